Source: an optimization exercise on an open RTL-to-GDS flow (aim: small area). Production flows keep margins and buffers that such runs may drop.
The RTL was checked by simulation tests, not by an equivalence proof against the original design.
Order is by start time. A run may have started before the one above it ended, and the first run may already hold edits.
Some runs may be left out. An edit can pass the tests and still lose a function that they never use.

<file path="design/flow/config.mk">
export PLATFORM = sky130hd
export DESIGN_NAME = MIPS_TopModule
export DESIGN_NICKNAME = MIPS_TopModule
export VERILOG_FILES = /design/flow/design.v
export SDC_FILE = /design/flow/constraint.sdc
export NUM_CORES = 4
export LEC_CHECK = 0
export CAP_MARGIN = 20
export CORE_MARGIN = 2
export CORE_UTILIZATION = 30
export SLEW_MARGIN = 20
</file>
<file path="design/flow/run.sh">
#!/bin/bash
# synth_recipe.tcl (not shown) runs the flow's synth.tcl, then flattens the netlist and writes it again
# the make line also repeats each setting of config.mk as NAME=value (left out here)
make -C /OpenROAD-flow-scripts/flow DESIGN_CONFIG=/design/flow/config.mk WORK_HOME=/design/flow/orfs CLKGATE_MAP_FILE= SYNTH_SCRIPT=/design/flow/synth_recipe.tcl finish
</file>
<file path="design/flow/design.v">
module MIPS_ProgramCounter #(parameter width = 32)
(
input wire 			         CLK, 
input wire 					 RST,
input wire [width-1:0] 	 PC_old,
output reg [width-1:0] 	 PC_new
);
always @ (posedge CLK or negedge RST)
	begin
	  if(!RST)
      begin
        PC_new <= 0;
      end
    else
      begin
        PC_new <= PC_old;
      end
  end
endmodule
module MIPS_RegisterFile #(parameter width = 32 , depth = 32 , Address = 5)
(
	input wire [Address-1:0] 	A1,
	input wire [Address-1:0] 	A2,
	input wire [Address-1:0] 	A3,
	input wire 				CLK,
	input wire 				RST,
	input wire 			 	WE3,	
	input wire [width-1:0]	WD3,
	output reg [width-1:0]	RD1,
	output reg [width-1:0]	RD2
);
reg [width-1:0] RegFile [depth-1:0];
integer i;
always @ (posedge CLK or negedge RST)	 
	begin 
		if (!RST)
			begin
				for (i = 0 ; i < depth ; i = i + 1)
				begin
					RegFile[i] <= 32'b0;
				end
			end
		else if (WE3)
			begin
				RegFile[A3] <= WD3;
			end
	end
always @ (*)
	begin
		RD1 = RegFile[A1];
	end
always @ (*)
	begin
		RD2 = RegFile[A2];
	end
endmodule
module MIPS_ALU #(parameter width = 32)
(
input wire 	[width-1:0] 	SrcA,		 
input wire 	[width-1:0] 	SrcB,		 
input wire 	[2:0]  	       	ALUControl,
output reg 	[width-1:0]  ALUResult,
output wire 					           ZeroFlag   
);
always @ (*)
	begin
		case (ALUControl)
			3'b000: 
				begin
					ALUResult = SrcA && SrcB;	 
				end
			3'b001:
				begin
					ALUResult = SrcA || SrcB;	 
				end
			3'b010:
				begin
					ALUResult = SrcA + SrcB;
				end
			3'b100:
				begin
					ALUResult = SrcA - SrcB;
				end
			3'b101:
				begin
					ALUResult = SrcA * SrcB;
				end
			3'b110:
				begin
					if (SrcA < SrcB)
						ALUResult = 32'b1;
					else
						ALUResult = 32'b0;
				end
			default:
				begin
					ALUResult = 32'b0;			 
				end
		endcase
	end
assign ZeroFlag = (ALUResult == 32'b0);
endmodule 
module MIPS_SignExtend 
  (
  input wire [15:0] Inst,
  output reg [31:0] Signlmm
  );
  always @(*)
    begin 
      if (Inst[15] == 0)
        Signlmm = {16'b0 , Inst};
      else
        Signlmm = {~(16'b0) , Inst};
    end
  endmodule
module MIPS_MainDecoder 
(
input wire [5:0] 	Opcode,
output reg			Mem2Reg,
output wire			MemWrite,
output wire			Branch,
output reg			ALUSrc,
output wire			RegDst,
output reg			RegWrite,
output wire			Jump,
output reg	[1:0]	ALUOp
);
assign Jump 	= (Opcode == 6'b000010);
assign MemWrite = (Opcode == 6'b101011);
assign RegDst 	= (Opcode == 6'b000000);
assign Branch 	= (Opcode == 6'b000100);
always @(*)
  begin
	casex(Opcode)
		6'b10x011: 	begin	Mem2Reg = 1'b1;		end
		default:	begin	Mem2Reg = 1'b0;		end
	endcase
  end
always @(*)
  begin
	case(Opcode)
		6'b000000: 	begin	ALUOp = 2'b10;		end
		6'b000100: 	begin	ALUOp = 2'b01;		end
		default:	begin	ALUOp = 2'b00;		end
	endcase
  end 
always @(*)
  begin
	casex(Opcode)
		6'b100011: 	begin	RegWrite = 1'b1;	end
		6'b00x000: 	begin	RegWrite = 1'b1;	end
		default:	begin	RegWrite = 1'b0;	end
	endcase
  end
always @(*)
  begin
	casex(Opcode)
		6'b10x011: 	begin	ALUSrc = 1'b1;		end
		6'b001000: 	begin	ALUSrc = 1'b1;		end
		default:	begin	ALUSrc = 1'b0;		end
	endcase
  end
endmodule
module MIPS_ALUDecoder 
(
input wire	[1:0]	ALUOp,
input wire  [5:0] 	Funct,
output reg	[2:0]	ALUControl
);
always @(*)
  begin
	case(ALUOp)
		2'b00:	begin	ALUControl = 3'b010;	end
		2'b01:	begin	ALUControl = 3'b100;	end
		2'b10:	
		  begin	
			case(Funct)
				6'b100000: begin 	ALUControl = 3'b010;	end
				6'b100010: begin 	ALUControl = 3'b100;	end
				6'b101010: begin 	ALUControl = 3'b110;	end
				6'b011100: begin 	ALUControl = 3'b101;	end
				6'b100100: begin 	ALUControl = 3'b000;	end
				6'b100101: begin 	ALUControl = 3'b001;	end
				default:   begin	ALUControl = 3'b010;	end
			endcase
		  end
		 default: begin	ALUControl = 3'b010;	end
	endcase
  end
  endmodule
module MIPS_shift_left_twice #(parameter width = 32)
(
	input wire [width-3:0] IN ,
	output wire [width-1:0] OUT
);
assign OUT = IN << 2 ;
endmodule
module MIPS_Adder #(parameter width = 32)
(
input wire 	[width-1:0] A,		
input wire 	[width-1:0] B,		
output wire 	[width-1:0] C
 );
assign C = A + B;
endmodule
module MIPS_MUX #(parameter width =32)
(
input wire [width-1:0] 	IN1,
input wire [width-1:0] 	IN2,
input wire 			   	sel,
output reg [width-1:0] OUT
);
always @(*)
	begin
		if (sel)
			OUT = IN2;
		else
			OUT = IN1;
	end
endmodule
module MIPS_TopModule 
#( parameter 	Width32 = 32, Depth32 = 32, Address5 = 5,
				Depth100 = 100, Width28 = 28  )
(
input  wire			CLK_Top,			 
input  wire			RST_Top,			 
output wire [31:0]	imem_addr_Top,
input  wire [31:0]	imem_rdata_Top,
output wire [31:0]	dmem_addr_Top,
output wire [31:0]	dmem_wdata_Top,
output wire			dmem_we_Top,
input  wire [31:0]	dmem_rdata_Top
);
wire 				Jump_Top;			 
wire 				Mem2Reg_Top;		 
wire 				Memwrite_Top;		 
wire 				Branch_Top;			 
wire [2:0]			ALUControl_Top;		 
wire 				ALUSrc_Top;			 
wire 				RegDst_Top;			 
wire 				RegWrite_Top;		 
wire [1:0]			ALUOp_Top;			 
wire [Width32-1:0]	Instr_Top;			 
wire [Width32-1:0]	PC_old_Top;			 
wire [Width32-1:0]	PC_new_Top;			 
wire [Address5-1:0]	WrireAddress_Top;	 
wire [Width32-1:0]	ALUResult_Top;		 
wire [Width32-1:0]	SrcA_Top;			 
wire [Width32-1:0]	SrcB_Top;			 
wire 				Zeroflag_Top;		 
wire [Width32-1:0]	WriteData_Top;		 
wire [Width32-1:0]	ReadData_Top;		 
wire [Width32-1:0]	Result_Top;			 
wire [Width32-1:0]	Signlmm_Top;		 
wire [Width32-1:0]	ShiftedSignlmm_Top;	 
wire [Width32-1:0]	PCPlus4_Top;		 
wire [Width32-1:0]	PCBranch_Top;		 
wire [Width28-1:0]	PCJump_Top;			 
wire [Width32-1:0]	NOJump_Top;			 
 MIPS_ProgramCounter #(.width(Width32)) ProgramCounter_inst 
  (
    .CLK(CLK_Top),
    .RST(RST_Top),
    .PC_old(PC_old_Top),
    .PC_new(PC_new_Top)
  );
 MIPS_RegisterFile #(.width(Width32),.depth(Depth32),.Address(Address5)) RegisterFile_inst 
  (
    .A1(Instr_Top[25:21]),
    .A2(Instr_Top[20:16]),
    .A3(WrireAddress_Top),				
    .CLK(CLK_Top),
    .RST(RST_Top),				
    .WE3(RegWrite_Top),				
    .WD3(Result_Top),				
    .RD1(SrcA_Top),				
    .RD2(WriteData_Top)				
  );
 assign imem_addr_Top  = PC_new_Top;
 assign Instr_Top      = imem_rdata_Top;
 assign dmem_addr_Top  = ALUResult_Top;
 assign dmem_wdata_Top = WriteData_Top;
 assign dmem_we_Top    = Memwrite_Top;
 assign ReadData_Top   = dmem_rdata_Top;
 MIPS_ALU #(.width(Width32)) inst
  (
    .SrcA(SrcA_Top),
    .SrcB(SrcB_Top),
    .ALUControl(ALUControl_Top),
    .ALUResult(ALUResult_Top),
    .ZeroFlag(Zeroflag_Top)
  );
 MIPS_SignExtend  SignExtend_inst
  (
	.Inst(Instr_Top[15:0]),
	.Signlmm(Signlmm_Top)
	);
 MIPS_MainDecoder MainDecoder_inst
 (
	.Opcode(Instr_Top[31:26]), 
	.Mem2Reg(Mem2Reg_Top),
	.MemWrite(Memwrite_Top),
	.Branch(Branch_Top),
	.ALUSrc(ALUSrc_Top),
	.RegDst(RegDst_Top),
	.RegWrite(RegWrite_Top),
	.Jump(Jump_Top),
	.ALUOp(ALUOp_Top)		
);
 MIPS_ALUDecoder ALUDecoder_inst
 (
	.ALUOp(ALUOp_Top), 
	.Funct(Instr_Top[5:0]), 
	.ALUControl(ALUControl_Top)
 );
 MIPS_shift_left_twice #(.width(Width32)) shift_left_twice_inst1
 (
	.IN(Signlmm_Top), 
	.OUT(ShiftedSignlmm_Top)
 );
 MIPS_Adder #(.width(Width32)) Adder_inst1
 (
	.A(ShiftedSignlmm_Top), 
	.B(PCPlus4_Top), 
	.C(PCBranch_Top)
 );
 MIPS_Adder #(.width(Width32)) Adder_inst2
 (
	.A(PC_new_Top), 
	.B(32'd4), 
	.C(PCPlus4_Top)
 );
 MIPS_shift_left_twice #(.width(Width28)) shift_left_twice_inst2
 (
	.IN(Instr_Top[25:0]), 
	.OUT(PCJump_Top)
 );
 MIPS_MUX #(.width(Width32)) MUX_inst1
 (
	.IN1(NOJump_Top), 
	.IN2({PCPlus4_Top[31:28],PCJump_Top[27:0]}),
	.sel(Jump_Top),
	.OUT(PC_old_Top)
 );
 MIPS_MUX #(.width(Width32)) MUX_inst2
 (
	.IN1(PCPlus4_Top), 
	.IN2(PCBranch_Top),
	.sel(Branch_Top && Zeroflag_Top),
	.OUT(NOJump_Top)
 );
 MIPS_MUX #(.width(Width32)) MUX_inst3
 (
	.IN1(WriteData_Top),  
	.IN2(Signlmm_Top),
	.sel(ALUSrc_Top),
	.OUT(SrcB_Top)
 );
 MIPS_MUX #(.width(Width32)) MUX_inst4
 (
	.IN1(Instr_Top[20:16]), 
	.IN2(Instr_Top[15:11]),
	.sel(RegDst_Top),
	.OUT(WrireAddress_Top)
 );
 MIPS_MUX #(.width(Width32)) MUX_inst5
 (
	.IN1(ALUResult_Top), 
	.IN2(ReadData_Top),
	.sel(Mem2Reg_Top),
	.OUT(Result_Top)
 );
endmodule
</file>
<file path="design/flow/constraint.sdc">
create_clock -name core_clock -period 20.0 [get_ports {CLK_Top}]
set_input_delay 4.0000 -clock core_clock [delete_from_list [all_inputs] [get_ports {CLK_Top}]]
set_output_delay 4.0000 -clock core_clock [all_outputs]
set_load 0.01 [all_outputs]
</file>
==> results.txt, run 1 <==
The worst slew margin relative to its limit is 0.0698. The maximum number of buffers from clock root to sink came out at 3. The congestion estimate from routability-driven global placement came to between 1 and 1.5. The floorplan row count is 185. Along the worst path, the maximum fanout reaches 18. The number of cells on the worst hold path came out at 2. For the worst setup path, the data required time is 16000 ps. The number of global-route vias before repair came to 74900.

The number of cells on the worst reg-to-reg path is 39. The netlist area before placement is 76500 sq um. From synthesis to final layout, the design area changed by 16.1%.

The all-layer global routing usage is 0.362. At the pin with the least slew margin, the transition time is 1360 ps. TritonCTS built the clock tree. In this run the critical register-to-register path is launched from RegisterFile_inst.RegFile[5][7]. Pin placement for this block handled 163 I/O pins. The leftover overflow at the end of global routing is 0. For the worst-skew pair, the clock arrives at the later sink with an insertion delay of 890 ps. The data arrival time at the worst-slack endpoint came out at 15750 ps. The final layout contains routed wiring with a total length of 479 mm. The highest cell delay on the worst timing path is 850 ps. The number of hold-repair buffers added at the cts stage came out at 0. The cell with the largest stage delay on the worst path is sky130_fd_sc_hd__nor2_1. The most used cell along the critical path is sky130_fd_sc_hd__fa_1. The number of hold-slack violations in the final timing report came out at 0. The sum of net half-perimeters after detailed placement is 343 mm. The kind of launch point of the worst setup path is an input port. The most used flip-flop cell after synthesis is sky130_fd_sc_hd__dfrtp_1. The fraction of final layout cells with drive strength greater than 1 came out at 0.135. Timing would allow up to 0.0506 GHz. The global-route wire length before repair came out at approximately 650 mm.

The setup check on the worst reg-to-reg path leaves a slack of 7810 ps. The floorplan step set the die width to just over 500 um. The cell count after synthesis came out at about 8800.

For this configuration, the core starts out at a cell density of 0.301. The synthesized design contains approximately 1100 register bits. The length of the first detailed-routing pass in iterations is 10. The worst clock skew is 143 ps.

The cell family contributing the most delay on the critical path is adder cells. The portion of the clock cycle consumed by the worst path in the final layout is 0.988. The number of enable flip-flop cells after synthesis is 0. The finished cells cover 88800 sq um. In this run the most critical hold path is launched from RegisterFile_inst.RegFile[6][18].

The number of DRC markers after the initial detailed-route iteration came out at 13300. The placed instances occupy a cell area of between 80000 and 90000 sq um. The reported max-cap violation count is 0.

The core region is 254000 sq um. The deepest level of the CTS H-tree came out at 3. The wire length per cell is 38.6 um. The critical path contains buffers and inverters numbering 8 combined. In this run the worst setup path begins at imem_rdata_Top[18]. The library cells used most frequently in the layout, excluding fill and tap cells, are 1154 x sky130_fd_sc_hd__nand2_1, 1054 x sky130_fd_sc_hd__dfrtp_1, 908 x sky130_fd_sc_hd__o21ai_0, 714 x sky130_fd_sc_hd__nand3_1, 579 x sky130_fd_sc_hd__inv_1.

The flow ran to the end and the layout has no timing, DRC or antenna violations. The sequential fraction of the synthesis area came out at 0.345. Setup violations remaining at the end of the flow were counted as 0. The capture instance of the worst register-to-register path is ProgramCounter_inst.PC_new[7]. The count of warnings emitted by yosys came out at 12. The clock buffer count from CTS came out at 120. The register clock-pin slew on the reported worst setup and hold paths is 70 ps. The maximum number of pins on one net before global-route repair is 160.

The final antenna-violating net count came out at 0. The unique cell type count in the Yosys netlist came out at 92. The via count came out at 78900. The class of the most critical setup path is input port to output port. The number of clock sinks came out at 1054. The post-layout minimum cycle time came out at 19750 ps. The worst hold path belongs to the class flip-flop to flip-flop.

For hold timing, the worst endpoint is RegisterFile_inst.RegFile[6][18]. The number of antenna violations at the first check in global routing is 72. The max-slew violation total from the final report came to 0. The die area came out at ~260000 sq um.

CTS placed an instance of sky130_fd_sc_hd__clkbuf_16 at the clock tree root. The routed via count divided by cell count came out at roughly 6.4. The number of filler instances in the final layout is 26200. A synthesized cell averages just under 9 sq um.

The most common cell after layout, fill and taps aside is sky130_fd_sc_hd__nand2_1. The number of buffers inserted by port buffering came out at 160. The die extent in y is 509 um. The number of design rule violations left after detail routing is 0. The worst setup path is captured at an output port. The layout net count came out at 9594. The async set-reset flop share out of synthesis is 1.00.

Setup repair after global routing left no endpoint under its margin.
==> synth_stat cells (99+ instances only) <==
cell / number / share of area
sky130_fd_sc_hd__nor2_1: 407 / 0.020
sky130_fd_sc_hd__nand4_1: 245 / 0.020
sky130_fd_sc_hd__inv_1: 579 / 0.028
sky130_fd_sc_hd__a2111oi_0: 103 / 0.012
sky130_fd_sc_hd__mux2_2: 248 / 0.036
sky130_fd_sc_hd__nand2_1: 1155 / 0.057
sky130_fd_sc_hd__nand3_1: 715 / 0.047
sky130_fd_sc_hd__fa_1: 411 / 0.11
sky130_fd_sc_hd__a21oi_1: 137 / 0.0090
sky130_fd_sc_hd__ha_1: 218 / 0.036
sky130_fd_sc_hd__and2_1: 126 / 0.010
sky130_fd_sc_hd__a22oi_1: 261 / 0.026
sky130_fd_sc_hd__and3_1: 381 / 0.031
sky130_fd_sc_hd__clkbuf_1: 604 / 0.030
sky130_fd_sc_hd__o21ai_0: 912 / 0.060
sky130_fd_sc_hd__buf_2: 99 / 0.0065
sky130_fd_sc_hd__dfrtp_1: 1054 / 0.34
==> flip-flops by register name, summed over array words and instances, names as in the netlist <==
name / count
RegisterFile_inst.RegFile: 1024
ProgramCounter_inst.PC_new: 30
==> layout make-up <==
type / count / area [sq um] / share of cell area
Antenna cell: 43 / 108 / 0.00121
Clock buffer: 162 / 3420 / 0.0385
Clock inverter: 64 / 1010 / 0.0113
Inverter: 592 / 2220 / 0.0250
Multi-Input combinational cell: 6441 / 45600 / 0.513
Sequential cell: 1054 / 26400 / 0.297
Tap cell: 3366 / 4210 / 0.0474
Timing Repair Buffer: 690 / 5870 / 0.0661
==> worst max path at each step <==
stage,cells past startpoint,end
6_report,35,dmem_addr_Top[31]
5_1_grt,37,dmem_addr_Top[28]
4_1_cts,41,dmem_addr_Top[31]
3_5_place_dp,40,dmem_addr_Top[31]
3_3_place_gp,41,dmem_addr_Top[31]
2_1_floorplan,45,dmem_addr_Top[31]
==> cell families (layout without fill, tap and decap cells) <==
kind of cell,count (synthesis),in the layout,synth area share
other,1,45,0.0000490
multiplexers,289,289,0.0419
AO/OA/AOI/OAI,1890,1890,0.157
buffers and inverters,1352,1508,0.0693
AND/OR/NAND/NOR,3494,3494,0.226
XOR/XNOR,137,137,0.0171
flip-flops,1054,1054,0.345
adder cells (fa/ha/maj),629,629,0.143
==> worst reg2reg max path, delay by kind of cell, from the launching register on <==
kind / cells / cell delay [ps]
adders and majority gates: 9 / 4020
and+or+nand+nor: 9 / 2880
AOI/OAI and AO/OA: 10 / 2610
buffers and inverters: 9 / 1280
DFF: 1 / 620
muxes: 1 / 510
xor gates and xnor gates: 1 / 180
==> metrics by stage <==
stage	setup TNS [ps]	hold slack, ps	worst slack (ps)	util	instances
after detailed placement	-729	481	-363	0.332	12100
after floorplan	0	455	2330	-	8847
after CTS	0	496	88.2	0.349	12400
after global placement	-2060	474	-763	0.332	12100
final	0	500	249	0.350	12400
after global routing	0	526	34.6	0.349	12400
==> metal layers <==
layer,GRT usage,part of all wire,routed length [um]
met1,0.476,0.39,189000
met2,0.501,0.40,191000
met3,0.133,0.13,63900
met4,0.218,0.074,35400
met5,0,0.00061,294
==> timing repair <==
item                                    in CTS  in global routing
endpoints found under the setup margin       3                  3
gates resized for setup                      2                  3
cloned                                       0                  0
buffers inserted                             0                  0
Power of run 1 is not shown: the default activity estimate is doubtful for this run.
==> inputs of run 2 (changes only) <==
==> design/flow/design.v (replaced) <==
module MIPS_RegisterFile
(
	input  wire [31:0]   Sel,
	input  wire [1023:0] Q,
	output wire [31:0]   RD
);
wire [32*11-1:0] y;
genvar g;
generate for (g = 0; g < 10; g = g + 1) begin : ao3
	MIPS_AO222 u (
		.s0(Sel[3*g]), .s1(Sel[3*g+1]), .s2(Sel[3*g+2]),
		.d0(Q[32*(3*g)   +: 32]),
		.d1(Q[32*(3*g+1) +: 32]),
		.d2(Q[32*(3*g+2) +: 32]),
		.yn(y[32*g +: 32]));
end endgenerate
MIPS_AO22 ao2 (
	.s0(Sel[30]), .s1(Sel[31]),
	.d0(Q[32*30 +: 32]), .d1(Q[32*31 +: 32]),
	.yn(y[32*10 +: 32]));
genvar b;
generate for (b = 0; b < 32; b = b + 1) begin : comb
	assign RD[b] = ~(y[b] & y[32+b] & y[64+b] & y[96+b] & y[128+b] & y[160+b] &
	                 y[192+b] & y[224+b] & y[256+b] & y[288+b] & y[320+b]);
end endgenerate
endmodule
module MIPS_AO222
(
	input  wire        s0, s1, s2,
	input  wire [31:0] d0, d1, d2,
	output wire [31:0] yn
);
assign yn = ~(({32{s0}} & d0) | ({32{s1}} & d1) | ({32{s2}} & d2));
endmodule
module MIPS_AO22
(
	input  wire        s0, s1,
	input  wire [31:0] d0, d1,
	output wire [31:0] yn
);
assign yn = ~(({32{s0}} & d0) | ({32{s1}} & d1));
endmodule
module MIPS_ALU
(
input  wire [31:0] SrcA,      
input  wire [31:0] RegB,      
input  wire [31:0] Imm,       
input  wire        UseImm,
input  wire        Sub,
input  wire        SelMul,
input  wire        SelSlt,
input  wire        SelAnd,
input  wire        SelOr,
output wire [31:0] Sum,       
output wire        Zero,
output wire        Small,     
output wire        Bit0
);
wire [30:0] r0, r1;
wire        t;
MIPS_Multiplier mul (.A(SrcA), .B(RegB), .R0(r0), .R1(r1), .T(t));
wire [31:0] a;
MIPS_MUX amux (.we(SelMul), .wen(~SelMul), .d({t, r0}), .q(SrcA), .y(a));
wire [31:0] rx, bn;
MIPS_XNORRow #(.W(32)) bx (.a(RegB), .b(~Sub), .y(rx));
MIPS_AO222 bmux (.s0(SelMul), .s1(UseImm), .s2(~(SelMul | UseImm)),
	.d0({1'b0, r1}), .d1(Imm), .d2(rx), .yn(bn));
wire [31:0] b = ~bn;
wire [32:0] s;
MIPS_ADD32 add (.a(a), .b(b), .ci(Sub), .s(s));
assign Sum  = s[31:0];
assign Zero = ~|s[31:0];
wire ltu = ~s[32];
wire anz = |SrcA;
wire bnz = |RegB;
assign Bit0  = (SelSlt & ltu) | (SelAnd & anz & bnz) | (SelOr & (anz | bnz));
assign Small = SelSlt | SelAnd | SelOr;
endmodule
module MIPS_Multiplier (input wire [31:0] A, input wire [31:0] B, output wire [30:0] R0, output wire [30:0] R1, output wire T);
wire one0 = B[0];
wire two0 = B[1] & ~B[0];
wire neg0 = B[1];
wire [31:0] pp0;
wire pp0_0 = (one0 & A[0]) ^ neg0;
wire one1 = B[2] ^ B[1];
wire two1 = (B[3] & ~B[2] & ~B[1]) | (~B[3] & B[2] & B[1]);
wire neg1 = B[3];
wire [31:0] pp1;
wire pp1_0 = (one1 & A[0]) ^ neg1;
wire one2 = B[4] ^ B[3];
wire two2 = (B[5] & ~B[4] & ~B[3]) | (~B[5] & B[4] & B[3]);
wire neg2 = B[5];
wire [31:0] pp2;
wire pp2_0 = (one2 & A[0]) ^ neg2;
wire one3 = B[6] ^ B[5];
wire two3 = (B[7] & ~B[6] & ~B[5]) | (~B[7] & B[6] & B[5]);
wire neg3 = B[7];
wire [31:0] pp3;
wire pp3_0 = (one3 & A[0]) ^ neg3;
wire one4 = B[8] ^ B[7];
wire two4 = (B[9] & ~B[8] & ~B[7]) | (~B[9] & B[8] & B[7]);
wire neg4 = B[9];
wire [31:0] pp4;
wire pp4_0 = (one4 & A[0]) ^ neg4;
wire one5 = B[10] ^ B[9];
wire two5 = (B[11] & ~B[10] & ~B[9]) | (~B[11] & B[10] & B[9]);
wire neg5 = B[11];
wire [31:0] pp5;
wire pp5_0 = (one5 & A[0]) ^ neg5;
wire one6 = B[12] ^ B[11];
wire two6 = (B[13] & ~B[12] & ~B[11]) | (~B[13] & B[12] & B[11]);
wire neg6 = B[13];
wire [31:0] pp6;
wire pp6_0 = (one6 & A[0]) ^ neg6;
wire one7 = B[14] ^ B[13];
wire two7 = (B[15] & ~B[14] & ~B[13]) | (~B[15] & B[14] & B[13]);
wire neg7 = B[15];
wire [31:0] pp7;
wire pp7_0 = (one7 & A[0]) ^ neg7;
wire one8 = B[16] ^ B[15];
wire two8 = (B[17] & ~B[16] & ~B[15]) | (~B[17] & B[16] & B[15]);
wire neg8 = B[17];
wire [31:0] pp8;
wire pp8_0 = (one8 & A[0]) ^ neg8;
wire one9 = B[18] ^ B[17];
wire two9 = (B[19] & ~B[18] & ~B[17]) | (~B[19] & B[18] & B[17]);
wire neg9 = B[19];
wire [31:0] pp9;
wire pp9_0 = (one9 & A[0]) ^ neg9;
wire one10 = B[20] ^ B[19];
wire two10 = (B[21] & ~B[20] & ~B[19]) | (~B[21] & B[20] & B[19]);
wire neg10 = B[21];
wire [31:0] pp10;
wire pp10_0 = (one10 & A[0]) ^ neg10;
wire one11 = B[22] ^ B[21];
wire two11 = (B[23] & ~B[22] & ~B[21]) | (~B[23] & B[22] & B[21]);
wire neg11 = B[23];
wire [31:0] pp11;
wire pp11_0 = (one11 & A[0]) ^ neg11;
wire one12 = B[24] ^ B[23];
wire two12 = (B[25] & ~B[24] & ~B[23]) | (~B[25] & B[24] & B[23]);
wire neg12 = B[25];
wire [31:0] pp12;
wire pp12_0 = (one12 & A[0]) ^ neg12;
wire one13 = B[26] ^ B[25];
wire two13 = (B[27] & ~B[26] & ~B[25]) | (~B[27] & B[26] & B[25]);
wire neg13 = B[27];
wire [31:0] pp13;
wire pp13_0 = (one13 & A[0]) ^ neg13;
wire one14 = B[28] ^ B[27];
wire two14 = (B[29] & ~B[28] & ~B[27]) | (~B[29] & B[28] & B[27]);
wire neg14 = B[29];
wire [31:0] pp14;
wire pp14_0 = (one14 & A[0]) ^ neg14;
wire one15 = B[30] ^ B[29];
wire two15 = (B[31] & ~B[30] & ~B[29]) | (~B[31] & B[30] & B[29]);
wire neg15 = B[31];
wire [31:0] pp15;
wire pp15_0 = (one15 & A[0]) ^ neg15;
wire s1, c2;
wire s3, c4;
wire s5, c6;
wire s7, c8;
wire s9, c10;
wire s11, c12;
wire s13, c14;
wire s15, c16;
wire s17, c18;
wire s19, c20;
wire s21, c22;
wire s23, c24;
wire s25, c26;
wire s27, c28;
wire s29, c30;
wire s31, c32;
wire s33, c34;
wire s35, c36;
wire s37, c38;
wire s39, c40;
wire s41, c42;
wire s43, c44;
wire s45, c46;
wire s47, c48;
wire s49, c50;
wire s51, c52;
wire s53, c54;
wire s55, c56;
wire s57, c58;
wire s59, c60;
wire s61, c62;
wire s63, c64;
wire s65, c66;
wire s67, c68;
wire s69, c70;
wire s71, c72;
wire s73, c74;
wire s75, c76;
wire s77, c78;
wire s79, c80;
wire s81, c82;
wire s83, c84;
wire s85, c86;
wire s87, c88;
wire s89, c90;
wire s91, c92;
wire s93, c94;
wire s95, c96;
wire s97, c98;
wire s99, c100;
wire s101, c102;
wire s103, c104;
wire s105, c106;
wire s107, c108;
wire s109, c110;
wire s111, c112;
wire s113, c114;
wire s115, c116;
wire s117, c118;
wire s119, c120;
wire s121, c122;
wire s123, c124;
wire s125, c126;
wire s127, c128;
wire s129, c130;
wire s131, c132;
wire s133, c134;
wire s135, c136;
wire s137, c138;
wire s139, c140;
wire s141, c142;
wire s143, c144;
wire s145, c146;
wire s147, c148;
wire s149, c150;
wire s151, c152;
wire s153, c154;
wire s155, c156;
wire s157, c158;
wire s159, c160;
wire s161, c162;
wire s163, c164;
wire s165, c166;
wire s167, c168;
wire s169, c170;
wire s171, c172;
wire s173, c174;
wire s175, c176;
wire s177, c178;
wire s179, c180;
wire s181, c182;
wire s183, c184;
wire s185, c186;
wire s187, c188;
wire s189, c190;
wire s191, c192;
wire s193, c194;
wire s195, c196;
wire s197, c198;
wire s199, c200;
wire s201, c202;
wire s203, c204;
wire s205, c206;
wire s207, c208;
wire s209, c210;
wire s211, c212;
wire s213, c214;
wire s215, c216;
wire s217, c218;
wire s219, c220;
wire s221, c222;
wire s223, c224;
wire s225, c226;
wire s227, c228;
wire s229, c230;
wire s231, c232;
wire s233, c234;
wire s235, c236;
wire s237, c238;
wire s239, c240;
wire s241, c242;
wire s243, c244;
wire s245, c246;
wire s247, c248;
wire s249, c250;
wire s251, c252;
wire s253, c254;
wire s255, c256;
wire s257, c258;
wire s259, c260;
wire s261, c262;
wire s263, c264;
wire s265, c266;
wire s267, c268;
wire s269, c270;
wire s271, c272;
wire s273, c274;
wire s275, c276;
wire s277, c278;
wire s279, c280;
wire s281, c282;
wire s283, c284;
wire s285, c286;
wire s287, c288;
wire s289, c290;
wire s291, c292;
wire s293, c294;
wire s295, c296;
wire s297, c298;
wire s299, c300;
wire s301, c302;
wire s303, c304;
wire s305, c306;
wire s307, c308;
wire s309, c310;
wire s311, c312;
wire s313, c314;
wire s315, c316;
wire s317, c318;
wire s319, c320;
wire s321, c322;
wire s323, c324;
wire s325, c326;
wire s327, c328;
wire s329, c330;
wire s331, c332;
wire s333, c334;
wire s335, c336;
wire s337, c338;
wire s339, c340;
wire s341, c342;
wire s343, c344;
wire s345, c346;
wire s347, c348;
wire s349, c350;
wire s351, c352;
wire s353, c354;
wire s355, c356;
wire s357, c358;
wire s359, c360;
wire s361, c362;
wire s363, c364;
wire s365, c366;
wire s367, c368;
wire s369, c370;
wire s371, c372;
wire s373, c374;
wire s375, c376;
wire s377, c378;
wire s379, c380;
wire s381, c382;
wire s383, c384;
wire s385, c386;
wire s387, c388;
wire s389, c390;
wire s391, c392;
wire s393, c394;
wire s395, c396;
wire s397, c398;
wire s399, c400;
wire s401, c402;
wire s403, c404;
wire s405, c406;
wire s407, c408;
wire s409, c410;
wire s411, c412;
wire s413, c414;
wire s415, c416;
wire s417, c418;
wire s419, c420;
wire s421, c422;
wire s423, c424;
wire s425, c426;
wire s427, c428;
wire s429, c430;
wire s431, c432;
wire s433, c434;
wire s435, c436;
wire s437, c438;
wire s439, c440;
wire s441, c442;
wire s443, c444;
wire s445, c446;
wire s447, c448;
wire s449, c450;
MIPS_BoothRow row0 (.one(one0), .two(two0), .neg(neg0), .a(A), .am1({A[30:0], A[31]}), .x(pp0));
MIPS_BoothRow row1 (.one(one1), .two(two1), .neg(neg1), .a(A), .am1({A[30:0], A[31]}), .x(pp1));
MIPS_BoothRow row2 (.one(one2), .two(two2), .neg(neg2), .a(A), .am1({A[30:0], A[31]}), .x(pp2));
MIPS_BoothRow row3 (.one(one3), .two(two3), .neg(neg3), .a(A), .am1({A[30:0], A[31]}), .x(pp3));
MIPS_BoothRow row4 (.one(one4), .two(two4), .neg(neg4), .a(A), .am1({A[30:0], A[31]}), .x(pp4));
MIPS_BoothRow row5 (.one(one5), .two(two5), .neg(neg5), .a(A), .am1({A[30:0], A[31]}), .x(pp5));
MIPS_BoothRow row6 (.one(one6), .two(two6), .neg(neg6), .a(A), .am1({A[30:0], A[31]}), .x(pp6));
MIPS_BoothRow row7 (.one(one7), .two(two7), .neg(neg7), .a(A), .am1({A[30:0], A[31]}), .x(pp7));
MIPS_BoothRow row8 (.one(one8), .two(two8), .neg(neg8), .a(A), .am1({A[30:0], A[31]}), .x(pp8));
MIPS_BoothRow row9 (.one(one9), .two(two9), .neg(neg9), .a(A), .am1({A[30:0], A[31]}), .x(pp9));
MIPS_BoothRow row10 (.one(one10), .two(two10), .neg(neg10), .a(A), .am1({A[30:0], A[31]}), .x(pp10));
MIPS_BoothRow row11 (.one(one11), .two(two11), .neg(neg11), .a(A), .am1({A[30:0], A[31]}), .x(pp11));
MIPS_BoothRow row12 (.one(one12), .two(two12), .neg(neg12), .a(A), .am1({A[30:0], A[31]}), .x(pp12));
MIPS_BoothRow row13 (.one(one13), .two(two13), .neg(neg13), .a(A), .am1({A[30:0], A[31]}), .x(pp13));
MIPS_BoothRow row14 (.one(one14), .two(two14), .neg(neg14), .a(A), .am1({A[30:0], A[31]}), .x(pp14));
MIPS_BoothRow row15 (.one(one15), .two(two15), .neg(neg15), .a(A), .am1({A[30:0], A[31]}), .x(pp15));
MIPS_HA ha2 (.a(pp0[24]), .b(pp1[22]), .s(s1), .co(c2));
MIPS_HA ha4 (.a(pp0[25]), .b(pp1[23]), .s(s3), .co(c4));
MIPS_FA fa6 (.a(pp0[26]), .b(pp1[24]), .c(pp2[22]), .s(s5), .co(c6));
MIPS_HA ha8 (.a(pp3[20]), .b(pp4[18]), .s(s7), .co(c8));
MIPS_FA fa10 (.a(pp0[27]), .b(pp1[25]), .c(pp2[23]), .s(s9), .co(c10));
MIPS_HA ha12 (.a(pp3[21]), .b(pp4[19]), .s(s11), .co(c12));
MIPS_FA fa14 (.a(pp0[28]), .b(pp1[26]), .c(pp2[24]), .s(s13), .co(c14));
MIPS_FA fa16 (.a(pp3[22]), .b(pp4[20]), .c(pp5[18]), .s(s15), .co(c16));
MIPS_HA ha18 (.a(pp6[16]), .b(pp7[14]), .s(s17), .co(c18));
MIPS_FA fa20 (.a(pp0[29]), .b(pp1[27]), .c(pp2[25]), .s(s19), .co(c20));
MIPS_FA fa22 (.a(pp3[23]), .b(pp4[21]), .c(pp5[19]), .s(s21), .co(c22));
MIPS_HA ha24 (.a(pp6[17]), .b(pp7[15]), .s(s23), .co(c24));
MIPS_FA fa26 (.a(pp0[30]), .b(pp1[28]), .c(pp2[26]), .s(s25), .co(c26));
MIPS_FA fa28 (.a(pp3[24]), .b(pp4[22]), .c(pp5[20]), .s(s27), .co(c28));
MIPS_FA fa30 (.a(pp6[18]), .b(pp7[16]), .c(pp8[14]), .s(s29), .co(c30));
MIPS_HA ha32 (.a(pp9[12]), .b(pp10[10]), .s(s31), .co(c32));
MIPS_HA ha34 (.a(pp0[16]), .b(pp1[14]), .s(s33), .co(c34));
MIPS_HA ha36 (.a(pp0[17]), .b(pp1[15]), .s(s35), .co(c36));
MIPS_FA fa38 (.a(pp0[18]), .b(pp1[16]), .c(pp2[14]), .s(s37), .co(c38));
MIPS_HA ha40 (.a(pp3[12]), .b(pp4[10]), .s(s39), .co(c40));
MIPS_FA fa42 (.a(pp0[19]), .b(pp1[17]), .c(pp2[15]), .s(s41), .co(c42));
MIPS_HA ha44 (.a(pp3[13]), .b(pp4[11]), .s(s43), .co(c44));
MIPS_FA fa46 (.a(pp0[20]), .b(pp1[18]), .c(pp2[16]), .s(s45), .co(c46));
MIPS_FA fa48 (.a(pp3[14]), .b(pp4[12]), .c(pp5[10]), .s(s47), .co(c48));
MIPS_HA ha50 (.a(pp6[8]), .b(pp7[6]), .s(s49), .co(c50));
MIPS_FA fa52 (.a(pp0[21]), .b(pp1[19]), .c(pp2[17]), .s(s51), .co(c52));
MIPS_FA fa54 (.a(pp3[15]), .b(pp4[13]), .c(pp5[11]), .s(s53), .co(c54));
MIPS_HA ha56 (.a(pp6[9]), .b(pp7[7]), .s(s55), .co(c56));
MIPS_FA fa58 (.a(pp0[22]), .b(pp1[20]), .c(pp2[18]), .s(s57), .co(c58));
MIPS_FA fa60 (.a(pp3[16]), .b(pp4[14]), .c(pp5[12]), .s(s59), .co(c60));
MIPS_FA fa62 (.a(pp6[10]), .b(pp7[8]), .c(pp8[6]), .s(s61), .co(c62));
MIPS_HA ha64 (.a(pp9[4]), .b(pp10[2]), .s(s63), .co(c64));
MIPS_FA fa66 (.a(pp0[23]), .b(pp1[21]), .c(pp2[19]), .s(s65), .co(c66));
MIPS_FA fa68 (.a(pp3[17]), .b(pp4[15]), .c(pp5[13]), .s(s67), .co(c68));
MIPS_FA fa70 (.a(pp6[11]), .b(pp7[9]), .c(pp8[7]), .s(s69), .co(c70));
MIPS_HA ha72 (.a(pp9[5]), .b(pp10[3]), .s(s71), .co(c72));
MIPS_FA fa74 (.a(s1), .b(pp2[20]), .c(pp3[18]), .s(s73), .co(c74));
MIPS_FA fa76 (.a(pp4[16]), .b(pp5[14]), .c(pp6[12]), .s(s75), .co(c76));
MIPS_FA fa78 (.a(pp7[10]), .b(pp8[8]), .c(pp9[6]), .s(s77), .co(c78));
MIPS_FA fa80 (.a(pp10[4]), .b(pp11[2]), .c(pp12_0), .s(s79), .co(c80));
MIPS_FA fa82 (.a(s3), .b(pp2[21]), .c(pp3[19]), .s(s81), .co(c82));
MIPS_FA fa84 (.a(pp4[17]), .b(pp5[15]), .c(pp6[13]), .s(s83), .co(c84));
MIPS_FA fa86 (.a(pp7[11]), .b(pp8[9]), .c(pp9[7]), .s(s85), .co(c86));
MIPS_FA fa88 (.a(pp10[5]), .b(pp11[3]), .c(pp12[1]), .s(s87), .co(c88));
MIPS_FA fa90 (.a(s5), .b(s7), .c(pp5[16]), .s(s89), .co(c90));
MIPS_FA fa92 (.a(pp6[14]), .b(pp7[12]), .c(pp8[10]), .s(s91), .co(c92));
MIPS_FA fa94 (.a(pp9[8]), .b(pp10[6]), .c(pp11[4]), .s(s93), .co(c94));
MIPS_FA fa96 (.a(pp12[2]), .b(pp13_0), .c(neg13), .s(s95), .co(c96));
MIPS_FA fa98 (.a(s9), .b(s11), .c(pp5[17]), .s(s97), .co(c98));
MIPS_FA fa100 (.a(pp6[15]), .b(pp7[13]), .c(pp8[11]), .s(s99), .co(c100));
MIPS_FA fa102 (.a(pp9[9]), .b(pp10[7]), .c(pp11[5]), .s(s101), .co(c102));
MIPS_FA fa104 (.a(pp12[3]), .b(pp13[1]), .c(c6), .s(s103), .co(c104));
MIPS_FA fa106 (.a(s13), .b(s15), .c(s17), .s(s105), .co(c106));
MIPS_FA fa108 (.a(pp8[12]), .b(pp9[10]), .c(pp10[8]), .s(s107), .co(c108));
MIPS_FA fa110 (.a(pp11[6]), .b(pp12[4]), .c(pp13[2]), .s(s109), .co(c110));
MIPS_FA fa112 (.a(pp14_0), .b(neg14), .c(c10), .s(s111), .co(c112));
MIPS_FA fa114 (.a(s19), .b(s21), .c(s23), .s(s113), .co(c114));
MIPS_FA fa116 (.a(pp8[13]), .b(pp9[11]), .c(pp10[9]), .s(s115), .co(c116));
MIPS_FA fa118 (.a(pp11[7]), .b(pp12[5]), .c(pp13[3]), .s(s117), .co(c118));
MIPS_FA fa120 (.a(pp14[1]), .b(c14), .c(c16), .s(s119), .co(c120));
MIPS_FA fa122 (.a(s25), .b(s27), .c(s29), .s(s121), .co(c122));
MIPS_FA fa124 (.a(s31), .b(pp11[8]), .c(pp12[6]), .s(s123), .co(c124));
MIPS_FA fa126 (.a(pp13[4]), .b(pp14[2]), .c(pp15_0), .s(s125), .co(c126));
MIPS_FA fa128 (.a(neg15), .b(c20), .c(c22), .s(s127), .co(c128));
MIPS_HA ha130 (.a(pp0[10]), .b(pp1[8]), .s(s129), .co(c130));
MIPS_HA ha132 (.a(pp0[11]), .b(pp1[9]), .s(s131), .co(c132));
MIPS_FA fa134 (.a(pp0[12]), .b(pp1[10]), .c(pp2[8]), .s(s133), .co(c134));
MIPS_HA ha136 (.a(pp3[6]), .b(pp4[4]), .s(s135), .co(c136));
MIPS_FA fa138 (.a(pp0[13]), .b(pp1[11]), .c(pp2[9]), .s(s137), .co(c138));
MIPS_HA ha140 (.a(pp3[7]), .b(pp4[5]), .s(s139), .co(c140));
MIPS_FA fa142 (.a(pp0[14]), .b(pp1[12]), .c(pp2[10]), .s(s141), .co(c142));
MIPS_FA fa144 (.a(pp3[8]), .b(pp4[6]), .c(pp5[4]), .s(s143), .co(c144));
MIPS_HA ha146 (.a(pp6[2]), .b(pp7_0), .s(s145), .co(c146));
MIPS_FA fa148 (.a(pp0[15]), .b(pp1[13]), .c(pp2[11]), .s(s147), .co(c148));
MIPS_FA fa150 (.a(pp3[9]), .b(pp4[7]), .c(pp5[5]), .s(s149), .co(c150));
MIPS_HA ha152 (.a(pp6[3]), .b(pp7[1]), .s(s151), .co(c152));
MIPS_FA fa154 (.a(s33), .b(pp2[12]), .c(pp3[10]), .s(s153), .co(c154));
MIPS_FA fa156 (.a(pp4[8]), .b(pp5[6]), .c(pp6[4]), .s(s155), .co(c156));
MIPS_FA fa158 (.a(pp7[2]), .b(pp8_0), .c(neg8), .s(s157), .co(c158));
MIPS_FA fa160 (.a(s35), .b(pp2[13]), .c(pp3[11]), .s(s159), .co(c160));
MIPS_FA fa162 (.a(pp4[9]), .b(pp5[7]), .c(pp6[5]), .s(s161), .co(c162));
MIPS_FA fa164 (.a(pp7[3]), .b(pp8[1]), .c(c34), .s(s163), .co(c164));
MIPS_FA fa166 (.a(s37), .b(s39), .c(pp5[8]), .s(s165), .co(c166));
MIPS_FA fa168 (.a(pp6[6]), .b(pp7[4]), .c(pp8[2]), .s(s167), .co(c168));
MIPS_FA fa170 (.a(pp9_0), .b(neg9), .c(c36), .s(s169), .co(c170));
MIPS_FA fa172 (.a(s41), .b(s43), .c(pp5[9]), .s(s171), .co(c172));
MIPS_FA fa174 (.a(pp6[7]), .b(pp7[5]), .c(pp8[3]), .s(s173), .co(c174));
MIPS_FA fa176 (.a(pp9[1]), .b(c38), .c(c40), .s(s175), .co(c176));
MIPS_FA fa178 (.a(s45), .b(s47), .c(s49), .s(s177), .co(c178));
MIPS_FA fa180 (.a(pp8[4]), .b(pp9[2]), .c(pp10_0), .s(s179), .co(c180));
MIPS_FA fa182 (.a(neg10), .b(c42), .c(c44), .s(s181), .co(c182));
MIPS_FA fa184 (.a(s51), .b(s53), .c(s55), .s(s183), .co(c184));
MIPS_FA fa186 (.a(pp8[5]), .b(pp9[3]), .c(pp10[1]), .s(s185), .co(c186));
MIPS_FA fa188 (.a(c46), .b(c48), .c(c50), .s(s187), .co(c188));
MIPS_FA fa190 (.a(s57), .b(s59), .c(s61), .s(s189), .co(c190));
MIPS_FA fa192 (.a(s63), .b(pp11_0), .c(neg11), .s(s191), .co(c192));
MIPS_FA fa194 (.a(c52), .b(c54), .c(c56), .s(s193), .co(c194));
MIPS_FA fa196 (.a(s65), .b(s67), .c(s69), .s(s195), .co(c196));
MIPS_FA fa198 (.a(s71), .b(pp11[1]), .c(c58), .s(s197), .co(c198));
MIPS_FA fa200 (.a(c60), .b(c62), .c(c64), .s(s199), .co(c200));
MIPS_FA fa202 (.a(s73), .b(s75), .c(s77), .s(s201), .co(c202));
MIPS_FA fa204 (.a(s79), .b(neg12), .c(c66), .s(s203), .co(c204));
MIPS_FA fa206 (.a(c68), .b(c70), .c(c72), .s(s205), .co(c206));
MIPS_FA fa208 (.a(s81), .b(s83), .c(s85), .s(s207), .co(c208));
MIPS_FA fa210 (.a(s87), .b(c2), .c(c74), .s(s209), .co(c210));
MIPS_FA fa212 (.a(c76), .b(c78), .c(c80), .s(s211), .co(c212));
MIPS_FA fa214 (.a(s89), .b(s91), .c(s93), .s(s213), .co(c214));
MIPS_FA fa216 (.a(s95), .b(c4), .c(c82), .s(s215), .co(c216));
MIPS_FA fa218 (.a(c84), .b(c86), .c(c88), .s(s217), .co(c218));
MIPS_FA fa220 (.a(s97), .b(s99), .c(s101), .s(s219), .co(c220));
MIPS_FA fa222 (.a(s103), .b(c8), .c(c90), .s(s221), .co(c222));
MIPS_FA fa224 (.a(c92), .b(c94), .c(c96), .s(s223), .co(c224));
MIPS_FA fa226 (.a(s105), .b(s107), .c(s109), .s(s225), .co(c226));
MIPS_FA fa228 (.a(s111), .b(c12), .c(c98), .s(s227), .co(c228));
MIPS_FA fa230 (.a(c100), .b(c102), .c(c104), .s(s229), .co(c230));
MIPS_FA fa232 (.a(s113), .b(s115), .c(s117), .s(s231), .co(c232));
MIPS_FA fa234 (.a(s119), .b(c18), .c(c106), .s(s233), .co(c234));
MIPS_FA fa236 (.a(c108), .b(c110), .c(c112), .s(s235), .co(c236));
MIPS_FA fa238 (.a(s121), .b(s123), .c(s125), .s(s237), .co(c238));
MIPS_FA fa240 (.a(s127), .b(c24), .c(c114), .s(s239), .co(c240));
MIPS_FA fa242 (.a(c116), .b(c118), .c(c120), .s(s241), .co(c242));
MIPS_HA ha244 (.a(pp0[6]), .b(pp1[4]), .s(s243), .co(c244));
MIPS_HA ha246 (.a(pp0[7]), .b(pp1[5]), .s(s245), .co(c246));
MIPS_FA fa248 (.a(pp0[8]), .b(pp1[6]), .c(pp2[4]), .s(s247), .co(c248));
MIPS_HA ha250 (.a(pp3[2]), .b(pp4_0), .s(s249), .co(c250));
MIPS_FA fa252 (.a(pp0[9]), .b(pp1[7]), .c(pp2[5]), .s(s251), .co(c252));
MIPS_HA ha254 (.a(pp3[3]), .b(pp4[1]), .s(s253), .co(c254));
MIPS_FA fa256 (.a(s129), .b(pp2[6]), .c(pp3[4]), .s(s255), .co(c256));
MIPS_FA fa258 (.a(pp4[2]), .b(pp5_0), .c(neg5), .s(s257), .co(c258));
MIPS_FA fa260 (.a(s131), .b(pp2[7]), .c(pp3[5]), .s(s259), .co(c260));
MIPS_FA fa262 (.a(pp4[3]), .b(pp5[1]), .c(c130), .s(s261), .co(c262));
MIPS_FA fa264 (.a(s133), .b(s135), .c(pp5[2]), .s(s263), .co(c264));
MIPS_FA fa266 (.a(pp6_0), .b(neg6), .c(c132), .s(s265), .co(c266));
MIPS_FA fa268 (.a(s137), .b(s139), .c(pp5[3]), .s(s267), .co(c268));
MIPS_FA fa270 (.a(pp6[1]), .b(c134), .c(c136), .s(s269), .co(c270));
MIPS_FA fa272 (.a(s141), .b(s143), .c(s145), .s(s271), .co(c272));
MIPS_FA fa274 (.a(neg7), .b(c138), .c(c140), .s(s273), .co(c274));
MIPS_FA fa276 (.a(s147), .b(s149), .c(s151), .s(s275), .co(c276));
MIPS_FA fa278 (.a(c142), .b(c144), .c(c146), .s(s277), .co(c278));
MIPS_FA fa280 (.a(s153), .b(s155), .c(s157), .s(s279), .co(c280));
MIPS_FA fa282 (.a(c148), .b(c150), .c(c152), .s(s281), .co(c282));
MIPS_FA fa284 (.a(s159), .b(s161), .c(s163), .s(s283), .co(c284));
MIPS_FA fa286 (.a(c154), .b(c156), .c(c158), .s(s285), .co(c286));
MIPS_FA fa288 (.a(s165), .b(s167), .c(s169), .s(s287), .co(c288));
MIPS_FA fa290 (.a(c160), .b(c162), .c(c164), .s(s289), .co(c290));
MIPS_FA fa292 (.a(s171), .b(s173), .c(s175), .s(s291), .co(c292));
MIPS_FA fa294 (.a(c166), .b(c168), .c(c170), .s(s293), .co(c294));
MIPS_FA fa296 (.a(s177), .b(s179), .c(s181), .s(s295), .co(c296));
MIPS_FA fa298 (.a(c172), .b(c174), .c(c176), .s(s297), .co(c298));
MIPS_FA fa300 (.a(s183), .b(s185), .c(s187), .s(s299), .co(c300));
MIPS_FA fa302 (.a(c178), .b(c180), .c(c182), .s(s301), .co(c302));
MIPS_FA fa304 (.a(s189), .b(s191), .c(s193), .s(s303), .co(c304));
MIPS_FA fa306 (.a(c184), .b(c186), .c(c188), .s(s305), .co(c306));
MIPS_FA fa308 (.a(s195), .b(s197), .c(s199), .s(s307), .co(c308));
MIPS_FA fa310 (.a(c190), .b(c192), .c(c194), .s(s309), .co(c310));
MIPS_FA fa312 (.a(s201), .b(s203), .c(s205), .s(s311), .co(c312));
MIPS_FA fa314 (.a(c196), .b(c198), .c(c200), .s(s313), .co(c314));
MIPS_FA fa316 (.a(s207), .b(s209), .c(s211), .s(s315), .co(c316));
MIPS_FA fa318 (.a(c202), .b(c204), .c(c206), .s(s317), .co(c318));
MIPS_FA fa320 (.a(s213), .b(s215), .c(s217), .s(s319), .co(c320));
MIPS_FA fa322 (.a(c208), .b(c210), .c(c212), .s(s321), .co(c322));
MIPS_FA fa324 (.a(s219), .b(s221), .c(s223), .s(s323), .co(c324));
MIPS_FA fa326 (.a(c214), .b(c216), .c(c218), .s(s325), .co(c326));
MIPS_FA fa328 (.a(s225), .b(s227), .c(s229), .s(s327), .co(c328));
MIPS_FA fa330 (.a(c220), .b(c222), .c(c224), .s(s329), .co(c330));
MIPS_FA fa332 (.a(s231), .b(s233), .c(s235), .s(s331), .co(c332));
MIPS_FA fa334 (.a(c226), .b(c228), .c(c230), .s(s333), .co(c334));
MIPS_FA fa336 (.a(s237), .b(s239), .c(s241), .s(s335), .co(c336));
MIPS_FA fa338 (.a(c232), .b(c234), .c(c236), .s(s337), .co(c338));
MIPS_HA ha340 (.a(pp0[4]), .b(pp1[2]), .s(s339), .co(c340));
MIPS_HA ha342 (.a(pp0[5]), .b(pp1[3]), .s(s341), .co(c342));
MIPS_FA fa344 (.a(s243), .b(pp2[2]), .c(pp3_0), .s(s343), .co(c344));
MIPS_FA fa346 (.a(s245), .b(pp2[3]), .c(pp3[1]), .s(s345), .co(c346));
MIPS_FA fa348 (.a(s247), .b(s249), .c(neg4), .s(s347), .co(c348));
MIPS_FA fa350 (.a(s251), .b(s253), .c(c248), .s(s349), .co(c350));
MIPS_FA fa352 (.a(s255), .b(s257), .c(c252), .s(s351), .co(c352));
MIPS_FA fa354 (.a(s259), .b(s261), .c(c256), .s(s353), .co(c354));
MIPS_FA fa356 (.a(s263), .b(s265), .c(c260), .s(s355), .co(c356));
MIPS_FA fa358 (.a(s267), .b(s269), .c(c264), .s(s357), .co(c358));
MIPS_FA fa360 (.a(s271), .b(s273), .c(c268), .s(s359), .co(c360));
MIPS_FA fa362 (.a(s275), .b(s277), .c(c272), .s(s361), .co(c362));
MIPS_FA fa364 (.a(s279), .b(s281), .c(c276), .s(s363), .co(c364));
MIPS_FA fa366 (.a(s283), .b(s285), .c(c280), .s(s365), .co(c366));
MIPS_FA fa368 (.a(s287), .b(s289), .c(c284), .s(s367), .co(c368));
MIPS_FA fa370 (.a(s291), .b(s293), .c(c288), .s(s369), .co(c370));
MIPS_FA fa372 (.a(s295), .b(s297), .c(c292), .s(s371), .co(c372));
MIPS_FA fa374 (.a(s299), .b(s301), .c(c296), .s(s373), .co(c374));
MIPS_FA fa376 (.a(s303), .b(s305), .c(c300), .s(s375), .co(c376));
MIPS_FA fa378 (.a(s307), .b(s309), .c(c304), .s(s377), .co(c378));
MIPS_FA fa380 (.a(s311), .b(s313), .c(c308), .s(s379), .co(c380));
MIPS_FA fa382 (.a(s315), .b(s317), .c(c312), .s(s381), .co(c382));
MIPS_FA fa384 (.a(s319), .b(s321), .c(c316), .s(s383), .co(c384));
MIPS_FA fa386 (.a(s323), .b(s325), .c(c320), .s(s385), .co(c386));
MIPS_FA fa388 (.a(s327), .b(s329), .c(c324), .s(s387), .co(c388));
MIPS_FA fa390 (.a(s331), .b(s333), .c(c328), .s(s389), .co(c390));
MIPS_FA fa392 (.a(s335), .b(s337), .c(c332), .s(s391), .co(c392));
MIPS_HA ha394 (.a(pp0[2]), .b(pp1_0), .s(s393), .co(c394));
MIPS_HA ha396 (.a(pp0[3]), .b(pp1[1]), .s(s395), .co(c396));
MIPS_FA fa398 (.a(s339), .b(pp2_0), .c(neg2), .s(s397), .co(c398));
MIPS_FA fa400 (.a(s341), .b(pp2[1]), .c(c340), .s(s399), .co(c400));
MIPS_FA fa402 (.a(s343), .b(neg3), .c(c342), .s(s401), .co(c402));
MIPS_FA fa404 (.a(s345), .b(c244), .c(c344), .s(s403), .co(c404));
MIPS_FA fa406 (.a(s347), .b(c246), .c(c346), .s(s405), .co(c406));
MIPS_FA fa408 (.a(s349), .b(c250), .c(c348), .s(s407), .co(c408));
MIPS_FA fa410 (.a(s351), .b(c254), .c(c350), .s(s409), .co(c410));
MIPS_FA fa412 (.a(s353), .b(c258), .c(c352), .s(s411), .co(c412));
MIPS_FA fa414 (.a(s355), .b(c262), .c(c354), .s(s413), .co(c414));
MIPS_FA fa416 (.a(s357), .b(c266), .c(c356), .s(s415), .co(c416));
MIPS_FA fa418 (.a(s359), .b(c270), .c(c358), .s(s417), .co(c418));
MIPS_FA fa420 (.a(s361), .b(c274), .c(c360), .s(s419), .co(c420));
MIPS_FA fa422 (.a(s363), .b(c278), .c(c362), .s(s421), .co(c422));
MIPS_FA fa424 (.a(s365), .b(c282), .c(c364), .s(s423), .co(c424));
MIPS_FA fa426 (.a(s367), .b(c286), .c(c366), .s(s425), .co(c426));
MIPS_FA fa428 (.a(s369), .b(c290), .c(c368), .s(s427), .co(c428));
MIPS_FA fa430 (.a(s371), .b(c294), .c(c370), .s(s429), .co(c430));
MIPS_FA fa432 (.a(s373), .b(c298), .c(c372), .s(s431), .co(c432));
MIPS_FA fa434 (.a(s375), .b(c302), .c(c374), .s(s433), .co(c434));
MIPS_FA fa436 (.a(s377), .b(c306), .c(c376), .s(s435), .co(c436));
MIPS_FA fa438 (.a(s379), .b(c310), .c(c378), .s(s437), .co(c438));
MIPS_FA fa440 (.a(s381), .b(c314), .c(c380), .s(s439), .co(c440));
MIPS_FA fa442 (.a(s383), .b(c318), .c(c382), .s(s441), .co(c442));
MIPS_FA fa444 (.a(s385), .b(c322), .c(c384), .s(s443), .co(c444));
MIPS_FA fa446 (.a(s387), .b(c326), .c(c386), .s(s445), .co(c446));
MIPS_FA fa448 (.a(s389), .b(c330), .c(c388), .s(s447), .co(c448));
MIPS_FA fa450 (.a(s391), .b(c334), .c(c390), .s(s449), .co(c450));
assign R0 = {s449, s447, s445, s443, s441, s439, s437, s435, s433, s431, s429, s427, s425, s423, s421, s419, s417, s415, s413, s411, s409, s407, s405, s403, s401, s399, s397, s395, s393, pp0[1], pp0_0};
assign R1 = {c448, c446, c444, c442, c440, c438, c436, c434, c432, c430, c428, c426, c424, c422, c420, c418, c416, c414, c412, c410, c408, c406, c404, c402, c400, c398, c396, c394, neg1, 1'b0, neg0};
assign T = ^{pp0[31], pp1[29], pp2[27], pp3[25], pp4[23], pp5[21], pp6[19], pp7[17], pp8[15], pp9[13], pp10[11], pp11[9], pp12[7], pp13[5], pp14[3], pp15[1], c26, c28, c30, c32, c122, c124, c126, c128, c238, c240, c242, c336, c338, c392, c450};
endmodule
module MIPS_ADD32 (input wire [31:0] a, input wire [31:0] b, input wire ci, output wire [32:0] s);
wire [31:0] g = a & b;
wire [31:0] p = a ^ b;
wire g0c = g[0] | (p[0] & ci);
wire bk_g1 = g[1] | (p[1] & g0c);
wire bk_p1 = p[1] & p[0];
wire bk_g2 = g[3] | (p[3] & g[2]);
wire bk_p2 = p[3] & p[2];
wire bk_g3 = g[5] | (p[5] & g[4]);
wire bk_p3 = p[5] & p[4];
wire bk_g4 = g[7] | (p[7] & g[6]);
wire bk_p4 = p[7] & p[6];
wire bk_g5 = g[9] | (p[9] & g[8]);
wire bk_p5 = p[9] & p[8];
wire bk_g6 = g[11] | (p[11] & g[10]);
wire bk_p6 = p[11] & p[10];
wire bk_g7 = g[13] | (p[13] & g[12]);
wire bk_p7 = p[13] & p[12];
wire bk_g8 = g[15] | (p[15] & g[14]);
wire bk_p8 = p[15] & p[14];
wire bk_g9 = g[17] | (p[17] & g[16]);
wire bk_p9 = p[17] & p[16];
wire bk_g10 = g[19] | (p[19] & g[18]);
wire bk_p10 = p[19] & p[18];
wire bk_g11 = g[21] | (p[21] & g[20]);
wire bk_p11 = p[21] & p[20];
wire bk_g12 = g[23] | (p[23] & g[22]);
wire bk_p12 = p[23] & p[22];
wire bk_g13 = g[25] | (p[25] & g[24]);
wire bk_p13 = p[25] & p[24];
wire bk_g14 = g[27] | (p[27] & g[26]);
wire bk_p14 = p[27] & p[26];
wire bk_g15 = g[29] | (p[29] & g[28]);
wire bk_p15 = p[29] & p[28];
wire bk_g16 = g[31] | (p[31] & g[30]);
wire bk_p16 = p[31] & p[30];
wire bk_g17 = bk_g2 | (bk_p2 & bk_g1);
wire bk_p17 = bk_p2 & bk_p1;
wire bk_g18 = bk_g4 | (bk_p4 & bk_g3);
wire bk_p18 = bk_p4 & bk_p3;
wire bk_g19 = bk_g6 | (bk_p6 & bk_g5);
wire bk_p19 = bk_p6 & bk_p5;
wire bk_g20 = bk_g8 | (bk_p8 & bk_g7);
wire bk_p20 = bk_p8 & bk_p7;
wire bk_g21 = bk_g10 | (bk_p10 & bk_g9);
wire bk_p21 = bk_p10 & bk_p9;
wire bk_g22 = bk_g12 | (bk_p12 & bk_g11);
wire bk_p22 = bk_p12 & bk_p11;
wire bk_g23 = bk_g14 | (bk_p14 & bk_g13);
wire bk_p23 = bk_p14 & bk_p13;
wire bk_g24 = bk_g16 | (bk_p16 & bk_g15);
wire bk_p24 = bk_p16 & bk_p15;
wire bk_g25 = bk_g18 | (bk_p18 & bk_g17);
wire bk_p25 = bk_p18 & bk_p17;
wire bk_g26 = bk_g20 | (bk_p20 & bk_g19);
wire bk_p26 = bk_p20 & bk_p19;
wire bk_g27 = bk_g22 | (bk_p22 & bk_g21);
wire bk_p27 = bk_p22 & bk_p21;
wire bk_g28 = bk_g24 | (bk_p24 & bk_g23);
wire bk_p28 = bk_p24 & bk_p23;
wire bk_g29 = bk_g26 | (bk_p26 & bk_g25);
wire bk_p29 = bk_p26 & bk_p25;
wire bk_g30 = bk_g28 | (bk_p28 & bk_g27);
wire bk_p30 = bk_p28 & bk_p27;
wire bk_g31 = bk_g30 | (bk_p30 & bk_g29);
wire bk_p31 = bk_p30 & bk_p29;
wire bk_g32 = bk_g27 | (bk_p27 & bk_g29);
wire bk_g33 = bk_g19 | (bk_p19 & bk_g25);
wire bk_g34 = bk_g21 | (bk_p21 & bk_g29);
wire bk_g35 = bk_g23 | (bk_p23 & bk_g32);
wire bk_g36 = bk_g3 | (bk_p3 & bk_g17);
wire bk_g37 = bk_g5 | (bk_p5 & bk_g25);
wire bk_g38 = bk_g7 | (bk_p7 & bk_g33);
wire bk_g39 = bk_g9 | (bk_p9 & bk_g29);
wire bk_g40 = bk_g11 | (bk_p11 & bk_g34);
wire bk_g41 = bk_g13 | (bk_p13 & bk_g32);
wire bk_g42 = bk_g15 | (bk_p15 & bk_g35);
wire bk_g43 = g[2] | (p[2] & bk_g1);
wire bk_g44 = g[4] | (p[4] & bk_g17);
wire bk_g45 = g[6] | (p[6] & bk_g36);
wire bk_g46 = g[8] | (p[8] & bk_g25);
wire bk_g47 = g[10] | (p[10] & bk_g37);
wire bk_g48 = g[12] | (p[12] & bk_g33);
wire bk_g49 = g[14] | (p[14] & bk_g38);
wire bk_g50 = g[16] | (p[16] & bk_g29);
wire bk_g51 = g[18] | (p[18] & bk_g39);
wire bk_g52 = g[20] | (p[20] & bk_g34);
wire bk_g53 = g[22] | (p[22] & bk_g40);
wire bk_g54 = g[24] | (p[24] & bk_g32);
wire bk_g55 = g[26] | (p[26] & bk_g41);
wire bk_g56 = g[28] | (p[28] & bk_g35);
wire bk_g57 = g[30] | (p[30] & bk_g42);
assign s[0] = p[0] ^ ci;
assign s[1] = p[1] ^ g0c;
assign s[2] = p[2] ^ bk_g1;
assign s[3] = p[3] ^ bk_g43;
assign s[4] = p[4] ^ bk_g17;
assign s[5] = p[5] ^ bk_g44;
assign s[6] = p[6] ^ bk_g36;
assign s[7] = p[7] ^ bk_g45;
assign s[8] = p[8] ^ bk_g25;
assign s[9] = p[9] ^ bk_g46;
assign s[10] = p[10] ^ bk_g37;
assign s[11] = p[11] ^ bk_g47;
assign s[12] = p[12] ^ bk_g33;
assign s[13] = p[13] ^ bk_g48;
assign s[14] = p[14] ^ bk_g38;
assign s[15] = p[15] ^ bk_g49;
assign s[16] = p[16] ^ bk_g29;
assign s[17] = p[17] ^ bk_g50;
assign s[18] = p[18] ^ bk_g39;
assign s[19] = p[19] ^ bk_g51;
assign s[20] = p[20] ^ bk_g34;
assign s[21] = p[21] ^ bk_g52;
assign s[22] = p[22] ^ bk_g40;
assign s[23] = p[23] ^ bk_g53;
assign s[24] = p[24] ^ bk_g32;
assign s[25] = p[25] ^ bk_g54;
assign s[26] = p[26] ^ bk_g41;
assign s[27] = p[27] ^ bk_g55;
assign s[28] = p[28] ^ bk_g35;
assign s[29] = p[29] ^ bk_g56;
assign s[30] = p[30] ^ bk_g42;
assign s[31] = p[31] ^ bk_g57;
assign s[32] = bk_g31;
endmodule
module MIPS_BoothRow #(parameter W = 32) (input wire one, input wire two, input wire neg, input wire [W-1:0] a, input wire [W-1:0] am1, output wire [W-1:0] x);
wire [W-1:0] mn;
MIPS_AOI22Row #(.W(W)) sel (.s0(one), .s1(two), .d0(a), .d1(am1), .yn(mn));
MIPS_XNORRow #(.W(W)) fix (.a(mn), .b(neg), .y(x));
endmodule
module MIPS_AOI22Row #(parameter W = 32) (input wire s0, input wire s1, input wire [W-1:0] d0, input wire [W-1:0] d1, output wire [W-1:0] yn);
assign yn = ~(({W{s0}} & d0) | ({W{s1}} & d1));
endmodule
module MIPS_XNORRow #(parameter W = 32) (input wire [W-1:0] a, input wire b, output wire [W-1:0] y);
assign y = ~(a ^ {W{b}});
endmodule
module MIPS_FA (input wire a, input wire b, input wire c, output wire s, output wire co);
assign s  = a ^ b ^ c;
assign co = (a & b) | (a & c) | (b & c);
endmodule
module MIPS_HA (input wire a, input wire b, output wire s, output wire co);
assign s  = a ^ b;
assign co = a & b;
endmodule
module MIPS_Inc30 (input wire [29:0] a, output wire [29:0] s);
wire [30:0] c;
assign c[0] = 1'b1;
genvar i;
generate for (i = 0; i < 30; i = i + 1) begin : h
	MIPS_HA u (.a(a[i]), .b(c[i]), .s(s[i]), .co(c[i+1]));
end endgenerate
endmodule
module MIPS_Add30c (input wire [29:0] a, input wire [29:0] b, output wire [29:0] s);
wire [30:0] c;
assign c[0] = 1'b1;
genvar i;
generate for (i = 0; i < 30; i = i + 1) begin : f
	MIPS_FA u (.a(a[i]), .b(b[i]), .c(c[i]), .s(s[i]), .co(c[i+1]));
end endgenerate
endmodule
module MIPS_MUX
(
	input  wire        we,
	input  wire        wen,
	input  wire [31:0] d,
	input  wire [31:0] q,
	output wire [31:0] y
);
assign y = ({32{we}} & d) | ({32{wen}} & q);
endmodule
module MIPS_DecM
(
	input  wire [4:0]  a,
	input  wire [31:0] m,
	output wire [31:0] y
);
wire [3:0] lo = {a[1] & a[0], a[1] & ~a[0], ~a[1] & a[0], ~a[1] & ~a[0]};
wire [7:0] hi;
genvar i;
generate for (i = 0; i < 8; i = i + 1) begin : h
	assign hi[i] = (a[4:2] == i);
end endgenerate
generate for (i = 0; i < 32; i = i + 1) begin : o
	assign y[i] = m[i] & hi[i/4] & lo[i%4];
end endgenerate
endmodule
module MIPS_DecW
(
	input  wire [4:0]  a,
	input  wire        en,
	output wire [31:0] y,
	output wire [31:0] yn
);
wire [3:0] lo = {a[1] & a[0], a[1] & ~a[0], ~a[1] & a[0], ~a[1] & ~a[0]};
wire [7:0] hi;
genvar i;
generate for (i = 0; i < 8; i = i + 1) begin : h
	assign hi[i] = en & (a[4:2] == i);
end endgenerate
generate for (i = 0; i < 32; i = i + 1) begin : o
	assign y[i]  = hi[i/4] & lo[i%4];
	assign yn[i] = ~(hi[i/4] & lo[i%4]);
end endgenerate
endmodule
module MIPS_TopModule
(
input  wire			CLK_Top,
input  wire			RST_Top,
output wire [31:0]	imem_addr_Top,
input  wire [31:0]	imem_rdata_Top,
output wire [31:0]	dmem_addr_Top,
output wire [31:0]	dmem_wdata_Top,
output wire			dmem_we_Top,
input  wire [31:0]	dmem_rdata_Top
);
wire [31:0] instr = imem_rdata_Top;
wire [5:0]  op    = instr[31:26];
wire [5:0]  funct = instr[5:0];
wire [4:0]  rs    = instr[25:21];
wire [4:0]  rt    = instr[20:16];
wire rtype = (op == 6'b000000);
wire addi  = (op == 6'b001000);
wire lw    = (op == 6'b100011);
wire sw    = (op == 6'b101011);
wire beq   = (op == 6'b000100);
wire jmp   = (op == 6'b000010);
wire f_sub = rtype & (funct == 6'b100010);
wire f_slt = rtype & (funct == 6'b101010);
wire f_mul = rtype & (funct == 6'b011100);
wire f_and = rtype & (funct == 6'b100100);
wire f_or  = rtype & (funct == 6'b100101);
wire        regwrite = rtype | addi | lw;
wire [4:0]  dst      = rtype ? instr[15:11] : rt;
wire [31:0] sext     = {{16{instr[15]}}, instr[15:0]};
wire [31:0] rd1, rd2, sum;
wire        zero, smallop, bit0;
wire [31:0] wd, wd_hi;
MIPS_MUX wbsel (.we(lw), .wen(~(lw | smallop)), .d(dmem_rdata_Top), .q(sum), .y(wd_hi));
assign wd = {wd_hi[31:1], lw ? dmem_rdata_Top[0] : smallop ? bit0 : sum[0]};
reg  [31:0]   valid;
wire [1023:0] q;
wire [31:0]   we, wen, sel1, sel2;
MIPS_DecW dw  (.a(dst), .en(regwrite), .y(we), .yn(wen));
MIPS_DecM ds1 (.a(rs), .m(valid), .y(sel1));
MIPS_DecM ds2 (.a(rt), .m(valid), .y(sel2));
always @(posedge CLK_Top or negedge RST_Top)
	if (!RST_Top) valid <= 32'b0;
	else          valid <= valid | we;
genvar g;
generate for (g = 0; g < 32; g = g + 1) begin : regs
	reg  [31:0] r;
	wire [31:0] r_next;
	MIPS_MUX wsel (.we(we[g]), .wen(wen[g]), .d(wd), .q(r), .y(r_next));
	always @(posedge CLK_Top)
		r <= r_next;
	assign q[32*g +: 32] = r;
end endgenerate
MIPS_RegisterFile rp1 (.Sel(sel1), .Q(q), .RD(rd1));
MIPS_RegisterFile rp2 (.Sel(sel2), .Q(q), .RD(rd2));
MIPS_ALU alu (
	.SrcA(rd1), .RegB(rd2), .Imm(sext), .UseImm(~(rtype | beq)),
	.Sub(beq | f_sub | f_slt),
	.SelMul(f_mul), .SelSlt(f_slt), .SelAnd(f_and), .SelOr(f_or),
	.Sum(sum), .Zero(zero), .Small(smallop), .Bit0(bit0)
);
reg  [29:0] pc;
wire [29:0] pc1, pcb;
MIPS_Inc30   inc (.a(pc), .s(pc1));
MIPS_Add30c  bra (.a(pc), .b(sext[29:0]), .s(pcb));    
wire        take = beq & zero;
wire [31:0] pcn_n;
MIPS_AO222 pcsel (.s0(jmp), .s1(~jmp & take), .s2(~jmp & ~take),
	.d0({2'b00, pc1[29:26], instr[25:0]}), .d1({2'b00, pcb}), .d2({2'b00, pc1}), .yn(pcn_n));
wire [29:0] pcn = ~pcn_n[29:0];
always @(posedge CLK_Top or negedge RST_Top)
	if (!RST_Top) pc <= 30'b0;
	else          pc <= pcn;
assign imem_addr_Top  = {pc, 2'b00};
assign dmem_addr_Top  = sum;
assign dmem_wdata_Top = rd2;
assign dmem_we_Top    = sw;
endmodule
==> design/flow/flow/run.sh (new file) <==
#!/bin/bash
# Own layout flow: the standard ORFS flow (standard.sh, with its synthesis
# unchanged) with three ORFS settings changed:
#  - each port gets a sky130_fd_sc_hd__buf_1 buffer (instead of the
#    resizer's default pick, clkdlybuf4s50_1);
#  - clock tree: no dummy loads, clkbuf_4 buffers, leaf clusters of at most
#    8 flip-flops within 40 um;
#  - power recovery (downsizing gates that have slack) after global routing.
# The full make output goes to standard.log here; ORFS's per-step logs are
# under orfs/logs.
set -euo pipefail
bash standard.sh \
  "BUFFER_PORTS_ARGS=-buffer_cell sky130_fd_sc_hd__buf_1" \
  "CTS_ARGS=-sink_clustering_enable -repair_clock_nets -dont_use_dummy_load -buf_list sky130_fd_sc_hd__clkbuf_4 -sink_clustering_size 8 -sink_clustering_max_diameter 40" \
  RECOVER_POWER=100 \
  finish > standard.log 2>&1
==> design/flow/standard.sh (new file) <==
#!/bin/bash
# synth_recipe.tcl (not shown) runs the flow's synth.tcl, then flattens the netlist and writes it again
# the make line also repeats each setting of config.mk as NAME=value (left out here)
make -C /OpenROAD-flow-scripts/flow DESIGN_CONFIG=/design/flow/config.mk WORK_HOME=/design/flow/orfs CLKGATE_MAP_FILE= SYNTH_SCRIPT=/design/flow/synth_recipe.tcl "${@:-finish}"
--- a/design/flow/config.mk
+++ b/design/flow/config.mk
@@ -9,3 +9,4 @@
 export CORE_MARGIN = 2
-export CORE_UTILIZATION = 30
+export CORE_UTILIZATION = 50
 export SLEW_MARGIN = 20
+export SYNTH_HIERARCHICAL = 1
removed: design/flow/run.sh
==> results.txt, run 2 <==
The congestion estimate from routability-driven global placement came to 0.974. The worst clock skew came out at 153 ps. The reported max-cap violation count came out at 63. In this run the horizontal extent of the chip is 354 um.

The worst slew margin relative to its limit is -1.63. The class of the most critical setup path is input port to output port. The class of the most critical hold timing path is flip-flop to flip-flop. The aggregate routed wire length is 262 mm. The number of hold-repair buffers added at the cts stage is 0. The number of buffers inserted by port buffering came out at 160. The largest registers in the layout are regs.r (1024), valid (32), pc (30). The floorplan row count is 128. The clock buffer count from CTS came out at 169.

The count of warnings emitted by yosys is 7. The number of clock sinks came out at 1086. The average instance area after synthesis came out at 11.6 sq um. The number of global-route vias before repair was 50600.

The clock tree from TritonCTS is yes. The die extent in y is between 300 and 400 um. The area added between synthesis and finish is -1.00%. The number of antenna violations at the first check in global routing is 24.

The max-slew violation total from the final report is 2095. The worst setup path is captured at an output port. The setup TNS is 0 ps. Setup violations remaining at the end of the flow were counted as 0. In the routed layout, each cell is associated on average with a via count of 7.85. Along the worst path, the maximum fanout reaches 26. For this run, the detailed router's first-pass iteration total came to 14.

The area inside the core boundary is 122000 sq um. regs.r holds more flip-flops than any other register. Counting along the longest clock path gives a buffer depth of 3. The die covers 125000 sq um. The register with the most flip-flops in the layout has 1024 of them. The count of placed standard cells including taps is 6659. The wire length per cell came out at 38.3 um. The leftover overflow at the end of global routing is 0. The transition time at the pin with the least slew margin came out at just under 4000 ps. The post-cts resize count is 0. The most common cell after layout, fill and taps aside is sky130_fd_sc_hd__dfxtp_1.

Setup repair after global routing left no endpoint under its margin. The top cell types in the final layout, fill and taps aside, are 1024 x sky130_fd_sc_hd__dfxtp_1, 1021 x sky130_fd_sc_hd__a22o_1, 702 x sky130_fd_sc_hd__a222oi_1, 320 x sky130_fd_sc_hd__a22oi_1, 298 x sky130_fd_sc_hd__xnor2_1. The run finished, with violations left. Data arrives at the worst endpoint at ~16000 ps. The number of hold-slack violations in the final timing report came to 0. Of the cells placed in the final design, the portion with a size suffix greater than 1 is 0.105. The register clock-pin slew on the reported worst setup and hold paths came out at about 80 ps. At the later pin of the worst-skew pair, clock insertion delay measures roughly 1300 ps. Across every metal layer, demand over resource in global routing totals 0.401. The sum of net half-perimeters after detailed placement came out at roughly 170 mm. The detailed router placed 53700 vias in this run. The number of design rule violations left after detail routing came out at 0. The global-route wire length before repair is 371 mm. CTS placed an instance of sky130_fd_sc_hd__clkbuf_4 at the clock tree root. The mapped netlist covers 61100 sq um. The worst path needs 19500 ps of the cycle, external delays included. The reasons given for failing layout checks are capacitance limit, slew limit. The filler-free cell count of the finished design came out at 6843. The deepest level of the CTS H-tree came out at 4. The cell count after synthesis is 5286. Dividing the final minimum period by the clock period gives 0.975.

The detailed router finished its first iteration with about 12000 violations. The effective utilization at floorplan is 0.502. The I/O pin count came out at 163. The post-CTS setup-driven buffer insertion count is 0. The maximum operating frequency is 0.0513 GHz. In the final design database the tool counted approximately 5600 nets. STA classifies the critical path startpoint as an input port. The number of filler instances in the final layout came out at 11100. The detail route stage leaves a number of antenna-violating nets equal to 0. Entering global routing, the biggest net connects 63 pins.

The final core area utilization is 0.497. STA puts the critical path data required time at around 16000 ps.
[run 2: cell type report]
| cell class | count | area [sq um] | area share |
|---|---|---|---|
| antenna | 11 | 27.5 | 0.000455 |
| clock buffer | 169 | 1270 | 0.0210 |
| inverter | 89 | 334 | 0.00553 |
| multi-input combinational | 3501 | 32700 | 0.542 |
| sequential | 1086 | 22100 | 0.365 |
| tap | 1625 | 2030 | 0.0336 |
| timing repair buffer | 362 | 2000 | 0.0332 |
[run 2: stage by stage]
step           hold slack [ps]  cell area [sq um]  setup slack (ps)
2_1_floorplan              443              61100              4110
3_3_place_gp               460              59500              1790
3_5_place_dp               459              59500              1670
4_1_cts                    481              60700              1650
5_1_grt                    499              60400               561
6_report                   482              60500               504
[run 2: per-layer routing]
layer / routed length, um / up-vias / track usage
met2: 107000 / 4783 / 0.577
met3: 39600 / 1010 / 0.153
met1: 95600 / 26300 / 0.508
met5: 274 / - / 0
li1: - / 21500 / -
met4: 19600 / 26 / 0.245
[run 2: final timing paths]
kind	from	endpoint	slack (ps)	cells after the start
worst max-delay path	imem_rdata_Top[22]	dmem_addr_Top[27]	500	25
worst min-delay path	valid[20]	valid[20]	480	1
worst max register to register	valid[6]	pc[28]	6630	28
worst min register to register	valid[20]	valid[20]	480	1
max in group asynchronous	RST_Top	pc[19]	13470	2
min in group asynchronous	RST_Top	pc[13]	4260	2
[run 2: critical path, cell delays in order]
cell                        delay (ps)
sky130_fd_sc_hd__clkbuf_1          450
sky130_fd_sc_hd__nor2b_1           990
sky130_fd_sc_hd__and3_1           1310
sky130_fd_sc_hd__clkbuf_1          590
sky130_fd_sc_hd__a222oi_1          270
sky130_fd_sc_hd__nand4_1           140
sky130_fd_sc_hd__or3_1             680
sky130_fd_sc_hd__clkbuf_1         1360
sky130_fd_sc_hd__a22oi_1           320
sky130_fd_sc_hd__xnor2_1           240
sky130_fd_sc_hd__ha_1              330
sky130_fd_sc_hd__fa_1              480
sky130_fd_sc_hd__fa_1              540
sky130_fd_sc_hd__fa_1              470
sky130_fd_sc_hd__a222oi_1          470
sky130_fd_sc_hd__inv_1             150
sky130_fd_sc_hd__ha_1              300
sky130_fd_sc_hd__nand2_1           120
sky130_fd_sc_hd__o2bb2ai_1         770
sky130_fd_sc_hd__o21ai_0           300
sky130_fd_sc_hd__a31oi_1           250
sky130_fd_sc_hd__fa_1              220
sky130_fd_sc_hd__xor2_1            200
sky130_fd_sc_hd__clkbuf_1          300
sky130_fd_sc_hd__buf_1             190
Power of run 2 is not shown: the default activity estimate is doubtful for this run.
==> inputs of run 3 (changes only) <==
==> design/flow/run.sh (new file) <==
#!/bin/bash
# synth_recipe.tcl (not shown) runs the flow's synth.tcl, then flattens the netlist and writes it again
# the make line also repeats each setting of config.mk as NAME=value (left out here)
make -C /OpenROAD-flow-scripts/flow DESIGN_CONFIG=/design/flow/config.mk WORK_HOME=/design/flow/orfs CLKGATE_MAP_FILE= SYNTH_SCRIPT=/design/flow/synth_recipe.tcl finish
--- a/design/flow/config.mk
+++ b/design/flow/config.mk
@@ -10,2 +10,5 @@
 export CORE_UTILIZATION = 50
+export CTS_BUF_LIST = sky130_fd_sc_hd__clkbuf_4
+export CTS_CLUSTER_DIAMETER = 40
+export CTS_CLUSTER_SIZE = 8
 export SLEW_MARGIN = 20
removed: design/flow/flow/run.sh
removed: design/flow/standard.sh
==> results.txt, run 3 <==
The length in cells of the worst reg-to-reg path is 32. The capture endpoint of the worst hold path is valid[19]. In the global route stage, overall resource usage came out at 0.413. The max-slew violation total from the final report came out at 0. Of all nets on the critical path, the largest fanout is 17. Measured along the y axis, the die boundary spans 354 um. Clock-pin slew was measured on the worst setup and hold paths at 100 ps.

The average instance area after synthesis came out at 11.6 sq um. Counting instances, the worst hold path has a depth of 1. The number of DRC markers after the initial detailed-route iteration is 12900. The count of buffer and inverter cells on the critical path is 4. The clock buffer count from CTS is 171. From left edge to right edge, the die measures 354 um. The setup check on the worst reg-to-reg path leaves a slack of 6960 ps. The layout net count came out at 5673.

The path class of the tightest hold or removal check is flip-flop to flip-flop. The floorplan step defined a die boundary enclosing 125000 sq um. The global-route wire length before repair came out at about 380 mm. The transition time at the pin with the least slew margin came out at between 1000 and 1500 ps. Grouping stages by cell kind, the critical path spends the most delay in adder cells. Derived from the worst setup path, the maximum achievable clock frequency is 0.0526 GHz. The number of buffers inserted by port buffering came out at 160. During I/O placement, the number of pins put on the boundary was 163. The library cell used most frequently in the layout, excluding fill and tap cells, is sky130_fd_sc_hd__dfxtp_1.

Clock skew on the completed layout was measured at 107 ps. The fraction of final layout cells with drive strength greater than 1 came out at 0.142. The final antenna-violating net count is 0. After detailed routing, the average wire length per cell comes to approximately 38 um. The post-layout minimum cycle time came out at 19020 ps. The top cell types in the final layout, fill and taps aside, are 1024 x sky130_fd_sc_hd__dfxtp_1, 1019 x sky130_fd_sc_hd__a22o_1, 702 x sky130_fd_sc_hd__a222oi_1, 320 x sky130_fd_sc_hd__a22oi_1, 298 x sky130_fd_sc_hd__xnor2_1.

The maximum number of buffers from clock root to sink is 3. The number of global-route vias before repair is 52200. The highest cell delay on the worst timing path is between 900 and 1000 ps.

The number of design rule violations left after detail routing came out at 0. The via count is roughly 55000. The region available for standard cell placement spans approximately 120000 sq um. Among the stages of the critical path, the cell type that occurs most often is sky130_fd_sc_hd__fa_1. The number of setup violations in the final report came out at 0. The area added between synthesis and finish is 3.66%. In this run the most critical hold path is launched from valid[19].

The number of clock sinks is 1086. The setup TNS is 0 ps. The worst register-to-register path ends at pc[29]. The maximum number of pins on one net before global-route repair is 63. regs.r holds more flip-flops than any other register. The kind of launch point of the worst setup path is an input port. The register with the most flip-flops in the layout has ~1000 of them.

The worst-skew pair later-pin latency came out at 1230 ps. In this run the tightest slew margin relative to its limit is 0.141. Post-CTS repair changed the size of 0 cells.

STA classifies the critical path endpoint as an output port. The slowest stage of the critical path is the sky130_fd_sc_hd__and2_0 cell. The number of antenna violations at the first check in global routing came out at 23. Setup repair after global routing left no endpoint under its margin.

The effective utilization at floorplan came out at 0.502. The length of the first detailed-routing pass in iterations is 13. The count of warnings emitted by yosys is 7. The number of hold-repair buffers added at the cts stage came out at 0. Max-cap violations in this run came to 0. The cell count after synthesis is 5286.

Data arrives at the worst endpoint at 15020 ps. The wire-length estimate of the detail-placed layout is 175 mm. The startpoint identified for the worst register-to-register timing path is pc[0].

The post-CTS setup-driven buffer insertion count came out at 0. In the finished design, the share of the clock period the worst path needs comes to 0.951. The floorplan row count came out at 128.

In this run the clock root is driven by a sky130_fd_sc_hd__clkbuf_4. At the end of routability-driven placement, the weighted congestion stood at 0.976. The run finished with no timing, DRC or antenna violations. The leftover overflow at the end of global routing is 0. The aggregate routed wire length is 268 mm.

The routed via count divided by cell count is 7.82. The critical path is of the input port to output port type. The number of hold-slack violations in the final timing report came out at 0. Data on the critical path is required at its endpoint by 16000 ps. TritonCTS built the clock tree. The deepest level of the CTS H-tree is 4. In the final layout, the registers with the most flip-flops are regs.r (1024), valid (32), pc (30). The netlist area before placement came out at a little over 60000 sq um.
run 3: area by class of cell:
cell class | instances | area (sq um)
clock inverter | 50 | 676
multi-input combinational | 3501 | 32900
fill | 10800 | 58200
clock buffer | 202 | 1520
sequential | 1086 | 22100
antenna | 17 | 42.5
tap | 1625 | 2030
timing repair buffer | 426 | 3710
inverter | 89 | 334
run 3: how the worst max path moves through the flow:
| stage | slack, ps | start | depth (start not counted) | endpoint |
|---|---|---|---|---|
| finish | 980 | imem_rdata_Top[22] | 26 | dmem_addr_Top[31] |
| global route | 790 | imem_rdata_Top[21] | 26 | dmem_addr_Top[31] |
| CTS | 1500 | imem_rdata_Top[17] | 26 | dmem_addr_Top[31] |
| detailed placement | 1540 | imem_rdata_Top[17] | 26 | dmem_addr_Top[31] |
| global placement | 1550 | imem_rdata_Top[17] | 26 | dmem_addr_Top[31] |
| floorplan | 4110 | imem_rdata_Top[0] | 32 | pc[29] |
run 3: per-stage QoR:
stage                util  hold slack [ps]  area, sq um  std cells  worst slack [ps]
finish              0.521              485        63300       6996               981
global route        0.521              505        63300       6984               793
CTS                 0.520              483        63200       6977              1500
detailed placement  0.502              461        61000       6725              1540
global placement    0.501              458        60900       6720              1550
floorplan               -              443        61100       5287              4110
run 3: layer usage:
layer  vias up  global-route usage  wire length, um
met2      4799               0.588           110000
met1     27100               0.514            95800
met4        28               0.278            21400
li1      21800                   -                -
met3      1036               0.161            40800
met5         -             0.00717              298
Power of run 3 is not shown: the default activity estimate is doubtful for this run.
==> inputs of run 4 (changes only) <==
==> design/flow/design.v (replaced) <==
module MIPS_RegisterFile
(
	input  wire [31:0]   Sel,
	input  wire [1023:0] Q,
	output wire [31:0]   RD
);
wire [32*11-1:0] y;
genvar g;
generate for (g = 0; g < 10; g = g + 1) begin : ao3
	MIPS_AO222 u (
		.s0(Sel[3*g]), .s1(Sel[3*g+1]), .s2(Sel[3*g+2]),
		.d0(Q[32*(3*g)   +: 32]),
		.d1(Q[32*(3*g+1) +: 32]),
		.d2(Q[32*(3*g+2) +: 32]),
		.yn(y[32*g +: 32]));
end endgenerate
MIPS_AO22 ao2 (
	.s0(Sel[30]), .s1(Sel[31]),
	.d0(Q[32*30 +: 32]), .d1(Q[32*31 +: 32]),
	.yn(y[32*10 +: 32]));
genvar b;
generate for (b = 0; b < 32; b = b + 1) begin : comb
	assign RD[b] = ~(y[b] & y[32+b] & y[64+b] & y[96+b] & y[128+b] & y[160+b] &
	                 y[192+b] & y[224+b] & y[256+b] & y[288+b] & y[320+b]);
end endgenerate
endmodule
module MIPS_AO222
(
	input  wire        s0, s1, s2,
	input  wire [31:0] d0, d1, d2,
	output wire [31:0] yn
);
assign yn = ~(({32{s0}} & d0) | ({32{s1}} & d1) | ({32{s2}} & d2));
endmodule
module MIPS_AO22
(
	input  wire        s0, s1,
	input  wire [31:0] d0, d1,
	output wire [31:0] yn
);
assign yn = ~(({32{s0}} & d0) | ({32{s1}} & d1));
endmodule
module MIPS_ALU
(
input  wire [31:0] SrcA,      
input  wire [31:0] RegB,      
input  wire [31:0] Imm,       
input  wire        UseImm,
input  wire        Sub,
input  wire        SelMul,
input  wire        SelSlt,
input  wire        SelAnd,
input  wire        SelOr,
output wire [31:0] Sum,       
output wire        Zero,
output wire        Small,     
output wire        Bit0
);
wire [30:0] r0, r1;
wire        t;
MIPS_Multiplier mul (.A(SrcA), .B(RegB), .R0(r0), .R1(r1), .T(t));
wire [31:0] a;
MIPS_MUX amux (.we(SelMul), .wen(~SelMul), .d({t, r0}), .q(SrcA), .y(a));
wire [31:0] rx, bn;
MIPS_XNORRow #(.W(32)) bx (.a(RegB), .b(~Sub), .y(rx));
MIPS_AO222 bmux (.s0(SelMul), .s1(UseImm), .s2(~(SelMul | UseImm)),
	.d0({1'b0, r1}), .d1(Imm), .d2(rx), .yn(bn));
wire [31:0] b = ~bn;
wire [32:0] s;
MIPS_ADD32 add (.a(a), .b(b), .ci(Sub), .s(s));
assign Sum  = s[31:0];
assign Zero = ~|s[31:0];
wire ltu = ~s[32];
wire anz = |SrcA;
wire bnz = |RegB;
assign Bit0  = (SelSlt & ltu) | (SelAnd & anz & bnz) | (SelOr & (anz | bnz));
assign Small = SelSlt | SelAnd | SelOr;
endmodule
module MIPS_Multiplier (input wire [31:0] A, input wire [31:0] B, output wire [30:0] R0, output wire [30:0] R1, output wire T);
wire [31:0] A3;
assign A3[0] = A[0];
wire s1_0 = B[0] & ~B[1];
wire s2_0 = B[1] & ~B[0];
wire s3_0 = B[1] & B[0];
wire [31:0] pn0;
wire pn0_0 = ~((s1_0 | s3_0) & A[0]);
wire s1_1 = B[2] & ~B[3];
wire s2_1 = B[3] & ~B[2];
wire s3_1 = B[3] & B[2];
wire [31:0] pn1;
wire pn1_0 = ~((s1_1 | s3_1) & A[0]);
wire s1_2 = B[4] & ~B[5];
wire s2_2 = B[5] & ~B[4];
wire s3_2 = B[5] & B[4];
wire [31:0] pn2;
wire pn2_0 = ~((s1_2 | s3_2) & A[0]);
wire s1_3 = B[6] & ~B[7];
wire s2_3 = B[7] & ~B[6];
wire s3_3 = B[7] & B[6];
wire [31:0] pn3;
wire pn3_0 = ~((s1_3 | s3_3) & A[0]);
wire s1_4 = B[8] & ~B[9];
wire s2_4 = B[9] & ~B[8];
wire s3_4 = B[9] & B[8];
wire [31:0] pn4;
wire pn4_0 = ~((s1_4 | s3_4) & A[0]);
wire s1_5 = B[10] & ~B[11];
wire s2_5 = B[11] & ~B[10];
wire s3_5 = B[11] & B[10];
wire [31:0] pn5;
wire pn5_0 = ~((s1_5 | s3_5) & A[0]);
wire s1_6 = B[12] & ~B[13];
wire s2_6 = B[13] & ~B[12];
wire s3_6 = B[13] & B[12];
wire [31:0] pn6;
wire pn6_0 = ~((s1_6 | s3_6) & A[0]);
wire s1_7 = B[14] & ~B[15];
wire s2_7 = B[15] & ~B[14];
wire s3_7 = B[15] & B[14];
wire [31:0] pn7;
wire pn7_0 = ~((s1_7 | s3_7) & A[0]);
wire s1_8 = B[16] & ~B[17];
wire s2_8 = B[17] & ~B[16];
wire s3_8 = B[17] & B[16];
wire [31:0] pn8;
wire pn8_0 = ~((s1_8 | s3_8) & A[0]);
wire s1_9 = B[18] & ~B[19];
wire s2_9 = B[19] & ~B[18];
wire s3_9 = B[19] & B[18];
wire [31:0] pn9;
wire pn9_0 = ~((s1_9 | s3_9) & A[0]);
wire s1_10 = B[20] & ~B[21];
wire s2_10 = B[21] & ~B[20];
wire s3_10 = B[21] & B[20];
wire [31:0] pn10;
wire pn10_0 = ~((s1_10 | s3_10) & A[0]);
wire s1_11 = B[22] & ~B[23];
wire s2_11 = B[23] & ~B[22];
wire s3_11 = B[23] & B[22];
wire [31:0] pn11;
wire pn11_0 = ~((s1_11 | s3_11) & A[0]);
wire s1_12 = B[24] & ~B[25];
wire s2_12 = B[25] & ~B[24];
wire s3_12 = B[25] & B[24];
wire [31:0] pn12;
wire pn12_0 = ~((s1_12 | s3_12) & A[0]);
wire s1_13 = B[26] & ~B[27];
wire s2_13 = B[27] & ~B[26];
wire s3_13 = B[27] & B[26];
wire [31:0] pn13;
wire pn13_0 = ~((s1_13 | s3_13) & A[0]);
wire s1_14 = B[28] & ~B[29];
wire s2_14 = B[29] & ~B[28];
wire s3_14 = B[29] & B[28];
wire [31:0] pn14;
wire pn14_0 = ~((s1_14 | s3_14) & A[0]);
wire s1_15 = B[30] & ~B[31];
wire s2_15 = B[31] & ~B[30];
wire s3_15 = B[31] & B[30];
wire [31:0] pn15;
wire pn15_0 = ~((s1_15 | s3_15) & A[0]);
wire s1, c2;
wire s3, c4;
wire s5, c6;
wire s7, c8;
wire s9, c10;
wire s11, c12;
wire s13, c14;
wire s15, c16;
wire s17, c18;
wire s19, c20;
wire s21, c22;
wire s23, c24;
wire s25, c26;
wire s27, c28;
wire s29, c30;
wire s31, c32;
wire s33, c34;
wire s35, c36;
wire s37, c38;
wire s39, c40;
wire s41, c42;
wire s43, c44;
wire s45, c46;
wire s47, c48;
wire s49, c50;
wire s51, c52;
wire s53, c54;
wire s55, c56;
wire s57, c58;
wire s59, c60;
wire s61, c62;
wire s63, c64;
wire s65, c66;
wire s67, c68;
wire s69, c70;
wire s71, c72;
wire s73, c74;
wire s75, c76;
wire s77, c78;
wire s79, c80;
wire s81, c82;
wire s83, c84;
wire s85, c86;
wire s87, c88;
wire s89, c90;
wire s91, c92;
wire s93, c94;
wire s95, c96;
wire s97, c98;
wire s99, c100;
wire s101, c102;
wire s103, c104;
wire s105, c106;
wire s107, c108;
wire s109, c110;
wire s111, c112;
wire s113, c114;
wire s115, c116;
wire s117, c118;
wire s119, c120;
wire s121, c122;
wire s123, c124;
wire s125, c126;
wire s127, c128;
wire s129, c130;
wire s131, c132;
wire s133, c134;
wire s135, c136;
wire s137, c138;
wire s139, c140;
wire s141, c142;
wire s143, c144;
wire s145, c146;
wire s147, c148;
wire s149, c150;
wire s151, c152;
wire s153, c154;
wire s155, c156;
wire s157, c158;
wire s159, c160;
wire s161, c162;
wire s163, c164;
wire s165, c166;
wire s167, c168;
wire s169, c170;
wire s171, c172;
wire s173, c174;
wire s175, c176;
wire s177, c178;
wire s179, c180;
wire s181, c182;
wire s183, c184;
wire s185, c186;
wire s187, c188;
wire s189, c190;
wire s191, c192;
wire s193, c194;
wire s195, c196;
wire s197, c198;
wire s199, c200;
wire s201, c202;
wire s203, c204;
wire s205, c206;
wire s207, c208;
wire s209, c210;
wire s211, c212;
wire s213, c214;
wire s215, c216;
wire s217, c218;
wire s219, c220;
wire s221, c222;
wire s223, c224;
wire s225, c226;
wire s227, c228;
wire s229, c230;
wire s231, c232;
wire s233, c234;
wire s235, c236;
wire s237, c238;
wire s239, c240;
wire s241, c242;
wire s243, c244;
wire s245, c246;
wire s247, c248;
wire s249, c250;
wire s251, c252;
wire s253, c254;
wire s255, c256;
wire s257, c258;
wire s259, c260;
wire s261, c262;
wire s263, c264;
wire s265, c266;
wire s267, c268;
wire s269, c270;
wire s271, c272;
wire s273, c274;
wire s275, c276;
wire s277, c278;
wire s279, c280;
wire s281, c282;
wire s283, c284;
wire s285, c286;
wire s287, c288;
wire s289, c290;
wire s291, c292;
wire s293, c294;
wire s295, c296;
wire s297, c298;
wire s299, c300;
wire s301, c302;
wire s303, c304;
wire s305, c306;
wire s307, c308;
wire s309, c310;
wire s311, c312;
wire s313, c314;
wire s315, c316;
wire s317, c318;
wire s319, c320;
wire s321, c322;
wire s323, c324;
wire s325, c326;
wire s327, c328;
wire s329, c330;
wire s331, c332;
wire s333, c334;
wire s335, c336;
wire s337, c338;
wire s339, c340;
wire s341, c342;
wire s343, c344;
wire s345, c346;
wire s347, c348;
wire s349, c350;
wire s351, c352;
wire s353, c354;
wire s355, c356;
wire s357, c358;
wire s359, c360;
wire s361, c362;
wire s363, c364;
wire s365, c366;
wire s367, c368;
wire s369, c370;
wire s371, c372;
wire s373, c374;
wire s375, c376;
wire s377, c378;
wire s379, c380;
wire s381, c382;
wire s383, c384;
wire s385, c386;
wire s387, c388;
wire s389, c390;
wire s391, c392;
MIPS_ADD31 add3 (.a(A[31:1]), .b(A[30:0]), .s(A3[31:1]));
MIPS_AO222 row0 (.s0(s1_0), .s1(s2_0), .s2(s3_0), .d0(A), .d1({A[30:0], A[31]}), .d2(A3), .yn(pn0));
MIPS_AO222 row1 (.s0(s1_1), .s1(s2_1), .s2(s3_1), .d0(A), .d1({A[30:0], A[31]}), .d2(A3), .yn(pn1));
MIPS_AO222 row2 (.s0(s1_2), .s1(s2_2), .s2(s3_2), .d0(A), .d1({A[30:0], A[31]}), .d2(A3), .yn(pn2));
MIPS_AO222 row3 (.s0(s1_3), .s1(s2_3), .s2(s3_3), .d0(A), .d1({A[30:0], A[31]}), .d2(A3), .yn(pn3));
MIPS_AO222 row4 (.s0(s1_4), .s1(s2_4), .s2(s3_4), .d0(A), .d1({A[30:0], A[31]}), .d2(A3), .yn(pn4));
MIPS_AO222 row5 (.s0(s1_5), .s1(s2_5), .s2(s3_5), .d0(A), .d1({A[30:0], A[31]}), .d2(A3), .yn(pn5));
MIPS_AO222 row6 (.s0(s1_6), .s1(s2_6), .s2(s3_6), .d0(A), .d1({A[30:0], A[31]}), .d2(A3), .yn(pn6));
MIPS_AO222 row7 (.s0(s1_7), .s1(s2_7), .s2(s3_7), .d0(A), .d1({A[30:0], A[31]}), .d2(A3), .yn(pn7));
MIPS_AO222 row8 (.s0(s1_8), .s1(s2_8), .s2(s3_8), .d0(A), .d1({A[30:0], A[31]}), .d2(A3), .yn(pn8));
MIPS_AO222 row9 (.s0(s1_9), .s1(s2_9), .s2(s3_9), .d0(A), .d1({A[30:0], A[31]}), .d2(A3), .yn(pn9));
MIPS_AO222 row10 (.s0(s1_10), .s1(s2_10), .s2(s3_10), .d0(A), .d1({A[30:0], A[31]}), .d2(A3), .yn(pn10));
MIPS_AO222 row11 (.s0(s1_11), .s1(s2_11), .s2(s3_11), .d0(A), .d1({A[30:0], A[31]}), .d2(A3), .yn(pn11));
MIPS_AO222 row12 (.s0(s1_12), .s1(s2_12), .s2(s3_12), .d0(A), .d1({A[30:0], A[31]}), .d2(A3), .yn(pn12));
MIPS_AO222 row13 (.s0(s1_13), .s1(s2_13), .s2(s3_13), .d0(A), .d1({A[30:0], A[31]}), .d2(A3), .yn(pn13));
MIPS_AO222 row14 (.s0(s1_14), .s1(s2_14), .s2(s3_14), .d0(A), .d1({A[30:0], A[31]}), .d2(A3), .yn(pn14));
MIPS_AO222 row15 (.s0(s1_15), .s1(s2_15), .s2(s3_15), .d0(A), .d1({A[30:0], A[31]}), .d2(A3), .yn(pn15));
MIPS_HXN hx2 (.a(pn0[26]), .b(pn1[24]), .y(s1)); MIPS_OR2 ho2 (.a(pn0[26]), .b(pn1[24]), .y(c2));
MIPS_FA fa4 (.a(pn0[27]), .b(pn1[25]), .c(pn2[23]), .s(s3), .co(c4));
MIPS_FA fa6 (.a(pn0[28]), .b(pn1[26]), .c(pn2[24]), .s(s5), .co(c6));
MIPS_HXN hx8 (.a(pn3[22]), .b(pn4[20]), .y(s7)); MIPS_OR2 ho8 (.a(pn3[22]), .b(pn4[20]), .y(c8));
MIPS_FA fa10 (.a(pn0[29]), .b(pn1[27]), .c(pn2[25]), .s(s9), .co(c10));
MIPS_FA fa12 (.a(pn3[23]), .b(pn4[21]), .c(pn5[19]), .s(s11), .co(c12));
MIPS_FA fa14 (.a(pn0[30]), .b(pn1[28]), .c(pn2[26]), .s(s13), .co(c14));
MIPS_FA fa16 (.a(pn3[24]), .b(pn4[22]), .c(pn5[20]), .s(s15), .co(c16));
MIPS_HXN hx18 (.a(pn6[18]), .b(pn7[16]), .y(s17)); MIPS_OR2 ho18 (.a(pn6[18]), .b(pn7[16]), .y(c18));
MIPS_HXN hx20 (.a(pn0[18]), .b(pn1[16]), .y(s19)); MIPS_OR2 ho20 (.a(pn0[18]), .b(pn1[16]), .y(c20));
MIPS_FA fa22 (.a(pn0[19]), .b(pn1[17]), .c(pn2[15]), .s(s21), .co(c22));
MIPS_FA fa24 (.a(pn0[20]), .b(pn1[18]), .c(pn2[16]), .s(s23), .co(c24));
MIPS_HXN hx26 (.a(pn3[14]), .b(pn4[12]), .y(s25)); MIPS_OR2 ho26 (.a(pn3[14]), .b(pn4[12]), .y(c26));
MIPS_FA fa28 (.a(pn0[21]), .b(pn1[19]), .c(pn2[17]), .s(s27), .co(c28));
MIPS_FA fa30 (.a(pn3[15]), .b(pn4[13]), .c(pn5[11]), .s(s29), .co(c30));
MIPS_FA fa32 (.a(pn0[22]), .b(pn1[20]), .c(pn2[18]), .s(s31), .co(c32));
MIPS_FA fa34 (.a(pn3[16]), .b(pn4[14]), .c(pn5[12]), .s(s33), .co(c34));
MIPS_HXN hx36 (.a(pn6[10]), .b(pn7[8]), .y(s35)); MIPS_OR2 ho36 (.a(pn6[10]), .b(pn7[8]), .y(c36));
MIPS_FA fa38 (.a(pn0[23]), .b(pn1[21]), .c(pn2[19]), .s(s37), .co(c38));
MIPS_FA fa40 (.a(pn3[17]), .b(pn4[15]), .c(pn5[13]), .s(s39), .co(c40));
MIPS_FA fa42 (.a(pn6[11]), .b(pn7[9]), .c(pn8[7]), .s(s41), .co(c42));
MIPS_FA fa44 (.a(pn0[24]), .b(pn1[22]), .c(pn2[20]), .s(s43), .co(c44));
MIPS_FA fa46 (.a(pn3[18]), .b(pn4[16]), .c(pn5[14]), .s(s45), .co(c46));
MIPS_FA fa48 (.a(pn6[12]), .b(pn7[10]), .c(pn8[8]), .s(s47), .co(c48));
MIPS_HXN hx50 (.a(pn9[6]), .b(pn10[4]), .y(s49)); MIPS_OR2 ho50 (.a(pn9[6]), .b(pn10[4]), .y(c50));
MIPS_FA fa52 (.a(pn0[25]), .b(pn1[23]), .c(pn2[21]), .s(s51), .co(c52));
MIPS_FA fa54 (.a(pn3[19]), .b(pn4[17]), .c(pn5[15]), .s(s53), .co(c54));
MIPS_FA fa56 (.a(pn6[13]), .b(pn7[11]), .c(pn8[9]), .s(s55), .co(c56));
MIPS_FA fa58 (.a(pn9[7]), .b(pn10[5]), .c(pn11[3]), .s(s57), .co(c58));
MIPS_FA fa60 (.a(s1), .b(pn2[22]), .c(pn3[20]), .s(s59), .co(c60));
MIPS_FA fa62 (.a(pn4[18]), .b(pn5[16]), .c(pn6[14]), .s(s61), .co(c62));
MIPS_FA fa64 (.a(pn7[12]), .b(pn8[10]), .c(pn9[8]), .s(s63), .co(c64));
MIPS_FA fa66 (.a(pn10[6]), .b(pn11[4]), .c(pn12[2]), .s(s65), .co(c66));
MIPS_FA fa68 (.a(s3), .b(pn3[21]), .c(pn4[19]), .s(s67), .co(c68));
MIPS_FA fa70 (.a(pn5[17]), .b(pn6[15]), .c(pn7[13]), .s(s69), .co(c70));
MIPS_FA fa72 (.a(pn8[11]), .b(pn9[9]), .c(pn10[7]), .s(s71), .co(c72));
MIPS_FA fa74 (.a(pn11[5]), .b(pn12[3]), .c(pn13[1]), .s(s73), .co(c74));
MIPS_FA fa76 (.a(s5), .b(s7), .c(pn5[18]), .s(s75), .co(c76));
MIPS_FA fa78 (.a(pn6[16]), .b(pn7[14]), .c(pn8[12]), .s(s77), .co(c78));
MIPS_FA fa80 (.a(pn9[10]), .b(pn10[8]), .c(pn11[6]), .s(s79), .co(c80));
MIPS_FA fa82 (.a(pn12[4]), .b(pn13[2]), .c(pn14_0), .s(s81), .co(c82));
MIPS_FA fa84 (.a(s9), .b(s11), .c(pn6[17]), .s(s83), .co(c84));
MIPS_FA fa86 (.a(pn7[15]), .b(pn8[13]), .c(pn9[11]), .s(s85), .co(c86));
MIPS_FA fa88 (.a(pn10[9]), .b(pn11[7]), .c(pn12[5]), .s(s87), .co(c88));
MIPS_FA fa90 (.a(pn13[3]), .b(pn14[1]), .c(c6), .s(s89), .co(c90));
MIPS_FA fa92 (.a(s13), .b(s15), .c(s17), .s(s91), .co(c92));
MIPS_FA fa94 (.a(pn8[14]), .b(pn9[12]), .c(pn10[10]), .s(s93), .co(c94));
MIPS_FA fa96 (.a(pn11[8]), .b(pn12[6]), .c(pn13[4]), .s(s95), .co(c96));
MIPS_FA fa98 (.a(pn14[2]), .b(pn15_0), .c(c10), .s(s97), .co(c98));
MIPS_HXN hx100 (.a(pn0[12]), .b(pn1[10]), .y(s99)); MIPS_OR2 ho100 (.a(pn0[12]), .b(pn1[10]), .y(c100));
MIPS_FA fa102 (.a(pn0[13]), .b(pn1[11]), .c(pn2[9]), .s(s101), .co(c102));
MIPS_FA fa104 (.a(pn0[14]), .b(pn1[12]), .c(pn2[10]), .s(s103), .co(c104));
MIPS_HXN hx106 (.a(pn3[8]), .b(pn4[6]), .y(s105)); MIPS_OR2 ho106 (.a(pn3[8]), .b(pn4[6]), .y(c106));
MIPS_FA fa108 (.a(pn0[15]), .b(pn1[13]), .c(pn2[11]), .s(s107), .co(c108));
MIPS_FA fa110 (.a(pn3[9]), .b(pn4[7]), .c(pn5[5]), .s(s109), .co(c110));
MIPS_FA fa112 (.a(pn0[16]), .b(pn1[14]), .c(pn2[12]), .s(s111), .co(c112));
MIPS_FA fa114 (.a(pn3[10]), .b(pn4[8]), .c(pn5[6]), .s(s113), .co(c114));
MIPS_HXN hx116 (.a(pn6[4]), .b(pn7[2]), .y(s115)); MIPS_OR2 ho116 (.a(pn6[4]), .b(pn7[2]), .y(c116));
MIPS_FA fa118 (.a(pn0[17]), .b(pn1[15]), .c(pn2[13]), .s(s117), .co(c118));
MIPS_FA fa120 (.a(pn3[11]), .b(pn4[9]), .c(pn5[7]), .s(s119), .co(c120));
MIPS_FA fa122 (.a(pn6[5]), .b(pn7[3]), .c(pn8[1]), .s(s121), .co(c122));
MIPS_FA fa124 (.a(s19), .b(pn2[14]), .c(pn3[12]), .s(s123), .co(c124));
MIPS_FA fa126 (.a(pn4[10]), .b(pn5[8]), .c(pn6[6]), .s(s125), .co(c126));
MIPS_FA fa128 (.a(pn7[4]), .b(pn8[2]), .c(pn9_0), .s(s127), .co(c128));
MIPS_FA fa130 (.a(s21), .b(pn3[13]), .c(pn4[11]), .s(s129), .co(c130));
MIPS_FA fa132 (.a(pn5[9]), .b(pn6[7]), .c(pn7[5]), .s(s131), .co(c132));
MIPS_FA fa134 (.a(pn8[3]), .b(pn9[1]), .c(c20), .s(s133), .co(c134));
MIPS_FA fa136 (.a(s23), .b(s25), .c(pn5[10]), .s(s135), .co(c136));
MIPS_FA fa138 (.a(pn6[8]), .b(pn7[6]), .c(pn8[4]), .s(s137), .co(c138));
MIPS_FA fa140 (.a(pn9[2]), .b(pn10_0), .c(c22), .s(s139), .co(c140));
MIPS_FA fa142 (.a(s27), .b(s29), .c(pn6[9]), .s(s141), .co(c142));
MIPS_FA fa144 (.a(pn7[7]), .b(pn8[5]), .c(pn9[3]), .s(s143), .co(c144));
MIPS_FA fa146 (.a(pn10[1]), .b(c24), .c(c26), .s(s145), .co(c146));
MIPS_FA fa148 (.a(s31), .b(s33), .c(s35), .s(s147), .co(c148));
MIPS_FA fa150 (.a(pn8[6]), .b(pn9[4]), .c(pn10[2]), .s(s149), .co(c150));
MIPS_FA fa152 (.a(pn11_0), .b(c28), .c(c30), .s(s151), .co(c152));
MIPS_FA fa154 (.a(s37), .b(s39), .c(s41), .s(s153), .co(c154));
MIPS_FA fa156 (.a(pn9[5]), .b(pn10[3]), .c(pn11[1]), .s(s155), .co(c156));
MIPS_FA fa158 (.a(c32), .b(c34), .c(c36), .s(s157), .co(c158));
MIPS_FA fa160 (.a(s43), .b(s45), .c(s47), .s(s159), .co(c160));
MIPS_FA fa162 (.a(s49), .b(pn11[2]), .c(pn12_0), .s(s161), .co(c162));
MIPS_FA fa164 (.a(c38), .b(c40), .c(c42), .s(s163), .co(c164));
MIPS_FA fa166 (.a(s51), .b(s53), .c(s55), .s(s165), .co(c166));
MIPS_FA fa168 (.a(s57), .b(pn12[1]), .c(c44), .s(s167), .co(c168));
MIPS_FA fa170 (.a(c46), .b(c48), .c(c50), .s(s169), .co(c170));
MIPS_FA fa172 (.a(s59), .b(s61), .c(s63), .s(s171), .co(c172));
MIPS_FA fa174 (.a(s65), .b(pn13_0), .c(c52), .s(s173), .co(c174));
MIPS_FA fa176 (.a(c54), .b(c56), .c(c58), .s(s175), .co(c176));
MIPS_FA fa178 (.a(s67), .b(s69), .c(s71), .s(s177), .co(c178));
MIPS_FA fa180 (.a(s73), .b(c2), .c(c60), .s(s179), .co(c180));
MIPS_FA fa182 (.a(c62), .b(c64), .c(c66), .s(s181), .co(c182));
MIPS_FA fa184 (.a(s75), .b(s77), .c(s79), .s(s183), .co(c184));
MIPS_FA fa186 (.a(s81), .b(c4), .c(c68), .s(s185), .co(c186));
MIPS_FA fa188 (.a(c70), .b(c72), .c(c74), .s(s187), .co(c188));
MIPS_FA fa190 (.a(s83), .b(s85), .c(s87), .s(s189), .co(c190));
MIPS_FA fa192 (.a(s89), .b(c8), .c(c76), .s(s191), .co(c192));
MIPS_FA fa194 (.a(c78), .b(c80), .c(c82), .s(s193), .co(c194));
MIPS_FA fa196 (.a(s91), .b(s93), .c(s95), .s(s195), .co(c196));
MIPS_FA fa198 (.a(s97), .b(c12), .c(c84), .s(s197), .co(c198));
MIPS_FA fa200 (.a(c86), .b(c88), .c(c90), .s(s199), .co(c200));
MIPS_HXN hx202 (.a(pn0[8]), .b(pn1[6]), .y(s201)); MIPS_OR2 ho202 (.a(pn0[8]), .b(pn1[6]), .y(c202));
MIPS_FA fa204 (.a(pn0[9]), .b(pn1[7]), .c(pn2[5]), .s(s203), .co(c204));
MIPS_FA fa206 (.a(pn0[10]), .b(pn1[8]), .c(pn2[6]), .s(s205), .co(c206));
MIPS_HXN hx208 (.a(pn3[4]), .b(pn4[2]), .y(s207)); MIPS_OR2 ho208 (.a(pn3[4]), .b(pn4[2]), .y(c208));
MIPS_FA fa210 (.a(pn0[11]), .b(pn1[9]), .c(pn2[7]), .s(s209), .co(c210));
MIPS_FA fa212 (.a(pn3[5]), .b(pn4[3]), .c(pn5[1]), .s(s211), .co(c212));
MIPS_FA fa214 (.a(s99), .b(pn2[8]), .c(pn3[6]), .s(s213), .co(c214));
MIPS_FA fa216 (.a(pn4[4]), .b(pn5[2]), .c(pn6_0), .s(s215), .co(c216));
MIPS_FA fa218 (.a(s101), .b(pn3[7]), .c(pn4[5]), .s(s217), .co(c218));
MIPS_FA fa220 (.a(pn5[3]), .b(pn6[1]), .c(c100), .s(s219), .co(c220));
MIPS_FA fa222 (.a(s103), .b(s105), .c(pn5[4]), .s(s221), .co(c222));
MIPS_FA fa224 (.a(pn6[2]), .b(pn7_0), .c(c102), .s(s223), .co(c224));
MIPS_FA fa226 (.a(s107), .b(s109), .c(pn6[3]), .s(s225), .co(c226));
MIPS_FA fa228 (.a(pn7[1]), .b(c104), .c(c106), .s(s227), .co(c228));
MIPS_FA fa230 (.a(s111), .b(s113), .c(s115), .s(s229), .co(c230));
MIPS_FA fa232 (.a(pn8_0), .b(c108), .c(c110), .s(s231), .co(c232));
MIPS_FA fa234 (.a(s117), .b(s119), .c(s121), .s(s233), .co(c234));
MIPS_FA fa236 (.a(c112), .b(c114), .c(c116), .s(s235), .co(c236));
MIPS_FA fa238 (.a(s123), .b(s125), .c(s127), .s(s237), .co(c238));
MIPS_FA fa240 (.a(c118), .b(c120), .c(c122), .s(s239), .co(c240));
MIPS_FA fa242 (.a(s129), .b(s131), .c(s133), .s(s241), .co(c242));
MIPS_FA fa244 (.a(c124), .b(c126), .c(c128), .s(s243), .co(c244));
MIPS_FA fa246 (.a(s135), .b(s137), .c(s139), .s(s245), .co(c246));
MIPS_FA fa248 (.a(c130), .b(c132), .c(c134), .s(s247), .co(c248));
MIPS_FA fa250 (.a(s141), .b(s143), .c(s145), .s(s249), .co(c250));
MIPS_FA fa252 (.a(c136), .b(c138), .c(c140), .s(s251), .co(c252));
MIPS_FA fa254 (.a(s147), .b(s149), .c(s151), .s(s253), .co(c254));
MIPS_FA fa256 (.a(c142), .b(c144), .c(c146), .s(s255), .co(c256));
MIPS_FA fa258 (.a(s153), .b(s155), .c(s157), .s(s257), .co(c258));
MIPS_FA fa260 (.a(c148), .b(c150), .c(c152), .s(s259), .co(c260));
MIPS_FA fa262 (.a(s159), .b(s161), .c(s163), .s(s261), .co(c262));
MIPS_FA fa264 (.a(c154), .b(c156), .c(c158), .s(s263), .co(c264));
MIPS_FA fa266 (.a(s165), .b(s167), .c(s169), .s(s265), .co(c266));
MIPS_FA fa268 (.a(c160), .b(c162), .c(c164), .s(s267), .co(c268));
MIPS_FA fa270 (.a(s171), .b(s173), .c(s175), .s(s269), .co(c270));
MIPS_FA fa272 (.a(c166), .b(c168), .c(c170), .s(s271), .co(c272));
MIPS_FA fa274 (.a(s177), .b(s179), .c(s181), .s(s273), .co(c274));
MIPS_FA fa276 (.a(c172), .b(c174), .c(c176), .s(s275), .co(c276));
MIPS_FA fa278 (.a(s183), .b(s185), .c(s187), .s(s277), .co(c278));
MIPS_FA fa280 (.a(c178), .b(c180), .c(c182), .s(s279), .co(c280));
MIPS_FA fa282 (.a(s189), .b(s191), .c(s193), .s(s281), .co(c282));
MIPS_FA fa284 (.a(c184), .b(c186), .c(c188), .s(s283), .co(c284));
MIPS_FA fa286 (.a(s195), .b(s197), .c(s199), .s(s285), .co(c286));
MIPS_FA fa288 (.a(c190), .b(c192), .c(c194), .s(s287), .co(c288));
MIPS_HXN hx290 (.a(pn0[6]), .b(pn1[4]), .y(s289)); MIPS_OR2 ho290 (.a(pn0[6]), .b(pn1[4]), .y(c290));
MIPS_FA fa292 (.a(pn0[7]), .b(pn1[5]), .c(pn2[3]), .s(s291), .co(c292));
MIPS_FA fa294 (.a(s201), .b(pn2[4]), .c(pn3[2]), .s(s293), .co(c294));
MIPS_FA fa296 (.a(s203), .b(pn3[3]), .c(pn4[1]), .s(s295), .co(c296));
MIPS_FA fa298 (.a(s205), .b(s207), .c(pn5_0), .s(s297), .co(c298));
MIPS_FA fa300 (.a(s209), .b(s211), .c(c206), .s(s299), .co(c300));
MIPS_FA fa302 (.a(s213), .b(s215), .c(c210), .s(s301), .co(c302));
MIPS_FA fa304 (.a(s217), .b(s219), .c(c214), .s(s303), .co(c304));
MIPS_FA fa306 (.a(s221), .b(s223), .c(c218), .s(s305), .co(c306));
MIPS_FA fa308 (.a(s225), .b(s227), .c(c222), .s(s307), .co(c308));
MIPS_FA fa310 (.a(s229), .b(s231), .c(c226), .s(s309), .co(c310));
MIPS_FA fa312 (.a(s233), .b(s235), .c(c230), .s(s311), .co(c312));
MIPS_FA fa314 (.a(s237), .b(s239), .c(c234), .s(s313), .co(c314));
MIPS_FA fa316 (.a(s241), .b(s243), .c(c238), .s(s315), .co(c316));
MIPS_FA fa318 (.a(s245), .b(s247), .c(c242), .s(s317), .co(c318));
MIPS_FA fa320 (.a(s249), .b(s251), .c(c246), .s(s319), .co(c320));
MIPS_FA fa322 (.a(s253), .b(s255), .c(c250), .s(s321), .co(c322));
MIPS_FA fa324 (.a(s257), .b(s259), .c(c254), .s(s323), .co(c324));
MIPS_FA fa326 (.a(s261), .b(s263), .c(c258), .s(s325), .co(c326));
MIPS_FA fa328 (.a(s265), .b(s267), .c(c262), .s(s327), .co(c328));
MIPS_FA fa330 (.a(s269), .b(s271), .c(c266), .s(s329), .co(c330));
MIPS_FA fa332 (.a(s273), .b(s275), .c(c270), .s(s331), .co(c332));
MIPS_FA fa334 (.a(s277), .b(s279), .c(c274), .s(s333), .co(c334));
MIPS_FA fa336 (.a(s281), .b(s283), .c(c278), .s(s335), .co(c336));
MIPS_FA fa338 (.a(s285), .b(s287), .c(c282), .s(s337), .co(c338));
MIPS_HXN hx340 (.a(pn0[4]), .b(pn1[2]), .y(s339)); MIPS_OR2 ho340 (.a(pn0[4]), .b(pn1[2]), .y(c340));
MIPS_FA fa342 (.a(pn0[5]), .b(pn1[3]), .c(pn2[1]), .s(s341), .co(c342));
MIPS_FA fa344 (.a(s289), .b(pn2[2]), .c(pn3_0), .s(s343), .co(c344));
MIPS_FA fa346 (.a(s291), .b(pn3[1]), .c(c290), .s(s345), .co(c346));
MIPS_FA fa348 (.a(s293), .b(pn4_0), .c(c292), .s(s347), .co(c348));
MIPS_FA fa350 (.a(s295), .b(c202), .c(c294), .s(s349), .co(c350));
MIPS_FA fa352 (.a(s297), .b(c204), .c(c296), .s(s351), .co(c352));
MIPS_FA fa354 (.a(s299), .b(c208), .c(c298), .s(s353), .co(c354));
MIPS_FA fa356 (.a(s301), .b(c212), .c(c300), .s(s355), .co(c356));
MIPS_FA fa358 (.a(s303), .b(c216), .c(c302), .s(s357), .co(c358));
MIPS_FA fa360 (.a(s305), .b(c220), .c(c304), .s(s359), .co(c360));
MIPS_FA fa362 (.a(s307), .b(c224), .c(c306), .s(s361), .co(c362));
MIPS_FA fa364 (.a(s309), .b(c228), .c(c308), .s(s363), .co(c364));
MIPS_FA fa366 (.a(s311), .b(c232), .c(c310), .s(s365), .co(c366));
MIPS_FA fa368 (.a(s313), .b(c236), .c(c312), .s(s367), .co(c368));
MIPS_FA fa370 (.a(s315), .b(c240), .c(c314), .s(s369), .co(c370));
MIPS_FA fa372 (.a(s317), .b(c244), .c(c316), .s(s371), .co(c372));
MIPS_FA fa374 (.a(s319), .b(c248), .c(c318), .s(s373), .co(c374));
MIPS_FA fa376 (.a(s321), .b(c252), .c(c320), .s(s375), .co(c376));
MIPS_FA fa378 (.a(s323), .b(c256), .c(c322), .s(s377), .co(c378));
MIPS_FA fa380 (.a(s325), .b(c260), .c(c324), .s(s379), .co(c380));
MIPS_FA fa382 (.a(s327), .b(c264), .c(c326), .s(s381), .co(c382));
MIPS_FA fa384 (.a(s329), .b(c268), .c(c328), .s(s383), .co(c384));
MIPS_FA fa386 (.a(s331), .b(c272), .c(c330), .s(s385), .co(c386));
MIPS_FA fa388 (.a(s333), .b(c276), .c(c332), .s(s387), .co(c388));
MIPS_FA fa390 (.a(s335), .b(c280), .c(c334), .s(s389), .co(c390));
MIPS_FA fa392 (.a(s337), .b(c284), .c(c336), .s(s391), .co(c392));
assign R0 = ~{s391, s389, s387, s385, s383, s381, s379, s377, s375, s373, s371, s369, s367, s365, s363, s361, s359, s357, s355, s353, s351, s349, s347, s345, s343, s341, s339, pn0[3], pn0[2], pn0[1], pn0_0};
assign R1 = ~{c390, c388, c386, c384, c382, c380, c378, c376, c374, c372, c370, c368, c366, c364, c362, c360, c358, c356, c354, c352, c350, c348, c346, c344, c342, c340, pn2_0, pn1[1], pn1_0, 1'b1, 1'b1};
assign T = (^{pn0[31], pn1[29], pn2[27], pn3[25], pn4[23], pn5[21], pn6[19], pn7[17], pn8[15], pn9[13], pn10[11], pn11[9], pn12[7], pn13[5], pn14[3], pn15[1], c14, c16, c18, c92, c94, c96, c98, c196, c198, c200, c286, c288, c338, c392});
endmodule
module MIPS_ADD31 (input wire [30:0] a, input wire [30:0] b, output wire [30:0] s);
wire [30:0] g = a & b;
wire [30:0] p = a ^ b;
wire bk_g1 = g[1] | (p[1] & g[0]);
wire bk_p1 = p[1] & p[0];
wire bk_g2 = g[3] | (p[3] & g[2]);
wire bk_p2 = p[3] & p[2];
wire bk_g3 = g[5] | (p[5] & g[4]);
wire bk_p3 = p[5] & p[4];
wire bk_g4 = g[7] | (p[7] & g[6]);
wire bk_p4 = p[7] & p[6];
wire bk_g5 = g[9] | (p[9] & g[8]);
wire bk_p5 = p[9] & p[8];
wire bk_g6 = g[11] | (p[11] & g[10]);
wire bk_p6 = p[11] & p[10];
wire bk_g7 = g[13] | (p[13] & g[12]);
wire bk_p7 = p[13] & p[12];
wire bk_g8 = g[15] | (p[15] & g[14]);
wire bk_p8 = p[15] & p[14];
wire bk_g9 = g[17] | (p[17] & g[16]);
wire bk_p9 = p[17] & p[16];
wire bk_g10 = g[19] | (p[19] & g[18]);
wire bk_p10 = p[19] & p[18];
wire bk_g11 = g[21] | (p[21] & g[20]);
wire bk_p11 = p[21] & p[20];
wire bk_g12 = g[23] | (p[23] & g[22]);
wire bk_p12 = p[23] & p[22];
wire bk_g13 = g[25] | (p[25] & g[24]);
wire bk_p13 = p[25] & p[24];
wire bk_g14 = g[27] | (p[27] & g[26]);
wire bk_p14 = p[27] & p[26];
wire bk_g15 = g[29] | (p[29] & g[28]);
wire bk_p15 = p[29] & p[28];
wire bk_g16 = bk_g2 | (bk_p2 & bk_g1);
wire bk_p16 = bk_p2 & bk_p1;
wire bk_g17 = bk_g4 | (bk_p4 & bk_g3);
wire bk_p17 = bk_p4 & bk_p3;
wire bk_g18 = bk_g6 | (bk_p6 & bk_g5);
wire bk_p18 = bk_p6 & bk_p5;
wire bk_g19 = bk_g8 | (bk_p8 & bk_g7);
wire bk_p19 = bk_p8 & bk_p7;
wire bk_g20 = bk_g10 | (bk_p10 & bk_g9);
wire bk_p20 = bk_p10 & bk_p9;
wire bk_g21 = bk_g12 | (bk_p12 & bk_g11);
wire bk_p21 = bk_p12 & bk_p11;
wire bk_g22 = bk_g14 | (bk_p14 & bk_g13);
wire bk_p22 = bk_p14 & bk_p13;
wire bk_g23 = bk_g17 | (bk_p17 & bk_g16);
wire bk_p23 = bk_p17 & bk_p16;
wire bk_g24 = bk_g19 | (bk_p19 & bk_g18);
wire bk_p24 = bk_p19 & bk_p18;
wire bk_g25 = bk_g21 | (bk_p21 & bk_g20);
wire bk_p25 = bk_p21 & bk_p20;
wire bk_g26 = bk_g24 | (bk_p24 & bk_g23);
wire bk_p26 = bk_p24 & bk_p23;
wire bk_g27 = bk_g25 | (bk_p25 & bk_g26);
wire bk_g28 = bk_g18 | (bk_p18 & bk_g23);
wire bk_g29 = bk_g20 | (bk_p20 & bk_g26);
wire bk_g30 = bk_g22 | (bk_p22 & bk_g27);
wire bk_g31 = bk_g3 | (bk_p3 & bk_g16);
wire bk_g32 = bk_g5 | (bk_p5 & bk_g23);
wire bk_g33 = bk_g7 | (bk_p7 & bk_g28);
wire bk_g34 = bk_g9 | (bk_p9 & bk_g26);
wire bk_g35 = bk_g11 | (bk_p11 & bk_g29);
wire bk_g36 = bk_g13 | (bk_p13 & bk_g27);
wire bk_g37 = bk_g15 | (bk_p15 & bk_g30);
wire bk_g38 = g[2] | (p[2] & bk_g1);
wire bk_g39 = g[4] | (p[4] & bk_g16);
wire bk_g40 = g[6] | (p[6] & bk_g31);
wire bk_g41 = g[8] | (p[8] & bk_g23);
wire bk_g42 = g[10] | (p[10] & bk_g32);
wire bk_g43 = g[12] | (p[12] & bk_g28);
wire bk_g44 = g[14] | (p[14] & bk_g33);
wire bk_g45 = g[16] | (p[16] & bk_g26);
wire bk_g46 = g[18] | (p[18] & bk_g34);
wire bk_g47 = g[20] | (p[20] & bk_g29);
wire bk_g48 = g[22] | (p[22] & bk_g35);
wire bk_g49 = g[24] | (p[24] & bk_g27);
wire bk_g50 = g[26] | (p[26] & bk_g36);
wire bk_g51 = g[28] | (p[28] & bk_g30);
wire bk_g52 = g[30] | (p[30] & bk_g37);
assign s[0] = p[0];
assign s[1] = p[1] ^ g[0];
assign s[2] = p[2] ^ bk_g1;
assign s[3] = p[3] ^ bk_g38;
assign s[4] = p[4] ^ bk_g16;
assign s[5] = p[5] ^ bk_g39;
assign s[6] = p[6] ^ bk_g31;
assign s[7] = p[7] ^ bk_g40;
assign s[8] = p[8] ^ bk_g23;
assign s[9] = p[9] ^ bk_g41;
assign s[10] = p[10] ^ bk_g32;
assign s[11] = p[11] ^ bk_g42;
assign s[12] = p[12] ^ bk_g28;
assign s[13] = p[13] ^ bk_g43;
assign s[14] = p[14] ^ bk_g33;
assign s[15] = p[15] ^ bk_g44;
assign s[16] = p[16] ^ bk_g26;
assign s[17] = p[17] ^ bk_g45;
assign s[18] = p[18] ^ bk_g34;
assign s[19] = p[19] ^ bk_g46;
assign s[20] = p[20] ^ bk_g29;
assign s[21] = p[21] ^ bk_g47;
assign s[22] = p[22] ^ bk_g35;
assign s[23] = p[23] ^ bk_g48;
assign s[24] = p[24] ^ bk_g27;
assign s[25] = p[25] ^ bk_g49;
assign s[26] = p[26] ^ bk_g36;
assign s[27] = p[27] ^ bk_g50;
assign s[28] = p[28] ^ bk_g30;
assign s[29] = p[29] ^ bk_g51;
assign s[30] = p[30] ^ bk_g37;
endmodule
module MIPS_ADD32 (input wire [31:0] a, input wire [31:0] b, input wire ci, output wire [32:0] s);
wire [31:0] g = a & b;
wire [31:0] p = a ^ b;
wire g0c = g[0] | (p[0] & ci);
wire bk_g1 = g[1] | (p[1] & g0c);
wire bk_p1 = p[1] & p[0];
wire bk_g2 = g[3] | (p[3] & g[2]);
wire bk_p2 = p[3] & p[2];
wire bk_g3 = g[5] | (p[5] & g[4]);
wire bk_p3 = p[5] & p[4];
wire bk_g4 = g[7] | (p[7] & g[6]);
wire bk_p4 = p[7] & p[6];
wire bk_g5 = g[9] | (p[9] & g[8]);
wire bk_p5 = p[9] & p[8];
wire bk_g6 = g[11] | (p[11] & g[10]);
wire bk_p6 = p[11] & p[10];
wire bk_g7 = g[13] | (p[13] & g[12]);
wire bk_p7 = p[13] & p[12];
wire bk_g8 = g[15] | (p[15] & g[14]);
wire bk_p8 = p[15] & p[14];
wire bk_g9 = g[17] | (p[17] & g[16]);
wire bk_p9 = p[17] & p[16];
wire bk_g10 = g[19] | (p[19] & g[18]);
wire bk_p10 = p[19] & p[18];
wire bk_g11 = g[21] | (p[21] & g[20]);
wire bk_p11 = p[21] & p[20];
wire bk_g12 = g[23] | (p[23] & g[22]);
wire bk_p12 = p[23] & p[22];
wire bk_g13 = g[25] | (p[25] & g[24]);
wire bk_p13 = p[25] & p[24];
wire bk_g14 = g[27] | (p[27] & g[26]);
wire bk_p14 = p[27] & p[26];
wire bk_g15 = g[29] | (p[29] & g[28]);
wire bk_p15 = p[29] & p[28];
wire bk_g16 = g[31] | (p[31] & g[30]);
wire bk_p16 = p[31] & p[30];
wire bk_g17 = bk_g2 | (bk_p2 & bk_g1);
wire bk_p17 = bk_p2 & bk_p1;
wire bk_g18 = bk_g4 | (bk_p4 & bk_g3);
wire bk_p18 = bk_p4 & bk_p3;
wire bk_g19 = bk_g6 | (bk_p6 & bk_g5);
wire bk_p19 = bk_p6 & bk_p5;
wire bk_g20 = bk_g8 | (bk_p8 & bk_g7);
wire bk_p20 = bk_p8 & bk_p7;
wire bk_g21 = bk_g10 | (bk_p10 & bk_g9);
wire bk_p21 = bk_p10 & bk_p9;
wire bk_g22 = bk_g12 | (bk_p12 & bk_g11);
wire bk_p22 = bk_p12 & bk_p11;
wire bk_g23 = bk_g14 | (bk_p14 & bk_g13);
wire bk_p23 = bk_p14 & bk_p13;
wire bk_g24 = bk_g16 | (bk_p16 & bk_g15);
wire bk_p24 = bk_p16 & bk_p15;
wire bk_g25 = bk_g18 | (bk_p18 & bk_g17);
wire bk_p25 = bk_p18 & bk_p17;
wire bk_g26 = bk_g20 | (bk_p20 & bk_g19);
wire bk_p26 = bk_p20 & bk_p19;
wire bk_g27 = bk_g22 | (bk_p22 & bk_g21);
wire bk_p27 = bk_p22 & bk_p21;
wire bk_g28 = bk_g24 | (bk_p24 & bk_g23);
wire bk_p28 = bk_p24 & bk_p23;
wire bk_g29 = bk_g26 | (bk_p26 & bk_g25);
wire bk_p29 = bk_p26 & bk_p25;
wire bk_g30 = bk_g28 | (bk_p28 & bk_g27);
wire bk_p30 = bk_p28 & bk_p27;
wire bk_g31 = bk_g30 | (bk_p30 & bk_g29);
wire bk_p31 = bk_p30 & bk_p29;
wire bk_g32 = bk_g27 | (bk_p27 & bk_g29);
wire bk_g33 = bk_g19 | (bk_p19 & bk_g25);
wire bk_g34 = bk_g21 | (bk_p21 & bk_g29);
wire bk_g35 = bk_g23 | (bk_p23 & bk_g32);
wire bk_g36 = bk_g3 | (bk_p3 & bk_g17);
wire bk_g37 = bk_g5 | (bk_p5 & bk_g25);
wire bk_g38 = bk_g7 | (bk_p7 & bk_g33);
wire bk_g39 = bk_g9 | (bk_p9 & bk_g29);
wire bk_g40 = bk_g11 | (bk_p11 & bk_g34);
wire bk_g41 = bk_g13 | (bk_p13 & bk_g32);
wire bk_g42 = bk_g15 | (bk_p15 & bk_g35);
wire bk_g43 = g[2] | (p[2] & bk_g1);
wire bk_g44 = g[4] | (p[4] & bk_g17);
wire bk_g45 = g[6] | (p[6] & bk_g36);
wire bk_g46 = g[8] | (p[8] & bk_g25);
wire bk_g47 = g[10] | (p[10] & bk_g37);
wire bk_g48 = g[12] | (p[12] & bk_g33);
wire bk_g49 = g[14] | (p[14] & bk_g38);
wire bk_g50 = g[16] | (p[16] & bk_g29);
wire bk_g51 = g[18] | (p[18] & bk_g39);
wire bk_g52 = g[20] | (p[20] & bk_g34);
wire bk_g53 = g[22] | (p[22] & bk_g40);
wire bk_g54 = g[24] | (p[24] & bk_g32);
wire bk_g55 = g[26] | (p[26] & bk_g41);
wire bk_g56 = g[28] | (p[28] & bk_g35);
wire bk_g57 = g[30] | (p[30] & bk_g42);
assign s[0] = p[0] ^ ci;
assign s[1] = p[1] ^ g0c;
assign s[2] = p[2] ^ bk_g1;
assign s[3] = p[3] ^ bk_g43;
assign s[4] = p[4] ^ bk_g17;
assign s[5] = p[5] ^ bk_g44;
assign s[6] = p[6] ^ bk_g36;
assign s[7] = p[7] ^ bk_g45;
assign s[8] = p[8] ^ bk_g25;
assign s[9] = p[9] ^ bk_g46;
assign s[10] = p[10] ^ bk_g37;
assign s[11] = p[11] ^ bk_g47;
assign s[12] = p[12] ^ bk_g33;
assign s[13] = p[13] ^ bk_g48;
assign s[14] = p[14] ^ bk_g38;
assign s[15] = p[15] ^ bk_g49;
assign s[16] = p[16] ^ bk_g29;
assign s[17] = p[17] ^ bk_g50;
assign s[18] = p[18] ^ bk_g39;
assign s[19] = p[19] ^ bk_g51;
assign s[20] = p[20] ^ bk_g34;
assign s[21] = p[21] ^ bk_g52;
assign s[22] = p[22] ^ bk_g40;
assign s[23] = p[23] ^ bk_g53;
assign s[24] = p[24] ^ bk_g32;
assign s[25] = p[25] ^ bk_g54;
assign s[26] = p[26] ^ bk_g41;
assign s[27] = p[27] ^ bk_g55;
assign s[28] = p[28] ^ bk_g35;
assign s[29] = p[29] ^ bk_g56;
assign s[30] = p[30] ^ bk_g42;
assign s[31] = p[31] ^ bk_g57;
assign s[32] = bk_g31;
endmodule
module MIPS_BoothRow #(parameter W = 32) (input wire one, input wire two, input wire neg, input wire [W-1:0] a, input wire [W-1:0] am1, output wire [W-1:0] x);
wire [W-1:0] mn;
MIPS_AOI22Row #(.W(W)) sel (.s0(one), .s1(two), .d0(a), .d1(am1), .yn(mn));
MIPS_XNORRow #(.W(W)) fix (.a(mn), .b(neg), .y(x));
endmodule
module MIPS_AOI22Row #(parameter W = 32) (input wire s0, input wire s1, input wire [W-1:0] d0, input wire [W-1:0] d1, output wire [W-1:0] yn);
assign yn = ~(({W{s0}} & d0) | ({W{s1}} & d1));
endmodule
module MIPS_XNORRow #(parameter W = 32) (input wire [W-1:0] a, input wire b, output wire [W-1:0] y);
assign y = ~(a ^ {W{b}});
endmodule
module MIPS_FA (input wire a, input wire b, input wire c, output wire s, output wire co);
assign s  = a ^ b ^ c;
assign co = (a & b) | (a & c) | (b & c);
endmodule
module MIPS_HXN (input wire a, input wire b, output wire y);
assign y = ~(a ^ b);
endmodule
module MIPS_OR2 (input wire a, input wire b, output wire y);
assign y = a | b;
endmodule
module MIPS_HA (input wire a, input wire b, output wire s, output wire co);
assign s  = a ^ b;
assign co = a & b;
endmodule
module MIPS_Inc30 (input wire [29:0] a, output wire [29:0] s);
wire [30:0] c;
assign c[0] = 1'b1;
genvar i;
generate for (i = 0; i < 30; i = i + 1) begin : h
	MIPS_HA u (.a(a[i]), .b(c[i]), .s(s[i]), .co(c[i+1]));
end endgenerate
endmodule
module MIPS_Add30c (input wire [29:0] a, input wire [29:0] b, output wire [29:0] s);
wire [30:0] c;
assign c[0] = 1'b1;
genvar i;
generate for (i = 0; i < 30; i = i + 1) begin : f
	MIPS_FA u (.a(a[i]), .b(b[i]), .c(c[i]), .s(s[i]), .co(c[i+1]));
end endgenerate
endmodule
module MIPS_MUX
(
	input  wire        we,
	input  wire        wen,
	input  wire [31:0] d,
	input  wire [31:0] q,
	output wire [31:0] y
);
assign y = ({32{we}} & d) | ({32{wen}} & q);
endmodule
module MIPS_DecM
(
	input  wire [4:0]  a,
	input  wire [31:0] m,
	output wire [31:0] y
);
wire [3:0] lo = {a[1] & a[0], a[1] & ~a[0], ~a[1] & a[0], ~a[1] & ~a[0]};
wire [7:0] hi;
genvar i;
generate for (i = 0; i < 8; i = i + 1) begin : h
	assign hi[i] = (a[4:2] == i);
end endgenerate
generate for (i = 0; i < 32; i = i + 1) begin : o
	assign y[i] = m[i] & hi[i/4] & lo[i%4];
end endgenerate
endmodule
module MIPS_DecW
(
	input  wire [4:0]  a,
	input  wire        en,
	output wire [31:0] y,
	output wire [31:0] yn
);
wire [3:0] lo = {a[1] & a[0], a[1] & ~a[0], ~a[1] & a[0], ~a[1] & ~a[0]};
wire [7:0] hi;
genvar i;
generate for (i = 0; i < 8; i = i + 1) begin : h
	assign hi[i] = en & (a[4:2] == i);
end endgenerate
generate for (i = 0; i < 32; i = i + 1) begin : o
	assign y[i]  = hi[i/4] & lo[i%4];
	assign yn[i] = ~(hi[i/4] & lo[i%4]);
end endgenerate
endmodule
module MIPS_TopModule
(
input  wire			CLK_Top,
input  wire			RST_Top,
output wire [31:0]	imem_addr_Top,
input  wire [31:0]	imem_rdata_Top,
output wire [31:0]	dmem_addr_Top,
output wire [31:0]	dmem_wdata_Top,
output wire			dmem_we_Top,
input  wire [31:0]	dmem_rdata_Top
);
wire [31:0] instr = imem_rdata_Top;
wire [5:0]  op    = instr[31:26];
wire [5:0]  funct = instr[5:0];
wire [4:0]  rs    = instr[25:21];
wire [4:0]  rt    = instr[20:16];
wire rtype = (op == 6'b000000);
wire addi  = (op == 6'b001000);
wire lw    = (op == 6'b100011);
wire sw    = (op == 6'b101011);
wire beq   = (op == 6'b000100);
wire jmp   = (op == 6'b000010);
wire f_sub = rtype & (funct == 6'b100010);
wire f_slt = rtype & (funct == 6'b101010);
wire f_mul = rtype & (funct == 6'b011100);
wire f_and = rtype & (funct == 6'b100100);
wire f_or  = rtype & (funct == 6'b100101);
wire        regwrite = rtype | addi | lw;
wire [4:0]  dst      = rtype ? instr[15:11] : rt;
wire [31:0] sext     = {{16{instr[15]}}, instr[15:0]};
wire [31:0] rd1, rd2, sum;
wire        zero, smallop, bit0;
wire [31:0] wd, wd_hi;
MIPS_MUX wbsel (.we(lw), .wen(~(lw | smallop)), .d(dmem_rdata_Top), .q(sum), .y(wd_hi));
assign wd = {wd_hi[31:1], lw ? dmem_rdata_Top[0] : smallop ? bit0 : sum[0]};
reg  [31:0]   valid;
wire [1023:0] q;
wire [31:0]   we, wen, sel1, sel2;
MIPS_DecW dw  (.a(dst), .en(regwrite), .y(we), .yn(wen));
MIPS_DecM ds1 (.a(rs), .m(valid), .y(sel1));
MIPS_DecM ds2 (.a(rt), .m(valid), .y(sel2));
always @(posedge CLK_Top or negedge RST_Top)
	if (!RST_Top) valid <= 32'b0;
	else          valid <= valid | we;
genvar g;
generate for (g = 0; g < 32; g = g + 1) begin : regs
	reg  [31:0] r;
	wire [31:0] r_next;
	MIPS_MUX wsel (.we(we[g]), .wen(wen[g]), .d(wd), .q(r), .y(r_next));
	always @(posedge CLK_Top)
		r <= r_next;
	assign q[32*g +: 32] = r;
end endgenerate
MIPS_RegisterFile rp1 (.Sel(sel1), .Q(q), .RD(rd1));
MIPS_RegisterFile rp2 (.Sel(sel2), .Q(q), .RD(rd2));
MIPS_ALU alu (
	.SrcA(rd1), .RegB(rd2), .Imm(sext), .UseImm(~(rtype | beq)),
	.Sub(beq | f_sub | f_slt),
	.SelMul(f_mul), .SelSlt(f_slt), .SelAnd(f_and), .SelOr(f_or),
	.Sum(sum), .Zero(zero), .Small(smallop), .Bit0(bit0)
);
reg  [29:0] pc;
wire [29:0] pc1, pcb;
MIPS_Inc30   inc (.a(pc), .s(pc1));
MIPS_Add30c  bra (.a(pc), .b(sext[29:0]), .s(pcb));    
wire        take = beq & zero;
wire [31:0] pcn_n;
MIPS_AO222 pcsel (.s0(jmp), .s1(~jmp & take), .s2(~jmp & ~take),
	.d0({2'b00, pc1[29:26], instr[25:0]}), .d1({2'b00, pcb}), .d2({2'b00, pc1}), .yn(pcn_n));
wire [29:0] pcn = ~pcn_n[29:0];
always @(posedge CLK_Top or negedge RST_Top)
	if (!RST_Top) pc <= 30'b0;
	else          pc <= pcn;
assign imem_addr_Top  = {pc, 2'b00};
assign dmem_addr_Top  = sum;
assign dmem_wdata_Top = rd2;
assign dmem_we_Top    = sw;
endmodule
==> design/flow/flow/run.sh (new file) <==
#!/bin/bash
# Own layout flow: the standard ORFS flow (standard.sh, with its synthesis
# unchanged) with two ORFS settings changed:
#  - each port gets a sky130_fd_sc_hd__buf_1 buffer (instead of the
#    resizer's default pick, clkdlybuf4s50_1);
#  - clock tree: no dummy loads, clkbuf_4 buffers, leaf clusters of at most
#    8 flip-flops within 40 um.
# The full make output goes to standard.log here; ORFS's per-step logs are
# under orfs/logs.
set -euo pipefail
bash standard.sh \
  "BUFFER_PORTS_ARGS=-buffer_cell sky130_fd_sc_hd__buf_1" \
  "CTS_ARGS=-sink_clustering_enable -repair_clock_nets -dont_use_dummy_load -buf_list sky130_fd_sc_hd__clkbuf_4 -sink_clustering_size 8 -sink_clustering_max_diameter 40" \
  finish > standard.log 2>&1
==> design/flow/standard.sh (new file) <==
#!/bin/bash
# synth_recipe.tcl (not shown) runs the flow's synth.tcl, then flattens the netlist and writes it again
# the make line also repeats each setting of config.mk as NAME=value (left out here)
make -C /OpenROAD-flow-scripts/flow DESIGN_CONFIG=/design/flow/config.mk WORK_HOME=/design/flow/orfs CLKGATE_MAP_FILE= SYNTH_SCRIPT=/design/flow/synth_recipe.tcl "${@:-finish}"
--- a/design/flow/config.mk
+++ b/design/flow/config.mk
@@ -10,5 +10,2 @@
 export CORE_UTILIZATION = 50
-export CTS_BUF_LIST = sky130_fd_sc_hd__clkbuf_4
-export CTS_CLUSTER_DIAMETER = 40
-export CTS_CLUSTER_SIZE = 8
 export SLEW_MARGIN = 20
removed: design/flow/run.sh
==> results.txt, run 4 <==
The deepest level of the CTS H-tree came out at 4. The length of the first detailed-routing pass in iterations is 23. The portion of the clock cycle consumed by the worst path in the final layout came out at 0.977.

Setup repair after global routing left no endpoint under its margin. The post-layout instance area came out at ~60000 sq um. TritonCTS built the clock tree.

The worst-skew pair later-pin latency came out at 1200 ps. The flow ran to the end and the layout has no timing, DRC or antenna violations. The max-slew violation total from the final report is 0. The clock buffer count from CTS is 173. The largest single stage delay on the critical path is 640 ps. The register with the most flip-flops in the final layout is regs.r. The leftover overflow at the end of global routing came out at 0.

Summed over all failing endpoints, the final setup total negative slack is 0 ps. The initialized floorplan defines 126 standard-cell rows. The root buffer cell chosen for the clock tree is sky130_fd_sc_hd__clkbuf_4. Post-CTS repair changed the size of 0 cells. The all-layer global routing usage is 0.434. The data arrival time at the worst-slack endpoint is 15530 ps. The transition time at the pin with the least slew margin is between 1000 and 1500 ps. The worst slew margin relative to its limit came out at 0.120. The number of global-route vias before repair is 52300.

The count of warnings emitted by yosys came out at 7. The maximum number of buffers from clock root to sink came out at 3. The number of setup violations in the final report is 0. The post-detailed-placement cell area is 58800 sq um. The critical path starts at imem_rdata_Top[25]. STA puts the critical path data required time at 16000 ps. The final weighted congestion in routability-driven placement came out at 1.01.

The number of clock sinks came out at ~1100. The largest registers in the layout are regs.r (1024), valid (32), pc (30). The most critical setup path has its endpoint at dmem_addr_Top[21].

The number of antenna violations at the first check in global routing is 22. The number of hold-repair buffers added at the cts stage came out at 0. The layout net count came out at 5559. The maximum fanout along the worst path came out at 19.

The worst setup path is captured at an output port. In this run the horizontal extent of the chip is 348 um. In the routed design, unresolved DRC markers number 0. The cell with the largest stage delay on the worst path is sky130_fd_sc_hd__buf_1. The netlist area before placement is about 59000 sq um. The clock period could shrink to 19530 ps. The number of DRC markers after the initial detailed-route iteration is 16400. The fraction of final layout cells with drive strength greater than 1 is 0.126. The post-CTS setup-driven buffer insertion count is 0. In the layout the commonest cells are 1024 x sky130_fd_sc_hd__dfxtp_1, 1019 x sky130_fd_sc_hd__a22o_1, 958 x sky130_fd_sc_hd__a222oi_1, 252 x sky130_fd_sc_hd__buf_4, 244 x sky130_fd_sc_hd__fa_1.

The via count is 55700. The global-route wire length before repair is 385 mm. The tightest min-delay check is of the flip-flop to flip-flop type.

The most common cell after layout, fill and taps aside is sky130_fd_sc_hd__dfxtp_1. Fill cells in the final layout number about 11000. The number of buffers inserted by port buffering came out at 160.

The register clock-pin slew on the reported worst setup and hold paths came out at around 80 ps. The number of hold-slack violations in the final timing report came out at 0. The die area came out at 121000 sq um.

The worst register-to-register path has a depth of 37. The I/O pin count came out at about 160. The maximum operating frequency is 0.0512 GHz. The die extent in y is ~350 um. The kind of launch point of the worst setup path is an input port. The wire length per cell is 41.0 um. The aggregate routed wire length is 275 mm. Detailed placement ended at an HPWL of 177 mm. Counting instances, the worst hold path has a depth of 1. The worst clock skew came out at 148 ps. The average instance area after synthesis came out at 11.6 sq um. The area inside the core boundary came out at around 120000 sq um. The footprint of the multi-input gates came out at approximately 32000 sq um. The register with the most flip-flops in the layout has 1024 of them.

The routed via count divided by cell count is approximately 8.3. The cell count after synthesis is slightly above 5000. The final antenna-violating net count is 0. The area added between synthesis and finish came out at 1.63%. Max-cap violations in this run came to 0. The capture instance of the worst register-to-register path is regs[10].r[0].

The worst register-to-register path begins at valid[9]. The effective utilization at floorplan came out at 0.503. The register area came out at approximately 22000 sq um. The cell that appears most often on the critical path is sky130_fd_sc_hd__fa_1. The worst setup slack for register-to-register paths is ~7000 ps.

The critical path in this run is classified as input port to output port. The maximum number of pins on one net before global-route repair came out at 63.
-- run 4: per-layer routing --
layer,global-route usage,part of all wire,vias to the layer above
met5,0.0284,0.0011,-
met4,0.311,0.087,23
met3,0.192,0.17,1253
met2,0.594,0.39,5385
met1,0.537,0.35,27200
li1,-,-,21900
-- run 4: stage by stage --
step / hold WS (ps) / worst slack, ps / instances / utilization
CTS: 478 / 895 / 6692 / 0.511
finish: 477 / 470 / 6714 / 0.512
floorplan: 443 / 2770 / 5102 / -
global placement: 457 / 917 / 6515 / 0.499
global route: 496 / 160 / 6699 / 0.511
detailed placement: 458 / 905 / 6519 / 0.500
-- run 4: layout make-up --
type	instances	share of cell area
Inverter	168	0.0105
Tap cell	1536	0.0319
Antenna cell	20	0.000831
Sequential cell	1086	0.366
Clock buffer	173	0.0216
Timing Repair Buffer	418	0.0438
Multi-Input combinational cell	3313	0.525
-- run 4: how the worst min path moves through the flow --
stage	start	endpoint	slack, ps
2_1_floorplan	valid[0]	valid[0]	440
5_1_grt	valid[21]	valid[21]	500
4_1_cts	valid[7]	valid[7]	480
3_3_place_gp	valid[20]	valid[20]	460
3_5_place_dp	valid[29]	valid[29]	460
6_report	valid[29]	valid[29]	480
-- run 4: critical path, delay by kind of cell --
kind,cells,cell delay [ps]
buffers and inverters,5,1610
adders and majority gates,8,3520
xor gates and xnor gates,2,780
and+or+nand+nor,10,2990
AOI/OAI and AO/OA,10,2580
Power of run 4 is not shown: the default activity estimate is doubtful for this run.
==> inputs of run 5 (changes only) <==
==> design/flow/design.v: back to that of run 2 <==
==> results.txt, run 5 <==
The flow ran to the end and the layout has no timing, DRC or antenna violations. The post-CTS setup-driven buffer insertion count came out at 0. The post-layout minimum cycle time is 18830 ps. The number of hold-repair buffers added at the cts stage is 0.

The launching point of the worst reg2reg path is pc[0]. The maximum number of buffers from clock root to sink came out at 3. Across all register-to-register paths, the minimum setup slack is 6970 ps.

The area added between synthesis and finish is -0.371%. The number of design rule violations left after detail routing is 0. Clock tree synthesis found a total of 1086 sinks.

Setup violations remaining at the end of the flow were counted as 0. The routed via count divided by cell count is 7.85. The number of antenna violations at the first check in global routing was 24. The all-layer global routing usage is 0.401.

The final weighted congestion in routability-driven placement is around 1. The number of DRC markers after the initial detailed-route iteration is roughly 13000. The via count came out at 53700. The leftover overflow at the end of global routing came out at 0. Of all nets on the critical path, the largest fanout is 17.

Static timing analysis puts the maximum clock frequency at 0.0531 GHz. The cell with the largest stage delay on the worst path is sky130_fd_sc_hd__or3_1. The first global-routing pass estimated 371 mm of wire. The most numerous cell type found on the critical path is sky130_fd_sc_hd__fa_1. The average instance area after synthesis came out at 11.6 sq um. The number of global-route vias before repair is 50600. The maximum number of pins on one net before global-route repair came out at 63. The horizontal die dimension came out at 354 um. At the end of the flow, the number of nets in the layout was 5607. The final antenna-violating net count is 0. The core region is 122000 sq um. The floorplan has 128 rows. Data arrives at the worst endpoint at 14830 ps. The deepest level of the CTS H-tree came out at 4. Wires add up to between 200 and 300 mm. At the later pin of the worst-skew pair, clock insertion delay measures around 1300 ps. The count of warnings emitted by yosys came out at 7. The data required time at the worst endpoint is roughly 16000 ps. The worst hold path belongs to the class flip-flop to flip-flop. The max-slew violation total from the final report is 0. The length in cells of the worst reg-to-reg path is 32. The length of the first detailed-routing pass in iterations is 17. For hold timing, the worst endpoint is valid[22]. The I/O pin count came out at 163. The worst hold margin came out at just under 500 ps. The number of cells on the worst hold path came out at 1. The kind of launch point of the worst setup path is an input port. Leaving out fill and tap cells, the most frequent cells in the layout are 1024 x sky130_fd_sc_hd__dfxtp_1, 1019 x sky130_fd_sc_hd__a22o_1, 702 x sky130_fd_sc_hd__a222oi_1, 320 x sky130_fd_sc_hd__a22oi_1, 298 x sky130_fd_sc_hd__xnor2_1. For the final database, setup skew stands at 152 ps. TritonCTS created 169 clock buffers.

The clock tree from TritonCTS is yes. Counting every instance in the synthesized netlist gives 5286. The netlist area before placement is 61100 sq um. The portion of the clock cycle consumed by the worst path in the final layout is 0.941.

The number of flip-flops in the largest register came out at 1024. After detailed routing, the average wire length per cell comes to roughly 38 um. The worst hold path begins at valid[22]. The register with the most flip-flops in the final layout is regs.r.

The worst slew margin relative to its limit is 0.170. For the pin with the worst max-slew slack, the measured transition is 1240 ps. The sum of net half-perimeters after detailed placement is 166 mm. Of the cells placed in the final design, the portion with a size suffix greater than 1 is 0.121. Input and output buffers added on the ports amount to 160.

Fill cells in the final layout number 11000. The register clock-pin slew on the reported worst setup and hold paths came out at 80 ps. The die covers between 100000 and 150000 sq um. In this run the critical register-to-register path is captured at pc[29]. The post-cts resize count is 0. The largest registers in the layout are regs.r (1024), valid (32), pc (30). The reported max-cap violation count came out at 0. The root buffer cell chosen for the clock tree is sky130_fd_sc_hd__clkbuf_4. The number of hold-slack violations in the final timing report came out at 0.

The setup TNS is 0 ps. The die extent in y is 354 um. The worst setup path is captured at an output port. The initial utilization of the core area, before any placement, comes to 0.502.

The library cell used most frequently in the layout, excluding fill and tap cells, is sky130_fd_sc_hd__dfxtp_1. The highest cell delay on the worst timing path is 920 ps. By startpoint and endpoint, the worst setup path is classified as input port to output port. Setup repair after global routing left no endpoint under its margin.
==> run 5: critical path, delay by kind of cell <==
kind | cells | cell delay (ps)
adder cells (fa/ha/maj) | 7 | 3290
AND/OR/NAND/NOR | 5 | 3260
XOR/XNOR | 6 | 1730
buffers and inverters | 4 | 1390
AO/OA/AOI/OAI | 4 | 1130
==> run 5: worst max path at each step <==
stage	from	endpoint	slack, ps	cells past startpoint
2_1_floorplan	imem_rdata_Top[0]	pc[29]	4110	32
3_3_place_gp	imem_rdata_Top[19]	dmem_addr_Top[31]	1790	27
3_5_place_dp	imem_rdata_Top[17]	dmem_addr_Top[31]	1670	26
4_1_cts	imem_rdata_Top[17]	dmem_addr_Top[31]	1650	26
5_1_grt	imem_rdata_Top[17]	dmem_addr_Top[31]	1090	26
6_report	imem_rdata_Top[17]	dmem_addr_Top[31]	1170	26
==> run 5: metal layers <==
layer	GRT usage	share of wire	wire length [um]	vias to the layer above
met3	0.153	0.15	39900	988
met2	0.577	0.41	107000	4833
met5	0	0.00091	238	-
li1	-	-	-	21500
met4	0.245	0.073	19100	24
met1	0.508	0.36	95500	26300
==> run 5: per-stage QoR <==
stage	area [sq um]	std cells	util	setup WS, ps
CTS	60700	6828	0.500	1650
global route	60800	6836	0.500	1090
detailed placement	59500	6659	0.489	1670
finish	60800	6843	0.501	1170
global placement	59500	6659	0.489	1790
floorplan	61100	5287	-	4110
==> run 5: area by class of cell <==
cell class / count / area (sq um) / share of cell area
tap: 1625 / 2030 / 0.0334
sequential: 1086 / 22100 / 0.362
timing repair buffer: 362 / 2180 / 0.0358
clock buffer: 169 / 1270 / 0.0209
antenna: 11 / 27.5 / 0.000452
multi-input combinational: 3501 / 33000 / 0.542
inverter: 89 / 334 / 0.00549
Power of run 5 is not shown: the default activity estimate is doubtful for this run.
==> inputs of run 6 (changes only) <==
==> design/flow/design.v: back to that of run 4 <==
--- a/design/flow/config.mk
+++ b/design/flow/config.mk
@@ -9,3 +9,3 @@
 export CORE_MARGIN = 2
-export CORE_UTILIZATION = 50
+export CORE_UTILIZATION = 60
 export SLEW_MARGIN = 20
==> results.txt, run 6 <==
Setup total negative slack on the finished layout was measured at 0 ps. The final weighted congestion in routability-driven placement is about 1.0. The worst setup path is captured at an output port.

The register with the most flip-flops in the layout has ~1000 of them. Setup repair after global routing left no endpoint under its margin. The floorplan row count is 115. The largest individual stage delay along the critical path comes from the cell sky130_fd_sc_hd__and3_1. In this run the tool buffered the top-level ports with 160 buffer cells. The routed layout has 55700 vias. The number of antenna violations at the first check in global routing came out at 25. The class of the most critical hold timing path is flip-flop to flip-flop. The flow ran to the end and the layout has no timing, DRC or antenna violations. Counting along the longest clock path gives a buffer depth of 3.

The number of hold-slack violations in the final timing report is 0. The netlist area before placement is between 50000 and 60000 sq um. The cell family contributing the most delay on the critical path is adder cells. The maximum fanout along the worst path came out at 18. The critical path crosses 37 cells after its start point. In the global route stage, overall resource usage came out at 0.502. Along the worst hold path, the cell count comes to 1. The maximum operating frequency came out at around 0.05 GHz. The leftover overflow at the end of global routing is 0. The portion of the clock cycle consumed by the worst path in the final layout is 0.982. The library cells used most frequently in the layout, excluding fill and tap cells, are 1024 x sky130_fd_sc_hd__dfxtp_1, 1020 x sky130_fd_sc_hd__a22o_1, 958 x sky130_fd_sc_hd__a222oi_1, 244 x sky130_fd_sc_hd__fa_1, 229 x sky130_fd_sc_hd__buf_4. The clock tree synthesis step divided the H-tree into 4 levels. The area added between synthesis and finish came out at 1.06%. The reported max-cap violation count is 0. The data required time at the worst endpoint came out at about 16000 ps. 163 I/O pins were placed. The count of warnings emitted by yosys came out at 7. At the pin with the least slew margin, the transition time is 1310 ps.

The die covers 101000 sq um. For the worst flop-to-flop path, the logic depth is 40. At the end of the flow, the number of nets in the layout was 5538. The sum of net half-perimeters after detailed placement is 170 mm. The horizontal die dimension came out at 318 um. The number of filler instances in the final layout is 8313.

The register containing the most flip-flops in the final layout is regs.r. The post-cts resize count came out at 0. The aggregate routed wire length is 265 mm. The routed via count divided by cell count came out at 8.66. Before antenna repair, the detailed router went through 21 iterations. By startpoint and endpoint, the worst setup path is classified as input port to output port. For this run, design rule violations remaining after detail routing come to 0.

The number of clock sinks came out at 1086. The final antenna-violating net count is 0. The post-layout minimum cycle time is 19640 ps. In the final layout, the registers with the most flip-flops are regs.r (1024), valid (32), pc (30).

In the final routed layout, each cell accounts on average for 41.2 um. The first global-routing pass estimated between 300 and 400 mm of wire. The register area came out at 22100 sq um. The fraction of final layout cells with drive strength greater than 1 came out at 0.120. The root buffer cell chosen for the clock tree is sky130_fd_sc_hd__clkbuf_4.

The footprint of the multi-input gates came out at 31600 sq um. TritonCTS built the clock tree. The worst setup path is launched from an input port.

The number of global-route vias before repair came out at around 53000. The number of DRC markers after the initial detailed-route iteration came out at 15800. Across the routed clock network, the largest skew measured is 178 ps. The count of buffer and inverter cells on the critical path came out at 5. The number of hold-repair buffers added at the cts stage came out at 0.

The average instance in the mapped netlist occupies 11.6 sq um. The effective utilization at floorplan is 0.604. The highest cell delay on the worst timing path came out at approximately 1000 ps. The maximum number of pins on one net before global-route repair came out at 63. Setup violations remaining at the end of the flow were counted as 0.

The data arrival time at the worst-slack endpoint is 15640 ps. The post-CTS setup-driven buffer insertion count came out at 0. By instance count, the cell type seen most on the critical path is sky130_fd_sc_hd__fa_1. The most common cell after layout, fill and taps aside is sky130_fd_sc_hd__dfxtp_1. Counting every instance in the synthesized netlist gives 5100.

The number of clock buffers added by TritonCTS is 166. The max-slew violation total from the final report is 0. The worst-skew pair later-pin latency is 1150 ps. The worst slew margin relative to its limit is 0.127. The register clock-pin slew on the reported worst setup and hold paths is 70 ps. The die is 318 um tall.

The total area inside the core boundary comes to a little under 100000 sq um.
-- run 6: layout make-up --
type / instances / share of cell area
Antenna cell: 14 / 0.000585
Multi-Input combinational cell: 3313 / 0.528
Sequential cell: 1086 / 0.368
Tap cell: 1287 / 0.0269
Timing Repair Buffer: 404 / 0.0448
Clock buffer: 166 / 0.0208
Inverter: 168 / 0.0105
-- run 6: metrics by stage --
| stage | std cells | hold WS [ps] | cell area, sq um | worst slack [ps] | util |
|---|---|---|---|---|---|
| final | 6438 | 484 | 59900 | 361 | 0.610 |
| after global routing | 6430 | 497 | 59900 | 151 | 0.610 |
| after CTS | 6417 | 483 | 59700 | 781 | 0.608 |
| after detailed placement | 6251 | 458 | 58400 | 774 | 0.595 |
| after global placement | 6246 | 457 | 58300 | 859 | 0.594 |
| after floorplan | 5102 | 443 | 59300 | 2770 | - |
-- run 6: final timing paths --
kind,start,end,slack [ps]
setup / recovery,imem_rdata_Top[21],dmem_addr_Top[29],360
hold / removal,valid[23],valid[23],480
setup reg to reg,valid[9],pc[3],6760
hold reg to reg,valid[23],valid[23],480
max in group asynchronous,RST_Top,valid[4],16130
min in group asynchronous,RST_Top,pc[3],3160
-- run 6: metal layers --
| metal | share of wire | wire length, um | vias to the layer above | GRT usage |
|---|---|---|---|---|
| li1 | - | - | 21800 | - |
| met1 | 0.34 | 89800 | 27000 | 0.618 |
| met2 | 0.40 | 105000 | 5700 | 0.690 |
| met3 | 0.18 | 47500 | 1277 | 0.233 |
| met4 | 0.085 | 22500 | 20 | 0.352 |
| met5 | 0.0010 | 278 | - | 0.0128 |
Power of run 6 is not shown: the default activity estimate is doubtful for this run.
==> inputs of run 7 (changes only) <==
==> design/flow/design.v: back to that of run 2 <==
==> results.txt, run 7 <==
Clock latency on the worst-skew pair, taken at its later pin, is 1170 ps. The cell family contributing the most delay on the critical path is adder cells. The register clock-pin slew on the reported worst setup and hold paths is 60 ps. The fraction of final layout cells with drive strength greater than 1 is 0.120. The final antenna-violating net count is 0. The maximum fanout along the worst path is 39. TritonCTS built the clock tree.

The number of flip-flops in the largest register is 1024. The worst pin sits at a relative slew slack of 0.158. The horizontal die dimension came out at 323 um. The worst setup path is captured at an output port. For this run, the number of Yosys warnings is 7. The aggregate routed wire length is 256 mm. The number of global-route vias before repair is 50400.

The data arrival time at the worst-slack endpoint is 14440 ps. The register containing the most flip-flops in the final layout is regs.r. The portion of the clock cycle consumed by the worst path in the final layout came out at 0.922. The final weighted congestion in routability-driven placement came out at 0.974. The min-delay analysis places its worst path in the category flip-flop to flip-flop.

The number of hold-repair buffers added at the cts stage came out at 0. The uppermost layer routed is met5. The leftover overflow at the end of global routing is 0. The cell count after synthesis came out at between 5000 and 6000.

The floorplan row count is 117. The post-layout minimum cycle time is approximately 18000 ps. The via count came out at about 54000. The post-route met1 wirelength is 91.4 mm. The wire length per cell is 38.8 um. For the final routed database, the setup TNS stands at 0 ps.

The top cell types in the final layout, fill and taps aside, are 1024 x sky130_fd_sc_hd__dfxtp_1, 1019 x sky130_fd_sc_hd__a22o_1, 702 x sky130_fd_sc_hd__a222oi_1, 320 x sky130_fd_sc_hd__a22oi_1, 298 x sky130_fd_sc_hd__xnor2_1. The number of setup violations in the final report came out at 0. The deepest level of the CTS H-tree is 4. The number of clock sinks is 1086.

The die area is 104000 sq um. The critical path in this run is classified as input port to output port. The detailed-routed wire length on met2 is about 110 mm. The effective utilization at floorplan came out at 0.603. The maximum operating frequency is 0.0542 GHz. The run finished with no timing, DRC or antenna violations.

The post-CTS setup-driven buffer insertion count is 0. The number of buffers inserted by port buffering is 160. The clock passes through at most 3 buffers. In this run the clock root is driven by a sky130_fd_sc_hd__clkbuf_4. The maximum number of pins on one net before global-route repair is 67. In this run, CTS created clock tree buffers numbering 167.

Across the routed clock network, the largest skew measured is 147 ps. In the global route stage, overall resource usage came out at 0.472. The slowest stage of the critical path belongs to the cell sky130_fd_sc_hd__buf_1. The global-route wire length before repair is approximately 360 mm.

After legalization and detailed placement, the total HPWL measured 163 mm. The number of hold-slack violations in the final timing report came to 0. For the pin with the worst max-slew slack, the measured transition is 1260 ps. Among the stages of the critical path, the cell type that occurs most often is sky130_fd_sc_hd__fa_1. Setup repair after global routing left no endpoint under its margin.

The routed via count divided by cell count is 8.20. The highest cell delay on the worst timing path is 780 ps. The synthesized netlist occupies a cell area of between 60000 and 70000 sq um. The layout net count came out at 5621. The data required time at the worst endpoint came out at 16000 ps. In the final layout, the registers with the most flip-flops are regs.r (1024), valid (32), pc (30).

The length of the first detailed-routing pass in iterations is 14. From synthesis to final layout, the design area changed by -0.483%. The average instance area after synthesis came out at 11.6 sq um.

The max-slew violation total from the final report came to 0. Pin placement for this block handled between 150 and 200 I/O pins. The area inside the core boundary came out at 101000 sq um.

The die extent in y came out at 323 um. For this run, design rule violations remaining after detail routing come to 0. The count of buffer and inverter cells on the critical path came out at 6. The reported max-cap violation count is 0. The length of routed met3 wiring is 40.0 mm. The worst setup path is launched from an input port. The most common cell after layout, fill and taps aside is sky130_fd_sc_hd__dfxtp_1.

The number of DRC markers after the initial detailed-route iteration is 12800. The post-cts resize count came out at 0. The number of antenna violations at the first check in global routing came out at 12.
run 7: per-layer routing:
layer  vias to the layer above  GRT usage
li1                      21600          -
met1                     26600      0.600
met2                      5004      0.673
met3                      1039      0.169
met4                         2      0.313
met5                         -          0
run 7: layout make-up:
| type | count | area, sq um |
|---|---|---|
| diodes | 16 | 40.0 |
| clock buffers | 167 | 1250 |
| fillers | 8651 | 40500 |
| inverters | 89 | 334 |
| multi-input cells | 3501 | 33000 |
| flip-flops and latches | 1086 | 22100 |
| well taps | 1368 | 1710 |
| repair buffers | 378 | 2430 |
run 7: final timing paths:
kind                                    start           endpoint  slack (ps)  cells after the start
setup / recovery           imem_rdata_Top[20]  dmem_addr_Top[31]        1560                     30
max in group asynchronous             RST_Top          valid[16]       16180                      2
hold / removal                      valid[28]          valid[28]         480                      1
setup reg to reg                        pc[0]             pc[29]        6980                     32
hold reg to reg                     valid[28]          valid[28]         480                      1
min in group asynchronous             RST_Top              pc[4]        3110                      2
run 7: metrics by stage:
step                instance area, sq um  hold WS, ps  instances  setup slack (ps)  utilization
detailed placement                 59300          459       6413              1840        0.585
global placement                   59200          457       6409              1900        0.584
global route                       60800          499       6599              1400        0.600
floorplan                          61100          443       5287              4110            -
CTS                                60500          480       6580              1840        0.598
finish                             60800          477       6605              1560        0.600
Power of run 7 is not shown: the default activity estimate is doubtful for this run.

afterwards: timing with drivers on the ports:
The results above use ideal ports. As a check the final layouts listed here were re-extracted and re-timed, cells and wires unchanged. Step 1, drivers: a clkbuf_16 drives CLK_Top and a buf_2 each remaining input, both assumed. Step 2 also shifts input and output timing later by t, the mid clock arrival at the registers, as if the neighbouring blocks saw the same clock. a / b / c = ideal / step 1 / step 2; a / b = the first two.
run	t, ns	setup WS [ns]	latest minus earliest clock arrival (ns)	slew at the worst register clock pin (ns)
run 1	0.911	0.249 / 0.129 / 0.129	0.144 / 0.144	0.07 / 0.07
run 2	1.258	0.504 / 0.477 / 0.477	0.153 / 0.153	0.10 / 0.10
run 3	1.256	0.981 / 0.955 / 0.955	0.107 / 0.107	0.10 / 0.10
run 4	1.208	0.470 / 0.426 / 0.426	0.148 / 0.147	0.10 / 0.10
run 5	1.262	1.170 / 1.135 / 1.135	0.153 / 0.152	0.11 / 0.11
run 6	1.138	0.361 / 0.334 / 0.334	0.178 / 0.178	0.10 / 0.10
run 7	1.175	1.561 / 1.510 / 1.510	0.148 / 0.147	0.11 / 0.11
For run 1, which loses most, drivers alone change the setup slack by -0.120 ns; drivers and shift together by -0.120 ns.
